Background: an optimization exercise with open tools, aiming at small area, a short achievable clock period and few clock cycles. Do not read the settings as production practice. At most, simulation tests tie the RTL to the original design; equivalence was not proved. Runs are listed by start time; runs that overlapped did not see each other's results, and the first one shown may already differ from the original design. Not every run is shown, and edits may drop behaviour that the tests do not exercise. No functional check of the RTL was part of run 2. Power figures rest on the tool's default switching activity, not on a simulated workload.

--- run.sh ---
#!/bin/bash
# synth_recipe.tcl (not shown) runs the flow's synth.tcl, then flattens the netlist and writes it again
# the make line also repeats each setting of config.mk as NAME=value (left out here)
make -C /OpenROAD-flow-scripts/flow DESIGN_CONFIG=/design/flow/config.mk WORK_HOME=/design/flow/orfs CLKGATE_MAP_FILE= SYNTH_SCRIPT=/design/flow/synth_recipe.tcl finish
--- config.mk ---
export PLATFORM = sky130hd
export DESIGN_NAME = pipeline
export DESIGN_NICKNAME = pipeline
export VERILOG_FILES = /design/flow/design.v
export SDC_FILE = /design/flow/constraint.sdc
export NUM_CORES = 8
export LEC_CHECK = 0
export CAP_MARGIN = 30
export CORE_MARGIN = 2
export CORE_UTILIZATION = 40
export SLEW_MARGIN = 30
--- constraint.sdc ---
create_clock -name core_clock -period 12.0 [get_ports {clk}]
set_input_delay 2.4000 -clock core_clock [delete_from_list [all_inputs] [get_ports {clk}]]
set_output_delay 2.4000 -clock core_clock [all_outputs]
set_load 0.01 [all_outputs]
--- design.v ---
`timescale 1ns / 1ps
module PC(curr, clk, next, PCWrite, reset);
    parameter word = 32;
    input   [word - 1:0]    next;
    input                   clk,    PCWrite,    reset;
    output  [word - 1:0]    curr;
    reg     [word - 1:0]    PC_mem;
    always @(posedge clk or posedge reset) begin
        if (reset == 1'b1) begin
            PC_mem <= 0;
        end
        else begin
            if (PCWrite) begin
                PC_mem <= next;
            end
        end
    end 
    assign curr = PC_mem;
endmodule
`timescale 1ns / 1ps
module adder(result, a, b);
    parameter word = 32;
    input   [word - 1:0]    a,     b;
    output  [word - 1:0]    result;
    reg     [word - 1:0]    result;
    always @(a, b) begin
        result = a + b;
    end
endmodule
`timescale 1ns / 1ps
module mux_by_2(F, sel, A, B);
    parameter N = 32;
    input               sel;
    input   [N-1 : 0]   A,  B;
    output  [N-1 : 0]   F; 
    reg     [N-1 : 0]   F;
    always @ (A, B, sel) begin
        case (sel)
            1'b0 : F = A;
            1'b1 : F = B;
            default : F = 0;
        endcase
    end
endmodule
`timescale 1ns / 1ps
module mux_by_3(F, sel, A, B, C);
    parameter N = 32;
    input   [1:0]       sel;
    input   [N-1 : 0]   A,  B,  C;
    output  [N-1 : 0]   F; 
    reg     [N-1 : 0]   F;
    always @ (A, B, C, sel) begin
        case (sel)
            2'b00 : F = A;
            2'b01 : F = B;
            2'b10 : F = C;
            2'b11 : F = C;
            default : F = 0;
        endcase
    end
endmodule
`timescale 1ns / 1ps
module IF_ID(IFID_pcplus4, IFID_instr, IF_pcplus4, IF_instr, IF_flush, IFID_write, clk, reset);
    parameter word = 32;
    input   [word - 1:0]  IF_pcplus4,     IF_instr;
    input                 IF_flush,       IFID_write,   clk,    reset;
    output  [word - 1:0]  IFID_pcplus4,   IFID_instr;
    reg     [word - 1:0]  IFID_pcplus4,   IFID_instr;
    always @(posedge clk or posedge reset) begin
        if (reset) begin
            IFID_pcplus4 <= 0;
            IFID_instr   <= 0;
        end
        else if (IF_flush) begin
            IFID_pcplus4 <= 0;
            IFID_instr   <= 0;
        end
        else if (IFID_write) begin
            IFID_pcplus4 <= IF_pcplus4;
            IFID_instr   <= IF_instr;
        end 
    end
endmodule
`timescale 1ns / 1ps
module control(RegDst, Jump, Branch, MemRead, MemtoReg, ALUop, MemWrite, ALUSrc, RegWrite, Beq, op);
    input   [5:0]   op;
    output          RegDst, Jump, Branch, MemRead, MemtoReg, MemWrite, ALUSrc, RegWrite, Beq;
    output  [1:0]   ALUop;
    reg             RegDst, Jump, Branch, MemRead, MemtoReg, MemWrite, ALUSrc, RegWrite, Beq;
    reg     [1:0]   ALUop;
    always @(op) begin
        case (op)
            6'b100011: begin
                ALUop = 2'b00; RegDst = 0; Jump = 0; Branch = 0; MemRead = 1; MemtoReg = 1; MemWrite = 0; ALUSrc = 1; RegWrite = 1; Beq = 0;
            end
            6'b101011: begin
                ALUop = 2'b00; RegDst = 0; Jump = 0; Branch = 0; MemRead = 0; MemtoReg = 0; MemWrite = 1; ALUSrc = 1; RegWrite = 0; Beq = 0;
            end
            6'b000000: begin
                ALUop = 2'b10; RegDst = 1; Jump = 0; Branch = 0; MemRead = 0; MemtoReg = 0; MemWrite = 0; ALUSrc = 0; RegWrite = 1; Beq = 0;
            end
            6'b001000: begin
                ALUop = 2'b00; RegDst = 0; Jump = 0; Branch = 0; MemRead = 0; MemtoReg = 0; MemWrite = 0; ALUSrc = 1; RegWrite = 1; Beq = 0;
            end
            6'b001100: begin
                ALUop = 2'b11; RegDst = 0; Jump = 0; Branch = 0; MemRead = 0; MemtoReg = 0; MemWrite = 0; ALUSrc = 1; RegWrite = 1; Beq = 0;
            end
            6'b000100: begin
                ALUop = 2'b01; RegDst = 0; Jump = 0; Branch = 1; MemRead = 0; MemtoReg = 0; MemWrite = 0; ALUSrc = 0; RegWrite = 0; Beq = 1;
            end
            6'b000101: begin
                ALUop = 2'b01; RegDst = 0; Jump = 0; Branch = 1; MemRead = 0; MemtoReg = 0; MemWrite = 0; ALUSrc = 0; RegWrite = 0; Beq = 0;
            end
            6'b000010: begin
                ALUop = 2'b00; RegDst = 0; Jump = 1; Branch = 0; MemRead = 0; MemtoReg = 0; MemWrite = 0; ALUSrc = 0; RegWrite = 0; Beq = 0;
            end
            default: begin
                ALUop = 2'b00; RegDst = 0; Jump = 0; Branch = 0; MemRead = 0; MemtoReg = 0; MemWrite = 0; ALUSrc = 0; RegWrite = 0; Beq = 0;
            end
        endcase
    end
endmodule
`timescale 1ns / 1ps
module reg_file(read_data1, read_data2, read_addr1, read_addr2, write_addr, write_data, regwrite, clk, reset);
    parameter addr_size = 5;
    parameter word = 32;
    input   [addr_size - 1:0] read_addr1, read_addr2, write_addr;
    input   [word - 1:0]      write_data;
    input                     regwrite,   clk,        reset;
    output  [word - 1:0]      read_data1, read_data2;
    reg     [word - 1:0]      reg_mem[2**addr_size - 1:0];
    integer                   n;
    always @(negedge clk or posedge reset) begin
        if (reset == 1'b1) begin
            for (n = 0; n < 2**addr_size; n = n + 1) begin
                reg_mem[n] = 0;
            end
        end
        else if (regwrite == 1'b1 && write_addr != 0) begin
            reg_mem[write_addr] = write_data;
        end
    end
    assign read_data1 = reg_mem[read_addr1];
    assign read_data2 = reg_mem[read_addr2];
endmodule
`timescale 1ns / 1ps
module comparator (equal, a, b);
    parameter word = 32;
    input   [word - 1:0] a,     b;
    output               equal;
    reg                  equal;
    always @(a or b) begin
        if (a == b) equal = 1'b1;
        else        equal = 1'b0;
    end
endmodule  
`timescale 1ns / 1ps
module sign_ext(out, in);
    parameter word = 32;
    parameter half_word = 16;
    input [half_word - 1:0] in;
    output [word - 1:0] out;
    assign out = {{half_word{in[half_word-1]}}, in};
endmodule
`timescale 1ns / 1ps
module shifter_1(out, in);
    parameter in_size = 26;
    parameter by = 2;
    input [in_size - 1:0] in;
    output [in_size - 1 + by:0] out;
    assign out[in_size - 1+by:by] = in;
    assign out[by - 1:0] = 0;
endmodule
`timescale 1ns / 1ps
module shifter_2(out, in);
    parameter word = 32;
    parameter by = 2;
    input [word - 1:0] in;
    output [word - 1:0] out;
    assign out[word - 1:by] = in[word - 1 - by:0];
    assign out[by - 1:0] = 0;
endmodule
module ID_EX(EX_RegDst, EX_MemRead, EX_MemtoReg, EX_ALUOp, EX_MemWrite, EX_ALUSrc, 
            EX_RegWrite, EX_Registers_Read_data_1, EX_Registers_Read_data_2, 
            EX_Sign_extend_out, ID_EX_RegisterRs, ID_EX_RegisterRt, ID_EX_RegisterRd, 
            Clock, Reset, ID_EX_Flush, ID_RegDst, ID_MemRead, ID_MemtoReg, ID_ALUOp, 
            ID_MemWrite, ID_ALUSrc, ID_RegWrite, ID_Registers_Read_data_1, 
            ID_Registers_Read_data_2, ID_Sign_extend_out, IF_ID_RegisterRs, IF_ID_RegisterRt, IF_ID_RegisterRd);
    parameter sel = 2;       
    parameter rwidth = 5;    
    parameter word = 32;
    input                       Clock, Reset, ID_EX_Flush,         ID_RegDst,                  ID_MemRead,         ID_MemtoReg,    ID_MemWrite,    ID_ALUSrc,  ID_RegWrite;
    input   [sel - 1:0]         ID_ALUOp;
    input   [rwidth - 1:0]      IF_ID_RegisterRs,           IF_ID_RegisterRt,           IF_ID_RegisterRd;
    input   [word - 1:0]        ID_Registers_Read_data_1,   ID_Registers_Read_data_2,   ID_Sign_extend_out;
    output                      EX_RegDst,                  EX_MemRead, EX_MemtoReg,    EX_MemWrite,        EX_ALUSrc,      EX_RegWrite;
    output  [sel - 1:0]         EX_ALUOp;
    output  [rwidth - 1:0]      ID_EX_RegisterRs,           ID_EX_RegisterRt,           ID_EX_RegisterRd;
    output  [word - 1:0]        EX_Registers_Read_data_1,   EX_Registers_Read_data_2,   EX_Sign_extend_out;
    reg                         EX_RegDst,                  EX_MemRead, EX_MemtoReg,    EX_MemWrite,        EX_ALUSrc,      EX_RegWrite;
    reg     [sel - 1:0]         EX_ALUOp;
    reg     [rwidth - 1:0]      ID_EX_RegisterRs,           ID_EX_RegisterRt,           ID_EX_RegisterRd;
    reg     [word - 1:0]        EX_Registers_Read_data_1,   EX_Registers_Read_data_2,   EX_Sign_extend_out;
    always @ (posedge Clock or posedge Reset) begin
        if (Reset == 1'b1) begin
            EX_RegDst   <= 0;
            EX_MemRead  <= 0;
            EX_MemtoReg <= 0;
            EX_ALUOp    <= 0;
            EX_MemWrite <= 0;
            EX_ALUSrc   <= 0;
            EX_RegWrite <= 0;
            EX_Registers_Read_data_1    <= 0;
            EX_Registers_Read_data_2    <= 0;
            EX_Sign_extend_out          <= 0;
            ID_EX_RegisterRs            <= 0;
            ID_EX_RegisterRt            <= 0;
            ID_EX_RegisterRd            <= 0;
        end
        else begin
        if (ID_EX_Flush == 1'b1) begin
            EX_RegDst   <= 0;
            EX_MemRead  <= 0;
            EX_MemtoReg <= 0;
            EX_ALUOp    <= 0;
            EX_MemWrite <= 0;
            EX_ALUSrc   <= 0;
            EX_RegWrite <= 0;
        end
        else begin
            EX_RegDst   <= ID_RegDst;
            EX_MemRead  <= ID_MemRead;
            EX_MemtoReg <= ID_MemtoReg;
            EX_ALUOp    <= ID_ALUOp;
            EX_MemWrite <= ID_MemWrite;
            EX_ALUSrc   <= ID_ALUSrc;
            EX_RegWrite <= ID_RegWrite;
        end
        EX_Registers_Read_data_1    <= ID_Registers_Read_data_1;
        EX_Registers_Read_data_2    <= ID_Registers_Read_data_2;
        EX_Sign_extend_out          <= ID_Sign_extend_out;
        ID_EX_RegisterRs            <= IF_ID_RegisterRs;
        ID_EX_RegisterRt            <= IF_ID_RegisterRt;
        ID_EX_RegisterRd            <= IF_ID_RegisterRd;
        end
    end
endmodule
`timescale 1ns / 1ps
module ALUcontrol(ALU_control, funct, ALU_op);
    input   [1:0]   ALU_op;
    input   [5:0]   funct;
    output  [3:0]   ALU_control;
    reg     [3:0]   ALU_control;
    always @ (funct or ALU_op) begin
        case (ALU_op)
            2'b00: ALU_control = 4'b0010;
            2'b01: ALU_control = 4'b0110;
            2'b11: ALU_control = 4'b0000;
            2'b10: begin
                case (funct)
                    6'b100000: ALU_control = 4'b0010;
                    6'b100010: ALU_control = 4'b0110;
                    6'b100101: ALU_control = 4'b0001;
                    6'b101010: ALU_control = 4'b0111;
                    6'b100100: ALU_control = 4'b0000; 
                    default:   ALU_control = 4'b0000;
                endcase
            end
            default: ALU_control <= 4'b0000;
        endcase
    end
endmodule
`timescale 1ns / 1ps
module ALU(result, a, b, ALU_control);
    parameter word = 32;
    input   [word - 1:0]    a,           b;
    input   [3:0]           ALU_control;
    output  [word - 1:0]    result;
    reg     [word - 1:0]    result;
    always @(a or b or ALU_control) begin
        case (ALU_control)
            4'b0010: result = a + b;
            4'b0110: result = a - b;
            4'b0000: result = a & b;
            4'b0001: result = a | b;
            4'b0111: result = (a < b)?1:0;
            default: result = 0;
        endcase
    end
endmodule
module EX_MEM (MEM_MemRead, MEM_MemtoReg, MEM_MemWrite, MEM_RegWrite, MEM_ALU_result, MEM_MUX6_out, MEM_MUX8_out,
            Clock, Reset, EX_MemRead, EX_MemtoReg, EX_MemWrite, EX_RegWrite, EX_ALU_result, EX_MUX6_out, EX_MUX8_out);
    parameter rwidth = 5;
    parameter word = 32;
    input                   Clock,  Reset,  EX_MemRead,     EX_MemtoReg,    EX_MemWrite,    EX_RegWrite;
    input   [rwidth - 1:0]  EX_MUX8_out;    
    input   [word - 1:0]    EX_ALU_result,  EX_MUX6_out;
    output                  MEM_MemRead,    MEM_MemtoReg,   MEM_MemWrite,   MEM_RegWrite;
    output  [rwidth - 1:0]  MEM_MUX8_out;
    output  [word - 1:0]    MEM_ALU_result, MEM_MUX6_out;
    reg                     MEM_MemRead,    MEM_MemtoReg,   MEM_MemWrite,   MEM_RegWrite;
    reg     [rwidth - 1:0]  MEM_MUX8_out;
    reg     [word - 1:0]    MEM_ALU_result, MEM_MUX6_out;
    always @ (posedge Clock or posedge Reset) begin
        if (Reset == 1'b1) begin
        MEM_MemRead     <= 0;
        MEM_MemtoReg    <= 0;
        MEM_MemWrite    <= 0;
        MEM_RegWrite    <= 0;
        MEM_ALU_result  <= 0;
        MEM_MUX6_out    <= 0;
        MEM_MUX8_out    <= 0;
        end
        else begin
        MEM_MemRead     <= EX_MemRead;
        MEM_MemtoReg    <= EX_MemtoReg;
        MEM_MemWrite    <= EX_MemWrite;
        MEM_RegWrite    <= EX_RegWrite;
        MEM_ALU_result  <= EX_ALU_result;
        MEM_MUX6_out    <= EX_MUX6_out;
        MEM_MUX8_out    <= EX_MUX8_out;
        end
    end
endmodule
module MEM_WB (WB_MemtoReg, WB_RegWrite, WB_Data_memory_Read_data, WB_ALU_result, WB_MUX8_out,
            Clock, Reset, MEM_RegWrite, MEM_MemtoReg, MEM_Data_memory_Read_data, MEM_ALU_result, MEM_MUX8_out);
    parameter rwidth = 5;
    parameter word = 32;
    input                   Clock,  Reset,              MEM_RegWrite,       MEM_MemtoReg;
    input   [rwidth - 1:0]  MEM_MUX8_out;
    input   [word - 1:0]    MEM_Data_memory_Read_data,  MEM_ALU_result;
    output                  WB_MemtoReg,                WB_RegWrite;
    output  [rwidth - 1:0]  WB_MUX8_out;
    output  [word - 1:0]    WB_Data_memory_Read_data,   WB_ALU_result;
    reg                     WB_MemtoReg,                WB_RegWrite;
    reg     [rwidth - 1:0]  WB_MUX8_out;
    reg     [word - 1:0]    WB_Data_memory_Read_data,   WB_ALU_result;
    always @ (posedge Clock or posedge Reset) begin
        if (Reset == 1'b1) begin
        WB_MemtoReg                 <= 0;
        WB_RegWrite                 <= 0;
        WB_Data_memory_Read_data    <= 0;
        WB_ALU_result               <= 0;
        WB_MUX8_out                 <= 0;
        end
        else begin
        WB_MemtoReg                 <= MEM_MemtoReg;
        WB_RegWrite                 <= MEM_RegWrite;
        WB_Data_memory_Read_data    <= MEM_Data_memory_Read_data;
        WB_ALU_result               <= MEM_ALU_result;
        WB_MUX8_out                 <= MEM_MUX8_out;
        end
    end
endmodule
`timescale 1ns / 1ps
module brc_hazard(forward1, forward2, PCWrite, IFID_write, ID_flush, 
                 ID_branch, IDEX_regWrite, EXMEM_regWrite, EXMEM_memRead, EX_regDst, EXMEM_regRd, ID_regRt, ID_regRs, clk);
    input           ID_branch,  IDEX_regWrite,  EXMEM_regWrite,     EXMEM_memRead,  clk;
    input [4:0]     EX_regDst,  EXMEM_regRd,    ID_regRt,           ID_regRs;
    output          forward1,   forward2,       PCWrite,            IFID_write,     ID_flush;
    reg             forward1,   forward2,       PCWrite,            IFID_write,     ID_flush;
    always @(negedge clk) begin
        forward1 = 0; forward2 = 0; PCWrite = 1; IFID_write = 1; ID_flush = 0;
        if (IDEX_regWrite && ID_branch) begin
            if (EX_regDst == ID_regRs || EX_regDst == ID_regRt) begin
                PCWrite = 0; IFID_write = 0; ID_flush = 1;
            end
        end
        if (EXMEM_regWrite && !EXMEM_memRead && ID_branch) begin
            if (EXMEM_regRd == ID_regRs && EXMEM_regRd != 0) forward1 = 1;
            if (EXMEM_regRd == ID_regRt && EXMEM_regRd != 0) forward2 = 1;
        end
        if (EXMEM_memRead && ID_branch) begin
            if (EXMEM_regRd == ID_regRs || EXMEM_regRd == ID_regRt) begin
                PCWrite = 0; IFID_write = 0; ID_flush = 1;
            end
        end
    end
endmodule  
`timescale 1ns / 1ps
module lw_hazard (PCWrite, IFID_write, ID_flush, IDEX_memRead, IFID_regRs, IFID_regRt, IDEX_regRt, clk);
    input   [4:0]   IFID_regRs,     IFID_regRt,     IDEX_regRt;
    input           IDEX_memRead,   clk;
    output          PCWrite,        IFID_write,     ID_flush;
    reg             PCWrite,        IFID_write,     ID_flush;
    always @(negedge clk) begin
        PCWrite     = 1;
        ID_flush    = 0;
        IFID_write  = 1;
        if (IDEX_memRead && (IFID_regRs == IDEX_regRt || IFID_regRt == IDEX_regRt)) begin
            PCWrite     = 0;
            ID_flush    = 1;
            IFID_write  = 0;
        end
    end
endmodule  
`timescale 1ns / 1ps
module R_forward(forward_A, forward_B, EXMEM_regWrite, MEMWB_regWrite, EXMEM_regRd, MEMWB_regRd, IDEX_regRs, IDEX_regRt, clk);
	input 	                EXMEM_regWrite, 	                MEMWB_regWrite,     clk;
	input 	[4:0] 			EXMEM_regRd, 	MEMWB_regRd, 		IDEX_regRs, 		IDEX_regRt;
	output 	[1:0] 			forward_A, 		forward_B;
	reg 	[1:0] 			forward_A, 		forward_B;
	always @(negedge clk) begin
        forward_A[1] = EXMEM_regWrite & (EXMEM_regRd != 0) & (EXMEM_regRd == IDEX_regRs);
        forward_B[1] = EXMEM_regWrite & (EXMEM_regRd != 0) & (EXMEM_regRd == IDEX_regRt);
        forward_A[0] = MEMWB_regWrite & (MEMWB_regRd != 0) & (MEMWB_regRd == IDEX_regRs) & (~(EXMEM_regWrite & EXMEM_regRd & (EXMEM_regRd == IDEX_regRs)));
        forward_B[0] = MEMWB_regWrite & (MEMWB_regRd != 0) & (MEMWB_regRd == IDEX_regRt) & (~(EXMEM_regWrite & EXMEM_regRd & (EXMEM_regRd == IDEX_regRt)));
	end
endmodule
`timescale 1ns / 1ps
module pipeline (clk, reset, imem_addr, imem_rdata, dmem_addr, dmem_wdata, dmem_we, dmem_rdata);
    parameter word = 32;
    input                       clk,            reset;
    output  [word - 1:0]        imem_addr;
    input   [word - 1:0]        imem_rdata;
    output  [word - 1:0]        dmem_addr,      dmem_wdata;
    output                      dmem_we;
    input   [word - 1:0]        dmem_rdata;
    wire    [word - 1:0]        curr;
    wire    [word - 1:0]        next,           IF_pcplus4,                     IF_instr,               jump_target;
    wire    [word - 1:0]        brc_target,     not_jump_target;
    wire                        PCWrite,        ID_real_brc,                    ID_jump,                IF_flush;
    PC          pc(curr, clk, next, PCWrite, reset);
    adder       pc_adder(IF_pcplus4, curr, 4);
    mux_by_2    brc_mux(not_jump_target, ID_real_brc, IF_pcplus4, brc_target);
    mux_by_2    jmp_mux(next, ID_jump, not_jump_target, jump_target);
    assign      imem_addr = curr;
    assign      IF_instr = imem_rdata;
    assign      IF_flush = (ID_real_brc | ID_jump) & PCWrite;
    wire    [word - 1:0]        IFID_pcplus4,   IFID_instr;
    wire                        IFID_write;
    IF_ID       ifid(IFID_pcplus4, IFID_instr, IF_pcplus4, IF_instr, IF_flush, IFID_write, clk, reset);
    wire                        ID_regDst,      ID_branch,      ID_memRead,         ID_beq;
    wire                        ID_memtoReg,    ID_memWrite,    ID_ALUSrc,          ID_regWrite,        ID_brc_part;
    wire                        MEMWB_memtoReg, MEMWB_regWrite, reg_equal,          forward1,           forward2;
    wire    [1:0]               ID_ALUop;
    wire    [4:0]               MEMWB_regRd;
    wire    [word - 1:0]        ID_read_data1,  ID_read_data2,  ID_reg_data1,       ID_reg_data2,       ext_imt;
    wire    [word - 1:0]        sh_ext_imt;
    wire    [word - 1:0]        EXMEM_ALU_result,               EXMEM_val_regRt,    WB_write_data;
    wire    [27:0]              jump_part;
    control     ctrl(ID_regDst, ID_jump, ID_branch, ID_memRead, ID_memtoReg, ID_ALUop, ID_memWrite, ID_ALUSrc, ID_regWrite, ID_beq, IFID_instr[31:26]);
    reg_file    regfile(ID_read_data1, ID_read_data2, IFID_instr[25:21], IFID_instr[20:16], MEMWB_regRd, WB_write_data, MEMWB_regWrite, clk, reset);
    mux_by_2    read_data_mux1(ID_reg_data1, forward1, ID_read_data1, EXMEM_ALU_result); 
    mux_by_2    read_data_mux2(ID_reg_data2, forward2, ID_read_data2, EXMEM_ALU_result);
    comparator  comp(reg_equal, ID_reg_data1, ID_reg_data2);
    sign_ext    extended(ext_imt, IFID_instr[15:0]);
    shifter_1   sh1(jump_part, IFID_instr[25:0]);
    assign      jump_target = {IFID_pcplus4[31:28], jump_part};
    shifter_2   sh2(sh_ext_imt, ext_imt);
    adder       brc_addr_adder(brc_target, sh_ext_imt, IFID_pcplus4);
    mux_by_2 #(1) beqOrbne(ID_brc_part, ID_beq, ~reg_equal, reg_equal);
    assign      ID_real_brc = ID_brc_part & ID_branch;
    wire    [word - 1:0]        IDEX_ext_imt,   IDEX_reg_data1, IDEX_reg_data2;
    wire    [4:0]               IDEX_regRs,     IDEX_regRt,     IDEX_regRd;
    wire                        IDEX_regDst,    IDEX_memRead,   IDEX_memtoReg,      IDEX_memWrite;
    wire                        IDEX_ALUSrc,    IDEX_regWrite,  ID_flush;
    wire    [1:0]               IDEX_ALUOp;
    ID_EX       idex(IDEX_regDst, IDEX_memRead, IDEX_memtoReg, IDEX_ALUOp, IDEX_memWrite, IDEX_ALUSrc, 
                IDEX_regWrite, IDEX_reg_data1, IDEX_reg_data2, IDEX_ext_imt, IDEX_regRs, IDEX_regRt, IDEX_regRd, 
                clk, reset, ID_flush, ID_regDst, ID_memRead, ID_memtoReg, ID_ALUop, ID_memWrite, ID_ALUSrc, 
                ID_regWrite, ID_reg_data1, ID_reg_data2, ext_imt, IFID_instr[25:21], IFID_instr[20:16], IFID_instr[15:11]);
    wire    [word - 1:0]        ALU_operand1,   ALU_operand2,       ALU_operand2_part;
    wire    [4:0]               EX_regDst;
    wire    [word - 1:0]        EX_ALU_result;
    wire    [3:0]               ALU_control;
    wire    [1:0]               forwardA,       forwardB;
    mux_by_2 #(5) regDst_mux(EX_regDst, IDEX_regDst, IDEX_regRt, IDEX_regRd);
    mux_by_3    ALU_mux1(ALU_operand1, forwardA, IDEX_reg_data1, WB_write_data, EXMEM_ALU_result);
    mux_by_3    ALU_mux2(ALU_operand2_part, forwardB, IDEX_reg_data2, WB_write_data, EXMEM_ALU_result);
    mux_by_2    ALU_mux3(ALU_operand2, IDEX_ALUSrc, ALU_operand2_part, IDEX_ext_imt);
    ALUcontrol  alu_ctrl(ALU_control, IDEX_ext_imt[5:0], IDEX_ALUOp);
    ALU         alu_com(EX_ALU_result, ALU_operand1, ALU_operand2, ALU_control);
    wire    [4:0]               EXMEM_regRd;   
    wire                        EXMEM_memRead,    EXMEM_memtoReg, EXMEM_memWrite,     EXMEM_regWrite;
    EX_MEM      exmem(EXMEM_memRead, EXMEM_memtoReg, EXMEM_memWrite, EXMEM_regWrite, EXMEM_ALU_result, EXMEM_val_regRt, EXMEM_regRd,
                clk, reset, IDEX_memRead, IDEX_memtoReg, IDEX_memWrite, IDEX_regWrite, EX_ALU_result, ALU_operand2_part, EX_regDst);
    wire    [word - 1:0]        MEM_read_mem;
    assign      dmem_addr = EXMEM_ALU_result;
    assign      dmem_wdata = EXMEM_val_regRt;
    assign      dmem_we = EXMEM_memWrite;
    assign      MEM_read_mem = dmem_rdata;
    wire    [word - 1:0]        MEMWB_ALU_result,   MEMWB_read_mem;
    MEM_WB      memwb(MEMWB_memtoReg, MEMWB_regWrite, MEMWB_read_mem, MEMWB_ALU_result, MEMWB_regRd,
                clk, reset, EXMEM_regWrite, EXMEM_memtoReg, MEM_read_mem, EXMEM_ALU_result, EXMEM_regRd);
    mux_by_2    mem2reg(WB_write_data, MEMWB_memtoReg, MEMWB_ALU_result, MEMWB_read_mem);
    wire                        PCWrite1,       IFID_write1;
    wire                        ID_flush1;
    brc_hazard  brc_hazard_detect(forward1, forward2, PCWrite1, IFID_write1, ID_flush1, 
                ID_branch, IDEX_regWrite, EXMEM_regWrite, EXMEM_memRead, EX_regDst, EXMEM_regRd, IFID_instr[20:16], IFID_instr[25:21], clk);
    wire                        PCWrite2,       IFID_write2,    ID_flush2;
    lw_hazard   lw_hazard_detect(PCWrite2, IFID_write2, ID_flush2, IDEX_memRead, IFID_instr[25:21], IFID_instr[20:16], IDEX_regRt, clk);
    assign      PCWrite = PCWrite1 & PCWrite2;
    assign      IFID_write = IFID_write1 & IFID_write2;
    assign      ID_flush = ID_flush1 | ID_flush2;
    R_forward   forwarding(forwardA, forwardB, EXMEM_regWrite, MEMWB_regWrite, EXMEM_regRd, MEMWB_regRd, IDEX_regRs, IDEX_regRt, clk);
endmodule  
==> flow_summary_export.csv, run 1 <==
group,metric,value,unit
outcome,outcome,"finished clean",
clock_network,cts_resized,0,
synthesis,syn_area,70900,sq um
clock_network,clockBufferDepth,3,
cells_and_area,layout-drive-gt1-share,0.100,
clock_network,cts_hold_buf,0,
timing,fin_setup_tns,0,ns
cells_and_area,fill_cells,16800,
setup_path,critPathKind,"reg2reg",
cells_and_area,layout.nets,8056,
route,wl,365,mm
synthesis,yosysWarnings,19,
timing,slew_headroom,0.193,
floorplan,design.core.area,176000,sq um
grt,grt_pass1_wl,510,mm
worst_hold_path,holdCritPathClass,"reg2reg",
synthesis,synth_fa_ha_area_frac,0.0234,
timing,rsz0062_at_grt,"no",
cells_and_area,utilization,0.462,
route,avgViaCountPerCell,6.97,
floorplan,rows,154,
setup_path,cp_data_required_time,12.68,ns
floorplan,fp.dieW,425,um
setup_path,path_max_fanout,58,
synthesis,synth-compound-area-share,0.222,
timing,setup_ws,0.854,ns
cells_and_area,fin_cells,10400,
synthesis,ys_seq_area_frac,0.483,
timing,hold_ws,0.348,ns
synthesis,synth_top_family_by_area,"compound AO/OA/AOI/OAI gates",
floorplan,die_height,425,um
synthesis,synth.most_common_cell,"dfrtn_1",
grt,antenna_found_initial,53,
job,cap_violations,0,
clock_network,htreeDepth,4,
clock_network,post_cts_buffers,0,
place,hpwl,228,mm
setup_path,cp-start-kind,"register",
synthesis,synth_edf_count,0,
route,drt_iter0_drc,14200,
power,vdd_ir_drop_max,0.110,mV
setup_path,worstSetupEndpointType,"register",
clock_network,cts_tree,"done",
grt,grtUsageTotal,0.395,
timing,setup_viol,0,
floorplan,die_area,181000,sq um
route,antenna_left,0,
route,drc_errors,0,
power,leakage,36.2,nW
timing,final-max-slew-violation-count,0,
clock_network,root_buffer,"clkbuf_16",
synthesis,yosys-top-cells-area,"dfrtn_1, dfrtp_1, a22oi_1",
cells_and_area,final_area,81400,sq um
cells_and_area,areaGrowthSynthToFinish,14.8,%
grt,grt_max_degree,95,
clock_network,clk_latency,0.82,ns
place,portBuffers,162,
place,placed_area,75900,sq um
synthesis,synth_cell_types,95,
clock_network,cts_buffers,153,
synthesis,synth_ff_type,"dfrtn_1",
grt,grt_pass1_vias,66500,
place,post-place-ws,1.10,ns
synthesis,synthTopCellsByCount,"dfrtn_1, nor2_1, nand2_1",
grt,grt_overflow,0,
synthesis,synth_mux_area_frac,0.0104,
place,finalWeightedCongestion,1.03,
route,drtPass1Iterations,13,
clock_network,numClockSinks,1370,
power,power,13.8,mW
synthesis,yosysTopAreaCell,"dfrtn_1",
synthesis,synthXorXnorAreaFrac,0.0194,
synthesis,synth_seq_cells,1370,
synthesis,synth-simple-area-share,0.189,
synthesis,yosysTopAreaCellShare,0.361,
place,dp.cells,10000,
floorplan,io_pins,163,
timing,fin_skew,0.104,ns
synthesis,async_reset_ff_frac,0.993,
synthesis,synth.avg_cell_area,8.88,sq um
timing,hold_violations,0,
timing,tightest_slew,1.20,ns
cells_and_area,multiInputGateArea,34000,sq um
setup_path,arrival,11.83,ns
synthesis,synth_cells,7986,
route,wl_per_cell,35.2,um
floorplan,initial_core_util,0.403,
power,p_per_area,170,nW/um^2
cells_and_area,regArea,34300,sq um
route,vias,72300,
clock_network,clk_pin_slew,0.06,ns
## power breakdown
group	internal, mW	total (mW)	leakage, nW	switching (mW)
clock network	2.95	5.05	2.65	2.10
logic	1.02	3.00	15.1	1.97
registers	5.17	5.78	18.4	0.604
## cell usage in the layout (no fill, tap or decap), drive strengths merged, types with 20 or more instances in the layout
cell	Yosys	layout
o31ai	59	59
a31oi	20	20
a211oi	51	51
xor2	64	64
a21o	50	50
a2111oi	95	95
or3	20	20
nor3	89	89
mux2i	52	52
o211ai	25	25
o21ai	610	610
diode	0	48
clkdlybuf4s50	0	162
dfrtp	336	336
xnor2	93	93
nand4	183	183
dfrtn	1024	1024
clkbuf	550	224
a21oi	741	741
ha	128	128
nor4	55	55
a221oi	36	36
nand2b	28	28
a22o	23	23
or4	25	25
clkinv	0	31
nand3	397	397
and3	289	289
inv	167	181
nor2	891	891
o21a	26	26
buf	202	299
a22oi	603	603
nand2	759	759
## registers in the layout (all words and copies together) (netlist names), 2 cells and up
| signal | flops |
|---|---|
| idex.ID_EX_RegisterRd | 5 |
| forwarding.forward_A | 2 |
| memwb.WB_MUX8_out | 5 |
| memwb.WB_Data_memory_Read_data | 32 |
| idex.EX_Registers_Read_data_2 | 32 |
| idex.ID_EX_RegisterRs | 5 |
| idex.ID_EX_RegisterRt | 5 |
| ifid.IFID_instr | 32 |
| idex.EX_Registers_Read_data_1 | 32 |
| idex.EX_Sign_extend_out | 11 |
| idex.EX_ALUOp | 2 |
| pc.PC_mem | 32 |
| exmem.MEM_MUX8_out | 5 |
| memwb.WB_ALU_result | 32 |
| exmem.MEM_ALU_result | 32 |
| regfile.reg_mem | 1024 |
| forwarding.forward_B | 2 |
| ifid.IFID_pcplus4 | 32 |
| exmem.MEM_MUX6_out | 32 |
## cell families after synthesis
logic type	count (synthesis)
XOR/XNOR	157
buffers and inverters	919
AO/OA/AOI/OAI	2482
flip-flops	1370
multiplexers	71
AND/OR/NAND/NOR	2856
adder cells (fa/ha/maj)	131
## critical path: stages (launching register included)
cell	delay, ns
dfrtn_1	0.37
mux2_2	0.26
and4_1	0.20
a31oi_1	0.15
nand4b_1	0.14
or4_1	0.94
a22oi_1	0.38
xor2_1	0.11
nor4_1	0.31
and3b_1	0.44
nand4_1	0.27
or3b_4	0.87
buf_4	0.30
nand2_1	0.09
a22o_1	0.22
## final timing paths
path / endpoint / from / cells past startpoint / slack (ns)
setup / recovery: pc.PC_mem[0] / regfile.reg_mem[19][3] / 14 / 0.85
hold / removal: exmem.MEM_MemWrite / idex.EX_MemWrite / 0 / 0.35
setup reg to reg: pc.PC_mem[0] / regfile.reg_mem[19][3] / 14 / 0.85
hold reg to reg: exmem.MEM_MemWrite / idex.EX_MemWrite / 0 / 0.35
max in group asynchronous: regfile.reg_mem[0][10] / reset / 5 / 3.06
min in group asynchronous: idex.EX_Registers_Read_data_1[25] / reset / 4 / 2.39
## layer usage
layer / wire [um] / global-route usage / part of all wire
met5: 337 / 0.00873 / 0.00092
met4: 32500 / 0.264 / 0.089
met3: 55300 / 0.176 / 0.15
met2: 145000 / 0.543 / 0.40
met1: 132000 / 0.496 / 0.36
## layout make-up
type | count | share of cell area
clock buffers | 224 | 0.0562
repair buffers | 461 | 0.0519
clock inverters | 66 | 0.00910
flip-flops and latches | 1370 | 0.421
inverters | 166 | 0.00770
diodes | 48 | 0.00148
multi-input cells | 5697 | 0.417
well taps | 2340 | 0.0360
Testbench counts, summed over its fixed seeds: cycles 43,039.
==> run 2, diff against run 1 <==
==> design.v (replaced) <==
`timescale 1ns / 1ps
module reg_file(read_data1, read_data2, read_addr1, read_addr2, write_addr, write_data, regwrite, clk, reset);
    input   [4:0]   read_addr1, read_addr2, write_addr;
    input   [31:0]  write_data;
    input           regwrite, clk, reset;
    output  [31:0]  read_data1, read_data2;
    reg     [31:0]  mem [1:31];
    reg     [31:1]  valid;
    integer i;
    always @(posedge clk or posedge reset) begin
        if (reset)
            valid <= 31'b0;
        else if (regwrite && write_addr != 5'd0)
            valid[write_addr] <= 1'b1;
    end
    genvar g;
    generate
        for (g = 1; g < 32; g = g + 1) begin : w
            always @(posedge clk)
                if (regwrite && write_addr == g)
                    mem[g] <= write_data;
        end
    endgenerate
    wire    [31:1]  sel1, sel2;
    generate
        for (g = 1; g < 32; g = g + 1) begin : s
            assign sel1[g] = valid[g] && read_addr1 == g;
            assign sel2[g] = valid[g] && read_addr2 == g;
        end
    endgenerate
    reg     [31:0]  r1, r2;
    always @* begin
        r1 = 32'b0;
        r2 = 32'b0;
        for (i = 1; i < 32; i = i + 1) begin
            r1 = r1 | ({32{sel1[i]}} & mem[i]);
            r2 = r2 | ({32{sel2[i]}} & mem[i]);
        end
    end
    assign read_data1 = r1;
    assign read_data2 = r2;
endmodule
`timescale 1ns / 1ps
module pipeline (clk, reset, imem_addr, imem_rdata, dmem_addr, dmem_wdata, dmem_we, dmem_rdata);
    input           clk, reset;
    output  [31:0]  imem_addr;
    input   [31:0]  imem_rdata;
    output  [31:0]  dmem_addr, dmem_wdata;
    output          dmem_we;
    input   [31:0]  dmem_rdata;
    reg     [31:2]  pc;
    reg             e_wr, e_lw, e_sw, e_br, e_bne;
    reg             e_imm_src, e_sub, e_and, e_or, e_slt;
    reg             e_fa, e_fb;
    reg     [4:0]   e_rd;
    reg     [31:0]  e_a, e_b;
    reg     [15:0]  e_imm;
    reg             m_wr, m_lw, m_we;
    reg     [4:0]   m_rd;
    reg     [31:0]  m_res, m_sd;
    wire    [31:0]  inst = imem_rdata;
    wire    [5:0]   op   = inst[31:26];
    wire    [5:0]   fn   = inst[5:0];
    wire    [4:0]   rs   = inst[25:21];
    wire    [4:0]   rt   = inst[20:16];
    wire    [4:0]   rdf  = inst[15:11];
    wire            is_r    = op == 6'h00;
    wire            is_j    = op == 6'h02;
    wire            is_beq  = op == 6'h04;
    wire            is_bne  = op == 6'h05;
    wire            is_addi = op == 6'h08;
    wire            is_andi = op == 6'h0C;
    wire            is_lw   = op == 6'h23;
    wire            is_sw   = op == 6'h2B;
    wire            use_rs  = is_r | is_beq | is_bne | is_addi | is_andi | is_lw | is_sw;
    wire            use_rt  = is_r | is_beq | is_bne | is_sw;
    wire            wr_rt   = is_addi | is_andi | is_lw;
    wire    [4:0]   dst     = is_r ? rdf : (wr_rt ? rt : 5'd0);
    wire            f_add   = is_r & (fn == 6'h20);
    wire            f_sub   = is_r & (fn == 6'h22);
    wire            f_or    = is_r & (fn == 6'h25);
    wire            f_slt   = is_r & (fn == 6'h2A);
    wire            f_and   = (is_r & ~f_add & ~f_sub & ~f_or & ~f_slt) | is_andi;
    wire    [31:0]  w_data  = m_lw ? dmem_rdata : m_res;
    wire    [31:0]  rf_a, rf_b;
    reg_file regfile(rf_a, rf_b, rs, rt, m_rd, w_data, m_wr, clk, reset);
    wire            byp_a   = m_wr && m_rd == rs;
    wire            byp_b   = m_wr && m_rd == rt;
    wire    [31:0]  f_a     = byp_a ? w_data : rf_a;
    wire    [31:0]  f_b     = byp_b ? w_data : rf_b;
    wire            fwd_a   = e_wr && !e_lw && e_rd == rs;
    wire            fwd_b   = e_wr && !e_lw && e_rd == rt;
    wire            ld_use  = e_wr && e_lw && ((use_rs && e_rd == rs) || (use_rt && e_rd == rt));
    wire    [31:0]  a       = e_fa ? m_res : e_a;
    wire    [31:0]  b       = e_fb ? m_res : e_b;
    wire    [31:0]  ext     = {{16{e_imm[15]}}, e_imm};
    wire    [31:0]  bo      = e_imm_src ? ext : b;
    wire    [32:0]  sum     = {1'b0, a} + {1'b0, bo ^ {32{e_sub}}} + {32'b0, e_sub};
    wire    [31:0]  res     = e_and ? (a & bo) :
                              e_or  ? (a | bo) :
                              e_slt ? {31'b0, ~sum[32]} :
                                      sum[31:0];
    wire            eq      = a == b;
    wire            taken   = e_br && (eq ^ e_bne);
    wire    [31:2]  target  = pc + {{14{e_imm[15]}}, e_imm};
    wire    [31:2]  pc_inc  = pc + 30'd1;
    wire    [31:2]  pc_next = taken  ? target :
                              ld_use ? pc :
                              is_j   ? {pc_inc[31:28], inst[25:0]} :
                                       pc_inc;
    wire            f_go    = !taken && !ld_use;
    always @(posedge clk or posedge reset) begin
        if (reset) begin
            pc      <= 30'b0;
            e_wr    <= 1'b0;
            e_lw    <= 1'b0;
            e_sw    <= 1'b0;
            e_br    <= 1'b0;
            m_wr    <= 1'b0;
            m_we    <= 1'b0;
        end else begin
            pc      <= pc_next;
            e_wr    <= f_go && dst != 5'd0;
            e_lw    <= f_go && is_lw;
            e_sw    <= f_go && is_sw;
            e_br    <= f_go && (is_beq | is_bne);
            m_wr    <= e_wr;
            m_we    <= e_sw;
        end
    end
    always @(posedge clk) begin
        e_rd        <= dst;
        e_bne       <= is_bne;
        e_imm_src   <= ~is_r;
        e_sub       <= f_sub | f_slt;
        e_and       <= f_and;
        e_or        <= f_or;
        e_slt       <= f_slt;
        e_fa        <= fwd_a;
        e_fb        <= fwd_b;
        e_a         <= f_a;
        e_b         <= f_b;
        e_imm       <= inst[15:0];
        m_lw        <= e_lw;
        m_rd        <= e_rd;
        m_res       <= res;
        m_sd        <= b;
    end
    assign imem_addr  = {pc, 2'b00};
    assign dmem_addr  = m_res;
    assign dmem_wdata = m_sd;
    assign dmem_we    = m_we;
endmodule
==> run 2 against run 1 <==
  * Critical path type unchanged
  * Sequential cell count shrank 148
  * Hold slack improved by 0.0063 ns
  * Core utilization decreased by 0.38 points
  * Final cell count shrank 41%
==> flow_summary_export.csv, run 2 <==
group,metric,value,unit
synthesis,synth_cells,4173,
synthesis,yosysWarnings,3,
clock_network,cts_hold_buf,0,
worst_hold_path,holdCritPathClass,"reg2reg",
synthesis,synth.avg_cell_area,13.2,sq um
place,portBuffers,160,
clock_network,root_buffer,"clkbuf_16",
clock_network,post_cts_buffers,0,
cells_and_area,regArea,34700,sq um
floorplan,design.core.area,137000,sq um
clock_network,clk_pin_slew,0.07,ns
route,wl_per_cell,42.0,um
power,p_per_area,153,nW/um^2
route,drtPass1Iterations,15,
floorplan,die_height,375,um
cells_and_area,multiInputGateArea,19200,sq um
power,vdd_ir_drop_max,0.130,mV
grt,grtUsageTotal,0.355,
cells_and_area,areaGrowthSynthToFinish,14.1,%
synthesis,synth_edf_count,992,
timing,min_period,5.58,ns
synthesis,syn_area,55100,sq um
cells_and_area,layout.nets,4381,
synthesis,synthTopCellsByCount,"edfxtp_1, a22o_1, a221oi_1",
setup_path,critPathKind,"reg2reg",
floorplan,initial_core_util,0.402,
synthesis,synth.most_common_cell,"edfxtp_1",
setup_path,arrival,6.19,ns
power,leakage,21.3,nW
timing,setup_ws,6.42,ns
outcome,outcome,"finished clean",
timing,period_share,0.465,
timing,fin_skew,0.0537,ns
grt,grt_overflow,0,
route,wl,258,mm
clock_network,clk_latency,0.80,ns
route,drc_errors,0,
synthesis,async_reset_ff_frac,0.0548,
clock_network,htreeDepth,3,
cells_and_area,layout_common_cells,"edfxtp_1, a22o_1, a221oi_1, a21oi_1, clkdlybuf4s50_1",
power,power,9.62,mW
setup_path,crit_path_end,"m_res[0]",
synthesis,synth_ff_type,"edfxtp_1",
setup_path,path_max_fanout,35,
synthesis,yosysTopAreaCellShare,0.540,
setup_path,crit_path_start,"e_fb",
setup_path,rr_worst_depth,14,
route,drt_iter0_drc,12400,
timing,slew_headroom,0.233,
timing,fin_setup_tns,0,ns
place,dp.cells,5911,
setup_path,worstSetupEndpointType,"register",
floorplan,io_pins,163,
floorplan,rows,136,
worst_hold_path,min_path_cells,0,
clock_network,cts_resized,0,
setup_path,cp-start-kind,"register",
clock_network,clockBufferDepth,3,
job,cap_violations,0,
setup_path,r2r_start,"e_fb",
grt,grt_pass1_wl,348,mm
cells_and_area,fill_cells,12100,
synthesis,synth_cell_types,72,
timing,max_freq,179,MHz
cells_and_area,layout-drive-gt1-share,0.109,
synthesis,yosys-top-cells-area,"edfxtp_1, a22o_1, a221oi_1",
synthesis,ys_seq_area_frac,0.630,
synthesis,yosysTopAreaCell,"edfxtp_1",
place,post-place-ws,6.15,ns
timing,tightest_slew,1.15,ns
clock_network,cts_tree,"done",
setup_path,r2r_slack,6.42,ns
cells_and_area,fin_cells,6148,
cells_and_area,final_common_cell,"edfxtp_1",
clock_network,numClockSinks,1222,
clock_network,cts_buffers,120,
floorplan,die_area,141000,sq um
timing,rsz0062_at_grt,"no",
route,avgViaCountPerCell,7.57,
setup_path,cp_data_required_time,12.61,ns
timing,final-max-slew-violation-count,0,
floorplan,fp.dieW,375,um
grt,antenna_found_initial,10,
grt,grt_pass1_vias,42400,
synthesis,synth_seq_cells,1222,
timing,setup_viol,0,
setup_path,reg2reg_to,"m_res[0]",
timing,hold_violations,0,
grt,grt_max_degree,72,
cells_and_area,largest_reg_flops,992,
place,hpwl,137,mm
route,vias,46600,
place,finalWeightedCongestion,0.971,
route,antenna_left,0,
[run 2: cell count changes after synthesis, sizes merged, moves of 202 or more]
cell    delta
a21oi    -576
a221oi   +337
a22o     +355
a22oi    -448
and3     -202
clkbuf   -253
dfrtn   -1024
dfrtp    -269
edfxtp   +992
nand2    -672
nand3    -289
nor2     -733
o21ai    -516
[run 2: cells by family (layout without fill, tap and decap cells)]
kind of cell / after synthesis / in the layout / share of synthesized area
AO/OA/AOI/OAI: 1431 / 1431 / 0.203
XOR/XNOR: 154 / 154 / 0.0245
adder cells (fa/ha/maj): 75 / 75 / 0.0173
buffers and inverters: 408 / 581 / 0.0289
flip-flops: 1222 / 1222 / 0.630
multiplexers: 125 / 125 / 0.0242
other: 1 / 9 / 0.0000680
AND/OR/NAND/NOR: 757 / 757 / 0.0715
[run 2: final cells by class]
cell class | instances | share of cell area
Clock inverter | 70 | 0.0102
Inverter | 74 | 0.00442
Multi-Input combinational cell | 2544 | 0.305
Sequential cell | 1222 | 0.552
Antenna cell | 7 | 0.000279
Clock buffer | 159 | 0.0522
Tap cell | 1794 | 0.0357
Timing Repair Buffer | 278 | 0.0401
[run 2: worst min-delay path by stage]
stage / start / to / slack (ns)
2_1_floorplan: e_sw / m_we / 0.33
3_3_place_gp: e_sw / m_we / 0.33
3_5_place_dp: e_sw / m_we / 0.34
4_1_cts: e_sw / m_we / 0.36
5_1_grt: e_sw / m_we / 0.36
6_report: e_sw / m_we / 0.35
[run 2: per-layer routing]
| metal | up-vias | GRT usage | routed length (um) |
|---|---|---|---|
| met2 | 5387 | 0.502 | 104000 |
| met4 | 16 | 0.219 | 22100 |
| met3 | 1660 | 0.170 | 46000 |
| met1 | 22100 | 0.434 | 86200 |
| met5 | - | 0.0137 | 336 |
| li1 | 17300 | - | - |
[run 2: through the flow]
| stage | cell area [sq um] | hold slack, ns | utilization |
|---|---|---|---|
| floorplan | 55100 | 0.331 | - |
| global placement | 58900 | 0.332 | 0.429 |
| detailed placement | 58900 | 0.340 | 0.430 |
| CTS | 62800 | 0.356 | 0.458 |
| global route | 62900 | 0.358 | 0.458 |
| finish | 62900 | 0.354 | 0.459 |
[run 2: worst max-delay path, cell delays in order, from the launching register on]
cell and delay [ns]:
dfxtp_2 0.95, mux2_2 0.47, mux2i_1 0.25, xnor2_1 0.20
inv_1 0.09, fa_1 0.41, nand2b_1 0.20, a21oi_1 0.25
o211ai_1 0.21, a211oi_1 0.55, nor4_1 0.16, o41ai_1 0.67
a31oi_1 0.23, o21ai_1 0.57, a21oi_1 0.19
[run 2: where the power goes]
group          switching [mW]  internal, mW  leakage [nW]  total [mW]
clock                    1.74          2.07          1.91        3.81
sequential              0.133          4.70          11.1        4.83
combinational           0.557         0.418          8.32       0.974
total                    2.43          7.19          21.3        9.62
==> run 3, diff against run 2 <==
--- a/design.v
+++ b/design.v
@@ -7,31 +7,40 @@
     reg     [31:0]  mem [1:31];
     reg     [31:1]  valid;
     integer i;
+    genvar  g;
+    wire    [31:1]  wsel;
+    generate
+        for (g = 1; g < 32; g = g + 1) begin : ws
+            assign wsel[g] = regwrite && write_addr == g;
+        end
+    endgenerate
     always @(posedge clk or posedge reset) begin
         if (reset)
             valid <= 31'b0;
-        else if (regwrite && write_addr != 5'd0)
-            valid[write_addr] <= 1'b1;
+        else
+            valid <= valid | wsel;
     end
-    genvar g;
     generate
         for (g = 1; g < 32; g = g + 1) begin : w
             always @(posedge clk)
-                if (regwrite && write_addr == g)
+                if (wsel[g])
                     mem[g] <= write_data;
         end
     endgenerate
+    wire    [31:1]  rd_en = valid & ~wsel;
     wire    [31:1]  sel1, sel2;
     generate
         for (g = 1; g < 32; g = g + 1) begin : s
-            assign sel1[g] = valid[g] && read_addr1 == g;
-            assign sel2[g] = valid[g] && read_addr2 == g;
+            assign sel1[g] = rd_en[g] && read_addr1 == g;
+            assign sel2[g] = rd_en[g] && read_addr2 == g;
         end
     endgenerate
+    wire            byp1 = regwrite && write_addr == read_addr1 && read_addr1 != 5'd0;
+    wire            byp2 = regwrite && write_addr == read_addr2 && read_addr2 != 5'd0;
     reg     [31:0]  r1, r2;
     always @* begin
-        r1 = 32'b0;
-        r2 = 32'b0;
+        r1 = {32{byp1}} & write_data;
+        r2 = {32{byp2}} & write_data;
         for (i = 1; i < 32; i = i + 1) begin
             r1 = r1 | ({32{sel1[i]}} & mem[i]);
             r2 = r2 | ({32{sel2[i]}} & mem[i]);
@@ -51,10 +60,10 @@
     reg     [31:2]  pc;
     reg             e_wr, e_lw, e_sw, e_br, e_bne;
     reg             e_imm_src, e_sub, e_and, e_or, e_slt;
-    reg             e_fa, e_fb;
     reg     [4:0]   e_rd;
     reg     [31:0]  e_a, e_b;
     reg     [15:0]  e_imm;
+    reg             e_pred;
     reg             m_wr, m_lw, m_we;
     reg     [4:0]   m_rd;
     reg     [31:0]  m_res, m_sd;
@@ -82,17 +91,13 @@
     wire            f_slt   = is_r & (fn == 6'h2A);
     wire            f_and   = (is_r & ~f_add & ~f_sub & ~f_or & ~f_slt) | is_andi;
     wire    [31:0]  w_data  = m_lw ? dmem_rdata : m_res;
-    wire    [31:0]  rf_a, rf_b;
-    reg_file regfile(rf_a, rf_b, rs, rt, m_rd, w_data, m_wr, clk, reset);
-    wire            byp_a   = m_wr && m_rd == rs;
-    wire            byp_b   = m_wr && m_rd == rt;
-    wire    [31:0]  f_a     = byp_a ? w_data : rf_a;
-    wire    [31:0]  f_b     = byp_b ? w_data : rf_b;
+    wire    [31:0]  f_a, f_b;
+    reg_file regfile(f_a, f_b, rs, rt, m_rd, w_data, m_wr, clk, reset);
     wire            fwd_a   = e_wr && !e_lw && e_rd == rs;
     wire            fwd_b   = e_wr && !e_lw && e_rd == rt;
     wire            ld_use  = e_wr && e_lw && ((use_rs && e_rd == rs) || (use_rt && e_rd == rt));
-    wire    [31:0]  a       = e_fa ? m_res : e_a;
-    wire    [31:0]  b       = e_fb ? m_res : e_b;
+    wire    [31:0]  a       = e_a;
+    wire    [31:0]  b       = e_b;
     wire    [31:0]  ext     = {{16{e_imm[15]}}, e_imm};
     wire    [31:0]  bo      = e_imm_src ? ext : b;
     wire    [32:0]  sum     = {1'b0, a} + {1'b0, bo ^ {32{e_sub}}} + {32'b0, e_sub};
@@ -101,14 +106,22 @@
                               e_slt ? {31'b0, ~sum[32]} :
                                       sum[31:0];
     wire            eq      = a == b;
-    wire            taken   = e_br && (eq ^ e_bne);
-    wire    [31:2]  target  = pc + {{14{e_imm[15]}}, e_imm};
+    wire            taken   = eq ^ e_bne;
+    wire            mispred = e_br && (taken ^ e_pred);
+    wire    [31:2]  e_ext   = {{14{e_imm[15]}}, e_imm};
+    wire    [31:2]  e_alt   = e_pred ? pc - e_ext : pc + e_ext;
     wire    [31:2]  pc_inc  = pc + 30'd1;
-    wire    [31:2]  pc_next = taken  ? target :
-                              ld_use ? pc :
-                              is_j   ? {pc_inc[31:28], inst[25:0]} :
-                                       pc_inc;
-    wire            f_go    = !taken && !ld_use;
+    wire            is_br   = is_beq | is_bne;
+    wire            pred    = is_br & inst[15];
+    wire    [16:0]  bt_lo   = {1'b0, pc_inc[17:2]} + {1'b0, inst[15:0]};
+    wire    [31:18] up_m1   = pc_inc[31:18] - 14'd1;
+    wire    [31:2]  btgt    = {bt_lo[16] ? pc_inc[31:18] : up_m1, bt_lo[15:0]};
+    wire    [31:2]  pc_next = mispred ? e_alt :
+                              ld_use  ? pc :
+                              is_j    ? {pc_inc[31:28], inst[25:0]} :
+                              pred    ? btgt :
+                                        pc_inc;
+    wire            f_go    = !mispred && !ld_use;
     always @(posedge clk or posedge reset) begin
         if (reset) begin
             pc      <= 30'b0;
@@ -123,7 +136,7 @@
             e_wr    <= f_go && dst != 5'd0;
             e_lw    <= f_go && is_lw;
             e_sw    <= f_go && is_sw;
-            e_br    <= f_go && (is_beq | is_bne);
+            e_br    <= f_go && is_br;
             m_wr    <= e_wr;
             m_we    <= e_sw;
         end
@@ -131,15 +144,14 @@
     always @(posedge clk) begin
         e_rd        <= dst;
         e_bne       <= is_bne;
+        e_pred      <= inst[15];
         e_imm_src   <= ~is_r;
         e_sub       <= f_sub | f_slt;
         e_and       <= f_and;
         e_or        <= f_or;
         e_slt       <= f_slt;
-        e_fa        <= fwd_a;
-        e_fb        <= fwd_b;
-        e_a         <= f_a;
-        e_b         <= f_b;
+        e_a         <= fwd_a ? res : f_a;
+        e_b         <= fwd_b ? res : f_b;
         e_imm       <= inst[15:0];
         m_lw        <= e_lw;
         m_rd        <= e_rd;
==> flow/run.sh (new file) <==
#!/bin/bash
# Own flow: the standard synthesis and layout with these changes:
#  - timing repair is asked for more setup slack than the 12 ns clock needs,
#    so that it shortens the worst paths (TNS_END_PERCENT=0: only the worst);
#  - port buffers are buf_2 rather than the slow delay buffer picked by default;
set -euo pipefail
cd "$(dirname "${BASH_SOURCE[0]}")/.."
bash standard.sh synth > synth.log 2>&1
bash standard.sh \
    SETUP_SLACK_MARGIN=8.3 TNS_END_PERCENT=0 \
    "BUFFER_PORTS_ARGS=-buffer_cell sky130_fd_sc_hd__buf_2" \
    CTS_CLUSTER_SIZE=20 CTS_CLUSTER_DIAMETER=100 CTS_BUF_LIST=sky130_fd_sc_hd__clkbuf_16 \
    finish > layout.log 2>&1
==> standard.sh (new file) <==
#!/bin/bash
# synth_recipe.tcl (not shown) runs the flow's synth.tcl, then flattens the netlist and writes it again
# the make line also repeats each setting of config.mk as NAME=value (left out here)
make -C /OpenROAD-flow-scripts/flow DESIGN_CONFIG=/design/flow/config.mk WORK_HOME=/design/flow/orfs CLKGATE_MAP_FILE= SYNTH_SCRIPT=/design/flow/synth_recipe.tcl "${@:-finish}"
removed: run.sh
==> run 3 against run 2 <==
  * Still clean on timing, DRC and antenna
  * Worst setup slack improved by 0.84 ns
  * Core utilization down 0.76 points
  * Sequential cell count decreased by 2
  * Critical path depth fell by 4
  * Wire length rose by 5.0%
==> flow_summary_export.csv, run 3 <==
group,metric,value,unit
place,portBuffers,160,
power,p_per_area,143,nW/um^2
cells_and_area,layout.nets,4624,
cells_and_area,layout_common_cells,"edfxtp_1, a22oi_1, a21oi_1, a221oi_1, nand4_1",
outcome,outcome,"finished clean",
grt,grt_overflow,0,
synthesis,yosysWarnings,3,
clock_network,cts_tree,"done",
synthesis,synth_cell_types,88,
route,antenna_left,0,
grt,grt_max_degree,68,
timing,setup_viol,0,
clock_network,clockBufferDepth,3,
timing,final-max-slew-violation-count,0,
timing,hold_ws,0.360,ns
timing,rsz0062_at_grt,"yes",
setup_path,worstSetupEndpointType,"register",
cells_and_area,final_common_cell,"edfxtp_1",
cells_and_area,fill_cells,12400,
setup_path,crit_family,"buffers and inverters",
cells_and_area,layout-drive-gt1-share,0.142,
grt,antenna_found_initial,15,
cells_and_area,fin_cells,6346,
timing,period_share,0.394,
route,avgViaCountPerCell,7.60,
power,power.internal,6.42,mW
floorplan,initial_core_util,0.404,
job,cap_violations,0,
power,power,8.91,mW
synthesis,synthTopCellsByCount,"edfxtp_1, a22oi_1, clkbuf_1",
synthesis,synth.most_common_cell,"edfxtp_1",
route,wl_per_cell,42.8,um
power,pwr-share-seq,0.545,
worst_hold_path,hold_end,"m_we",
setup_path,critPathKind,"in2reg",
place,finalWeightedCongestion,0.975,
setup_path,cp_data_required_time,12.57,ns
worst_hold_path,holdCritPathClass,"reg2reg",
setup_path,rr_worst_depth,10,
synthesis,yosys-top-cells-area,"edfxtp_1, a22oi_1, dfxtp_1",
timing,fin_setup_tns,0,ns
synthesis,synth_ff_type,"edfxtp_1",
place,dp.cells,6182,
floorplan,die_area,142000,sq um
cells_and_area,regArea,34700,sq um
setup_path,critPathSlowestCell,"buf_4",
setup_path,reg2reg_to,"e_b[15]",
route,drtPass1Iterations,17,
power,combPwrFrac,0.152,
timing,fin_skew,0.0387,ns
synthesis,synth.avg_cell_area,12.8,sq um
setup_path,r2r_start,"m_rd[1]",
synthesis,synth_edf_count,992,
setup_path,cpPeakStageDelay,0.57,ns
setup_path,cp_num_buf_inv,3,
place,hpwl,149,mm
setup_path,arrival,5.31,ns
timing,hold_violations,0,
power,power.share.clock,0.303,
route,vias,48300,
synthesis,async_reset_ff_frac,0.0549,
clock_network,clk_pin_slew,0.09,ns
power,leakage,21.2,nW
grt,grt_pass1_vias,44000,
synthesis,syn_area,55700,sq um
clock_network,numClockSinks,1220,
synthesis,synth_cells,4352,
synthesis,yosysTopAreaCell,"edfxtp_1",
route,wl,271,mm
worst_hold_path,min_path_cells,0,
power,swShare,0.280,
setup_path,path_cells,"buf_2, nand3b_1, nor3_2, buf_4, buf_4, a22o_1, a221oi_1, nand4_1, nor3_1, a21oi_1",
synthesis,ys_seq_area_frac,0.623,
timing,max_freq,211,MHz
route,drt_iter0_drc,12500,
clock_network,root_buffer,"clkbuf_16",
timing,tightest_slew,1.20,ns
clock_network,htreeDepth,3,
grt,grtUsageTotal,0.368,
power,vdd_ir_drop_max,0.117,mV
setup_path,r2r_slack,7.42,ns
floorplan,die_height,377,um
worst_hold_path,hold_start,"e_sw",
cells_and_area,multiInputGateArea,20400,sq um
cells_and_area,largest_reg_flops,992,
grt,grt_pass1_wl,362,mm
synthesis,synth_seq_cells,1220,
floorplan,design.core.area,138000,sq um
setup_path,cpMostUsedCell,"buf_4",
floorplan,io_pins,163,
setup_path,worst-path-stages,10,
cells_and_area,areaGrowthSynthToFinish,11.7,%
floorplan,rows,136,
timing,slew_headroom,0.202,
clock_network,cts_buffers,74,
clock_network,clk_latency,0.70,ns
timing,min_period,4.73,ns
floorplan,fp.dieW,377,um
setup_path,cp-start-kind,"primary input",
setup_path,path_max_fanout,19,
power,power.switching,2.49,mW
route,drc_errors,0,
synthesis,yosysTopAreaCellShare,0.535,
run 3: what timing repair did:
item	4_1_cts	5_1_grt
pin swaps	11	8
hold buffers	0	0
buffers inserted	7	5
endpoints found under the setup margin	150	153
gates resized for setup	36	30
endpoints found under the hold margin	0	0
run 3: cells by family after synthesis:
family | after synthesis | synth area share
xor+xnor | 188 | 0.0296
flops | 1220 | 0.623
compound gates | 1498 | 0.202
simple gates | 939 | 0.0897
buf+inv | 361 | 0.0249
fa+ha+maj | 82 | 0.0188
other cells | 1 | 0.0000674
mux | 63 | 0.0119
run 3: worst max path at each step:
stage / from / end / slack [ns]
6_report: imem_rdata[23] / e_a[6] / 7.27
5_1_grt: imem_rdata[1] / pc[17] / 7.32
4_1_cts: imem_rdata[0] / pc[31] / 7.45
3_5_place_dp: imem_rdata[1] / pc[17] / 6.43
3_3_place_gp: imem_rdata[1] / pc[17] / 6.38
2_1_floorplan: imem_rdata[0] / pc[31] / 7.04
run 3: area by class of cell:
class,instances,share of cell area
Inverter,74,0.00453
Clock inverter,61,0.00552
Timing Repair Buffer,334,0.0353
Tap cell,1794,0.0361
Clock buffer,77,0.0310
Sequential cell,1220,0.558
Antenna cell,14,0.000564
Multi-Input combinational cell,2772,0.329
run 3: stage by stage:
step	util	worst slack [ns]	instance area [sq um]
2_1_floorplan	-	7.04	55700
3_3_place_gp	0.431	6.38	59400
3_5_place_dp	0.431	6.43	59400
5_1_grt	0.451	7.32	62100
6_report	0.451	7.27	62200
4_1_cts	0.449	7.45	61900
run 3: power groups by stage:
stage / combinational (mW) / sequential [mW] / clock (mW)
after detailed placement: 1.26 / 4.95 / 0
final: 1.35 / 4.86 / 2.70
after CTS: 1.30 / 4.85 / 2.69
after global routing: 1.47 / 4.87 / 2.83
after global placement: 1.24 / 4.95 / 0
after floorplan: 0.875 / 4.90 / 0
run 3: per-layer routing:
layer  vias to the layer above  part of all wire  track usage
met4                        29             0.084        0.220
met1                     23200              0.33        0.448
met5                         -            0.0014       0.0106
met2                      5294              0.40        0.514
met3                      1605              0.18        0.194
li1                      18100                 -            -
Testbench counts for the RTL of run 3, summed over its fixed seeds: cycles 37,155.
==> run 4, diff against run 3 <==
==> design.v (replaced) <==
`timescale 1ns / 1ps
module pipeline (clk, reset, imem_addr, imem_rdata, dmem_addr, dmem_wdata, dmem_we, dmem_rdata);
    input           clk, reset;
    output  [31:0]  imem_addr;
    input   [31:0]  imem_rdata;
    output  [31:0]  dmem_addr, dmem_wdata;
    output          dmem_we;
    input   [31:0]  dmem_rdata;
    reg     [31:2]  pc;
    reg             d_v;
    reg     [31:0]  d_ir;
    reg             d_bt_c;      
    reg             e_wr, e_lw, e_sw, e_br, e_bne;
    reg             e_sub, e_and, e_or, e_slt;
    reg     [4:0]   e_rd;
    reg     [31:0]  e_a;         
    reg     [31:0]  e_b;         
    reg     [31:0]  e_c;         
    reg             e_pred;
    reg             m_wr, m_lw, m_we;
    reg     [4:0]   m_rd;
    reg     [31:0]  m_res, m_sd;
    wire            mispred;
    wire    [31:2]  e_alt;
    wire    [31:0]  res;
    wire            ld_use;
    wire    [31:0]  inst    = imem_rdata;
    wire    [31:2]  pc_next;
    wire            f_bt_c;
    fetch_next fnext(pc_next, f_bt_c, pc, inst, mispred, ld_use, e_alt);
    wire    [5:0]   op   = d_ir[31:26];
    wire    [5:0]   fn   = d_ir[5:0];
    wire    [4:0]   rs   = d_ir[25:21];
    wire    [4:0]   rt   = d_ir[20:16];
    wire    [4:0]   rdf  = d_ir[15:11];
    wire    [15:0]  imm  = d_ir[15:0];
    wire            is_r    = op == 6'h00;
    wire            is_beq  = op == 6'h04;
    wire            is_bne  = op == 6'h05;
    wire            is_addi = op == 6'h08;
    wire            is_andi = op == 6'h0C;
    wire            is_lw   = op == 6'h23;
    wire            is_sw   = op == 6'h2B;
    wire            is_br   = is_beq | is_bne;
    wire            use_rs  = is_r | is_br | is_addi | is_andi | is_lw | is_sw;
    wire            use_rt  = is_r | is_br | is_sw;
    wire            wr_rt   = is_addi | is_andi | is_lw;
    wire    [4:0]   dst     = is_r ? rdf : (wr_rt ? rt : 5'd0);
    wire            f_add   = is_r & (fn == 6'h20);
    wire            f_sub   = is_r & (fn == 6'h22);
    wire            f_or    = is_r & (fn == 6'h25);
    wire            f_slt   = is_r & (fn == 6'h2A);
    wire            f_and   = (is_r & ~f_add & ~f_sub & ~f_or & ~f_slt) | is_andi;
    wire    [31:0]  w_data  = m_lw ? dmem_rdata : m_res;
    reg     [31:0]  rf [1:31];
    reg     [31:1]  rf_v;
    wire    [31:1]  wsel, rd_en, sel_a, sel_b;
    genvar          g;
    generate
        for (g = 1; g < 32; g = g + 1) begin : rfw
            assign wsel[g]  = m_wr && m_rd == g;
            assign rd_en[g] = rf_v[g] && !wsel[g];
            assign sel_a[g] = rd_en[g] && rs == g;
            assign sel_b[g] = rd_en[g] && rt == g;
            always @(posedge clk)
                if (wsel[g])
                    rf[g] <= w_data;
        end
    endgenerate
    always @(posedge clk or posedge reset) begin
        if (reset)
            rf_v <= 31'b0;
        else
            rf_v <= rf_v | wsel;
    end
    wire            byp_a   = m_wr && m_rd == rs && rs != 5'd0;
    wire            byp_b   = m_wr && m_rd == rt && rt != 5'd0;
    reg     [31:0]  r_a, r_b;
    integer         i;
    always @* begin
        r_a = {32{byp_a}} & w_data;
        r_b = {32{byp_b}} & w_data;
        for (i = 1; i < 32; i = i + 1) begin
            r_a = r_a | ({32{sel_a[i]}} & rf[i]);
            r_b = r_b | ({32{sel_b[i]}} & rf[i]);
        end
    end
    wire            fwd_a   = e_wr && !e_lw && e_rd == rs;
    wire            fwd_b   = e_wr && !e_lw && e_rd == rt;
    wire    [31:0]  v_a     = fwd_a ? res : r_a;
    wire    [31:0]  v_b     = fwd_b ? res : r_b;
    assign          ld_use  = d_v && e_wr && e_lw && ((use_rs && e_rd == rs) || (use_rt && e_rd == rt));
    wire    [31:0]  ext     = {{16{imm[15]}}, imm};
    wire            d_back  = (imm[15:8] == 8'hFF) & d_bt_c;
    wire    [31:2]  br_alt  = d_back ? pc - ext[29:0] : pc + ext[29:0];
    wire            d_pred  = is_br & d_back;
    wire            d_go    = d_v && !ld_use && !mispred;
    wire    [32:0]  sum     = {1'b0, e_a} + {1'b0, e_b ^ {32{e_sub}}} + {32'b0, e_sub};
    assign          res     = e_and ? (e_a & e_b) :
                              e_or  ? (e_a | e_b) :
                              e_slt ? {31'b0, ~sum[32]} :
                                      sum[31:0];
    wire            eq      = e_a == e_c;
    wire            taken   = eq ^ e_bne;
    assign          mispred = e_br && (taken ^ e_pred);
    assign          e_alt   = e_b[29:0];
    always @(posedge clk or posedge reset) begin
        if (reset) begin
            pc      <= 30'b0;
            d_v     <= 1'b0;
            e_wr    <= 1'b0;
            e_lw    <= 1'b0;
            e_sw    <= 1'b0;
            e_br    <= 1'b0;
            m_wr    <= 1'b0;
            m_we    <= 1'b0;
        end else begin
            pc      <= pc_next;
            if (!ld_use)
                d_v <= !mispred;
            e_wr    <= d_go && dst != 5'd0;
            e_lw    <= d_go && is_lw;
            e_sw    <= d_go && is_sw;
            e_br    <= d_go && is_br;
            m_wr    <= e_wr;
            m_we    <= e_sw;
        end
    end
    always @(posedge clk) begin
        if (!ld_use) begin
            d_ir    <= inst;
            d_bt_c  <= f_bt_c;
        end
        e_rd        <= dst;
        e_bne       <= is_bne;
        e_pred      <= d_pred;
        e_sub       <= f_sub | f_slt;
        e_and       <= f_and;
        e_or        <= f_or;
        e_slt       <= f_slt;
        e_a         <= v_a;
        e_b         <= is_r ? v_b : (is_br ? {2'b00, br_alt} : ext);
        e_c         <= v_b;
        m_lw        <= e_lw;
        m_rd        <= e_rd;
        m_res       <= res;
        m_sd        <= e_c;
    end
    assign imem_addr  = {pc, 2'b00};
    assign dmem_addr  = m_res;
    assign dmem_wdata = m_sd;
    assign dmem_we    = m_we;
endmodule
module fetch_next(pc_next, bt_c, pc, inst, mispred, ld_use, e_alt);
    output  [31:2]  pc_next;
    output          bt_c;
    input   [31:2]  pc;
    input   [31:0]  inst;
    input           mispred, ld_use;
    input   [31:2]  e_alt;
    wire            f_j     = inst[31:26] == 6'h02;
    wire            f_br    = inst[31:27] == 5'b00010;       
    wire    [31:2]  pc_inc  = pc + 30'd1;
    wire    [8:0]   bt_lo   = {1'b0, pc_inc[9:2]} + {1'b0, inst[7:0]};
    wire            f_pred  = f_br & (inst[15:8] == 8'hFF) & bt_lo[8];
    wire    [31:2]  btgt    = {pc_inc[31:10], bt_lo[7:0]};
    assign          bt_c    = bt_lo[8];
    wire            s_alt   = mispred;
    wire            s_hold  = !mispred && ld_use;
    wire            s_j     = !mispred && !ld_use && f_j;
    wire            s_bt    = !mispred && !ld_use && f_pred;
    wire            s_inc   = !mispred && !ld_use && !f_j && !f_pred;
    assign          pc_next = ({30{s_alt}}  & e_alt) |
                              ({30{s_hold}} & pc) |
                              ({30{s_j}}    & {pc_inc[31:28], inst[25:0]}) |
                              ({30{s_bt}}   & btgt) |
                              ({30{s_inc}}  & pc_inc);
endmodule
==> flow/run.sh (replaced) <==
#!/bin/bash
# Own flow: the standard synthesis and layout with these changes:
#  - timing repair is asked for more setup slack than the 12 ns clock needs,
#    so that it shortens the paths (SETUP_SLACK_MARGIN);
#  - port buffers are buf_2 rather than the slow delay buffer picked by default;
set -euo pipefail
cd "$(dirname "${BASH_SOURCE[0]}")/.."
bash standard.sh synth > synth.log 2>&1
bash standard.sh \
    SETUP_SLACK_MARGIN=8.2 TNS_END_PERCENT=100 \
    "BUFFER_PORTS_ARGS=-buffer_cell sky130_fd_sc_hd__buf_2" \
    CTS_CLUSTER_SIZE=20 CTS_CLUSTER_DIAMETER=100 CTS_BUF_LIST=sky130_fd_sc_hd__clkbuf_16 \
    finish > layout.log 2>&1
--- a/config.mk
+++ b/config.mk
@@ -9,3 +9,4 @@
 export CORE_MARGIN = 2
 export CORE_UTILIZATION = 40
 export SLEW_MARGIN = 30
+export SYNTH_HIERARCHICAL = 1
==> run 4 against run 3 <==
  * Die area is 2.5% higher
  * Register-to-register slack improved by 0.63 ns
  * Wire length grew 7.5%
  * Synthesized cell count is 1.1% higher
  * Sequential power up 4.5%
  * Count of clock-buffer cells in the layout unchanged
  * Maximum frequency grew 20%
  * Sequential share of layout area down 0.94 points
  * First-iteration DRC count fell by 8.8%
  * Worst setup slack gained 0.79 ns
  * Area after synthesis is 2.5% higher
  * Final cell count increased by 4.6%
  * Critical path type is now reg2reg
==> flow_summary_export.csv, run 4 <==
group,metric,value,unit
timing,period_share,0.329,
place,finalWeightedCongestion,0.994,
grt,grt_pass1_vias,46800,
timing,hold_ws,0.373,ns
cells_and_area,fin_cells,6639,
cells_and_area,areaGrowthSynthToFinish,15.3,%
synthesis,synth.avg_cell_area,13.0,sq um
floorplan,io_pins,163,
place,hpwl,166,mm
synthesis,yosysTopAreaCell,"edfxtp_1",
synthesis,yosys-top-cells-area,"edfxtp_1, a22oi_1, dfxtp_1",
timing,slew_headroom,0.205,
route,drtPass1Iterations,12,
route,antenna_left,0,
setup_path,cp-start-kind,"register",
job,cap_violations,0,
floorplan,design.core.area,142000,sq um
synthesis,synth_cells,4398,
power,swShare,0.282,
grt,grtUsageTotal,0.384,
place,dp.cells,6344,
synthesis,synth.most_common_cell,"edfxtp_1",
cells_and_area,layout.nets,4815,
cells_and_area,utilization,0.465,
synthesis,synth_edf_count,1025,
clock_network,cts_buffers,76,
floorplan,rows,138,
route,drc_errors,0,
clock_network,clk_pin_slew,0.09,ns
setup_path,worstSetupEndpointType,"register",
setup_path,critPathKind,"reg2reg",
setup_path,arrival,4.52,ns
synthesis,async_reset_ff_frac,0.0535,
timing,tightest_slew,1.19,ns
setup_path,path_max_fanout,19,
timing,min_period,3.95,ns
worst_hold_path,holdCritPathClass,"reg2reg",
clock_network,numClockSinks,1270,
power,combPwrFrac,0.148,
clock_network,cts_hold_buf,0,
setup_path,cpPeakStageDelay,0.71,ns
timing,setup_ws,8.05,ns
cells_and_area,final_common_cell,"edfxtp_1",
power,power.switching,2.61,mW
clock_network,root_buffer,"clkbuf_16",
cells_and_area,layout-drive-gt1-share,0.200,
grt,grt_max_degree,69,
power,p_per_area,141,nW/um^2
cells_and_area,largest_reg_flops,992,
synthesis,ys_seq_area_frac,0.631,
route,wl,292,mm
grt,grt_overflow,0,
floorplan,die_area,146000,sq um
floorplan,initial_core_util,0.403,
clock_network,clk_latency,0.74,ns
timing,max_freq,253,MHz
synthesis,synth_cell_types,93,
floorplan,fp.dieW,382,um
setup_path,critPathSlowestCell,"edfxtp_1",
timing,fin_skew,0.0589,ns
synthesis,yosysWarnings,8,
grt,grt_pass1_wl,387,mm
cells_and_area,layout_common_cells,"edfxtp_1, a22oi_1, buf_4, a22o_1, a221oi_1",
setup_path,path_cells,"nand2b_1, or2_2, nor3_2, buf_4, buf_4, a22o_1, a221oi_1, nand4_1, nor3_1, a21oi_1",
synthesis,synth_seq_cells,1270,
synthesis,synthTopCellsByCount,"edfxtp_1, a22oi_1, a21oi_1",
route,avgViaCountPerCell,7.54,
power,power.share.clock,0.304,
synthesis,yosysTopAreaCellShare,0.539,
synthesis,synth_ff_type,"edfxtp_1",
timing,fin_setup_tns,0,ns
floorplan,die_height,382,um
cells_and_area,final_area,65800,sq um
power,pwr-share-seq,0.548,
clock_network,clockBufferDepth,3,
clock_network,cts_tree,"done",
power,power.internal,6.65,mW
outcome,outcome,"finished clean",
route,vias,50100,
power,power,9.27,mW
synthesis,syn_area,57100,sq um
route,wl_per_cell,43.9,um
place,portBuffers,160,
grt,antenna_found_initial,20,
timing,hold_violations,0,
setup_path,cpMostUsedCell,"buf_4",
setup_path,cp_data_required_time,12.58,ns
power,vdd_ir_drop_max,0.121,mV
timing,rsz0062_at_grt,"yes",
power,leakage,22.2,nW
place,placed_area,61200,sq um
timing,setup_viol,0,
timing,final-max-slew-violation-count,0,
clock_network,htreeDepth,3,
route,drt_iter0_drc,11400,
place,post-place-ws,7.09,ns
## run 4: cell count changes after synthesis, sizes merged, moves of 25 or more
cell,before,now
buf,44,80
nand3,65,94
edfxtp,992,1025
xnor2,114,89
clkbuf,243,213
a221oi,183,212
nand2,163,134
a22o,175,208
a222oi,100,41
a221o,5,30
## run 4: cells by family (layout without fill, tap and decap cells)
group	count (synthesis)	after routing	synth area share
other	1	17	0.0000657
and+or+nand+nor	923	923	0.0872
adders and majority gates	77	77	0.0173
DFF	1270	1270	0.631
xor gates and xnor gates	173	173	0.0267
muxes	41	41	0.00767
AOI/OAI and AO/OA	1529	1529	0.203
buffers and inverters	384	719	0.0272
## run 4: final timing paths
kind	cells past startpoint	endpoint	from	slack, ns
worst max-delay path	10	e_a[5]	d_ir[24]	8.05
worst min-delay path	0	m_we	e_sw	0.37
worst max register to register	10	e_a[5]	d_ir[24]	8.05
worst min register to register	0	m_we	e_sw	0.37
max in group asynchronous	3	m_wr	reset	9.48
min in group asynchronous	3	pc[7]	reset	1.88
## run 4: cell type report
cell class,instances,area (sq um)
fillers,12700,75800
flip-flops and latches,1270,36100
multi-input cells,2745,20900
repair buffers,485,3630
well taps,1890,2360
clock buffers,77,1930
clock inverters,63,409
inverters,91,357
diodes,15,37.5
repair inverters,3,15.0
## run 4: routing by layer
layer  global-route usage  wire (um)  vias up
li1                     -          -    18500
met1                0.443      93400    24300
met2                0.544     117000     5495
met3                0.198      52100     1742
met4                0.274      28300       34
met5              0.00728        565        -
## run 4: what timing repair did
item,CTS,global route
gates cloned,3,3
endpoints found under the setup margin,165,85
resized for setup,131,153
pin swaps,22,46
buffers inserted,71,63
## run 4: power groups by stage
stage	sequential (mW)	clock, mW	combinational [mW]
after detailed placement	5.21	0	1.13
final	5.08	2.82	1.37
after floorplan	5.12	0	0.727
after global placement	5.21	0	1.12
after global routing	5.08	2.94	1.46
after CTS	5.07	2.79	1.25
## run 4: per-module statistics from Yosys (local to each module, per instance)
module | cell area [sq um] | times used
fetch_next | 1890 | 1
pipeline | 55200 | 1
## run 4: critical path: cells and delay by family (launching register included)
kind                   cells  cell delay (ns)
AND/OR/NAND/NOR            5             1.24
buffers and inverters      2             0.99
AO/OA/AOI/OAI              3             0.81
flip-flops                 1             0.71
Testbench counts for the RTL of run 4, summed over its fixed seeds: cycles 38,834.
==> run 5, diff against run 4 <==
==> design.v (replaced) <==
`timescale 1ns / 1ps
module reg_file(read_data1, read_data2, read_addr1, read_addr2, write_addr, write_data, regwrite, clk, reset);
    input   [4:0]   read_addr1, read_addr2, write_addr;
    input   [31:0]  write_data;
    input           regwrite, clk, reset;
    output  [31:0]  read_data1, read_data2;
    reg     [31:0]  mem [1:31];
    reg     [31:1]  valid;
    integer i;
    genvar  g;
    wire    [31:1]  wsel;
    generate
        for (g = 1; g < 32; g = g + 1) begin : ws
            assign wsel[g] = regwrite && write_addr == g;
        end
    endgenerate
    always @(posedge clk or posedge reset) begin
        if (reset)
            valid <= 31'b0;
        else
            valid <= valid | wsel;
    end
    generate
        for (g = 1; g < 32; g = g + 1) begin : w
            always @(posedge clk)
                if (wsel[g])
                    mem[g] <= write_data;
        end
    endgenerate
    wire    [31:1]  rd_en = valid & ~wsel;
    wire    [31:1]  sel1, sel2;
    generate
        for (g = 1; g < 32; g = g + 1) begin : s
            assign sel1[g] = rd_en[g] && read_addr1 == g;
            assign sel2[g] = rd_en[g] && read_addr2 == g;
        end
    endgenerate
    wire            byp1 = regwrite && write_addr == read_addr1 && read_addr1 != 5'd0;
    wire            byp2 = regwrite && write_addr == read_addr2 && read_addr2 != 5'd0;
    reg     [31:0]  r1, r2;
    always @* begin
        r1 = {32{byp1}} & write_data;
        r2 = {32{byp2}} & write_data;
        for (i = 1; i < 32; i = i + 1) begin
            r1 = r1 | ({32{sel1[i]}} & mem[i]);
            r2 = r2 | ({32{sel2[i]}} & mem[i]);
        end
    end
    assign read_data1 = r1;
    assign read_data2 = r2;
endmodule
`timescale 1ns / 1ps
module pipeline (clk, reset, imem_addr, imem_rdata, dmem_addr, dmem_wdata, dmem_we, dmem_rdata);
    input           clk, reset;
    output  [31:0]  imem_addr;
    input   [31:0]  imem_rdata;
    output  [31:0]  dmem_addr, dmem_wdata;
    output          dmem_we;
    input   [31:0]  dmem_rdata;
    reg     [31:2]  pc;
    reg             e_wr, e_lw, e_sw, e_br, e_bne;
    reg             e_sub, e_and, e_or, e_slt;
    reg     [4:0]   e_rd;
    reg     [31:0]  e_a;         
    reg     [31:0]  e_b;         
    reg     [31:0]  e_c;         
    reg             e_pred;
    reg             m_wr, m_lw, m_we;
    reg     [4:0]   m_rd;
    reg     [31:0]  m_res, m_sd;
    wire    [31:0]  inst = imem_rdata;
    wire    [5:0]   op   = inst[31:26];
    wire    [5:0]   fn   = inst[5:0];
    wire    [4:0]   rs   = inst[25:21];
    wire    [4:0]   rt   = inst[20:16];
    wire    [4:0]   rdf  = inst[15:11];
    wire            is_r    = op == 6'h00;
    wire            is_j    = op == 6'h02;
    wire            is_beq  = op == 6'h04;
    wire            is_bne  = op == 6'h05;
    wire            is_addi = op == 6'h08;
    wire            is_andi = op == 6'h0C;
    wire            is_lw   = op == 6'h23;
    wire            is_sw   = op == 6'h2B;
    wire            use_rs  = is_r | is_beq | is_bne | is_addi | is_andi | is_lw | is_sw;
    wire            use_rt  = is_r | is_beq | is_bne | is_sw;
    wire            wr_rt   = is_addi | is_andi | is_lw;
    wire    [4:0]   dst     = is_r ? rdf : (wr_rt ? rt : 5'd0);
    wire            f_add   = is_r & (fn == 6'h20);
    wire            f_sub   = is_r & (fn == 6'h22);
    wire            f_or    = is_r & (fn == 6'h25);
    wire            f_slt   = is_r & (fn == 6'h2A);
    wire            f_and   = (is_r & ~f_add & ~f_sub & ~f_or & ~f_slt) | is_andi;
    wire    [31:0]  w_data  = m_lw ? dmem_rdata : m_res;
    wire    [31:0]  f_a, f_b;
    reg_file regfile(f_a, f_b, rs, rt, m_rd, w_data, m_wr, clk, reset);
    wire            fwd_a   = e_wr && !e_lw && e_rd == rs;
    wire            fwd_b   = e_wr && !e_lw && e_rd == rt;
    wire            ld_use  = e_wr && e_lw && (e_rd == rs || e_rd == rt);
    wire    [31:0]  a       = e_a;
    wire    [31:0]  bo      = e_b;
    wire    [32:0]  sum     = {1'b0, a} + {1'b0, bo ^ {32{e_sub}}} + {32'b0, e_sub};
    wire    [31:0]  res     = e_and ? (a & bo) :
                              e_or  ? (a | bo) :
                              e_slt ? {31'b0, ~sum[32]} :
                                      sum[31:0];
    wire            eq      = a == e_c;
    wire            taken   = eq ^ e_bne;
    wire            mispred = e_br && (taken ^ e_pred);
    wire    [31:2]  e_alt   = e_pred ? pc - e_b[29:0] : pc + e_b[29:0];
    wire    [31:2]  pc_inc  = pc + 30'd1;
    wire            is_br   = is_beq | is_bne;
    wire    [8:0]   bt_lo   = {1'b0, pc_inc[9:2]} + {1'b0, inst[7:0]};
    wire            pred    = is_br & (inst[15:8] == 8'hFF) & bt_lo[8];
    wire    [31:2]  btgt    = {pc_inc[31:10], bt_lo[7:0]};
    wire            s_alt   = mispred;
    wire            s_hold  = !mispred && ld_use;
    wire            s_j     = !mispred && !ld_use && is_j;
    wire            s_bt    = !mispred && !ld_use && pred;
    wire            s_inc   = !mispred && !ld_use && !is_j && !pred;
    wire    [31:2]  pc_next = ({30{s_alt}}  & e_alt) |
                              ({30{s_hold}} & pc) |
                              ({30{s_j}}    & {pc_inc[31:28], inst[25:0]}) |
                              ({30{s_bt}}   & btgt) |
                              ({30{s_inc}}  & pc_inc);
    wire            f_go    = !mispred && !ld_use;
    always @(posedge clk or posedge reset) begin
        if (reset) begin
            pc      <= 30'b0;
            e_wr    <= 1'b0;
            e_lw    <= 1'b0;
            e_sw    <= 1'b0;
            e_br    <= 1'b0;
            m_wr    <= 1'b0;
            m_we    <= 1'b0;
        end else begin
            pc      <= pc_next;
            e_wr    <= f_go && dst != 5'd0;
            e_lw    <= f_go && is_lw;
            e_sw    <= f_go && is_sw;
            e_br    <= f_go && is_br;
            m_wr    <= e_wr;
            m_we    <= e_sw;
        end
    end
    always @(posedge clk) begin
        e_rd        <= dst;
        e_bne       <= is_bne;
        e_pred      <= pred;
        e_sub       <= f_sub | f_slt;
        e_and       <= f_and;
        e_or        <= f_or;
        e_slt       <= f_slt;
        e_a         <= fwd_a ? res : f_a;
        e_b         <= is_r ? (fwd_b ? res : f_b) : {{16{inst[15]}}, inst[15:0]};
        e_c         <= fwd_b ? res : f_b;
        m_lw        <= e_lw;
        m_rd        <= e_rd;
        m_res       <= res;
        m_sd        <= e_c;
    end
    assign imem_addr  = {pc, 2'b00};
    assign dmem_addr  = m_res;
    assign dmem_wdata = m_sd;
    assign dmem_we    = m_we;
endmodule
--- a/flow/run.sh
+++ b/flow/run.sh
@@ -7,7 +7,7 @@
 cd "$(dirname "${BASH_SOURCE[0]}")/.."
 bash standard.sh synth > synth.log 2>&1
 bash standard.sh \
-    SETUP_SLACK_MARGIN=8.2 TNS_END_PERCENT=100 \
+    SETUP_SLACK_MARGIN=7.9 TNS_END_PERCENT=100 \
     "BUFFER_PORTS_ARGS=-buffer_cell sky130_fd_sc_hd__buf_2" \
     CTS_CLUSTER_SIZE=20 CTS_CLUSTER_DIAMETER=100 CTS_BUF_LIST=sky130_fd_sc_hd__clkbuf_16 \
     finish > layout.log 2>&1
--- a/config.mk
+++ b/config.mk
@@ -9,4 +9,3 @@
 export CORE_MARGIN = 2
 export CORE_UTILIZATION = 40
 export SLEW_MARGIN = 30
-export SYNTH_HIERARCHICAL = 1
==> run 5 against run 4 <==
  * Sequential cell count fell by 34
  * Clock power fell by 5%
  * Clock skew down 0.016 ns
  * Maximum frequency fell by 7.0%
  * First-iteration DRC count is 7.5% higher
  * Count of clock-buffer cells in the layout did not move
  * Sequential power shrank 3%
  * Hold slack got worse by 0.0067 ns
  * Non-clock buffer count decreased by 38
  * Final area down 0.26%
  * Wire length shrank 0.63%
==> flow_summary_export.csv, run 5 <==
group,metric,value,unit
outcome,outcome,"finished clean",
setup_path,cp_data_required_time,12.61,ns
setup_path,reg2reg_to,"e_b[13]",
cells_and_area,layout-drive-gt1-share,0.190,
worst_hold_path,hold_start,"e_sw",
clock_network,clk_pin_slew,0.09,ns
setup_path,critPathSlowestCell,"buf_6",
grt,grt_pass1_wl,380,mm
clock_network,cts_buffers,73,
setup_path,arrival,4.85,ns
grt,grt_pass1_vias,45400,
grt,grt_max_degree,68,
cells_and_area,regArea,35000,sq um
route,antenna_left,0,
synthesis,yosysWarnings,3,
timing,rsz0062_at_grt,"yes",
grt,antenna_found_initial,14,
synthesis,syn_area,56000,sq um
synthesis,synth_top_family_by_area,"compound AO/OA/AOI/OAI gates",
synthesis,synth_fa_ha_area_frac,0.0167,
synthesis,synth.most_common_cell,"edfxtp_1",
cells_and_area,multiInputGateArea,21300,sq um
synthesis,synth_ff_type,"edfxtp_1",
route,drtPass1Iterations,14,
floorplan,fp.dieW,378,um
worst_hold_path,hold_end,"m_we",
power,p_per_area,136,nW/um^2
timing,tightest_slew,1.15,ns
setup_path,r2r_slack,7.76,ns
grt,grtUsageTotal,0.388,
power,power.internal,6.42,mW
power,power.share.clock,0.301,
setup_path,path_max_fanout,17,
synthesis,synth_cell_types,89,
power,pwr-share-seq,0.553,
worst_hold_path,min_path_cells,0,
power,vdd_ir_drop_max,0.0990,mV
clock_network,htreeDepth,3,
power,power.switching,2.47,mW
setup_path,critPathKind,"in2reg",
cells_and_area,utilization,0.471,
timing,max_freq,236,MHz
place,hpwl,162,mm
setup_path,cpPeakStageDelay,0.38,ns
synthesis,synth-compound-area-share,0.208,
synthesis,synth_edf_count,992,
floorplan,io_pins,163,
setup_path,cp-start-kind,"primary input",
place,finalWeightedCongestion,1.00,
job,cap_violations,0,
clock_network,root_buffer,"clkbuf_16",
synthesis,synthTopCellsByCount,"edfxtp_1, a22oi_1, a221oi_1",
setup_path,r2r_start,"m_wr",
cells_and_area,fill_cells,12200,
route,vias,50000,
cells_and_area,layout_common_cells,"edfxtp_1, a22oi_1, a22o_1, a21oi_1, nand4_1",
grt,grt_overflow,0,
clock_network,clockBufferDepth,3,
timing,final-max-slew-violation-count,0,
synthesis,yosysTopAreaCell,"edfxtp_1",
place,post-place-ws,6.19,ns
synthesis,ys_seq_area_frac,0.625,
place,portBuffers,160,
floorplan,initial_core_util,0.402,
synthesis,yosys-top-cells-area,"edfxtp_1, a22oi_1, dfxtp_1",
synthesis,synth.avg_cell_area,12.6,sq um
timing,slew_headroom,0.237,
route,drc_errors,0,
synthesis,synthXorXnorAreaFrac,0.0267,
clock_network,clk_latency,0.75,ns
cells_and_area,final_common_cell,"edfxtp_1",
power,swShare,0.278,
clock_network,numClockSinks,1236,
floorplan,die_height,378,um
synthesis,async_reset_ff_frac,0.0542,
clock_network,cts_hold_buf,0,
route,drt_iter0_drc,12200,
setup_path,path_cells,"clkbuf_4, or2_4, buf_12, nor3_4, buf_6, buf_8, a22oi_1, nand4_1, nor2_1, nand4_1, o22a_1",
power,combPwrFrac,0.146,
synthesis,synth-simple-area-share,0.0830,
route,avgViaCountPerCell,7.57,
setup_path,worstSetupEndpointType,"register",
synthesis,synth_seq_cells,1236,
cells_and_area,largest_reg_flops,992,
synthesis,synth_cells,4439,
floorplan,die_area,143000,sq um
power,power,8.90,mW
synthesis,synth_mux_area_frac,0.00981,
route,wl,290,mm
power,leakage,22.8,nW
timing,setup_ws,7.76,ns
timing,fin_skew,0.0426,ns
timing,hold_violations,0,
clock_network,cts_tree,"done",
timing,fin_setup_tns,0,ns
timing,setup_viol,0,
synthesis,yosysTopAreaCellShare,0.532,
floorplan,rows,137,
route,wl_per_cell,43.9,um
setup_path,cpMostUsedCell,"nand4_1",
setup_path,rr_worst_depth,9,
timing,period_share,0.354,
worst_hold_path,holdCritPathClass,"reg2reg",
cells_and_area,areaGrowthSynthToFinish,17.1,%
timing,min_period,4.24,ns
floorplan,design.core.area,139000,sq um
cells_and_area,layout.nets,4794,
[run 5: layout make-up]
type,instances,share of cell area
multi-input combinational,2773,0.325
clock inverter,54,0.00376
inverter,124,0.00709
tap,1876,0.0358
clock buffer,77,0.0294
antenna,16,0.000610
sequential,1236,0.534
timing repair buffer,447,0.0646
[run 5: cells by family (layout without fill, tap and decap cells)]
group           Yosys count  count (layout)
compound gates         1579            1579
flops                  1236            1236
simple gates            895             895
buf+inv                 431             702
xor+xnor                171             171
fa+ha+maj                73              73
mux                      53              53
other cells               1              18
[run 5: layer usage]
layer	share of wire	up-vias	global-route usage	wire length [um]
met1	0.32	23900	0.456	93000
met5	0.0010	-	0.0110	290
met4	0.11	20	0.292	30900
met2	0.40	5652	0.545	116000
li1	-	18400	-	-
met3	0.17	1949	0.186	50100
[run 5: stage by stage]
stage               cells  instance area (sq um)  hold slack [ns]
global route         6589                  65600            0.384
floorplan            4440                  57000            0.331
finish               6603                  65600            0.366
CTS                  6504                  63800            0.370
global placement     6324                  60300            0.340
detailed placement   6327                  60400            0.350
[run 5: worst max path at each step]
stage | startpoint | endpoint | slack [ns] | depth (start not counted)
detailed placement | imem_rdata[16] | e_b[6] | 6.19 | 11
finish | imem_rdata[22] | e_a[16] | 7.76 | 11
global route | imem_rdata[16] | e_b[28] | 7.75 | 12
floorplan | imem_rdata[0] | pc[3] | 7.64 | 14
global placement | imem_rdata[21] | e_a[27] | 6.19 | 10
CTS | imem_rdata[23] | e_a[8] | 7.87 | 9
[run 5: worst max-delay path, delay by kind of cell]
| kind | cells | cell delay [ns] |
|---|---|---|
| buffers and inverters | 4 | 1.10 |
| AO/OA/AOI/OAI | 2 | 0.51 |
| AND/OR/NAND/NOR | 5 | 0.80 |
[run 5: what timing repair did]
item                                    CTS  global route
endpoints found under the hold margin     0             0
setup buffers                            44            71
pin swaps                                25            68
endpoints found under the setup margin  112            89
gates cloned                              2            12
resized for setup                       188           219
[run 5: power by group through the flow]
stage / clock, mW / sequential, mW / combinational (mW)
after floorplan: 0 / 4.97 / 0.779
after global placement: 0 / 5.01 / 1.15
after detailed placement: 0 / 5.01 / 1.16
after CTS: 2.65 / 4.91 / 1.20
after global routing: 2.81 / 4.93 / 1.40
final: 2.68 / 4.92 / 1.30
Testbench counts for the RTL of run 5, summed over its fixed seeds: cycles 37,217.
==> run 6, diff against run 5 <==
==> design.v (replaced) <==
`timescale 1ns / 1ps
module pipeline (clk, reset, imem_addr, imem_rdata, dmem_addr, dmem_wdata, dmem_we, dmem_rdata);
    input           clk, reset;
    output  [31:0]  imem_addr;
    input   [31:0]  imem_rdata;
    output  [31:0]  dmem_addr, dmem_wdata;
    output          dmem_we;
    input   [31:0]  dmem_rdata;
    reg     [31:2]  pc;
    reg             d_v;
    reg     [31:0]  d_ir;
    reg             d_bt_c;      
    reg     [9:2]   d_pclo;      
    reg             e_wr, e_lw, e_sw, e_br, e_bne;
    reg             e_sub, e_and, e_or, e_slt;
    reg     [4:0]   e_rd;
    reg     [31:0]  e_a;         
    reg     [31:0]  e_b;         
    reg     [31:0]  e_c;         
    reg             e_pred;
    reg             m_wr, m_lw, m_we;
    reg     [4:0]   m_rd;
    reg     [31:0]  m_res, m_sd;
    wire            mispred;
    wire    [31:2]  e_alt;
    wire    [31:0]  res;
    wire            ld_use;
    wire    [31:0]  inst    = imem_rdata;
    wire    [31:2]  pc_next;
    wire            f_bt_c;
    wire    [9:2]   f_pclo;
    fetch_next fnext(pc_next, f_bt_c, f_pclo, pc, inst, mispred, ld_use, e_alt);
    wire    [5:0]   op   = d_ir[31:26];
    wire    [5:0]   fn   = d_ir[5:0];
    wire    [4:0]   rs   = d_ir[25:21];
    wire    [4:0]   rt   = d_ir[20:16];
    wire    [4:0]   rdf  = d_ir[15:11];
    wire    [15:0]  imm  = d_ir[15:0];
    wire            is_r    = op == 6'h00;
    wire            is_beq  = op == 6'h04;
    wire            is_bne  = op == 6'h05;
    wire            is_addi = op == 6'h08;
    wire            is_andi = op == 6'h0C;
    wire            is_lw   = op == 6'h23;
    wire            is_sw   = op == 6'h2B;
    wire            is_br   = is_beq | is_bne;
    wire            use_rs  = is_r | is_br | is_addi | is_andi | is_lw | is_sw;
    wire            use_rt  = is_r | is_br | is_sw;
    wire            wr_rt   = is_addi | is_andi | is_lw;
    wire    [4:0]   dst     = is_r ? rdf : (wr_rt ? rt : 5'd0);
    wire            f_add   = is_r & (fn == 6'h20);
    wire            f_sub   = is_r & (fn == 6'h22);
    wire            f_or    = is_r & (fn == 6'h25);
    wire            f_slt   = is_r & (fn == 6'h2A);
    wire            f_and   = (is_r & ~f_add & ~f_sub & ~f_or & ~f_slt) | is_andi;
    wire    [31:0]  w_data  = m_lw ? dmem_rdata : m_res;
    reg     [31:0]  rf [1:31];
    reg     [31:1]  rf_v;
    wire    [31:1]  wsel, rd_en, sel_a, sel_b;
    genvar          g;
    generate
        for (g = 1; g < 32; g = g + 1) begin : rfw
            assign wsel[g]  = m_wr && m_rd == g;
            assign rd_en[g] = rf_v[g] && !wsel[g];
            assign sel_a[g] = rd_en[g] && rs == g;
            assign sel_b[g] = rd_en[g] && rt == g;
            always @(posedge clk)
                if (wsel[g])
                    rf[g] <= w_data;
        end
    endgenerate
    always @(posedge clk or posedge reset) begin
        if (reset)
            rf_v <= 31'b0;
        else
            rf_v <= rf_v | wsel;
    end
    wire    [32*31-1:0] rf_all;
    generate
        for (g = 1; g < 32; g = g + 1) begin : rfa
            assign rf_all[32*(g-1) +: 32] = rf[g];
        end
    endgenerate
    wire    [31:0]  t_a, t_b;
    and_or_31 rda(t_a, sel_a, rf_all);
    and_or_31 rdb(t_b, sel_b, rf_all);
    wire            byp_a   = m_wr && m_rd == rs && rs != 5'd0;
    wire            byp_b   = m_wr && m_rd == rt && rt != 5'd0;
    wire    [31:0]  r_a     = byp_a ? w_data : t_a;
    wire    [31:0]  r_b     = byp_b ? w_data : t_b;
    wire            fwd_a   = e_wr && !e_lw && e_rd == rs;
    wire            fwd_b   = e_wr && !e_lw && e_rd == rt;
    wire    [31:0]  v_a     = fwd_a ? res : r_a;
    wire    [31:0]  v_b     = fwd_b ? res : r_b;
    assign          ld_use  = d_v && e_wr && e_lw && ((use_rs && e_rd == rs) || (use_rt && e_rd == rt));
    wire    [31:0]  ext     = {{16{imm[15]}}, imm};
    wire            d_back  = (imm[15:8] == 8'hFF) & d_bt_c;
    wire    [31:2]  br_alt  = d_back ? {pc[31:10], d_pclo} : pc + {{14{imm[15]}}, imm};
    wire            d_pred  = is_br & d_back;
    wire            d_go    = d_v && !ld_use && !mispred;
    wire    [32:0]  sum     = {1'b0, e_a} + {1'b0, e_b ^ {32{e_sub}}} + {32'b0, e_sub};
    assign          res     = e_and ? (e_a & e_b) :
                              e_or  ? (e_a | e_b) :
                              e_slt ? {31'b0, ~sum[32]} :
                                      sum[31:0];
    wire            eq      = e_a == e_c;
    wire            taken   = eq ^ e_bne;
    assign          mispred = e_br && (taken ^ e_pred);
    assign          e_alt   = e_b[29:0];
    always @(posedge clk or posedge reset) begin
        if (reset) begin
            pc      <= 30'b0;
            d_v     <= 1'b0;
            e_wr    <= 1'b0;
            e_lw    <= 1'b0;
            e_sw    <= 1'b0;
            e_br    <= 1'b0;
            m_wr    <= 1'b0;
            m_we    <= 1'b0;
        end else begin
            pc      <= pc_next;
            if (!ld_use)
                d_v <= !mispred;
            e_wr    <= d_go && dst != 5'd0;
            e_lw    <= d_go && is_lw;
            e_sw    <= d_go && is_sw;
            e_br    <= d_go && is_br;
            m_wr    <= e_wr;
            m_we    <= e_sw;
        end
    end
    always @(posedge clk) begin
        if (!ld_use) begin
            d_ir    <= inst;
            d_bt_c  <= f_bt_c;
            d_pclo  <= f_pclo;
        end
        e_rd        <= dst;
        e_bne       <= is_bne;
        e_pred      <= d_pred;
        e_sub       <= f_sub | f_slt;
        e_and       <= f_and;
        e_or        <= f_or;
        e_slt       <= f_slt;
        e_a         <= v_a;
        e_b         <= is_r ? v_b : (is_br ? {2'b00, br_alt} : ext);
        e_c         <= v_b;
        m_lw        <= e_lw;
        m_rd        <= e_rd;
        m_res       <= res;
        m_sd        <= e_c;
    end
    assign imem_addr  = {pc, 2'b00};
    assign dmem_addr  = m_res;
    assign dmem_wdata = m_sd;
    assign dmem_we    = m_we;
endmodule
module fetch_next(pc_next, bt_c, pclo, pc, inst, mispred, ld_use, e_alt);
    output  [31:2]  pc_next;
    output          bt_c;
    output  [9:2]   pclo;
    input   [31:2]  pc;
    input   [31:0]  inst;
    input           mispred, ld_use;
    input   [31:2]  e_alt;
    wire            f_j     = inst[31:26] == 6'h02;
    wire            f_br    = inst[31:27] == 5'b00010;       
    wire    [31:2]  pc_inc  = pc + 30'd1;
    wire    [8:0]   bt_lo   = {1'b0, pc_inc[9:2]} + {1'b0, inst[7:0]};
    wire            f_pred  = f_br & (inst[15:8] == 8'hFF) & bt_lo[8];
    wire    [31:2]  btgt    = {pc_inc[31:10], bt_lo[7:0]};
    assign          bt_c    = bt_lo[8];
    assign          pclo    = pc_inc[9:2];
    wire            s_alt   = mispred;
    wire            s_hold  = !mispred && ld_use;
    wire            s_j     = !mispred && !ld_use && f_j;
    wire            s_bt    = !mispred && !ld_use && f_pred;
    wire            s_inc   = !mispred && !ld_use && !f_j && !f_pred;
    assign          pc_next = ({30{s_alt}}  & e_alt) |
                              ({30{s_hold}} & pc) |
                              ({30{s_j}}    & {pc_inc[31:28], inst[25:0]}) |
                              ({30{s_bt}}   & btgt) |
                              ({30{s_inc}}  & pc_inc);
endmodule
module and_or_31(out, sel, d);
    output  [31:0]      out;
    input   [31:1]      sel;
    input   [32*31-1:0] d;
    reg     [31:0]      r;
    integer             i;
    always @* begin
        r = 32'b0;
        for (i = 1; i < 32; i = i + 1)
            r = r | ({32{sel[i]}} & d[32*(i-1) +: 32]);
    end
    assign out = r;
endmodule
--- a/flow/run.sh
+++ b/flow/run.sh
@@ -7,7 +7,7 @@
 cd "$(dirname "${BASH_SOURCE[0]}")/.."
 bash standard.sh synth > synth.log 2>&1
 bash standard.sh \
-    SETUP_SLACK_MARGIN=7.9 TNS_END_PERCENT=100 \
+    SETUP_SLACK_MARGIN=8.4 TNS_END_PERCENT=100 \
     "BUFFER_PORTS_ARGS=-buffer_cell sky130_fd_sc_hd__buf_2" \
     CTS_CLUSTER_SIZE=20 CTS_CLUSTER_DIAMETER=100 CTS_BUF_LIST=sky130_fd_sc_hd__clkbuf_16 \
     finish > layout.log 2>&1
--- a/config.mk
+++ b/config.mk
@@ -9,3 +9,4 @@
 export CORE_MARGIN = 2
 export CORE_UTILIZATION = 40
 export SLEW_MARGIN = 30
+export SYNTH_HIERARCHICAL = 1
==> run 6 against run 5 <==
  * Critical path depth decreased by 10
  * Synthesized cell count rose by 1.3%
  * Critical path type is now reg2out
  * Power rose by 5.2%
  * Worst setup slack improved by 0.57 ns
  * Core utilization fell by 1.2 points
  * Sequential share of layout area increased by 1.6 points
  * Sequential cell count up 42
  * Count of clock-buffer cells in the layout rose by 1
  * Non-clock buffer count down 70
  * Final cell count increased by 0.11%
  * Die area grew 3.8%
  * Still clean
  * Critical endpoint is now imem_addr[20]
==> flow_summary_export.csv, run 6 <==
group,metric,value,unit
place,placed_area,61500,sq um
synthesis,synth_edf_count,1033,
setup_path,cp_num_buf_inv,1,
floorplan,io_pins,163,
setup_path,crit_family,"flip-flops",
cells_and_area,layout_common_cells,"edfxtp_1, a22oi_1, nand3_1, buf_4, nand4_1",
floorplan,die_height,385,um
clock_network,numClockSinks,1278,
clock_network,htreeDepth,3,
setup_path,critPathSlowestCell,"dfrtp_2",
setup_path,cpPeakStageDelay,0.44,ns
floorplan,rows,139,
clock_network,cts_hold_buf,0,
cells_and_area,layout.nets,4812,
timing,tightest_slew,1.04,ns
timing,max_freq,272,MHz
clock_network,root_buffer,"clkbuf_16",
clock_network,clockBufferDepth,3,
timing,rsz0062_at_grt,"yes",
clock_network,clk_latency,0.71,ns
route,drt_iter0_drc,7606,
cells_and_area,final_area,66200,sq um
cells_and_area,final_common_cell,"edfxtp_1",
timing,setup_viol,0,
clock_network,cts_buffers,75,
timing,min_period,3.67,ns
clock_network,clk_pin_slew,0.09,ns
place,finalWeightedCongestion,0.939,
power,vdd_ir_drop_max,0.0959,mV
cells_and_area,largest_reg_flops,992,
power,power,9.36,mW
cells_and_area,fill_cells,12800,
job,cap_violations,0,
synthesis,yosysWarnings,9,
synthesis,syn_area,58200,sq um
timing,hold_violations,0,
floorplan,design.core.area,144000,sq um
timing,fin_skew,0.0282,ns
timing,period_share,0.306,
power,p_per_area,141,nW/um^2
floorplan,die_area,149000,sq um
worst_hold_path,holdCritPathClass,"reg2reg",
synthesis,synth_seq_cells,1278,
synthesis,synth.most_common_cell,"edfxtp_1",
timing,setup_ws,8.33,ns
setup_path,critPathKind,"reg2out",
grt,grtUsageTotal,0.298,
setup_path,worstSetupEndpointType,"primary output",
route,drc_errors,0,
place,post-place-ws,7.42,ns
setup_path,cp-start-kind,"register",
floorplan,initial_core_util,0.404,
setup_path,arrival,1.27,ns
synthesis,yosysTopAreaCell,"edfxtp_1",
timing,slew_headroom,0.307,
grt,grt_pass1_vias,42900,
grt,grt_max_degree,69,
synthesis,ys_seq_area_frac,0.623,
route,avgViaCountPerCell,6.84,
setup_path,path_cells,"buf_6",
setup_path,cp_data_required_time,9.60,ns
synthesis,synthTopCellsByCount,"edfxtp_1, a22oi_1, clkbuf_1",
grt,antenna_found_initial,29,
route,wl_per_cell,34.9,um
route,antenna_left,0,
timing,fin_setup_tns,0,ns
outcome,outcome,"finished clean",
cells_and_area,areaGrowthSynthToFinish,13.8,%
floorplan,fp.dieW,385,um
place,portBuffers,160,
place,hpwl,143,mm
grt,grt_pass1_wl,316,mm
route,wl,231,mm
clock_network,cts_tree,"done",
synthesis,synth_cell_types,93,
synthesis,synth_ff_type,"edfxtp_1",
synthesis,yosys-top-cells-area,"edfxtp_1, a22oi_1, dfxtp_1",
synthesis,async_reset_ff_frac,0.0532,
cells_and_area,layout-drive-gt1-share,0.199,
route,drtPass1Iterations,10,
timing,final-max-slew-violation-count,0,
grt,grt_overflow,0,
synthesis,synth_cells,4498,
power,leakage,22.3,nW
route,vias,45200,
synthesis,yosysTopAreaCellShare,0.533,
setup_path,path_max_fanout,2,
synthesis,synth.avg_cell_area,12.9,sq um
[run 6: per-layer routing]
| metal | routed length [um] | global-route usage | vias to the layer above |
|---|---|---|---|
| met4 | 11100 | 0.133 | 10 |
| met2 | 105000 | 0.473 | 3246 |
| met1 | 86000 | 0.384 | 22800 |
| met3 | 28600 | 0.0779 | 617 |
| li1 | - | - | 18600 |
| met5 | 67 | 0 | - |
[run 6: what timing repair did]
| item | 4_1_cts | 5_1_grt |
|---|---|---|
| buffers inserted | 50 | 36 |
| cloned | 0 | 9 |
| endpoints found under the setup margin | 192 | 336 |
| pin swaps | 11 | 55 |
| resized for setup | 270 | 168 |
| hold endpoints to repair | 0 | 0 |
[run 6: power breakdown]
group / switching, mW / internal, mW / leakage (nW)
clock network: 1.52 / 1.21 / 1.17
logic: 0.949 / 0.587 / 9.41
registers: 0.105 / 4.98 / 11.7
total: 2.57 / 6.79 / 22.3
[run 6: stage by stage]
| step | util | cells | hold WS, ns |
|---|---|---|---|
| 6_report | 0.460 | 6610 | 0.361 |
| 5_1_grt | 0.460 | 6604 | 0.365 |
| 4_1_cts | 0.452 | 6554 | 0.354 |
| 3_5_place_dp | 0.427 | 6392 | 0.336 |
| 3_3_place_gp | 0.427 | 6391 | 0.332 |
| 2_1_floorplan | - | 4499 | 0.331 |
[run 6: worst paths after layout]
path | startpoint | endpoint | slack (ns) | depth (start not counted)
max in group asynchronous | reset | pc[29] | 9.50 | 3
worst min register to register | e_c[6] | m_sd[6] | 0.36 | 0
worst max-delay path | pc[20] | imem_addr[20] | 8.33 | 1
worst max register to register | d_ir[23] | e_a[31] | 8.35 | 10
min in group asynchronous | reset | pc[2] | 1.93 | 3
worst min-delay path | e_c[6] | m_sd[6] | 0.36 | 0
[run 6: Yosys stat by module (local to each module, per instance)]
module	cells	copies in the design	flip-flops and latches	area, sq um
and_or_31	733	2	0	5340
fetch_next	279	1	0	1960
pipeline	2753	1	1278	45500
[run 6: cell families after synthesis]
family,synth area share
flops,0.623
simple gates,0.0920
mux,0.0136
other cells,0.0000645
fa+ha+maj,0.0180
xor+xnor,0.0247
compound gates,0.198
buf+inv,0.0302
[run 6: final cells by class]
class / instances / area (sq um) / area share
Clock buffer: 78 / 1950 / 0.0295
Clock inverter: 34 / 270 / 0.00408
Antenna cell: 8 / 20.0 / 0.000302
Sequential cell: 1278 / 36400 / 0.550
Inverter: 114 / 465 / 0.00703
Multi-Input combinational cell: 2813 / 21400 / 0.323
Timing Repair inverter: 5 / 32.5 / 0.000491
Timing Repair Buffer: 377 / 3280 / 0.0495
Tap cell: 1903 / 2380 / 0.0360
Testbench counts for the RTL of run 6, summed over its fixed seeds: cycles 38,834.
==> run 7, diff against run 6 <==
--- a/design.v
+++ b/design.v
@@ -18,6 +18,7 @@
     reg     [31:0]  e_b;         
     reg     [31:0]  e_c;         
     reg             e_pred;
+    reg             e_skip1;     
     reg             m_wr, m_lw, m_we;
     reg     [4:0]   m_rd;
     reg     [31:0]  m_res, m_sd;
@@ -29,7 +30,8 @@
     wire    [31:2]  pc_next;
     wire            f_bt_c;
     wire    [9:2]   f_pclo;
-    fetch_next fnext(pc_next, f_bt_c, f_pclo, pc, inst, mispred, ld_use, e_alt);
+    wire            f_nseq;
+    fetch_next fnext(pc_next, f_bt_c, f_pclo, f_nseq, pc, inst, mispred, ld_use, e_alt);
     wire    [5:0]   op   = d_ir[31:26];
     wire    [5:0]   fn   = d_ir[5:0];
     wire    [4:0]   rs   = d_ir[25:21];
@@ -97,7 +99,8 @@
     wire            d_back  = (imm[15:8] == 8'hFF) & d_bt_c;
     wire    [31:2]  br_alt  = d_back ? {pc[31:10], d_pclo} : pc + {{14{imm[15]}}, imm};
     wire            d_pred  = is_br & d_back;
-    wire            d_go    = d_v && !ld_use && !mispred;
+    wire            d_go    = d_v && !ld_use && !mispred && !skip1;
+    wire            d_br    = is_br && imm != 16'd0;
     wire    [32:0]  sum     = {1'b0, e_a} + {1'b0, e_b ^ {32{e_sub}}} + {32'b0, e_sub};
     assign          res     = e_and ? (e_a & e_b) :
                               e_or  ? (e_a | e_b) :
@@ -105,7 +108,8 @@
                                       sum[31:0];
     wire            eq      = e_a == e_c;
     wire            taken   = eq ^ e_bne;
-    assign          mispred = e_br && (taken ^ e_pred);
+    wire            skip1   = e_br && taken && e_skip1;
+    assign          mispred = e_br && (taken ^ e_pred) && !e_skip1;
     assign          e_alt   = e_b[29:0];
     always @(posedge clk or posedge reset) begin
         if (reset) begin
@@ -124,7 +128,7 @@
             e_wr    <= d_go && dst != 5'd0;
             e_lw    <= d_go && is_lw;
             e_sw    <= d_go && is_sw;
-            e_br    <= d_go && is_br;
+            e_br    <= d_go && d_br;
             m_wr    <= e_wr;
             m_we    <= e_sw;
         end
@@ -138,6 +142,7 @@
         e_rd        <= dst;
         e_bne       <= is_bne;
         e_pred      <= d_pred;
+        e_skip1     <= imm == 16'd1 && !f_nseq;
         e_sub       <= f_sub | f_slt;
         e_and       <= f_and;
         e_or        <= f_or;
@@ -155,10 +160,11 @@
     assign dmem_wdata = m_sd;
     assign dmem_we    = m_we;
 endmodule
-module fetch_next(pc_next, bt_c, pclo, pc, inst, mispred, ld_use, e_alt);
+module fetch_next(pc_next, bt_c, pclo, nseq, pc, inst, mispred, ld_use, e_alt);
     output  [31:2]  pc_next;
     output          bt_c;
     output  [9:2]   pclo;
+    output          nseq;        
     input   [31:2]  pc;
     input   [31:0]  inst;
     input           mispred, ld_use;
@@ -171,6 +177,7 @@
     wire    [31:2]  btgt    = {pc_inc[31:10], bt_lo[7:0]};
     assign          bt_c    = bt_lo[8];
     assign          pclo    = pc_inc[9:2];
+    assign          nseq    = f_j | f_pred;
     wire            s_alt   = mispred;
     wire            s_hold  = !mispred && ld_use;
     wire            s_j     = !mispred && !ld_use && f_j;
==> run 7 against run 6 <==
  * Die area rose by 0.16%
  * Power rose by 1.4%
  * Final cell count up 2.0%
  * Critical path type is now in2reg
  * Combinational power is 8% higher
==> flow_summary_export.csv, run 7 <==
group,metric,value,unit
power,combPwrFrac,0.175,
cells_and_area,layout.nets,4934,
floorplan,design.core.area,145000,sq um
clock_network,cts_buffers,74,
power,p_per_area,141,nW/um^2
synthesis,synth_cells,4541,
setup_path,cp_data_required_time,12.28,ns
floorplan,initial_core_util,0.401,
place,placed_area,61600,sq um
place,portBuffers,160,
synthesis,synth.most_common_cell,"edfxtp_1",
synthesis,synth-simple-area-share,0.0916,
setup_path,path_max_fanout,15,
timing,hold_violations,0,
setup_path,cpPeakStageDelay,0.89,ns
floorplan,die_area,149000,sq um
synthesis,ys_seq_area_frac,0.623,
timing,period_share,0.325,
synthesis,synth_ff_type,"edfxtp_1",
setup_path,critPathSlowestCell,"clkinvlp_2",
clock_network,htreeDepth,3,
synthesis,synth.avg_cell_area,12.8,sq um
timing,final-max-slew-violation-count,0,
route,drc_errors,0,
grt,antenna_found_initial,18,
grt,grt_pass1_wl,320,mm
setup_path,path_cells,"buf_2, mux2i_2, clkinvlp_2",
cells_and_area,largest_reg_flops,992,
synthesis,synthTopCellsByCount,"edfxtp_1, a22oi_1, clkbuf_1",
setup_path,critPathKind,"in2reg",
setup_path,worstSetupEndpointType,"register",
place,hpwl,146,mm
synthesis,yosysWarnings,9,
power,power.share.clock,0.284,
synthesis,synth_fa_ha_area_frac,0.0180,
synthesis,synth_edf_count,1033,
clock_network,clockBufferDepth,3,
setup_path,cp-start-kind,"primary input",
power,swShare,0.285,
route,drtPass1Iterations,9,
route,wl,239,mm
clock_network,clk_latency,0.73,ns
setup_path,arrival,4.17,ns
cells_and_area,final_common_cell,"edfxtp_1",
cells_and_area,multiInputGateArea,21500,sq um
outcome,outcome,"finished clean",
synthesis,synth_seq_cells,1279,
route,antenna_left,0,
cells_and_area,regArea,36400,sq um
floorplan,io_pins,163,
clock_network,cts_tree,"done",
timing,fin_skew,0.0409,ns
place,finalWeightedCongestion,1.01,
route,drt_iter0_drc,7927,
cells_and_area,utilization,0.464,
route,vias,45900,
synthesis,yosysTopAreaCellShare,0.532,
grt,grt_overflow,0,
synthesis,synth_cell_types,98,
timing,tightest_slew,1.10,ns
power,vdd_ir_drop_max,0.0984,mV
synthesis,synth_mux_area_frac,0.0103,
setup_path,crit_family,"buffers and inverters",
cells_and_area,layout_common_cells,"edfxtp_1, a22oi_1, buf_4, nand2_1, nand3_1",
power,pwr-share-seq,0.541,
timing,setup_viol,0,
timing,slew_headroom,0.266,
cells_and_area,final_area,67400,sq um
clock_network,clk_pin_slew,0.10,ns
synthesis,syn_area,58300,sq um
cells_and_area,layout-drive-gt1-share,0.213,
clock_network,root_buffer,"clkbuf_16",
timing,rsz0062_at_grt,"yes",
power,power.switching,2.71,mW
power,power.internal,6.78,mW
synthesis,yosys-top-cells-area,"edfxtp_1, a22oi_1, dfxtp_1",
setup_path,cp_num_buf_inv,2,
synthesis,synth-compound-area-share,0.202,
timing,max_freq,257,MHz
floorplan,die_height,386,um
floorplan,fp.dieW,386,um
synthesis,synth_top_family_by_area,"compound AO/OA/AOI/OAI gates",
worst_hold_path,holdCritPathClass,"reg2reg",
grt,grtUsageTotal,0.302,
route,wl_per_cell,35.5,um
synthesis,synthXorXnorAreaFrac,0.0246,
timing,min_period,3.89,ns
power,leakage,23.1,nW
synthesis,async_reset_ff_frac,0.0532,
job,cap_violations,0,
grt,grt_max_degree,63,
timing,fin_setup_tns,0,ns
clock_network,numClockSinks,1279,
floorplan,rows,140,
grt,grt_pass1_vias,42400,
synthesis,yosysTopAreaCell,"edfxtp_1",
cells_and_area,areaGrowthSynthToFinish,15.7,%
cells_and_area,fill_cells,12700,
route,avgViaCountPerCell,6.81,
==> run 7: changes by cell type in the layout (fill, tap and decap cells not counted), moves of 15 or more <==
cell and delta:
a21o_1 -15, buf_2 -15, buf_4 +53, buf_6 +29
nand2_1 +36, nor2_1 -20, nor3b_1 -16, o211ai_1 +15
==> run 7: cell families (layout without fill, tap and decap cells) <==
family | after synthesis | count (layout)
compound gates | 1536 | 1536
flops | 1279 | 1279
simple gates | 990 | 990
buf+inv | 431 | 713
xor+xnor | 164 | 164
fa+ha+maj | 82 | 82
mux | 58 | 58
other cells | 1 | 6
==> run 7: worst register-to-register path: cells and delay by family (launching register included) <==
family                 cells  cell delay (ns)
AOI/OAI and AO/OA          5             1.30
DFF                        1             0.42
and+or+nand+nor            6             1.57
buffers and inverters      3             0.44
==> run 7: power groups by stage <==
stage / combinational [mW] / clock, mW / sequential (mW)
6_report: 1.66 / 2.70 / 5.13
5_1_grt: 1.74 / 2.86 / 5.13
4_1_cts: 1.54 / 2.70 / 5.13
3_5_place_dp: 1.27 / 0 / 5.28
3_3_place_gp: 1.27 / 0 / 5.29
2_1_floorplan: 0.778 / 0 / 5.20
==> run 7: through the flow <==
step                      hold WS [ns]  instances  setup slack [ns]  power (mW)
after floorplan                  0.331       4542              7.76        5.98
after global routing             0.369       6741              8.16        9.74
after CTS                        0.355       6647              8.22        9.37
after global placement           0.335       6436              7.43        6.56
final                            0.364       6745              8.11        9.49
after detailed placement         0.339       6438              7.33        6.56
==> run 7: Yosys stat by module (local to each module, per instance) <==
module / flip-flops and latches / cells / times used / area, sq um
and_or_31: 0 / 733 / 2 / 5340
pipeline: 1279 / 2787 / 1 / 45700
fetch_next: 0 / 288 / 1 / 1900
==> run 7: path summary, 6_finish.rpt <==
path,start,endpoint,slack (ns),cells after the start
setup / recovery,dmem_rdata[18],rf[11][18],8.11,3
hold / removal,e_sw,m_we,0.36,0
setup reg to reg,m_wr,e_b[5],8.14,14
hold reg to reg,e_sw,m_we,0.36,0
max in group asynchronous,reset,pc[6],9.59,4
min in group asynchronous,reset,rf_v[28],1.79,3
==> run 7: per-layer routing <==
metal / wire (um) / global-route usage / up-vias
met1: 86200 / 0.390 / 23000
met3: 31200 / 0.0807 / 618
met2: 105000 / 0.462 / 3446
met5: 54 / 0 / -
met4: 16500 / 0.167 / 8
li1: - / - / 18900
==> run 7: cell type report <==
type                    count  area share
flip-flops and latches   1279       0.540
well taps                1917      0.0356
diodes                      4    0.000148
clock buffers              75      0.0278
inverters                 129     0.00768
multi-input cells        2832       0.319
clock inverters            39     0.00414
repair inverters            8    0.000705
repair buffers            462      0.0642
==> run 7: repair_timing <==
action                                  4_1_cts  5_1_grt
pin swaps                                    27       73
resized for setup                           338      207
hold buffers                                  0        0
buffers inserted                             90       71
cloned                                        5       16
endpoints found under the setup margin      216      340
Testbench counts for the RTL of run 7, summed over its fixed seeds: cycles 38,424.
==> run 8, diff against run 7 <==
==> flow/run.sh (replaced) <==
#!/bin/bash
# Own flow: the standard synthesis and layout with these changes:
#  - timing repair is asked for more setup slack than the 12 ns clock needs,
#    so that it shortens the paths (SETUP_SLACK_MARGIN), working on the worst
#    half of the failing endpoints (TNS_END_PERCENT);
#  - floorplan removes synthesis's buffers instead of a first repair pass;
#  - port buffers are buf_2 rather than the slow delay buffer picked by default;
#  - larger clock-tree sink clusters, so fewer clock buffers;
set -euo pipefail
cd "$(dirname "${BASH_SOURCE[0]}")/.."
bash standard.sh synth > synth.log 2>&1
# the platform's don't-use list, and the cells repair may not use here
DU=""
for c in \
          probe_p_8 probec_p_8 lpflow_bleeder_1 lpflow_clkbufkapwr_1 lpflow_clkbufkapwr_16 \
          lpflow_clkbufkapwr_2 lpflow_clkbufkapwr_4 lpflow_clkbufkapwr_8 lpflow_clkinvkapwr_1 \
          lpflow_clkinvkapwr_16 lpflow_clkinvkapwr_2 lpflow_clkinvkapwr_4 lpflow_clkinvkapwr_8 \
          lpflow_decapkapwr_12 lpflow_decapkapwr_3 lpflow_decapkapwr_4 lpflow_decapkapwr_6 \
          lpflow_decapkapwr_8 lpflow_inputiso0n_1 lpflow_inputiso0p_1 lpflow_inputiso1n_1 \
          lpflow_inputiso1p_1 lpflow_inputisolatch_1 lpflow_isobufsrc_1 lpflow_isobufsrc_16 \
          lpflow_isobufsrc_2 lpflow_isobufsrc_4 lpflow_isobufsrc_8 lpflow_isobufsrckapwr_16 \
          lpflow_lsbuf_lh_hl_isowell_tap_1 lpflow_lsbuf_lh_hl_isowell_tap_2 \
          lpflow_lsbuf_lh_hl_isowell_tap_4 lpflow_lsbuf_lh_isowell_4 \
          lpflow_lsbuf_lh_isowell_tap_1 lpflow_lsbuf_lh_isowell_tap_2 \
          lpflow_lsbuf_lh_isowell_tap_4 \
         clkinvlp_2 clkinvlp_4 clkdlybuf4s15_1 clkdlybuf4s15_2 clkdlybuf4s18_1 clkdlybuf4s18_2 \
         clkdlybuf4s25_1 clkdlybuf4s25_2 clkdlybuf4s50_1 clkdlybuf4s50_2 dlygate4sd1_1 \
         dlygate4sd2_1 dlygate4sd3_1 dlymetal6s2s_1 dlymetal6s4s_1 dlymetal6s6s_1; do
    DU="$DU sky130_fd_sc_hd__$c"
done
echo "DONT_USE_CELLS=$DU" > dont_use.log
bash standard.sh \
    SETUP_SLACK_MARGIN=8.4 TNS_END_PERCENT=50 REMOVE_ABC_BUFFERS=1 \
    "BUFFER_PORTS_ARGS=-buffer_cell sky130_fd_sc_hd__buf_2" \
    CTS_CLUSTER_SIZE=20 CTS_CLUSTER_DIAMETER=100 CTS_BUF_LIST=sky130_fd_sc_hd__clkbuf_16 \
    "DONT_USE_CELLS=$DU" \
    finish > layout.log 2>&1
==> run 8 against run 7 <==
  * Still clean on timing, DRC and antenna
  * First-iteration DRC count decreased by 2.7%
  * Wire length decreased by 3.7%
  * Clock skew increased by 0.023 ns
  * Hold slack got worse by 0.010 ns
  * Sequential cell count unchanged
  * Final cell count decreased by 0.58%
  * Count of clock-buffer cells in the layout increased by 2
  * Clock power increased by 2%
==> flow_summary_export.csv, run 8 <==
group,metric,value,unit
floorplan,initial_core_util,0.401,
route,wl,230,mm
synthesis,synth_seq_cells,1279,
floorplan,design.core.area,145000,sq um
route,drt_iter0_drc,7713,
place,portBuffers,160,
grt,use_met2,0.447,
power,leakage,22.5,nW
route,drc_errors,0,
clock_network,cts_hold_buf,0,
synthesis,synth_top_family_by_area,"compound AO/OA/AOI/OAI gates",
clock_network,htreeDepth,3,
synthesis,synthTopCellsByCount,"edfxtp_1, a22oi_1, clkbuf_1",
timing,tightest_slew,1.04,ns
setup_path,worstSetupEndpointType,"register",
synthesis,synth.most_common_cell,"edfxtp_1",
cells_and_area,utilization,0.453,
synthesis,synth_mux_area_frac,0.0103,
route,wl_per_cell,34.4,um
place,dp.cells,6447,
cells_and_area,fin_cells,6706,
synthesis,ys_seq_area_frac,0.623,
setup_path,cp_data_required_time,12.58,ns
setup_path,cp-start-kind,"register",
cells_and_area,layout_common_cells,"edfxtp_1, a22oi_1, buf_2, nand2_1, nand3_1",
grt,grtUsageMet3,0.0871,
setup_path,r2r_slack,8.26,ns
grt,grt_pass1_vias,42800,
clock_network,cts_buffers,76,
timing,hold_violations,0,
grt,grtUsageTotal,0.300,
floorplan,die_area,149000,sq um
route,vias,45800,
synthesis,yosysTopAreaCellShare,0.532,
timing,fin_setup_tns,0,ns
synthesis,synth_edf_count,1033,
route,avgViaCountPerCell,6.83,
worst_hold_path,holdCritPathClass,"reg2reg",
cells_and_area,areaGrowthSynthToFinish,12.9,%
synthesis,synth-simple-area-share,0.0916,
timing,period_share,0.312,
grt,grt_max_degree,63,
synthesis,yosys-top-cells-area,"edfxtp_1, a22oi_1, dfxtp_1",
grt,antenna_found_initial,23,
grt,busiest_layer,"met2",
grt,grt_overflow,0,
synthesis,synth_cells,4541,
floorplan,fp.dieW,386,um
cells_and_area,largest_reg_flops,992,
power,vdd_ir_drop_max,0.0992,mV
synthesis,yosysWarnings,9,
grt,grt_pass1_wl,320,mm
clock_network,clk_latency,0.74,ns
setup_path,arrival,4.32,ns
route,antenna_left,0,
grt,use_met1,0.413,
floorplan,rows,140,
clock_network,cts_tree,"done",
synthesis,synth_cell_types,98,
cells_and_area,final_common_cell,"edfxtp_1",
synthesis,syn_area,58300,sq um
synthesis,synth_fa_ha_area_frac,0.0180,
place,finalWeightedCongestion,0.992,
timing,setup_ws,8.26,ns
setup_path,path_max_fanout,32,
power,p_per_area,142,nW/um^2
clock_network,clk_pin_slew,0.09,ns
floorplan,io_pins,163,
timing,setup_viol,0,
outcome,outcome,"finished clean",
setup_path,critPathKind,"reg2reg",
place,hpwl,150,mm
timing,rsz0062_at_grt,"yes",
synthesis,synthXorXnorAreaFrac,0.0246,
floorplan,die_height,386,um
timing,min_period,3.74,ns
timing,fin_skew,0.0637,ns
cells_and_area,layout-drive-gt1-share,0.179,
synthesis,synth.avg_cell_area,12.8,sq um
synthesis,async_reset_ff_frac,0.0532,
synthesis,synth_ff_type,"edfxtp_1",
timing,final-max-slew-violation-count,0,
synthesis,yosysTopAreaCell,"edfxtp_1",
clock_network,numClockSinks,1279,
timing,max_freq,267,MHz
clock_network,clockBufferDepth,3,
synthesis,synth-compound-area-share,0.202,
route,drtPass1Iterations,9,
clock_network,root_buffer,"clkbuf_16",
job,cap_violations,0,
cells_and_area,layout.nets,4895,
place,post-place-ws,7.16,ns
timing,slew_headroom,0.303,
==> run 8: changes by cell type in the layout (fill, tap and decap cells not counted), sizes merged <==
cell,change
bufbuf,-3
buf,-33
clkinv,-2
inv,+9
clkinvlp,-17
bufinv,+1
diode,+1
clkbuf,+5
==> run 8: per-module statistics from Yosys, one instance, submodules excluded <==
module | area, sq um | cells inside | times used
fetch_next | 1900 | 288 | 1
pipeline | 45700 | 2787 | 1
and_or_31 | 5340 | 733 | 2
==> run 8: cells by family after synthesis <==
kind of cell    after synthesis
compound gates             1536
xor+xnor                    164
fa+ha+maj                    82
buf+inv                     431
flops                      1279
mux                          58
other cells                   1
simple gates                990
==> run 8: timing repair <==
item	in CTS	in global routing
buffers inserted	84	47
cloned	0	2
endpoints found under the setup margin	249	272
endpoints found under the hold margin	0	0
gates resized for setup	239	173
pin swaps	23	37
==> run 8: power breakdown <==
| part | total [mW] | leakage [nW] | switching (mW) | internal, mW |
|---|---|---|---|---|
| sequential | 5.09 | 11.7 | 0.103 | 4.98 |
| combinational | 1.51 | 9.60 | 0.982 | 0.529 |
| clock | 2.76 | 1.18 | 1.53 | 1.23 |
==> run 8: through the flow <==
step / instance area (sq um) / total power [mW] / hold WS, ns
2_1_floorplan: 56900 / 5.97 / 0.331
3_3_place_gp: 61300 / 6.48 / 0.336
3_5_place_dp: 61400 / 6.48 / 0.337
4_1_cts: 64800 / 9.25 / 0.356
5_1_grt: 65800 / 9.64 / 0.360
6_report: 65800 / 9.35 / 0.353
==> run 8: cell type report <==
type	count	area, sq um
well taps	1917	2400
diodes	5	12.5
clock inverters	38	327
clock buffers	77	1930
fillers	13000	79400
repair buffers	429	3000
inverters	129	492
flip-flops and latches	1279	36400
multi-input cells	2832	21200
==> run 8: worst paths after layout <==
path                            startpoint  endpoint  depth (start not counted)
worst min-delay path                  e_sw      m_we                          0
worst max register to register        m_wr   e_b[23]                         13
worst min register to register        e_sw      m_we                          0
max in group asynchronous            reset    pc[31]                          3
min in group asynchronous            reset   rf_v[1]                          2
worst max-delay path                  m_wr   e_b[23]                         13
==> run 8: per-layer routing <==
metal  share of wire  wire length (um)
met1            0.39             89700
met5         0.00055               127
met4           0.043             10000
met3            0.13             30600
met2            0.43            100000
==> run 8: critical path: stages, from the launching register on <==
cell and delay (ns):
dfrtp_2 0.43, nor2b_4 0.22, nand3_4 0.15, buf_1 0.18, o21ai_2 0.20, nor3_2 0.11, buf_8 0.19, a22oi_2 0.21
nand4_1 0.35, or4_1 0.54, o211ai_1 0.32, o311ai_2 0.21, a221oi_1 0.32, o21ai_0 0.12
==> run 9, diff against run 8 <==
--- a/design.v
+++ b/design.v
@@ -83,22 +83,20 @@
             assign rf_all[32*(g-1) +: 32] = rf[g];
         end
     endgenerate
-    wire    [31:0]  t_a, t_b;
-    and_or_31 rda(t_a, sel_a, rf_all);
-    and_or_31 rdb(t_b, sel_b, rf_all);
     wire            byp_a   = m_wr && m_rd == rs && rs != 5'd0;
     wire            byp_b   = m_wr && m_rd == rt && rt != 5'd0;
-    wire    [31:0]  r_a     = byp_a ? w_data : t_a;
-    wire    [31:0]  r_b     = byp_b ? w_data : t_b;
     wire            fwd_a   = e_wr && !e_lw && e_rd == rs;
     wire            fwd_b   = e_wr && !e_lw && e_rd == rt;
-    wire    [31:0]  v_a     = fwd_a ? res : r_a;
-    wire    [31:0]  v_b     = fwd_b ? res : r_b;
+    wire    [31:0]  e_a_d, e_b_d, e_c_d, e_a_d2;
+    wire    [31:0]  e_b_imm;
+    read_port rpa(e_a_d, e_a_d2, sel_a, rf_all, byp_a, fwd_a, 1'b1, w_data, res, 32'b0);
+    read_port rpb(e_c_d, e_b_d, sel_b, rf_all, byp_b, fwd_b, is_r, w_data, res, e_b_imm);
     assign          ld_use  = d_v && e_wr && e_lw && ((use_rs && e_rd == rs) || (use_rt && e_rd == rt));
     wire    [31:0]  ext     = {{16{imm[15]}}, imm};
     wire            d_back  = (imm[15:8] == 8'hFF) & d_bt_c;
     wire    [31:2]  br_alt  = d_back ? {pc[31:10], d_pclo} : pc + {{14{imm[15]}}, imm};
     wire            d_pred  = is_br & d_back;
+    assign          e_b_imm = is_br ? {2'b00, br_alt} : ext;
     wire            d_go    = d_v && !ld_use && !mispred && !skip1;
     wire            d_br    = is_br && imm != 16'd0;
     wire    [32:0]  sum     = {1'b0, e_a} + {1'b0, e_b ^ {32{e_sub}}} + {32'b0, e_sub};
@@ -147,9 +145,9 @@
         e_and       <= f_and;
         e_or        <= f_or;
         e_slt       <= f_slt;
-        e_a         <= v_a;
-        e_b         <= is_r ? v_b : (is_br ? {2'b00, br_alt} : ext);
-        e_c         <= v_b;
+        e_a         <= e_a_d;
+        e_b         <= e_b_d;
+        e_c         <= e_c_d;
         m_lw        <= e_lw;
         m_rd        <= e_rd;
         m_res       <= res;
@@ -189,10 +187,12 @@
                               ({30{s_bt}}   & btgt) |
                               ({30{s_inc}}  & pc_inc);
 endmodule
-module and_or_31(out, sel, d);
-    output  [31:0]      out;
+module read_port(out, out2, sel, d, byp, fwd, use_reg, wd, res, other);
+    output  [31:0]      out, out2;
     input   [31:1]      sel;
     input   [32*31-1:0] d;
+    input               byp, fwd, use_reg;
+    input   [31:0]      wd, res, other;
     reg     [31:0]      r;
     integer             i;
     always @* begin
@@ -200,5 +200,6 @@
         for (i = 1; i < 32; i = i + 1)
             r = r | ({32{sel[i]}} & d[32*(i-1) +: 32]);
     end
-    assign out = r;
+    assign out  = fwd ? res : (byp ? wd : r);
+    assign out2 = use_reg ? out : other;
 endmodule
==> run 9 against run 8 <==
  * Power barely moved
  * Final area is 0.42% lower
  * Via count is 3.5% lower
  * Maximum frequency grew 0.44%
  * Die area increased by 0.31%
  * Worst setup slack better by 0.016 ns
  * Global-route usage decreased by 2.0 points
  * Largest power group unchanged
  * Highest routed layer unchanged
==> flow_summary_export.csv, run 9 <==
group,metric,value,unit
power,swShare,0.278,
worst_hold_path,hold_end,"m_sd[12]",
floorplan,die_height,386,um
power,power.share.clock,0.288,
timing,final-max-slew-violation-count,0,
power,power.switching,2.61,mW
synthesis,synth_cells,4483,
route,wl_per_cell,32.6,um
setup_path,crit_family,"flip-flops",
clock_network,cts_hold_buf,0,
worst_hold_path,holdCritPathClass,"reg2reg",
grt,antenna_found_initial,1,
place,placed_area,61600,sq um
cells_and_area,final_common_cell,"edfxtp_1",
setup_path,cpPeakStageDelay,0.47,ns
setup_path,cp_data_required_time,9.60,ns
floorplan,rows,140,
route,drtPass1Iterations,6,
cells_and_area,layout.nets,4822,
worst_hold_path,hold_start,"e_c[12]",
setup_path,path_cells,"buf_6",
setup_path,worstSetupEndpointType,"primary output",
power,leakage,22.1,nW
floorplan,fp.dieW,386,um
timing,tightest_slew,1.04,ns
grt,busiest_layer,"met2",
timing,fin_skew,0.0271,ns
timing,fin_setup_tns,0,ns
clock_network,clockBufferDepth,3,
grt,grtUsageMet3,0.0512,
cells_and_area,layout-drive-gt1-share,0.183,
setup_path,r2r_start,"pc[9]",
grt,grt_overflow,0,
cells_and_area,areaGrowthSynthToFinish,12.1,%
cells_and_area,fill_cells,13100,
setup_path,cp-start-kind,"register",
power,power,9.36,mW
floorplan,initial_core_util,0.402,
cells_and_area,largest_reg_flops,992,
place,portBuffers,160,
job,cap_violations,0,
synthesis,yosysWarnings,9,
clock_network,root_buffer,"clkbuf_16",
cells_and_area,utilization,0.451,
setup_path,critPathSlowestCell,"dfrtp_2",
setup_path,cp_num_buf_inv,1,
synthesis,syn_area,58500,sq um
power,power.internal,6.75,mW
clock_network,clk_latency,0.73,ns
timing,slew_headroom,0.306,
setup_path,path_max_fanout,6,
timing,max_freq,268,MHz
timing,period_share,0.311,
power,pwr-share-seq,0.545,
timing,min_period,3.73,ns
route,drc_errors,0,
route,avgViaCountPerCell,6.67,
floorplan,die_area,149000,sq um
power,p_per_area,143,nW/um^2
clock_network,htreeDepth,3,
clock_network,cts_tree,"done",
place,dp.cells,6376,
clock_network,clk_pin_slew,0.09,ns
grt,use_met1,0.360,
power,combPwrFrac,0.167,
grt,grt_pass1_wl,302,mm
route,wl,216,mm
clock_network,numClockSinks,1279,
grt,grt_max_degree,79,
setup_path,critPathKind,"reg2out",
timing,rsz0062_at_grt,"yes",
route,vias,44200,
cells_and_area,final_area,65500,sq um
place,hpwl,138,mm
setup_path,arrival,1.33,ns
grt,use_met2,0.456,
place,finalWeightedCongestion,0.945,
grt,grt_pass1_vias,42100,
timing,hold_violations,0,
floorplan,design.core.area,145000,sq um
route,antenna_left,0,
worst_hold_path,min_path_cells,0,
grt,grtUsageTotal,0.280,
cells_and_area,fin_cells,6635,
setup_path,r2r_slack,8.36,ns
outcome,outcome,"finished clean",
floorplan,io_pins,163,
synthesis,synth.avg_cell_area,13.0,sq um
power,vdd_ir_drop_max,0.108,mV
route,drt_iter0_drc,5550,
setup_path,rr_worst_depth,15,
cells_and_area,layout_common_cells,"edfxtp_1, a22oi_1, a22o_1, a221oi_1, nand2_1",
setup_path,reg2reg_to,"e_b[27]",
clock_network,cts_buffers,75,
timing,setup_viol,0,
==> run 9: per-layer routing <==
metal | up-vias | wire length, um
met5 | - | 13
met4 | 2 | 11500
met3 | 550 | 21300
met2 | 2710 | 102000
met1 | 22300 | 82100
li1 | 18700 | -
==> run 9: worst max path at each step <==
stage | start | end | slack, ns | depth (start not counted)
after floorplan | d_ir[28] | pc[5] | 5.61 | 8
after detailed placement | d_ir[27] | pc[27] | 6.98 | 10
after global placement | d_ir[27] | pc[27] | 7.03 | 10
after global routing | pc[4] | e_b[22] | 8.25 | 17
final | pc[16] | imem_addr[16] | 8.27 | 1
after CTS | m_res[20] | dmem_addr[20] | 8.20 | 1
==> run 9: cell type report <==
cell class              instances  area (sq um)  share of cell area
diodes                          4          10.0            0.000153
flip-flops and latches       1279         36400               0.555
well taps                    1917          2400              0.0366
inverters                      64           249             0.00380
clock buffers                  76          1900              0.0290
repair buffers                426          2610              0.0399
multi-input cells            2836         21700               0.332
clock inverters                33           240             0.00367
==> run 9: power groups by stage <==
stage	Clock (mW)	Combinational, mW	Sequential, mW
global route	2.87	1.68	5.11
CTS	2.72	1.28	5.12
floorplan	0	0.772	5.19
global placement	0	1.18	5.24
finish	2.69	1.57	5.10
detailed placement	0	1.19	5.24
==> run 9: metrics by stage <==
stage          worst slack (ns)  hold WS, ns
2_1_floorplan              5.61        0.331
3_3_place_gp               7.03        0.335
3_5_place_dp               6.98        0.341
4_1_cts                    8.20        0.360
5_1_grt                    8.25        0.365
6_report                   8.27        0.349
==> run 9: timing repair <==
action / CTS / global route
setup endpoints to repair: 224 / 188
endpoints found under the hold margin: 0 / 0
setup buffers: 41 / 102
cloned: 1 / 1
pin swaps: 14 / 39
gates resized for setup: 113 / 190
Testbench counts for the RTL of run 9, summed over its fixed seeds: cycles 38,424.
==> run 10, diff against run 9 <==
--- a/design.v
+++ b/design.v
@@ -66,9 +66,11 @@
             assign rd_en[g] = rf_v[g] && !wsel[g];
             assign sel_a[g] = rd_en[g] && rs == g;
             assign sel_b[g] = rd_en[g] && rt == g;
+            wire    [31:0]  rf_d;
+            wire            nwsel = !wsel[g];
+            hold_or_load hl [31:0] (rf_d, wsel[g], nwsel, w_data, rf[g]);
             always @(posedge clk)
-                if (wsel[g])
-                    rf[g] <= w_data;
+                rf[g] <= rf_d;
         end
     endgenerate
     always @(posedge clk or posedge reset) begin
@@ -203,3 +205,8 @@
     assign out  = fwd ? res : (byp ? wd : r);
     assign out2 = use_reg ? out : other;
 endmodule
+module hold_or_load(out, ld, keep, d, q);
+    output  out;
+    input   ld, keep, d, q;
+    assign  out = (ld & d) | (keep & q);
+endmodule
==> run 10 against run 9 <==
  * Sequential power is 9.6% lower
  * Register-to-register slack worse by 0.10 ns
  * Count of clock-buffer cells in the layout grew 1
  * Clock skew rose by 0.012 ns
  * Via count rose by 24%
  * Global-route usage grew 6.6 points
  * Core utilization is 0.26 points higher
  * Hold slack better by 0.012 ns
  * First-iteration DRC count is 46% higher
  * Still clean on timing, DRC and antenna
  * Highest routed layer unchanged
  * Worst setup slack got worse by 0.016 ns
  * Die area down 1.4%
  * Combinational power about the same
==> flow_summary_export.csv, run 10 <==
group,metric,value,unit
outcome,outcome,"finished clean",
grt,grtUsageTotal,0.346,
floorplan,rows,139,
clock_network,clk_pin_slew,0.09,ns
synthesis,synth_cells,5563,
setup_path,path_max_fanout,23,
place,finalWeightedCongestion,1.02,
timing,fin_skew,0.0386,ns
setup_path,critPathKind,"reg2reg",
synthesis,syn_area,57600,sq um
timing,min_period,3.74,ns
setup_path,critPathSlowestCell,"nor3_2",
setup_path,worstSetupEndpointType,"register",
timing,setup_ws,8.26,ns
power,p_per_area,138,nW/um^2
job,cap_violations,0,
timing,rsz0062_at_grt,"yes",
route,wl,268,mm
place,hpwl,174,mm
setup_path,cp_num_buf_inv,1,
timing,tightest_slew,1.14,ns
clock_network,htreeDepth,3,
floorplan,die_area,147000,sq um
route,vias,54900,
setup_path,cpPeakStageDelay,0.77,ns
grt,grt_pass1_vias,50200,
grt,grt_pass1_wl,376,mm
route,wl_per_cell,34.8,um
timing,setup_viol,0,
cells_and_area,areaGrowthSynthToFinish,12.7,%
clock_network,numClockSinks,1279,
clock_network,clockBufferDepth,3,
floorplan,design.core.area,143000,sq um
clock_network,clk_latency,0.74,ns
cells_and_area,layout.nets,5902,
timing,slew_headroom,0.237,
synthesis,synth.avg_cell_area,10.4,sq um
timing,period_share,0.312,
setup_path,cp-start-kind,"register",
cells_and_area,layout-drive-gt1-share,0.155,
route,antenna_left,0,
setup_path,arrival,4.38,ns
power,leakage,24.6,nW
place,portBuffers,160,
clock_network,root_buffer,"clkbuf_16",
route,avgViaCountPerCell,7.14,
floorplan,fp.dieW,384,um
cells_and_area,final_common_cell,"a22o_1",
floorplan,die_height,384,um
clock_network,cts_tree,"done",
power,vdd_ir_drop_max,0.149,mV
clock_network,cts_buffers,76,
setup_path,cpMostUsedCell,"nor3_2",
synthesis,yosysWarnings,9,
cells_and_area,layout_common_cells,"a22o_1, dfxtp_1, a22oi_1, nand2_1, a221oi_1",
grt,antenna_found_initial,6,
setup_path,crit_family,"simple AND/OR/NAND/NOR gates",
route,drc_errors,0,
grt,grt_overflow,0,
setup_path,cp_data_required_time,12.63,ns
floorplan,initial_core_util,0.402,
grt,grt_max_degree,62,
floorplan,io_pins,163,
place,post-place-ws,7.42,ns
route,drtPass1Iterations,7,
timing,max_freq,267,MHz
place,dp.cells,7467,
route,drt_iter0_drc,8079,
worst_hold_path,holdCritPathClass,"reg2reg",
timing,fin_setup_tns,0,ns
timing,hold_violations,0,
setup_path,path_cells,"or3b_2, nor3_2, buf_4, a221oi_1, nand4_1, nor3_2, o31ai_1",
cells_and_area,fin_cells,7691,
cells_and_area,largest_reg_flops,992,
timing,final-max-slew-violation-count,0,
[run 10: final timing paths]
path | startpoint | endpoint | slack, ns | depth (start not counted)
worst min register to register | e_sw | m_we | 0.36 | 0
min in group asynchronous | reset | pc[3] | 1.60 | 2
max in group asynchronous | reset | rf_v[18] | 9.31 | 3
worst max-delay path | d_ir[23] | e_a[19] | 8.26 | 7
worst min-delay path | e_sw | m_we | 0.36 | 0
worst max register to register | d_ir[23] | e_a[19] | 8.26 | 7
[run 10: metrics by stage]
stage	cell area [sq um]	util	power (mW)	hold slack (ns)
6_report	64900	0.453	8.94	0.361
5_1_grt	64900	0.453	9.19	0.362
4_1_cts	63700	0.445	8.81	0.360
3_5_place_dp	60700	0.423	6.06	0.348
3_3_place_gp	60600	0.423	6.06	0.336
2_1_floorplan	56200	-	5.54	0.331
[run 10: layout make-up]
class / count / area (sq um)
Tap cell: 1903 / 2380
Inverter: 81 / 308
Clock inverter: 26 / 233
Antenna cell: 1 / 2.50
Multi-Input combinational cell: 3893 / 31000
Fill cell: 13500 / 78400
Sequential cell: 1279 / 26400
Timing Repair Buffer: 431 / 2660
Clock buffer: 77 / 1930
[run 10: worst reg2reg max path, delay by kind of cell, from the launching register on]
kind	cells	cell delay [ns]
compound gates	2	0.48
flops	1	0.62
simple gates	4	2.02
buf+inv	1	0.56
[run 10: report_power, final]
group / switching, mW / internal (mW) / total (mW)
clock: 1.59 / 1.18 / 2.77
combinational: 0.994 / 0.569 / 1.56
sequential: 0.157 / 4.45 / 4.61
total: 2.74 / 6.21 / 8.94
[run 10: layer usage]
layer | routed length (um) | part of all wire | vias to the layer above | global-route usage
met5 | 174 | 0.00065 | - | 0.00682
met4 | 16100 | 0.060 | 8 | 0.177
met3 | 34800 | 0.13 | 737 | 0.105
met2 | 113000 | 0.42 | 3907 | 0.511
met1 | 104000 | 0.39 | 27200 | 0.455
li1 | - | - | 23000 | -
[run 10: what timing repair did]
item	4_1_cts	5_1_grt
gates cloned	1	0
pin swaps	26	40
hold buffers	0	0
gates resized for setup	157	164
setup buffers	55	58
setup endpoints to repair	222	206
Testbench counts for the RTL of run 10, summed over its fixed seeds: cycles 38,424.
==> run 11, diff against run 10 <==
--- a/design.v
+++ b/design.v
@@ -63,7 +63,7 @@
     generate
         for (g = 1; g < 32; g = g + 1) begin : rfw
             assign wsel[g]  = m_wr && m_rd == g;
-            assign rd_en[g] = rf_v[g] && !wsel[g];
+            assign rd_en[g] = rf_v[g];
             assign sel_a[g] = rd_en[g] && rs == g;
             assign sel_b[g] = rd_en[g] && rt == g;
             wire    [31:0]  rf_d;
@@ -91,8 +91,11 @@
     wire            fwd_b   = e_wr && !e_lw && e_rd == rt;
     wire    [31:0]  e_a_d, e_b_d, e_c_d, e_a_d2;
     wire    [31:0]  e_b_imm;
-    read_port rpa(e_a_d, e_a_d2, sel_a, rf_all, byp_a, fwd_a, 1'b1, w_data, res, 32'b0);
-    read_port rpb(e_c_d, e_b_d, sel_b, rf_all, byp_b, fwd_b, is_r, w_data, res, e_b_imm);
+    wire    [31:0]  t_a, t_b;
+    rf_tree tra(t_a, sel_a, rf_all);
+    rf_tree trb(t_b, sel_b, rf_all);
+    operand_mux oma(e_a_d, e_a_d2, t_a, byp_a, fwd_a, 1'b1, w_data, res, 32'b0);
+    operand_mux omb(e_c_d, e_b_d, t_b, byp_b, fwd_b, is_r, w_data, res, e_b_imm);
     assign          ld_use  = d_v && e_wr && e_lw && ((use_rs && e_rd == rs) || (use_rt && e_rd == rt));
     wire    [31:0]  ext     = {{16{imm[15]}}, imm};
     wire            d_back  = (imm[15:8] == 8'hFF) & d_bt_c;
@@ -189,21 +192,59 @@
                               ({30{s_bt}}   & btgt) |
                               ({30{s_inc}}  & pc_inc);
 endmodule
-module read_port(out, out2, sel, d, byp, fwd, use_reg, wd, res, other);
+module operand_mux(out, out2, t, byp, fwd, use_reg, wd, res, other);
     output  [31:0]      out, out2;
+    input   [31:0]      t;
+    input               byp, fwd, use_reg;
+    input   [31:0]      wd, res, other;
+    assign out  = fwd ? res : (byp ? wd : t);
+    assign out2 = use_reg ? out : other;
+endmodule
+module rf_tree(out, sel, d);
+    output  [31:0]      out;
     input   [31:1]      sel;
     input   [32*31-1:0] d;
-    input               byp, fwd, use_reg;
-    input   [31:0]      wd, res, other;
-    reg     [31:0]      r;
-    integer             i;
-    always @* begin
-        r = 32'b0;
-        for (i = 1; i < 32; i = i + 1)
-            r = r | ({32{sel[i]}} & d[32*(i-1) +: 32]);
-    end
-    assign out  = fwd ? res : (byp ? wd : r);
-    assign out2 = use_reg ? out : other;
+    genvar  b, k;
+    generate
+        for (b = 0; b < 32; b = b + 1) begin : bt
+            wire    [10:0]  y;
+            for (k = 0; k < 10; k = k + 1) begin : g
+                cell_aoi222 c(y[k], sel[3*k+1], d[32*(3*k)+b], sel[3*k+2], d[32*(3*k+1)+b],
+                              sel[3*k+3], d[32*(3*k+2)+b]);
+            end
+            cell_nand2 c31(y[10], sel[31], d[32*30+b]);
+            wire    [2:0]   z;
+            cell_nand4 n0(z[0], y[0], y[1], y[2], y[3]);
+            cell_nand4 n1(z[1], y[4], y[5], y[6], y[7]);
+            cell_nand3 n2(z[2], y[8], y[9], y[10]);
+            cell_or3   o(out[b], z[0], z[1], z[2]);
+        end
+    endgenerate
+endmodule
+module cell_aoi222(y, a1, a2, b1, b2, c1, c2);
+    output  y;
+    input   a1, a2, b1, b2, c1, c2;
+    assign  y = ~((a1 & a2) | (b1 & b2) | (c1 & c2));
+endmodule
+module cell_nand2(y, a, b);
+    output  y;
+    input   a, b;
+    assign  y = ~(a & b);
+endmodule
+module cell_nand3(y, a, b, c);
+    output  y;
+    input   a, b, c;
+    assign  y = ~(a & b & c);
+endmodule
+module cell_nand4(y, a, b, c, d);
+    output  y;
+    input   a, b, c, d;
+    assign  y = ~(a & b & c & d);
+endmodule
+module cell_or3(y, a, b, c);
+    output  y;
+    input   a, b, c;
+    assign  y = a | b | c;
 endmodule
 module hold_or_load(out, ld, keep, d, q);
     output  out;
--- a/flow/run.sh
+++ b/flow/run.sh
@@ -30,7 +30,7 @@
 done
 echo "DONT_USE_CELLS=$DU" > dont_use.log
 bash standard.sh \
-    SETUP_SLACK_MARGIN=8.4 TNS_END_PERCENT=50 REMOVE_ABC_BUFFERS=1 \
+    SETUP_SLACK_MARGIN=8.35 TNS_END_PERCENT=50 REMOVE_ABC_BUFFERS=1 \
     "BUFFER_PORTS_ARGS=-buffer_cell sky130_fd_sc_hd__buf_2" \
     CTS_CLUSTER_SIZE=20 CTS_CLUSTER_DIAMETER=100 CTS_BUF_LIST=sky130_fd_sc_hd__clkbuf_16 \
     "DONT_USE_CELLS=$DU" \
==> run 11 against run 10 <==
  * Clock skew grew 0.0088 ns
  * Area after synthesis decreased by 4.8%
  * First-iteration DRC count is 44% higher
  * Wire length down 4.7%
  * Die area is 4.8% lower
  * Clock power is 2% lower
  * Core utilization is 0.26 points higher
  * Hold slack better by 0.011 ns
  * Global-route usage decreased by 0.25 points
  * Register-to-register slack got worse by 0.05 ns
  * Count of clock-buffer cells in the layout unchanged
  * Synthesized cell count fell by 12%
==> flow_summary_export.csv, run 11 <==
group,metric,value,unit
timing,tightest_slew,1.17,ns
grt,grt_pass1_wl,357,mm
timing,max_freq,263,MHz
cells_and_area,areaGrowthSynthToFinish,12.9,%
setup_path,path_max_fanout,17,
clock_network,clockBufferDepth,3,
synthesis,synth_cells,4870,
floorplan,design.core.area,136000,sq um
floorplan,initial_core_util,0.404,
setup_path,r2r_slack,8.20,ns
clock_network,cts_buffers,75,
route,avgViaCountPerCell,7.42,
power,power,8.77,mW
setup_path,crit_path_end,"e_a[16]",
cells_and_area,layout_common_cells,"dfxtp_1, a22o_1, a222oi_1, buf_2, nand2_1",
worst_hold_path,holdCritPathClass,"reg2reg",
power,combPwrFrac,0.161,
setup_path,cp-start-kind,"register",
clock_network,clk_latency,0.74,ns
setup_path,arrival,4.47,ns
synthesis,syn_area,54800,sq um
job,cap_violations,0,
grt,grt_overflow,0,
place,finalWeightedCongestion,1.00,
grt,grtUsageMet3,0.0991,
power,power.switching,2.58,mW
power,power.internal,6.19,mW
worst_hold_path,min_path_cells,0,
floorplan,rows,135,
clock_network,clk_pin_slew,0.09,ns
outcome,outcome,"finished clean",
grt,grt_pass1_vias,48000,
grt,busiest_layer,"met2",
timing,rsz0062_at_grt,"yes",
power,power.share.clock,0.311,
power,vdd_ir_drop_max,0.127,mV
power,swShare,0.294,
grt,use_met1,0.453,
cells_and_area,layout-drive-gt1-share,0.150,
timing,fin_setup_tns,0,ns
timing,min_period,3.80,ns
timing,hold_violations,0,
clock_network,htreeDepth,3,
place,portBuffers,160,
synthesis,yosysWarnings,8,
setup_path,rr_worst_depth,9,
cells_and_area,fill_cells,12700,
route,antenna_left,0,
setup_path,r2r_start,"d_ir[23]",
timing,final-max-slew-violation-count,0,
route,drc_errors,0,
place,hpwl,165,mm
timing,period_share,0.316,
clock_network,numClockSinks,1279,
route,drt_iter0_drc,11700,
setup_path,reg2reg_to,"e_a[16]",
grt,grtUsageTotal,0.344,
cells_and_area,utilization,0.456,
power,leakage,24.2,nW
route,wl,255,mm
synthesis,synth.avg_cell_area,11.3,sq um
clock_network,cts_tree,"done",
timing,fin_skew,0.0474,ns
cells_and_area,largest_reg_flops,992,
setup_path,cp_data_required_time,12.67,ns
setup_path,critPathSlowestCell,"and3_1",
setup_path,worstSetupEndpointType,"register",
route,drtPass1Iterations,14,
clock_network,root_buffer,"clkbuf_16",
setup_path,crit_path_start,"d_ir[23]",
floorplan,io_pins,163,
timing,slew_headroom,0.222,
cells_and_area,final_common_cell,"dfxtp_1",
grt,grt_max_degree,51,
floorplan,fp.dieW,374,um
timing,setup_viol,0,
cells_and_area,layout.nets,5425,
floorplan,die_height,374,um
route,vias,52700,
floorplan,die_area,140000,sq um
power,pwr-share-seq,0.528,
setup_path,path_cells,"nand2_1, nor2_1, and3_1, buf_2, a222oi_1, nand3_1, or3_1, mux2_4, mux2_2",
grt,antenna_found_initial,20,
setup_path,critPathKind,"reg2reg",
setup_path,cpPeakStageDelay,1.06,ns
grt,use_met2,0.493,
power,p_per_area,142,nW/um^2
route,wl_per_cell,36.0,um
==> run 11: cell count changes in the layout (fill, tap and decap cells not counted), sizes merged, moves of 73 or more <==
cell,change
a221oi,-315
nor2b,-73
nor3,-142
a22oi,-315
o31ai,-99
mux2,+124
a222oi,+640
a22o,-324
==> run 11: worst max-delay path, delay by kind of cell, from the launching register on <==
| kind | cells | cell delay [ns] |
|---|---|---|
| flops | 1 | 0.56 |
| compound gates | 1 | 0.23 |
| buf+inv | 1 | 0.62 |
| simple gates | 5 | 2.06 |
| mux | 2 | 0.26 |
==> run 11: power by group through the flow <==
stage | sequential, mW | combinational (mW) | clock [mW]
6_report | 4.63 | 1.41 | 2.72
5_1_grt | 4.64 | 1.50 | 2.88
4_1_cts | 4.65 | 1.20 | 2.73
3_5_place_dp | 4.75 | 1.16 | 0
3_3_place_gp | 4.75 | 1.15 | 0
2_1_floorplan | 4.69 | 0.769 | 0
==> run 11: how the worst min path moves through the flow <==
stage                        from       end  slack (ns)
after floorplan              e_sw      m_we        0.33
after global placement       e_sw      m_we        0.35
after detailed placement     e_sw      m_we        0.35
after CTS                  e_c[5]   m_sd[5]        0.38
after global routing      e_c[12]  m_sd[12]        0.38
final                        e_sw      m_we        0.37
==> run 11: final cells by class <==
class                   instances  area (sq um)  area share
multi-input cells            3413         28300       0.457
flip-flops and latches       1279         26400       0.427
repair buffers                439          2530      0.0408
well taps                    1781          2230      0.0360
clock buffers                  77          1930      0.0311
inverters                      76           295     0.00477
clock inverters                24           179     0.00289
diodes                         12          30.0    0.000485
repair inverters                1          6.26    0.000101
==> run 11: routing by layer <==
| layer | part of all wire | routed length, um |
|---|---|---|
| met5 | 0.00051 | 129 |
| met4 | 0.072 | 18300 |
| met3 | 0.14 | 34900 |
| met2 | 0.41 | 105000 |
| met1 | 0.38 | 97100 |
==> run 11: timing repair <==
action / 4_1_cts / 5_1_grt
resized for setup: 110 / 160
hold buffers: 0 / 0
setup endpoints to repair: 324 / 353
buffers inserted: 33 / 100
pin swaps: 14 / 37
cloned: 2 / 0
==> run 11: per-stage QoR <==
stage / instance area [sq um] / hold slack [ns] / instances / setup WS (ns)
floorplan: 54300 / 0.331 / 4767 / 6.08
global placement: 58000 / 0.352 / 6843 / 6.15
detailed placement: 58300 / 0.350 / 6852 / 7.39
CTS: 60900 / 0.377 / 6988 / 8.14
global route: 61900 / 0.384 / 7092 / 8.19
finish: 61900 / 0.373 / 7102 / 8.20
Testbench counts for the RTL of run 11, summed over its fixed seeds: cycles 38,424.
==> run 12, diff against run 11 <==
--- a/design.v
+++ b/design.v
@@ -9,6 +9,8 @@
     reg     [31:2]  pc;
     reg             d_v;
     reg     [31:0]  d_ir;
+    reg     [3:0]   d_rs_hi, d_rt_hi;
+    reg     [7:0]   d_rs_lo, d_rt_lo;
     reg             d_bt_c;      
     reg     [9:2]   d_pclo;      
     reg             e_wr, e_lw, e_sw, e_br, e_bne;
@@ -64,8 +66,8 @@
         for (g = 1; g < 32; g = g + 1) begin : rfw
             assign wsel[g]  = m_wr && m_rd == g;
             assign rd_en[g] = rf_v[g];
-            assign sel_a[g] = rd_en[g] && rs == g;
-            assign sel_b[g] = rd_en[g] && rt == g;
+            assign sel_a[g] = rd_en[g] && d_rs_hi[g / 8] && d_rs_lo[g % 8];
+            assign sel_b[g] = rd_en[g] && d_rt_hi[g / 8] && d_rt_lo[g % 8];
             wire    [31:0]  rf_d;
             wire            nwsel = !wsel[g];
             hold_or_load hl [31:0] (rf_d, wsel[g], nwsel, w_data, rf[g]);
@@ -139,6 +141,10 @@
     always @(posedge clk) begin
         if (!ld_use) begin
             d_ir    <= inst;
+            d_rs_hi <= 4'b1 << inst[25:24];
+            d_rs_lo <= 8'b1 << inst[23:21];
+            d_rt_hi <= 4'b1 << inst[20:19];
+            d_rt_lo <= 8'b1 << inst[18:16];
             d_bt_c  <= f_bt_c;
             d_pclo  <= f_pclo;
         end
==> run 12 against run 11 <==
  * Non-clock buffer count is 76 lower
  * Clock skew is 0.0022 ns lower
  * Core utilization decreased by 0.27 points
  * Wire length grew 3.2%
  * Synthesized cell count rose by 0.92%
  * Maximum frequency down 1.1%
  * Global-route usage up 0.97 points
  * Hold slack worse by 0.028 ns
  * Sequential share of layout area up 0.91 points
  * Largest power group unchanged
==> flow_summary_export.csv, run 12 <==
group,metric,value,unit
outcome,outcome,"finished clean",
cells_and_area,final_common_cell,"dfxtp_1",
clock_network,cts_tree,"done",
power,vdd_ir_drop_max,0.128,mV
grt,grt_pass1_wl,368,mm
route,drt_iter0_drc,12200,
setup_path,cp_data_required_time,12.66,ns
floorplan,rows,136,
timing,tightest_slew,1.15,ns
timing,hold_ws,0.345,ns
setup_path,critPathSlowestCell,"inv_2",
place,placed_area,59100,sq um
timing,slew_headroom,0.231,
route,avgViaCountPerCell,7.51,
route,wl,264,mm
cells_and_area,final_area,62500,sq um
floorplan,die_area,142000,sq um
cells_and_area,layout-drive-gt1-share,0.144,
place,finalWeightedCongestion,1.00,
synthesis,synth_cells,4915,
cells_and_area,areaGrowthSynthToFinish,12.3,%
job,cap_violations,0,
timing,setup_viol,0,
floorplan,fp.dieW,377,um
floorplan,io_pins,163,
power,power,8.82,mW
timing,setup_ws,8.16,ns
cells_and_area,layout.nets,5408,
setup_path,cp-start-kind,"register",
timing,rsz0062_at_grt,"yes",
place,portBuffers,160,
setup_path,worstSetupEndpointType,"register",
cells_and_area,largest_reg_flops,992,
clock_network,clk_pin_slew,0.10,ns
grt,grt_pass1_vias,48700,
route,drtPass1Iterations,15,
power,p_per_area,141,nW/um^2
clock_network,htreeDepth,3,
setup_path,critPathKind,"reg2reg",
clock_network,numClockSinks,1303,
cells_and_area,fin_cells,7108,
timing,final-max-slew-violation-count,0,
place,post-place-ws,6.96,ns
timing,max_freq,260,MHz
grt,antenna_found_initial,28,
setup_path,arrival,4.50,ns
place,dp.cells,6927,
timing,fin_skew,0.0451,ns
grt,grt_overflow,0,
synthesis,synth.avg_cell_area,11.3,sq um
route,wl_per_cell,37.1,um
setup_path,path_max_fanout,22,
clock_network,cts_buffers,75,
grt,grtUsageTotal,0.354,
timing,hold_violations,0,
timing,min_period,3.84,ns
setup_path,cpPeakStageDelay,0.84,ns
route,vias,53400,
clock_network,clk_latency,0.74,ns
place,hpwl,171,mm
cells_and_area,utilization,0.453,
floorplan,initial_core_util,0.404,
timing,fin_setup_tns,0,ns
timing,period_share,0.320,
clock_network,clockBufferDepth,3,
grt,grt_max_degree,65,
clock_network,root_buffer,"clkbuf_16",
route,drc_errors,0,
setup_path,path_cells,"and2_1, nand2_1, inv_2, buf_1, a22o_1",
route,antenna_left,0,
synthesis,syn_area,55600,sq um
cells_and_area,layout_common_cells,"dfxtp_1, a22o_1, a222oi_1, nand2_1, buf_2",
floorplan,die_height,377,um
floorplan,design.core.area,138000,sq um
synthesis,yosysWarnings,8,
worst_hold_path,holdCritPathClass,"reg2reg",
power,leakage,24.3,nW
[run 12: changes by cell type in the layout (fill, tap and decap cells not counted), sizes merged, moves of 9 or more]
cell    change
inv        +26
nand3      -22
buf        -84
nor3b      -10
nor3       +21
edfxtp     +24
a211oi     +11
nor4       +16
nand3b     +12
a21oi       -9
[run 12: where the power goes]
group | internal, mW | switching, mW | total, mW
registers | 4.54 | 0.191 | 4.73
clock network | 1.16 | 1.57 | 2.74
logic | 0.535 | 0.822 | 1.36
[run 12: path summary, 6_finish.rpt]
check | start | endpoint | slack (ns) | depth (start not counted)
max | m_rd[1] | rf[31][31] | 8.16 | 5
min | e_c[11] | m_sd[11] | 0.34 | 0
max reg2reg | m_rd[1] | rf[31][31] | 8.16 | 5
min reg2reg | e_c[11] | m_sd[11] | 0.34 | 0
max in group asynchronous | reset | rf_v[25] | 8.78 | 3
min in group asynchronous | reset | pc[30] | 1.76 | 2
[run 12: cell type report]
cell class                      instances  area [sq um]
Fill cell                           12800         75400
Clock inverter                         29           200
Sequential cell                      1303         27200
Timing Repair Buffer                  363          2300
Tap cell                             1794          2240
Inverter                               97           379
Clock buffer                           76          1900
Multi-Input combinational cell       3428         28100
Antenna cell                           18          45.0
[run 12: repair_timing]
| item | CTS | global route |
|---|---|---|
| buffers inserted | 40 | 13 |
| gates cloned | 1 | 0 |
| setup endpoints to repair | 450 | 305 |
| gates resized for setup | 162 | 145 |
| pin swaps | 6 | 11 |
| hold buffers | 0 | 0 |
[run 12: worst max-delay path: cells and delay by family, from the launching register on]
kind,cells,cell delay [ns]
AOI/OAI and AO/OA,1,0.26
DFF,1,0.61
and+or+nand+nor,2,1.27
buffers and inverters,2,1.62
[run 12: per-layer routing]
metal,vias to the layer above,part of all wire,global-route usage
met3,790,0.14,0.107
li1,21800,-,-
met5,-,0.00028,0
met1,26400,0.38,0.475
met4,12,0.065,0.191
met2,4395,0.41,0.506
Testbench counts for the RTL of run 12, summed over its fixed seeds: cycles 38,424.
==> run 13, diff against run 12 <==
--- a/design.v
+++ b/design.v
@@ -60,11 +60,12 @@
     wire    [31:0]  w_data  = m_lw ? dmem_rdata : m_res;
     reg     [31:0]  rf [1:31];
     reg     [31:1]  rf_v;
-    wire    [31:1]  wsel, rd_en, sel_a, sel_b;
+    wire    [31:1]  rd_en, sel_a, sel_b;
+    reg     [31:1]  wsel;        
     genvar          g;
+    integer         i;
     generate
         for (g = 1; g < 32; g = g + 1) begin : rfw
-            assign wsel[g]  = m_wr && m_rd == g;
             assign rd_en[g] = rf_v[g];
             assign sel_a[g] = rd_en[g] && d_rs_hi[g / 8] && d_rs_lo[g % 8];
             assign sel_b[g] = rd_en[g] && d_rt_hi[g / 8] && d_rt_lo[g % 8];
@@ -125,6 +126,7 @@
             e_sw    <= 1'b0;
             e_br    <= 1'b0;
             m_wr    <= 1'b0;
+            wsel    <= 31'b0;
             m_we    <= 1'b0;
         end else begin
             pc      <= pc_next;
@@ -135,6 +137,8 @@
             e_sw    <= d_go && is_sw;
             e_br    <= d_go && d_br;
             m_wr    <= e_wr;
+            for (i = 1; i < 32; i = i + 1)
+                wsel[i] <= e_wr && e_rd == i;
             m_we    <= e_sw;
         end
     end
==> run 13 against run 12 <==
  * Still clean
  * Via count is 1.3% lower
  * Synthesized cell count is 0.43% higher
  * Maximum frequency is 0.82% higher
  * Register-to-register slack better by 0.03 ns
  * Non-clock buffer count is 30 higher
  * Sequential power is 4.2% higher
  * Critical path depth is 2 higher
  * Power is 7.9% higher
  * Highest routed layer unchanged
==> flow_summary_export.csv, run 13 <==
group,metric,value,unit
outcome,outcome,"finished clean",
power,leakage,24.7,nW
synthesis,synth.avg_cell_area,11.4,sq um
setup_path,worstSetupEndpointType,"register",
route,avgViaCountPerCell,7.29,
route,drt_iter0_drc,11100,
clock_network,htreeDepth,3,
floorplan,design.core.area,140000,sq um
grt,grt_pass1_vias,49000,
floorplan,fp.dieW,380,um
cells_and_area,final_area,63400,sq um
clock_network,cts_buffers,77,
synthesis,synth_cells,4936,
floorplan,rows,137,
cells_and_area,areaGrowthSynthToFinish,12.2,%
setup_path,critPathSlowestCell,"and3_1",
route,wl_per_cell,35.4,um
job,cap_violations,0,
timing,fin_skew,0.0511,ns
timing,min_period,3.81,ns
route,antenna_left,0,
place,post-place-ws,6.81,ns
grt,antenna_found_initial,22,
cells_and_area,layout_common_cells,"dfxtp_1, a22o_1, a222oi_1, buf_2, nand2_1",
setup_path,arrival,4.40,ns
cells_and_area,layout-drive-gt1-share,0.145,
setup_path,cp_data_required_time,12.59,ns
place,placed_area,59900,sq um
floorplan,die_height,380,um
floorplan,initial_core_util,0.404,
timing,rsz0062_at_grt,"yes",
clock_network,numClockSinks,1334,
cells_and_area,fill_cells,13000,
timing,hold_ws,0.354,ns
timing,period_share,0.317,
clock_network,clk_latency,0.71,ns
cells_and_area,final_common_cell,"dfxtp_1",
power,vdd_ir_drop_max,0.105,mV
timing,final-max-slew-violation-count,0,
grt,grtUsageTotal,0.334,
timing,setup_viol,0,
worst_hold_path,holdCritPathClass,"reg2reg",
timing,hold_violations,0,
setup_path,path_cells,"and3_1, buf_2, a222oi_1, nand4_1, or3_1, mux2_4, mux2_2",
timing,setup_ws,8.19,ns
place,portBuffers,160,
clock_network,cts_tree,"done",
synthesis,syn_area,56500,sq um
setup_path,path_max_fanout,18,
floorplan,io_pins,163,
setup_path,cp-start-kind,"register",
timing,max_freq,263,MHz
cells_and_area,largest_reg_flops,992,
power,p_per_area,150,nW/um^2
clock_network,clockBufferDepth,3,
clock_network,clk_pin_slew,0.09,ns
grt,grt_max_degree,63,
timing,fin_setup_tns,0,ns
timing,tightest_slew,1.19,ns
place,hpwl,165,mm
route,drtPass1Iterations,13,
route,drc_errors,0,
clock_network,cts_hold_buf,0,
grt,grt_overflow,0,
clock_network,root_buffer,"clkbuf_16",
timing,slew_headroom,0.204,
grt,grt_pass1_wl,358,mm
floorplan,die_area,144000,sq um
setup_path,critPathKind,"reg2reg",
route,vias,52600,
synthesis,yosysWarnings,8,
setup_path,cpPeakStageDelay,0.57,ns
route,wl,256,mm
place,finalWeightedCongestion,0.965,
cells_and_area,layout.nets,5453,
run 13: layer usage:
metal / wire length, um / vias to the layer above / track usage
li1: - / 21900 / -
met1: 97100 / 26000 / 0.430
met2: 107000 / 3999 / 0.487
met3: 31300 / 780 / 0.0869
met4: 20500 / 14 / 0.237
met5: 130 / - / 0.000331
run 13: stage by stage:
stage | cells | total power, mW | utilization
floorplan | 4840 | 5.93 | -
global route | 7219 | 9.83 | 0.453
CTS | 7173 | 9.40 | 0.449
detailed placement | 7024 | 6.55 | 0.429
global placement | 7022 | 6.53 | 0.428
finish | 7226 | 9.53 | 0.453
run 13: final cells by class:
class	count	area [sq um]	share of cell area
multi-input cells	3424	28200	0.445
flip-flops and latches	1334	28000	0.442
well taps	1876	2350	0.0370
repair buffers	393	2280	0.0360
clock buffers	81	2030	0.0320
inverters	83	329	0.00519
clock inverters	27	155	0.00245
diodes	8	20.0	0.000316
run 13: power by group:
group / internal, mW / switching, mW
clock network: 1.22 / 1.57
registers: 4.69 / 0.239
logic: 0.680 / 1.12
total: 6.59 / 2.93
run 13: final timing paths:
kind / from / end / slack [ns] / cells past startpoint
min: e_sw / m_we / 0.35 / 0
min reg2reg: e_sw / m_we / 0.35 / 0
min in group asynchronous: reset / m_we / 1.87 / 2
max: d_rs_lo[3] / e_a[19] / 8.19 / 7
max reg2reg: d_rs_lo[3] / e_a[19] / 8.19 / 7
max in group asynchronous: reset / wsel[24] / 8.92 / 3
run 13: what timing repair did:
item | CTS | global route
hold endpoints to repair | 0 | 0
cloned | 1 | 0
gates resized for setup | 147 | 120
setup buffers | 40 | 44
pin swaps | 7 | 34
endpoints found under the setup margin | 218 | 136
run 13: critical path: cells and delay by family (launching register included):
| family | cells | cell delay, ns |
|---|---|---|
| AND/OR/NAND/NOR | 3 | 1.56 |
| flip-flops | 1 | 0.55 |
| multiplexers | 2 | 0.55 |
| AO/OA/AOI/OAI | 1 | 0.54 |
| buffers and inverters | 1 | 0.48 |
Testbench counts for the RTL of run 13, summed over its fixed seeds: cycles 38,424.
==> run 14, diff against run 13 <==
--- a/flow/run.sh
+++ b/flow/run.sh
@@ -1,8 +1,8 @@
 #!/bin/bash
 # Own flow: the standard synthesis and layout with these changes:
 #  - timing repair is asked for more setup slack than the 12 ns clock needs,
-#    so that it shortens the paths (SETUP_SLACK_MARGIN), working on the worst
-#    half of the failing endpoints (TNS_END_PERCENT);
+#    so that it shortens the paths (SETUP_SLACK_MARGIN), on all the failing
+#    endpoints (TNS_END_PERCENT);
 #  - floorplan removes synthesis's buffers instead of a first repair pass;
 #  - port buffers are buf_2 rather than the slow delay buffer picked by default;
 #  - larger clock-tree sink clusters, so fewer clock buffers;
@@ -30,7 +30,7 @@
 done
 echo "DONT_USE_CELLS=$DU" > dont_use.log
 bash standard.sh \
-    SETUP_SLACK_MARGIN=8.35 TNS_END_PERCENT=50 REMOVE_ABC_BUFFERS=1 \
+    SETUP_SLACK_MARGIN=8.35 TNS_END_PERCENT=100 REMOVE_ABC_BUFFERS=1 \
     "BUFFER_PORTS_ARGS=-buffer_cell sky130_fd_sc_hd__buf_2" \
     CTS_CLUSTER_SIZE=20 CTS_CLUSTER_DIAMETER=100 CTS_BUF_LIST=sky130_fd_sc_hd__clkbuf_16 \
     "DONT_USE_CELLS=$DU" \
==> run 14 against run 13 <==
  * Non-clock buffer count fell by 15
  * Synthesized cell count did not move
  * Register-to-register slack improved by 0.08 ns
  * Critical path type unchanged
  * Still clean
  * Sequential power barely moved
  * First-iteration DRC count fell by 0.82%
  * Worst setup slack improved by 0.076 ns
  * Via count rose by 0.12%
  * Final cell count fell by 0.15%
  * Core utilization barely moved
  * Hold slack got worse by 0.0039 ns
  * Power fell by 0.16%
  * Final area barely moved
==> flow_summary_export.csv, run 14 <==
group,metric,value,unit
synthesis,synth_cells,4936,
timing,max_freq,268,MHz
clock_network,clk_latency,0.70,ns
setup_path,critPathKind,"reg2reg",
floorplan,io_pins,163,
grt,grtUsageMet3,0.0865,
grt,grt_pass1_vias,49000,
route,vias,52700,
route,avgViaCountPerCell,7.31,
timing,rsz0062_at_grt,"yes",
power,p_per_area,150,nW/um^2
grt,use_met2,0.487,
clock_network,numClockSinks,1334,
cells_and_area,layout-drive-gt1-share,0.149,
grt,grt_overflow,0,
setup_path,worstSetupEndpointType,"register",
setup_path,cp_data_required_time,12.59,ns
timing,period_share,0.311,
clock_network,clk_pin_slew,0.09,ns
clock_network,cts_tree,"done",
power,leakage,24.7,nW
grt,grt_pass1_wl,359,mm
grt,antenna_found_initial,23,
synthesis,yosysWarnings,8,
grt,grt_max_degree,63,
floorplan,fp.dieW,380,um
cells_and_area,largest_reg_flops,992,
route,drc_errors,0,
timing,setup_ws,8.27,ns
place,placed_area,59900,sq um
clock_network,root_buffer,"clkbuf_16",
cells_and_area,fin_cells,7215,
place,portBuffers,160,
floorplan,design.core.area,140000,sq um
place,hpwl,165,mm
cells_and_area,areaGrowthSynthToFinish,12.3,%
grt,grtUsageTotal,0.335,
power,vdd_ir_drop_max,0.105,mV
worst_hold_path,holdCritPathClass,"reg2reg",
timing,final-max-slew-violation-count,0,
cells_and_area,layout_common_cells,"dfxtp_1, a22o_1, a222oi_1, buf_2, nand2_1",
clock_network,clockBufferDepth,3,
cells_and_area,final_common_cell,"dfxtp_1",
route,wl,256,mm
clock_network,cts_buffers,77,
clock_network,htreeDepth,3,
place,dp.cells,7024,
floorplan,initial_core_util,0.404,
route,drtPass1Iterations,14,
place,post-place-ws,6.81,ns
place,finalWeightedCongestion,0.965,
outcome,outcome,"finished clean",
route,drt_iter0_drc,11000,
timing,fin_setup_tns,0,ns
setup_path,path_max_fanout,18,
timing,fin_skew,0.0435,ns
setup_path,arrival,4.32,ns
synthesis,syn_area,56500,sq um
floorplan,die_height,380,um
route,antenna_left,0,
timing,setup_viol,0,
job,cap_violations,0,
timing,slew_headroom,0.240,
timing,tightest_slew,1.14,ns
cells_and_area,utilization,0.453,
cells_and_area,final_area,63400,sq um
synthesis,synth.avg_cell_area,11.4,sq um
grt,use_met1,0.431,
timing,min_period,3.73,ns
setup_path,cp-start-kind,"register",
route,wl_per_cell,35.5,um
cells_and_area,layout.nets,5438,
floorplan,rows,137,
floorplan,die_area,144000,sq um
timing,hold_violations,0,
grt,busiest_layer,"met2",
## run 14: final timing paths
check,from,to,slack (ns),cells past startpoint
worst max-delay path,d_rs_lo[2],e_a[19],8.27,7
max in group asynchronous,reset,wsel[24],8.91,3
worst min-delay path,e_c[22],m_sd[22],0.35,0
worst max register to register,d_rs_lo[2],e_a[19],8.27,7
worst min register to register,e_c[22],m_sd[22],0.35,0
min in group asynchronous,reset,m_we,1.88,2
## run 14: repair_timing
action / in CTS / in global routing
cloned: 1 / 0
hold buffers: 0 / 0
setup buffers: 51 / 18
setup endpoints to repair: 218 / 113
resized for setup: 229 / 69
pin swaps: 8 / 33
## run 14: layer usage
metal	share of wire	routed length, um	vias up
li1	-	-	21900
met1	0.38	97500	26000
met2	0.42	107000	4090
met3	0.12	30900	777
met4	0.081	20700	14
met5	0.00041	106	-
## run 14: area by class of cell
class                      instances  area (sq um)
antenna                           12          30.0
clock buffer                      81          2030
clock inverter                    27           155
fill                           13000         76500
inverter                          83           329
multi-input combinational       3424         28200
sequential                      1334         28000
tap                             1876          2350
timing repair buffer             378          2280
## run 14: power breakdown
group	internal [mW]	leakage (nW)	total [mW]	switching, mW
combinational	0.671	12.0	1.79	1.12
clock	1.22	1.15	2.79	1.57
sequential	4.69	11.5	4.93	0.234
total	6.59	24.7	9.51	2.93
## run 14: worst max-delay path: stages (launching register included)
cell and delay, ns:
edfxtp_1 0.54, and3_1 0.58, buf_2 0.49, a222oi_1 0.47, nand4_1 0.46, or3_1 0.51, mux2_4 0.29, mux2_2 0.26
## run 14: stage by stage
stage	total power [mW]	hold WS [ns]
detailed placement	6.55	0.336
CTS	9.44	0.349
finish	9.51	0.350
global route	9.81	0.357
global placement	6.53	0.337
floorplan	5.93	0.331
==> run 15, diff against run 14 <==
--- a/flow/run.sh
+++ b/flow/run.sh
@@ -30,7 +30,7 @@
 done
 echo "DONT_USE_CELLS=$DU" > dont_use.log
 bash standard.sh \
-    SETUP_SLACK_MARGIN=8.35 TNS_END_PERCENT=100 REMOVE_ABC_BUFFERS=1 \
+    SETUP_SLACK_MARGIN=8.45 TNS_END_PERCENT=100 REMOVE_ABC_BUFFERS=1 \
     "BUFFER_PORTS_ARGS=-buffer_cell sky130_fd_sc_hd__buf_2" \
     CTS_CLUSTER_SIZE=20 CTS_CLUSTER_DIAMETER=100 CTS_BUF_LIST=sky130_fd_sc_hd__clkbuf_16 \
     "DONT_USE_CELLS=$DU" \
==> run 15 against run 14 <==
  * Die area stayed put
  * Clock skew grew 0.0041 ns
  * Maximum frequency is 0.78% higher
  * First-iteration DRC count rose by 0.42%
  * Synthesized cell count did not move
  * Still clean
  * Non-clock buffer count is 21 higher
  * Area after synthesis unchanged
==> flow_summary_export.csv, run 15 <==
group,metric,value,unit
timing,hold_violations,0,
setup_path,r2r_start,"d_rt_lo[7]",
route,vias,52900,
cells_and_area,layout.nets,5459,
cells_and_area,layout-drive-gt1-share,0.162,
synthesis,synth_cells,4936,
setup_path,cpPeakStageDelay,0.45,ns
worst_hold_path,hold_start,"e_c[22]",
clock_network,cts_buffers,77,
cells_and_area,fin_cells,7239,
worst_hold_path,holdCritPathClass,"reg2reg",
grt,grt_max_degree,63,
power,p_per_area,149,nW/um^2
setup_path,arrival,1.30,ns
floorplan,initial_core_util,0.404,
route,avgViaCountPerCell,7.31,
floorplan,design.core.area,140000,sq um
timing,period_share,0.309,
cells_and_area,fill_cells,13000,
power,pwr-share-seq,0.515,
setup_path,crit_family,"flip-flops",
synthesis,syn_area,56500,sq um
worst_hold_path,hold_end,"m_sd[22]",
grt,grt_pass1_vias,49100,
setup_path,cp-start-kind,"register",
grt,antenna_found_initial,23,
timing,tightest_slew,1.22,ns
grt,grt_overflow,0,
power,combPwrFrac,0.193,
clock_network,htreeDepth,3,
outcome,outcome,"finished clean",
timing,rsz0062_at_grt,"yes",
setup_path,critPathKind,"reg2out",
setup_path,critPathSlowestCell,"dfxtp_4",
clock_network,numClockSinks,1334,
timing,final-max-slew-violation-count,0,
synthesis,yosysWarnings,8,
timing,slew_headroom,0.184,
power,power.share.clock,0.292,
cells_and_area,utilization,0.459,
clock_network,cts_hold_buf,0,
timing,hold_ws,0.350,ns
route,drc_errors,0,
setup_path,path_max_fanout,2,
place,placed_area,59900,sq um
place,portBuffers,160,
clock_network,clk_latency,0.71,ns
setup_path,cp_data_required_time,9.60,ns
clock_network,clockBufferDepth,3,
floorplan,rows,137,
setup_path,r2r_slack,8.33,ns
route,drt_iter0_drc,11100,
setup_path,worstSetupEndpointType,"primary output",
cells_and_area,final_area,64100,sq um
grt,grt_pass1_wl,359,mm
timing,min_period,3.70,ns
clock_network,clk_pin_slew,0.09,ns
cells_and_area,largest_reg_flops,992,
setup_path,cp_num_buf_inv,1,
setup_path,reg2reg_to,"e_b[25]",
setup_path,path_cells,"buf_6",
floorplan,io_pins,163,
timing,max_freq,270,MHz
floorplan,die_height,380,um
place,post-place-ws,6.81,ns
cells_and_area,layout_common_cells,"dfxtp_1, a22o_1, a222oi_1, nand2_1, buf_2",
cells_and_area,areaGrowthSynthToFinish,13.6,%
timing,setup_viol,0,
clock_network,cts_tree,"done",
timing,fin_skew,0.0476,ns
floorplan,die_area,144000,sq um
floorplan,fp.dieW,380,um
synthesis,synth.avg_cell_area,11.4,sq um
route,drtPass1Iterations,11,
route,antenna_left,0,
worst_hold_path,min_path_cells,0,
power,leakage,24.9,nW
setup_path,rr_worst_depth,7,
timing,fin_setup_tns,0,ns
job,cap_violations,0,
power,power.internal,6.62,mW
clock_network,root_buffer,"clkbuf_16",
route,wl,256,mm
power,power,9.57,mW
power,power.switching,2.95,mW
place,finalWeightedCongestion,0.965,
cells_and_area,final_common_cell,"dfxtp_1",
power,vdd_ir_drop_max,0.107,mV
timing,setup_ws,8.30,ns
power,swShare,0.308,
route,wl_per_cell,35.4,um
place,dp.cells,7024,
place,hpwl,165,mm
grt,grtUsageTotal,0.335,
==> run 15: cell count changes in the layout (fill, tap and decap cells not counted), sizes merged <==
cell    previous run  this run
diode             12        15
buf              359       385
clkbuf           100        95
==> run 15: worst max-delay path by stage <==
stage,endpoint,depth (start not counted),from
floorplan,pc[10],10,e_a[25]
global placement,pc[23],11,d_ir[31]
detailed placement,pc[21],11,d_ir[31]
CTS,dmem_addr[24],1,m_res[24]
global route,dmem_addr[24],1,m_res[24]
finish,dmem_addr[0],1,m_res[0]
==> run 15: power groups by stage <==
stage | clock network, mW | logic, mW | registers [mW]
after floorplan | 0 | 0.964 | 4.97
after global placement | 0 | 1.46 | 5.08
after detailed placement | 0 | 1.47 | 5.08
after CTS | 2.82 | 1.72 | 4.92
after global routing | 2.97 | 1.95 | 4.95
final | 2.80 | 1.85 | 4.93
==> run 15: cell type report <==
class / count / area [sq um] / share of cell area
diodes: 15 / 37.5 / 0.000585
clock buffers: 81 / 2030 / 0.0316
inverters: 83 / 329 / 0.00513
well taps: 1876 / 2350 / 0.0366
flip-flops and latches: 1334 / 28100 / 0.438
multi-input cells: 3424 / 28500 / 0.444
repair buffers: 399 / 2680 / 0.0418
clock inverters: 27 / 155 / 0.00242
==> run 15: layer usage <==
metal  GRT usage  share of wire
met5    0.000331        0.00040
met4       0.242          0.080
met3      0.0857           0.12
met2       0.485           0.42
met1       0.432           0.38
==> run 15: what timing repair did <==
item	in CTS	in global routing
buffers inserted	61	29
hold endpoints to repair	0	0
resized for setup	350	112
pin swaps	18	51
gates cloned	1	0
setup endpoints to repair	249	162
==> run 16, diff against run 15 <==
--- a/design.v
+++ b/design.v
@@ -94,11 +94,8 @@
     wire            fwd_b   = e_wr && !e_lw && e_rd == rt;
     wire    [31:0]  e_a_d, e_b_d, e_c_d, e_a_d2;
     wire    [31:0]  e_b_imm;
-    wire    [31:0]  t_a, t_b;
-    rf_tree tra(t_a, sel_a, rf_all);
-    rf_tree trb(t_b, sel_b, rf_all);
-    operand_mux oma(e_a_d, e_a_d2, t_a, byp_a, fwd_a, 1'b1, w_data, res, 32'b0);
-    operand_mux omb(e_c_d, e_b_d, t_b, byp_b, fwd_b, is_r, w_data, res, e_b_imm);
+    read_port rpa(e_a_d, e_a_d2, sel_a, rf_all, byp_a, fwd_a, 1'b1, w_data, res, 32'b0);
+    read_port rpb(e_c_d, e_b_d, sel_b, rf_all, byp_b, fwd_b, is_r, w_data, res, e_b_imm);
     assign          ld_use  = d_v && e_wr && e_lw && ((use_rs && e_rd == rs) || (use_rt && e_rd == rt));
     wire    [31:0]  ext     = {{16{imm[15]}}, imm};
     wire            d_back  = (imm[15:8] == 8'hFF) & d_bt_c;
@@ -202,59 +199,21 @@
                               ({30{s_bt}}   & btgt) |
                               ({30{s_inc}}  & pc_inc);
 endmodule
-module operand_mux(out, out2, t, byp, fwd, use_reg, wd, res, other);
+module read_port(out, out2, sel, d, byp, fwd, use_reg, wd, res, other);
     output  [31:0]      out, out2;
-    input   [31:0]      t;
+    input   [31:1]      sel;
+    input   [32*31-1:0] d;
     input               byp, fwd, use_reg;
     input   [31:0]      wd, res, other;
-    assign out  = fwd ? res : (byp ? wd : t);
+    reg     [31:0]      r;
+    integer             i;
+    always @* begin
+        r = 32'b0;
+        for (i = 1; i < 32; i = i + 1)
+            r = r | ({32{sel[i]}} & d[32*(i-1) +: 32]);
+    end
+    assign out  = fwd ? res : (byp ? wd : r);
     assign out2 = use_reg ? out : other;
-endmodule
-module rf_tree(out, sel, d);
-    output  [31:0]      out;
-    input   [31:1]      sel;
-    input   [32*31-1:0] d;
-    genvar  b, k;
-    generate
-        for (b = 0; b < 32; b = b + 1) begin : bt
-            wire    [10:0]  y;
-            for (k = 0; k < 10; k = k + 1) begin : g
-                cell_aoi222 c(y[k], sel[3*k+1], d[32*(3*k)+b], sel[3*k+2], d[32*(3*k+1)+b],
-                              sel[3*k+3], d[32*(3*k+2)+b]);
-            end
-            cell_nand2 c31(y[10], sel[31], d[32*30+b]);
-            wire    [2:0]   z;
-            cell_nand4 n0(z[0], y[0], y[1], y[2], y[3]);
-            cell_nand4 n1(z[1], y[4], y[5], y[6], y[7]);
-            cell_nand3 n2(z[2], y[8], y[9], y[10]);
-            cell_or3   o(out[b], z[0], z[1], z[2]);
-        end
-    endgenerate
-endmodule
-module cell_aoi222(y, a1, a2, b1, b2, c1, c2);
-    output  y;
-    input   a1, a2, b1, b2, c1, c2;
-    assign  y = ~((a1 & a2) | (b1 & b2) | (c1 & c2));
-endmodule
-module cell_nand2(y, a, b);
-    output  y;
-    input   a, b;
-    assign  y = ~(a & b);
-endmodule
-module cell_nand3(y, a, b, c);
-    output  y;
-    input   a, b, c;
-    assign  y = ~(a & b & c);
-endmodule
-module cell_nand4(y, a, b, c, d);
-    output  y;
-    input   a, b, c, d;
-    assign  y = ~(a & b & c & d);
-endmodule
-module cell_or3(y, a, b, c);
-    output  y;
-    input   a, b, c;
-    assign  y = a | b | c;
 endmodule
 module hold_or_load(out, ld, keep, d, q);
     output  out;
--- a/flow/run.sh
+++ b/flow/run.sh
@@ -30,7 +30,7 @@
 done
 echo "DONT_USE_CELLS=$DU" > dont_use.log
 bash standard.sh \
-    SETUP_SLACK_MARGIN=8.45 TNS_END_PERCENT=100 REMOVE_ABC_BUFFERS=1 \
+    SETUP_SLACK_MARGIN=8.35 TNS_END_PERCENT=100 REMOVE_ABC_BUFFERS=1 \
     "BUFFER_PORTS_ARGS=-buffer_cell sky130_fd_sc_hd__buf_2" \
     CTS_CLUSTER_SIZE=20 CTS_CLUSTER_DIAMETER=100 CTS_BUF_LIST=sky130_fd_sc_hd__clkbuf_16 \
     "DONT_USE_CELLS=$DU" \
==> run 16 against run 15 <==
  * Critical path type is now reg2reg
  * Worst setup slack lost 0.034 ns
  * Highest routed layer unchanged
  * Power shrank 4.2%
  * Hold slack gained 0.0088 ns
==> flow_summary_export.csv, run 16 <==
group,metric,value,unit
cells_and_area,final_common_cell,"a22o_1",
synthesis,synth.avg_cell_area,10.7,sq um
timing,final-max-slew-violation-count,0,
floorplan,rows,140,
setup_path,rr_worst_depth,7,
setup_path,arrival,4.30,ns
route,avgViaCountPerCell,7.06,
route,wl,250,mm
timing,fin_setup_tns,0,ns
floorplan,die_area,150000,sq um
route,dr_wl_met2,110,mm
job,cap_violations,0,
timing,rsz0062_at_grt,"yes",
timing,min_period,3.74,ns
timing,fin_skew,0.0393,ns
worst_hold_path,hold_end,"m_we",
timing,hold_violations,0,
clock_network,htreeDepth,3,
route,antenna_left,0,
worst_hold_path,min_path_cells,0,
power,p_per_area,142,nW/um^2
power,leakage,24.9,nW
setup_path,worstSetupEndpointType,"register",
clock_network,root_buffer,"clkbuf_16",
route,wl_met1,101,mm
synthesis,syn_area,58600,sq um
clock_network,clockBufferDepth,3,
grt,antenna_found_initial,5,
route,vias,53500,
place,finalWeightedCongestion,0.934,
route,highest_layer,"met5",
grt,grtUsageTotal,0.317,
route,drt_iter0_drc,7512,
setup_path,r2r_slack,8.26,ns
place,hpwl,160,mm
clock_network,cts_buffers,78,
route,drc_errors,0,
place,placed_area,61300,sq um
floorplan,design.core.area,146000,sq um
cells_and_area,multiInputGateArea,29700,sq um
grt,grt_max_degree,82,
floorplan,fp.dieW,387,um
worst_hold_path,hold_start,"e_sw",
grt,grt_overflow,0,
clock_network,numClockSinks,1334,
grt,grt_pass1_vias,50300,
floorplan,die_height,387,um
setup_path,cp_data_required_time,12.57,ns
setup_path,reg2reg_to,"e_c[31]",
cells_and_area,largest_reg_flops,992,
power,vdd_ir_drop_max,0.120,mV
route,wl_met3,26.3,mm
floorplan,initial_core_util,0.403,
setup_path,cp-start-kind,"register",
cells_and_area,fill_cells,13600,
cells_and_area,layout-drive-gt1-share,0.139,
route,wl_per_cell,32.9,um
worst_hold_path,holdCritPathClass,"reg2reg",
timing,setup_viol,0,
synthesis,yosysWarnings,9,
clock_network,clk_pin_slew,0.09,ns
grt,grt_pass1_wl,358,mm
timing,period_share,0.311,
cells_and_area,final_area,64600,sq um
setup_path,r2r_start,"d_rt_hi[0]",
timing,tightest_slew,1.11,ns
timing,max_freq,268,MHz
place,portBuffers,160,
timing,slew_headroom,0.262,
cells_and_area,layout_common_cells,"a22o_1, dfxtp_1, a22oi_1, a221oi_1, buf_2",
clock_network,cts_tree,"done",
floorplan,io_pins,163,
cells_and_area,regArea,28000,sq um
cells_and_area,areaGrowthSynthToFinish,10.2,%
synthesis,synth_cells,5497,
setup_path,path_max_fanout,22,
clock_network,clk_latency,0.73,ns
outcome,outcome,"finished clean",
route,drtPass1Iterations,8,
setup_path,critPathKind,"reg2reg",
cells_and_area,layout.nets,5774,
-- run 16: power breakdown --
part / total [mW] / leakage, nW / internal, mW / switching (mW)
Combinational: 1.53 / 12.3 / 0.616 / 0.919
Clock: 2.80 / 1.12 / 1.21 / 1.59
Sequential: 4.83 / 11.5 / 4.66 / 0.172
Total: 9.17 / 24.9 / 6.48 / 2.68
-- run 16: metal layers --
metal,up-vias,global-route usage
li1,22600,-
met1,26600,0.420
met2,3533,0.491
met3,720,0.0728
met4,4,0.145
met5,-,0
-- run 16: worst max-delay path by stage --
stage	start	to	slack (ns)	cells after the start
detailed placement	e_a[5]	pc[27]	7.49	11
finish	d_rt_hi[0]	e_c[31]	8.26	7
floorplan	e_a[13]	pc[27]	6.35	10
global route	pc[23]	imem_addr[23]	8.26	1
CTS	pc[23]	imem_addr[23]	8.26	1
global placement	e_sub	e_b[26]	7.18	15
-- run 16: layout make-up --
| class | instances | area share |
|---|---|---|
| clock inverter | 27 | 0.00246 |
| inverter | 58 | 0.00362 |
| sequential | 1334 | 0.433 |
| clock buffer | 80 | 0.0310 |
| tap | 1917 | 0.0371 |
| antenna | 2 | 0.0000774 |
| timing repair buffer | 356 | 0.0333 |
| multi-input combinational | 3806 | 0.460 |
-- run 16: what timing repair did --
item | in CTS | in global routing
hold buffers | 0 | 0
resized for setup | 164 | 100
gates cloned | 0 | 0
pin swaps | 4 | 26
endpoints found under the hold margin | 0 | 0
endpoints found under the setup margin | 147 | 114
setup buffers | 49 | 16
-- run 16: worst max-delay path, cell delays in order (launching register included) --
cell and delay (ns):
edfxtp_1 0.56, and3_1 0.52, buf_2 0.55, a22o_1 0.32, a221oi_1 0.30, nand4_1 0.47, nor3_1 0.69, o31ai_1 0.14
-- run 16: metrics by stage --
stage | utilization | std cells | total power, mW | hold WS [ns] | worst slack, ns
3_5_place_dp | 0.421 | 7406 | 6.17 | 0.345 | 7.49
2_1_floorplan | - | 5198 | 5.72 | 0.331 | 6.35
6_report | 0.444 | 7580 | 9.17 | 0.359 | 8.26
5_1_grt | 0.444 | 7578 | 9.46 | 0.370 | 8.26
4_1_cts | 0.441 | 7562 | 9.04 | 0.359 | 8.26
3_3_place_gp | 0.421 | 7405 | 6.17 | 0.337 | 7.18
Testbench counts for the RTL of run 16, summed over its fixed seeds: cycles 38,424.
==> run 17, diff against run 16 <==
==> design.v: back to that of run 13 <==
--- a/flow/run.sh
+++ b/flow/run.sh
@@ -30,7 +30,7 @@
 done
 echo "DONT_USE_CELLS=$DU" > dont_use.log
 bash standard.sh \
-    SETUP_SLACK_MARGIN=8.35 TNS_END_PERCENT=100 REMOVE_ABC_BUFFERS=1 \
+    SETUP_SLACK_MARGIN=8.45 TNS_END_PERCENT=100 REMOVE_ABC_BUFFERS=1 \
     "BUFFER_PORTS_ARGS=-buffer_cell sky130_fd_sc_hd__buf_2" \
     CTS_CLUSTER_SIZE=20 CTS_CLUSTER_DIAMETER=100 CTS_BUF_LIST=sky130_fd_sc_hd__clkbuf_16 \
     "DONT_USE_CELLS=$DU" \
--- a/config.mk
+++ b/config.mk
@@ -7,6 +7,6 @@
 export LEC_CHECK = 0
 export CAP_MARGIN = 30
 export CORE_MARGIN = 2
-export CORE_UTILIZATION = 40
+export CORE_UTILIZATION = 50
 export SLEW_MARGIN = 30
 export SYNTH_HIERARCHICAL = 1
==> run 17 against run 16 <==
  * Worst setup slack improved by 0.043 ns
  * Combinational power rose by 22%
  * Sequential share of layout area rose by 0.79 points
  * Die area fell by 23%
  * Count of clock-buffer cells in the layout rose by 1
  * Clock skew fell by 0.0040 ns
==> flow_summary_export.csv, run 17 <==
group,metric,value,unit
floorplan,io_pins,163,
route,antenna_left,0,
grt,antenna_found_initial,20,
timing,hold_violations,0,
synthesis,synth.avg_cell_area,11.4,sq um
power,swShare,0.308,
cells_and_area,layout.nets,5500,
cells_and_area,fill_cells,9648,
timing,setup_viol,0,
cells_and_area,final_area,63600,sq um
clock_network,cts_tree,"done",
setup_path,cp-start-kind,"register",
cells_and_area,final_common_cell,"dfxtp_1",
route,drc_errors,0,
cells_and_area,areaGrowthSynthToFinish,12.6,%
floorplan,die_area,116000,sq um
synthesis,yosysWarnings,8,
power,p_per_area,151,nW/um^2
timing,final-max-slew-violation-count,0,
clock_network,numClockSinks,1334,
clock_network,clk_latency,0.70,ns
clock_network,clk_pin_slew,0.09,ns
power,leakage,24.9,nW
cells_and_area,layout-drive-gt1-share,0.156,
power,power,9.59,mW
timing,max_freq,271,MHz
timing,fin_skew,0.0352,ns
setup_path,critPathKind,"reg2reg",
power,vdd_ir_drop_max,0.144,mV
synthesis,synth_cells,4936,
route,drtPass1Iterations,13,
grt,grtUsageTotal,0.416,
power,power.share.clock,0.292,
route,wl_per_cell,37.0,um
synthesis,syn_area,56500,sq um
place,finalWeightedCongestion,0.956,
floorplan,fp.dieW,340,um
route,wl,255,mm
worst_hold_path,holdCritPathClass,"reg2reg",
setup_path,cp_data_required_time,12.60,ns
clock_network,clockBufferDepth,3,
timing,fin_setup_tns,0,ns
cells_and_area,layout_common_cells,"dfxtp_1, a22o_1, a222oi_1, buf_2, nand2_1",
timing,min_period,3.69,ns
timing,period_share,0.308,
setup_path,arrival,4.29,ns
route,drt_iter0_drc,11100,
job,cap_violations,0,
setup_path,worstSetupEndpointType,"register",
route,vias,53200,
grt,grt_max_degree,64,
floorplan,design.core.area,112000,sq um
route,avgViaCountPerCell,7.72,
floorplan,initial_core_util,0.503,
clock_network,root_buffer,"clkbuf_16",
clock_network,cts_buffers,77,
grt,grt_overflow,0,
floorplan,die_height,340,um
power,power.switching,2.95,mW
power,power.internal,6.63,mW
floorplan,rows,123,
setup_path,path_max_fanout,21,
timing,slew_headroom,0.247,
cells_and_area,largest_reg_flops,992,
grt,grt_pass1_vias,48800,
grt,grt_pass1_wl,356,mm
outcome,outcome,"finished clean",
timing,rsz0062_at_grt,"yes",
timing,tightest_slew,1.13,ns
clock_network,htreeDepth,3,
power,pwr-share-seq,0.514,
power,combPwrFrac,0.194,
clock_network,cts_hold_buf,0,
place,portBuffers,160,
place,hpwl,162,mm
place,placed_area,59500,sq um
run 17: cell count changes in the layout (fill, tap and decap cells not counted), moves of 42 or more:
cell	before	now
a221oi_1	292	1
a222oi_1	0	640
a22o_1	1291	998
a22oi_1	334	11
buf_1	52	117
buf_6	46	88
mux2_2	34	97
mux2_4	0	59
nor2b_1	121	44
nor3_2	60	3
o31ai_1	100	7
or3_1	6	67
run 17: power groups by stage:
stage | clock network [mW] | logic, mW | registers [mW]
after floorplan | 0 | 0.964 | 4.97
after global placement | 0 | 1.47 | 5.07
after detailed placement | 0 | 1.47 | 5.07
after CTS | 2.81 | 1.72 | 4.92
after global routing | 2.96 | 1.97 | 4.94
final | 2.80 | 1.86 | 4.93
run 17: what timing repair did:
item	4_1_cts	5_1_grt
buffers inserted	76	52
cloned	1	0
endpoints found under the setup margin	184	196
pin swaps	25	61
resized for setup	257	103
run 17: per-stage QoR:
step                      hold slack, ns  utilization  std cells  worst slack, ns
after floorplan                    0.331            -       4840             6.10
after global placement             0.349        0.529       6646             7.04
after detailed placement           0.354        0.531       6651             7.01
after CTS                          0.351        0.561       6834             8.29
after global routing               0.366        0.567       6887             8.31
final                              0.362        0.567       6895             8.31
run 17: area by class of cell:
cell class / count / area (sq um) / share of cell area
timing repair buffer: 440 / 2780 / 0.0436
inverter: 83 / 320 / 0.00504
clock inverter: 25 / 146 / 0.00230
tap: 1500 / 1880 / 0.0295
multi-input combinational: 3424 / 28400 / 0.447
antenna: 8 / 20.0 / 0.000315
sequential: 1334 / 28000 / 0.441
clock buffer: 81 / 2030 / 0.0319
run 17: per-layer routing:
metal | global-route usage | share of wire | routed length (um)
met5 | 0.00163 | 0.00029 | 75
met4 | 0.258 | 0.069 | 17600
met3 | 0.108 | 0.13 | 33300
met2 | 0.614 | 0.43 | 109000
met1 | 0.545 | 0.37 | 95600
run 17: final timing paths:
kind                       startpoint  endpoint  slack (ns)  depth (start not counted)
hold / removal                 e_c[5]   m_sd[5]        0.36                          0
setup / recovery           d_rt_hi[2]    e_b[4]        8.31                          7
max in group asynchronous       reset  wsel[22]        9.15                          4
hold reg to reg                e_c[5]   m_sd[5]        0.36                          0
setup reg to reg           d_rt_hi[2]    e_b[4]        8.31                          7
min in group asynchronous       reset     pc[4]        1.80                          2
run 17: critical path: stages (launching register included):
cell	delay [ns]
edfxtp_1	0.52
and3_1	0.53
buf_2	0.50
a222oi_1	0.40
nand4_1	0.41
or3_1	0.60
mux2_4	0.34
a221o_1	0.29
Testbench counts for the RTL of run 17, summed over its fixed seeds: cycles 38,424.

[separate check: timing with driven ports]
In the flow no input, the clock included, has a driving cell. The finished layouts below were timed again as built, in two steps.
Step 1 (the two cells are an assumption about what drives the block):
set clk [get_ports {clk}]
set_driving_cell -lib_cell sky130_fd_sc_hd__clkbuf_16 $clk
set_driving_cell -lib_cell sky130_fd_sc_hd__buf_2 [delete_from_list [all_inputs] $clk]
Step 2, shift: input delay + t, output delay - t, t = (earliest + latest rising clock arrival at the registers) / 2. This alone moves slack from input paths to output paths.
Three values: ideal, step 1, step 2; two values: the first two.
run | t, ns | setup slack, ns | worst data-port slew with drivers (ns)
run 2 | 0.858 | 6.423 / 6.423 / 5.822 | 0.07
run 3 | 0.754 | 7.266 / 7.299 / 6.545 | 0.09
run 4 | 0.796 | 8.054 / 7.995 / 7.329 | 0.05
run 5 | 0.810 | 7.758 / 7.744 / 6.934 | 0.14
run 6 | 0.774 | 8.328 / 8.252 / 7.619 | 0.05
run 7 | 0.793 | 8.105 / 8.137 / 7.351 | 0.07
run 8 | 0.788 | 8.257 / 8.243 / 7.543 | 0.06
run 9 | 0.795 | 8.274 / 8.187 / 7.701 | 0.05
run 10 | 0.787 | 8.257 / 8.224 / 7.624 | 0.04
run 11 | 0.796 | 8.205 / 8.146 / 7.694 | 0.05
run 12 | 0.803 | 8.161 / 8.133 / 7.633 | 0.11
run 13 | 0.770 | 8.192 / 8.177 / 7.681 | 0.06
run 14 | 0.772 | 8.269 / 8.212 / 7.677 | 0.06
run 15 | 0.776 | 8.298 / 8.216 / 7.752 | 0.06
run 16 | 0.792 | 8.264 / 8.207 / 7.656 | 0.06
run 17 | 0.772 | 8.307 / 8.226 / 7.780 | 0.04
After both steps setup and hold are still met in every run listed. For run 5, which loses most, drivers alone change the setup slack by -0.014 ns; drivers and shift together by -0.824 ns.
